This design comes from an exercise in tuning for small area on the open sky130 flow, not from production work.
At most, simulation tests tie the RTL to the original design; equivalence was not proved.
The runs stand in the order in which they began. Some may have run side by side, so a run need not build on the results above it, and the first need not be the original design.
Some runs may be left out. An edit can pass the tests and still lose a function that they never use.
The RTL of runs 4 to 8, 10 to 15, 17, 18 and 21 was laid out without a check of its function.
No activity file was given, so power comes from the tool's default toggle rates. The clock port is modelled as an ideal driver; clocking choices that lean on that would not hold on a real chip.

$ cat design/flow/design.v
module meas_comp
#(
parameter C_IWIDTH = 20
)
(
input       [C_IWIDTH-1:0]  I_comp1,
input       [C_IWIDTH-1:0]  I_comp2,
output                      O_res
);
assign O_res = I_comp1 > I_comp2;
endmodule
module meas_mux
#(
parameter C_INUM = 48,
parameter C_IDWIDTH = 20,
parameter C_ISWIDTH = 6
)
(
input           [C_INUM*C_IDWIDTH-1:0]  I_data,
input           [C_ISWIDTH-1:0]         I_sel,
output          [C_IDWIDTH-1:0]         O_data
);
assign O_data = I_data[C_IDWIDTH * I_sel +: C_IDWIDTH];
endmodule
module meas_osc
#(
parameter C_DWIDTH = 20,
parameter C_LWIDTH = 6
)
(
input                     I_clk,
input                     I_osc,
input                     I_rst,     
input                     I_snap,    
input                     I_clr_hi,
output [C_DWIDTH-1:0]     O_data
);
reg S_gated_d;
reg [C_LWIDTH-1:0] S_live;
reg [C_LWIDTH-1:0] S_lo;
reg [C_DWIDTH-C_LWIDTH-1:0] S_hi;
wire gated_osc = I_rst & I_osc;
wire S_edge = gated_osc & ~S_gated_d;
wire [C_LWIDTH:0] S_live_n = S_live + S_edge;
always @(posedge I_clk) begin
    S_gated_d <= gated_osc;
    S_live <= I_rst ? S_live_n[C_LWIDTH-1:0] : {C_LWIDTH{1'b0}};
    if (I_snap)
        S_lo <= S_live;
    if (I_clr_hi)
        S_hi <= 0;
    else
        S_hi <= S_hi + S_live_n[C_LWIDTH];
end
assign O_data = {S_hi, S_lo};
endmodule
module meas
#(
parameter C_IOSCNUM = 48,
parameter C_IOSCDWIDTH = 20,
parameter C_OIDWIDTH = 24,
parameter C_MEMDATAWIDTH = 8,
parameter C_MEMADDRWIDTH = 10
)
(
input                               I_osc_rst,
input       [C_IOSCNUM-1:0]         I_osc,
input                               I_sclk,
input       [C_MEMDATAWIDTH-1:0]    I_mem_data,
output      [C_MEMADDRWIDTH-1:0]    O_mem_addr,
output reg  [C_OIDWIDTH-1:0]        O_prim_id,
output reg                          O_id_v
);
wire [C_IOSCNUM*C_IOSCDWIDTH-1:0] S_osc_data;
wire [C_IOSCDWIDTH-1:0] S_mux_data;
reg [5:0] S_addr;
reg [1:0] S_sub;
wire S_done = S_addr[5] & S_addr[4] & (S_sub == 2'd0);
always @(posedge I_sclk) begin
    if (!I_osc_rst) begin
        S_addr <= 0;
        S_sub <= 0;
        O_id_v <= 0;
    end else if (!S_done) begin
        if (S_addr[0] | (S_sub == 2'd1))
            S_addr <= S_addr + 1'b1;
        if (!S_addr[0])
            S_sub <= S_sub + 1'b1;
    end else begin
        O_id_v <= 1;
    end
end
assign O_mem_addr = {{(C_MEMADDRWIDTH-6){1'b0}}, S_addr};
reg S_osc_rst_d;
always @(posedge I_sclk) begin
    S_osc_rst_d <= I_osc_rst;
end
wire S_snap = S_osc_rst_d & ~I_osc_rst;
wire S_clr_hi = ~O_id_v & (S_snap | (I_osc_rst & S_done));
genvar i;
for (i = 0; i < C_IOSCNUM; i = i + 1) begin: gen_meas_osc
    meas_osc #(.C_DWIDTH(C_IOSCDWIDTH)) m(
        .I_clk(I_sclk),
        .I_osc(I_osc[i]),
        .I_rst(I_osc_rst),
        .I_snap(S_snap),
        .I_clr_hi(S_clr_hi),
        .O_data(S_osc_data[i*C_IOSCDWIDTH +: C_IOSCDWIDTH])
    );
end
meas_mux #(.C_INUM(C_IOSCNUM), .C_IDWIDTH(C_IOSCDWIDTH), .C_ISWIDTH(6)) mux(
    .I_data(S_osc_data),
    .I_sel(I_mem_data[5:0]),
    .O_data(S_mux_data)
);
reg [C_IOSCDWIDTH-1:0] S_first;
always @(posedge I_sclk) begin
    S_first <= S_mux_data;
end
wire S_comp;
meas_comp #(.C_IWIDTH(C_IOSCDWIDTH)) comp(
    .I_comp1(S_first),
    .I_comp2(S_mux_data),
    .O_res(S_comp)
);
always @(posedge I_sclk) begin
    if (S_addr[0])
        O_prim_id <= {O_prim_id[C_OIDWIDTH-2:0], S_comp};
end
endmodule
module control
#(
parameter MODE_BITS = 3,
parameter MEAS_COUNT = 20
)
(
input                               I_clk,
input [MODE_BITS-1:0]               I_mode,
input                               I_start,
input                               I_en,
input                               I_meas_v,
output reg                          O_meas_rst,
output reg                          O_enc_en,
output reg                          O_enc_start,
input                               I_enc_ready,
output reg                          O_dec_en,
output reg                          O_dec_start,
input                               I_dec_ready,
output reg                          O_ready
);
localparam ENCODE = 1;
localparam DECODE = 2;
reg S_start_d;
always @(posedge I_clk) begin
    if (!I_en) begin
        S_start_d <= 0;
    end else begin
        S_start_d <= I_start;
    end
end
reg S_start_up;
always @(posedge I_clk) begin
    if (!I_en) begin
        S_start_up <= 0;
    end else if (S_start_d == 0 && I_start == 1) begin
        S_start_up <= 1;
    end else begin
        S_start_up <= 0;
    end
end
reg [MEAS_COUNT-1:0] S_meas_rst_count;
always @(posedge I_clk) begin
    if (!I_en) begin
        S_meas_rst_count <= 0;
    end else if (S_start_up) begin
        S_meas_rst_count <= 0;
    end else begin
        S_meas_rst_count <= S_meas_rst_count + 1;
    end
end
always @(posedge I_clk) begin
    if (!I_en) begin
        O_meas_rst <= 1;
    end else if (S_start_up || (&S_meas_rst_count)) begin
        O_meas_rst <= 0;
    end else begin
        O_meas_rst <= 1;
    end
end
reg S_meas_fin;
always @(posedge I_clk) begin
    if (!I_en) begin
        S_meas_fin <= 0;
    end else if (!O_meas_rst) begin
        S_meas_fin <= 0;
    end else if (I_meas_v) begin
        S_meas_fin <= 1;
    end
end
reg start_mode_begin;
always @(posedge I_clk) begin
    if (!I_en) begin
        O_enc_en <= 0;
        O_dec_en <= 0;
        start_mode_begin <= 0;
    end else if (S_meas_fin) begin
        if (I_mode == ENCODE) begin
            O_enc_en <= 1;
        end else if (I_mode == DECODE) begin
            O_dec_en <= 1;
        end
        start_mode_begin <= 1;
    end else begin
        O_dec_en <= 0;
        O_enc_en <= 0;
        start_mode_begin <= 0;
    end
end
always @(posedge I_clk) begin
    if (!I_en) begin
        O_enc_start <= 0;
        O_dec_start <= 0;
    end else if (start_mode_begin) begin
        if (I_mode == ENCODE) begin
            O_enc_start <= 1;
        end else if (I_mode == DECODE) begin
            O_dec_start <= 1;
        end
    end else begin
        O_enc_start <= 0;
        O_dec_start <= 0;
    end
end
always @(posedge I_clk) begin
    if (!I_en) begin
        O_ready <= 0;
    end else if (!S_meas_fin) begin
        O_ready <= 0;
    end else if (I_enc_ready || I_dec_ready) begin
        O_ready <= 1;
    end
end
endmodule
module bpuf_core
(
input           clk,
input           en,
input           start,
input  [2:0]    mode,
input  [47:0]   osc,
input  [7:0]    mem_data,
input           enc_ready,
input           dec_ready,
output [9:0]    mem_addr,
output [23:0]   prim_id,
output          id_v,
output          enc_en,
output          enc_start,
output          dec_en,
output          dec_start,
output          ready
);
wire meas_rst;
control #(.MODE_BITS(3), .MEAS_COUNT(20)) u_con (
    .I_clk(clk),
    .I_mode(mode),
    .I_start(start),
    .I_en(en),
    .I_meas_v(id_v),
    .O_meas_rst(meas_rst),
    .O_enc_en(enc_en),
    .O_enc_start(enc_start),
    .I_enc_ready(enc_ready),
    .O_dec_en(dec_en),
    .O_dec_start(dec_start),
    .I_dec_ready(dec_ready),
    .O_ready(ready)
);
meas #(.C_IOSCNUM(48), .C_IOSCDWIDTH(20), .C_OIDWIDTH(24),
    .C_MEMDATAWIDTH(8), .C_MEMADDRWIDTH(10)) u_meas (
    .I_osc_rst(meas_rst),
    .I_osc(osc),
    .I_sclk(clk),
    .I_mem_data(mem_data),
    .O_mem_addr(mem_addr),
    .O_prim_id(prim_id),
    .O_id_v(id_v)
);
endmodule
$ cat design/flow/config.mk
export PLATFORM = sky130hd
export DESIGN_NAME = bpuf_core
export DESIGN_NICKNAME = bpuf_core
export VERILOG_FILES = /design/flow/design.v
export SDC_FILE = /design/flow/constraint.sdc
export NUM_CORES = 8
export LEC_CHECK = 0
export CAP_MARGIN = 40
export CORE_MARGIN = 2
export CORE_UTILIZATION = 40
export PLACE_DENSITY = 0.6
export SLEW_MARGIN = 20
$ cat design/flow/constraint.sdc
create_clock -name core_clock -period 10.0 [get_ports {clk}]
set_input_delay 2.0000 -clock core_clock [delete_from_list [all_inputs] [get_ports {clk}]]
set_output_delay 2.0000 -clock core_clock [all_outputs]
set_load 0.01 [all_outputs]
$ cat design/flow/run.sh
#!/bin/bash
# synth_recipe.tcl (not shown) runs the flow's synth.tcl, then flattens the netlist and writes it again
# the make line also repeats each setting of config.mk as NAME=value (left out here)
make -C /OpenROAD-flow-scripts/flow DESIGN_CONFIG=/design/flow/config.mk WORK_HOME=/design/flow/orfs CLKGATE_MAP_FILE= SYNTH_SCRIPT=/design/flow/synth_recipe.tcl finish
==> flow_metrics.env, run 1 <==
export IMPL_drc_errors=0
export IMPL_clkLatencyLatePin_ps=770
export IMPL_synth_async_reset_ratio_pct=0
export IMPL_synth_area_mux_share_pct=9.69
export IMPL_die_w_microns=390
export IMPL_antenna_found_initial=4
export IMPL_maxCapViolCount=0
export IMPL_first_pass_iters=5
export IMPL_yosysSeqAreaShare_pct=51.5
export IMPL_vias=38500
export IMPL_htree_levels=4
export IMPL_viasPerCell=5.16
export IMPL_power_total_w=0.0132
export IMPL_fmax_ghz=0.159
export IMPL_routedWlPerCell_microns=17.4
export IMPL_area_delta_synth_final_pct=13.2
export IMPL_initial_core_util_pct=40.4
export IMPL_r2r_setup_slack_ps=5990
export IMPL_first_global_vias=37800
export IMPL_power_density_nw_per_um2=195
export IMPL_die_h_microns=390
export IMPL_min_to="u_con.S_start_up"
export IMPL_numCtsBuffers=147
export IMPL_clk_path_buf_depth=3
export IMPL_dpl_hpwl_microns=90900
export IMPL_finClkSkew_ps=23.0
export IMPL_synth_cell_type_count=42
export IMPL_ios=104
export IMPL_hold_start="u_con.S_start_d"
export IMPL_drive_above_1_share_pct=10.2
export IMPL_endpoint_kind="flop"
export IMPL_synth_simple_area_share_pct=18.5
export IMPL_crit_path_max_fanout=25
export IMPL_grt_overflow=0
export IMPL_worstHoldPathType="flop to flop"
export IMPL_floorplan_rows=141
export IMPL_rsz0062_at_grt="no"
export IMPL_clk_pin_slew_ps=60
export IMPL_antenna_cells=0
export IMPL_clkSinkCount=1380
export IMPL_worst_pin_slew_ps=1120
export IMPL_ys_seq_elements=1380
export IMPL_syn_inst=5325
export IMPL_critPathKind="input port to flop"
export IMPL_io_buffers=97
export IMPL_synth_cell_area_sq_um=59700
export IMPL_ant_nets=0
export IMPL_fin_setup_tns_ps=0
export IMPL_status="complete, no violations"
export IMPL_peakVddDrop_mv=0.165
export IMPL_grt_usage_pct=17.1
export IMPL_synth_top_family_by_area="simple AND/OR/NAND/NOR gates"
export IMPL_postCtsHoldBufs=0
export IMPL_synthXorXnorAreaFrac_pct=9.94
export IMPL_yosysWarningCount=3
export IMPL_synthAdderAreaFrac_pct=4.52
export IMPL_route_final_wire_length_microns=130000
export IMPL_syn_area_per_cell_sq_um=11.2
export IMPL_synth_edf_count=312
export IMPL_leakage_nw=25.9
export IMPL_min_period_ps=6310
export IMPL_synth_ff_type="dfxtp_1"
export IMPL_hold_violations=0
export IMPL_dieArea_sq_um=152000
export IMPL_critical_path_required_ps=10450
export IMPL_grt_max_degree=218
export IMPL_coreArea_sq_um=148000
export IMPL_reg2reg_depth=13
export IMPL_cp_data_arrival_time_ps=6750
export IMPL_nNetsFinal=5692
export IMPL_holdPathStages=1
export IMPL_worst_setup_path_start_kind="input port"
export IMPL_synth_compound_area_share_pct=4.02
export IMPL_drtIter0Drc=2460
export IMPL_gp_congestion=0.822
export IMPL_cts_resized=0
export IMPL_clockRootBuffer="clkbuf_16"
export IMPL_r2r_start="u_con.O_meas_rst"
export IMPL_slew_viol_final=0
export IMPL_r2r_end="u_meas.gen_meas_osc[3].m.S_hi[13]"
export IMPL_cts_setup_buffers=0
export IMPL_setup_violations_final=0
export IMPL_cts_tree="built"
export IMPL_grt_pass1_wl_microns=208000
export IMPL_slew_headroom_pct=25.6
export IMPL_finalCritPeriodShare_pct=63.1
==> critical path, cell delays in order <==
cell,delay (ps)
buf_2,580
buf_4,470
and2_2,580
buf_4,440
a22oi_1,150
a21oi_1,420
nor3_1,120
ha_1,320
nand4_1,180
nor4_1,410
o21ai_0,190
o211ai_1,140
a2bb2oi_1,720
==> power by group <==
group	switching, W	internal, W	leakage [nW]
logic	0.000456	0.000552	11.9
clock network	0.00226	0.00329	2.45
registers	0.000364	0.00628	11.6
==> final cells by class <==
| cell class | instances | area, sq um |
|---|---|---|
| Clock inverter | 62 | 696 |
| Inverter | 36 | 135 |
| Multi-Input combinational cell | 3710 | 27900 |
| Sequential cell | 1380 | 30800 |
| Tap cell | 1930 | 2410 |
| Clock buffer | 208 | 4260 |
| Timing Repair Buffer | 137 | 1470 |
| Fill cell | 13500 | 80400 |
==> layer usage <==
layer | vias to the layer above | track usage, % | share of wire (%)
met3 | 158 | 2.69 | 4.2
met4 | 0 | 4.58 | 1.8
met2 | 623 | 28.4 | 48
met1 | 18700 | 23.2 | 46
li1 | 19000 | - | -
met5 | - | 0 | 0
==> logic make-up after synthesis <==
logic type,Yosys count
flops,1380
other cells,1
mux,261
compound gates,384
simple gates,2167
fa+ha+maj,216
buf+inv,238
xor+xnor,678
==> through the flow <==
step / hold WS (ps) / cells / area, sq um / utilization (%) / setup WS (ps)
4_1_cts: 389 / 7461 / 67600 / 45.7 / 3840
2_1_floorplan: 367 / 5328 / 59700 / - / 1050
5_1_grt: 393 / 7463 / 67600 / 45.7 / 3570
3_5_place_dp: 380 / 7191 / 62600 / 42.3 / 3040
3_3_place_gp: 372 / 7184 / 62500 / 42.2 / 3050
6_report: 385 / 7463 / 67600 / 45.7 / 3690
==> synth_stat cells, types with 2 or more instances <==
master / count / area (sq um)
a21oi_1: 114 / 571
edfxtp_1: 312 / 9370
ha_1: 216 / 2700
nand2b_1: 4 / 25.0
a211oi_1: 13 / 97.6
nor3_1: 30 / 150
buf_6: 9 / 101
xnor2_1: 315 / 2760
nor3b_1: 2 / 15.0
o21ai_0: 118 / 591
nor2b_1: 171 / 1070
and2_1: 296 / 1850
inv_2: 13 / 48.8
or3_1: 120 / 751
mux2i_1: 7 / 70.1
nor2_1: 633 / 2380
nand4_1: 112 / 701
inv_1: 23 / 86.3
buf_2: 89 / 445
nand3_1: 334 / 1670
mux4_2: 254 / 5720
nor4_1: 3 / 18.8
dfxtp_1: 1068 / 21400
clkbuf_1: 89 / 334
nand2_1: 244 / 916
and4_1: 50 / 438
buf_1: 4 / 15.0
a21boi_0: 34 / 255
and3_1: 167 / 1040
xor2_1: 363 / 3180
a221oi_2: 13 / 195
a22oi_1: 80 / 601
buf_4: 11 / 82.6
a21o_1: 6 / 45.0
==> state kept, by name, summed over array words and instances (netlist names) <==
name                             flops
u_con.O_dec_en                       1
u_con.O_dec_start                    1
u_con.O_enc_en                       1
u_con.O_enc_start                    1
u_con.O_meas_rst                     1
u_con.O_ready                        1
u_con.S_meas_fin                     1
u_con.S_meas_rst_count              20
u_con.S_start_d                      1
u_con.S_start_up                     1
u_con.start_mode_begin               1
u_meas.O_id_v                        1
u_meas.O_prim_id                    24
u_meas.S_addr                        6
u_meas.S_first                      20
u_meas.S_osc_rst_d                   1
u_meas.S_sub                         2
u_meas.gen_meas_osc.m.S_gated_d     48
u_meas.gen_meas_osc.m.S_hi         672
u_meas.gen_meas_osc.m.S_live       288
u_meas.gen_meas_osc.m.S_lo         288
==> cell usage in the layout (no fill, tap or decap), types with 118 or more instances in the layout <==
master	synthesis	final
xor2_1	363	363
nor2_1	633	631
xnor2_1	315	315
mux4_2	254	254
and2_1	296	295
edfxtp_1	312	312
ha_1	216	216
o21ai_0	118	118
clkbuf_16	0	154
nor2b_1	171	168
and3_1	167	167
nand3_1	334	334
or3_1	120	120
nand2_1	244	244
dfxtp_1	1068	1067
==> how the worst max path moves through the flow <==
stage | from | endpoint | cells after the start
after floorplan | u_con.O_meas_rst | u_meas.gen_meas_osc[10].m.S_hi[2] | 7
after global placement | mem_data[2] | u_meas.O_prim_id[0] | 13
after detailed placement | mem_data[2] | u_meas.O_prim_id[0] | 13
after CTS | mem_data[2] | u_meas.O_prim_id[0] | 13
after global routing | mem_data[2] | u_meas.O_prim_id[0] | 13
final | mem_data[2] | u_meas.O_prim_id[0] | 13
==> inputs of run 2 (changes only) <==
--- a/design/flow/config.mk
+++ b/design/flow/config.mk
@@ -8,5 +8,6 @@
 export CAP_MARGIN = 40
 export CORE_MARGIN = 2
 export CORE_UTILIZATION = 40
+export CTS_BUF_LIST = sky130_fd_sc_hd__clkbuf_4
 export PLACE_DENSITY = 0.6
 export SLEW_MARGIN = 20
==> flow_metrics.env, run 2 <==
export IMPL_ant_nets=0
export IMPL_hold_start="u_meas.gen_meas_osc[8].m.S_live[5]"
export IMPL_routedWlPerCell_microns=16.8
export IMPL_synth_area_mux_share_pct=9.69
export IMPL_io_buffers=97
export IMPL_grt_overflow=0
export IMPL_internal_power_w=0.00953
export IMPL_cp_num_cells=13
export IMPL_preCtsSetupSlack_ps=3040
export IMPL_ios=104
export IMPL_slowest_delay_ps=690
export IMPL_grt_usage_pct=17.4
export IMPL_dpl_hpwl_microns=90900
export IMPL_nNetsFinal=5919
export IMPL_p_seq_share_pct=52.5
export IMPL_synth_ff_type="dfxtp_1"
export IMPL_cts_resized=0
export IMPL_grt_pass1_wl_microns=212000
export IMPL_reg2reg_depth=13
export IMPL_floorplan_rows=141
export IMPL_drc_errors=0
export IMPL_leakage_nw=26.3
export IMPL_worst_setup_path_start_kind="input port"
export IMPL_crit_buf_inv=3
export IMPL_ys_seq_elements=1380
export IMPL_layout_common_cells="dfxtp_1, nor2_1, clkbuf_4"
export IMPL_synth_top_cells_by_count="dfxtp_1, nor2_1, xor2_1, nand3_1, xnor2_1"
export IMPL_htree_levels=5
export IMPL_cp_data_arrival_time_ps=6710
export IMPL_coreArea_sq_um=148000
export IMPL_clk_path_buf_depth=4
export IMPL_crit_chain="buf_2 -> buf_4 -> and2_2 -> buf_4 -> a22oi_1 -> a21oi_1 -> nor3_1 -> ha_1 -> nand4_1 -> nor4_1 -> o21ai_0 -> o211ai_1 -> a2bb2oi_1"
export IMPL_r2r_start="u_con.O_meas_rst"
export IMPL_power_density_nw_per_um2=187
export IMPL_reg_top3="u_meas.gen_meas_osc.m.S_hi: 672 flops, u_meas.gen_meas_osc.m.S_live: 288 flops, u_meas.gen_meas_osc.m.S_lo: 288 flops"
export IMPL_switching_share_pct=24.6
export IMPL_initial_core_util_pct=40.4
export IMPL_r2r_setup_slack_ps=6040
export IMPL_m1WireLength_microns=60100
export IMPL_die_w_microns=390
export IMPL_r2r_end="u_meas.gen_meas_osc[46].m.S_hi[12]"
export IMPL_synth_edf_count=312
export IMPL_grt_max_degree=218
export IMPL_synth_async_reset_ratio_pct=0
export IMPL_syn_area_per_cell_sq_um=11.2
export IMPL_synthAdderAreaFrac_pct=4.52
export IMPL_utilization_pct=45.6
export IMPL_setup_violations_final=0
export IMPL_peakVddDrop_mv=0.161
export IMPL_synth_top_area_cell="dfxtp_1"
export IMPL_crit_slowest_cell="a2bb2oi_1"
export IMPL_hold_violations=0
export IMPL_synth_compound_area_share_pct=4.02
export IMPL_worstHoldPathType="flop to flop"
export IMPL_synth_cell_type_count=42
export IMPL_vias=40000
export IMPL_min_to="u_meas.gen_meas_osc[8].m.S_lo[5]"
export IMPL_endpoint_kind="flop"
export IMPL_status="complete, no violations"
export IMPL_fin_setup_tns_ps=0
export IMPL_viasPerCell=5.10
export IMPL_finClkSkew_ps=129
export IMPL_cts_setup_buffers=0
export IMPL_drive_above_1_share_pct=15.7
export IMPL_synth_most_common_cell="dfxtp_1"
export IMPL_layout_setup_ws_ps=4230
export IMPL_synth_top_area_share_pct=35.8
export IMPL_top_register="u_meas.gen_meas_osc.m.S_hi"
export IMPL_largest_reg_flops=672
export IMPL_synthXorXnorAreaFrac_pct=9.94
export IMPL_p_clk_share_pct=39.5
export IMPL_cts_tree="built"
export IMPL_first_pass_iters=6
export IMPL_dieArea_sq_um=152000
export IMPL_clkSinkCount=1380
export IMPL_dpl_cell_count=7191
export IMPL_synth_cell_area_sq_um=59700
export IMPL_critical_path_required_ps=10940
export IMPL_first_global_vias=39900
export IMPL_maxCapViolCount=0
export IMPL_yosysWarningCount=3
export IMPL_combPwrFrac_pct=8.0
export IMPL_clkLatencyLatePin_ps=1290
export IMPL_finalCritPeriodShare_pct=57.7
export IMPL_syn_inst=5325
export IMPL_numCtsBuffers=374
export IMPL_crit_family="compound AO/OA/AOI/OAI gates"
export IMPL_path_common_cell="buf_4"
export IMPL_route_final_wire_length_microns=132000
export IMPL_gp_congestion=0.822
export IMPL_crit_path_max_fanout=25
export IMPL_route_met3_wl_microns=6920
export IMPL_yosys_top_cells_area="dfxtp_1, edfxtp_1, mux4_2"
export IMPL_holdPathStages=0
export IMPL_power_switching_w=0.00310
export IMPL_dr_wl_met2_microns=62500
export IMPL_die_h_microns=390
export IMPL_rsz0062_at_grt="no"
export IMPL_clk_pin_slew_ps=60
export IMPL_min_period_ps=5770
export IMPL_final_common_cell="dfxtp_1"
export IMPL_synth_top_family_by_area="simple AND/OR/NAND/NOR gates"
export IMPL_drtIter0Drc=2528
export IMPL_top_layer_used="met5"
export IMPL_fmax_ghz=0.173
export IMPL_clockRootBuffer="clkbuf_4"
export IMPL_yosysSeqAreaShare_pct=51.5
export IMPL_antenna_found_initial=5
export IMPL_synth_simple_area_share_pct=18.5
export IMPL_postCtsHoldBufs=0
export IMPL_slew_viol_final=0
export IMPL_critPathKind="input port to flop"
export IMPL_final_cells=7848
export IMPL_worst_pin_slew_ps=1090
export IMPL_slew_headroom_pct=27.2
export IMPL_area_delta_synth_final_pct=12.9
## run 2: worst register-to-register path: stages, from the launching register on
cell and delay, ps:
dfxtp_4 540, buf_12 390, and2_1 490, nor2b_1 130, ha_1 190, ha_1 210, nand3_1 80, nor2_1 350
ha_1 320, ha_1 210, and3_1 270, nand3_1 210, or3_1 390, a21oi_1 150
## run 2: logic make-up after synthesis
kind of cell / after synthesis
buf+inv: 238
mux: 261
fa+ha+maj: 216
xor+xnor: 678
flops: 1380
compound gates: 384
simple gates: 2167
other cells: 1
## run 2: worst max path at each step
stage	end	slack, ps	from
2_1_floorplan	u_meas.gen_meas_osc[10].m.S_hi[2]	1050	u_con.O_meas_rst
3_3_place_gp	u_meas.O_prim_id[0]	3050	mem_data[2]
3_5_place_dp	u_meas.O_prim_id[0]	3040	mem_data[2]
4_1_cts	u_meas.O_prim_id[0]	4440	mem_data[2]
5_1_grt	u_meas.O_prim_id[0]	4180	mem_data[2]
6_report	u_meas.O_prim_id[0]	4230	mem_data[2]
## run 2: power groups by stage
| stage | sequential, W | combinational, W | clock [W] |
|---|---|---|---|
| detailed placement | 0.00676 | 0.00102 | 0 |
| finish | 0.00664 | 0.00101 | 0.00498 |
| global route | 0.00670 | 0.00117 | 0.00548 |
| CTS | 0.00664 | 0.00103 | 0.00518 |
| global placement | 0.00674 | 0.000990 | 0 |
| floorplan | 0.00670 | 0.000731 | 0 |
## run 2: cell type report
type | instances | area, sq um
Fill cell | 13800 | 80600
Sequential cell | 1380 | 30800
Multi-Input combinational cell | 3710 | 27900
Clock buffer | 590 | 4430
Tap cell | 1930 | 2410
Timing Repair Buffer | 137 | 1470
Clock inverter | 60 | 287
Inverter | 36 | 135
Antenna cell | 5 | 12.5
## run 2: routing by layer
| layer | global-route usage, % | vias to the layer above |
|---|---|---|
| met5 | 0 | - |
| met1 | 22.7 | 19300 |
| met3 | 3.88 | 223 |
| li1 | - | 19700 |
| met4 | 5.74 | 2 |
| met2 | 28.5 | 853 |
## run 2: stage by stage
| stage | instance area (sq um) | hold slack, ps | power (W) |
|---|---|---|---|
| 6_report | 67400 | 377 | 0.0126 |
| 5_1_grt | 67400 | 394 | 0.0133 |
| 4_1_cts | 67400 | 367 | 0.0129 |
| 3_5_place_dp | 62600 | 380 | 0.00778 |
| 3_3_place_gp | 62500 | 372 | 0.00773 |
| 2_1_floorplan | 59700 | 367 | 0.00743 |
==> inputs of run 3 (changes only) <==
--- a/design/flow/config.mk
+++ b/design/flow/config.mk
@@ -7,7 +7,8 @@
 export LEC_CHECK = 0
 export CAP_MARGIN = 40
 export CORE_MARGIN = 2
-export CORE_UTILIZATION = 40
-export CTS_BUF_LIST = sky130_fd_sc_hd__clkbuf_4
-export PLACE_DENSITY = 0.6
+export CORE_UTILIZATION = 65
+export CTS_BUF_LIST = sky130_fd_sc_hd__clkbuf_8
+export CTS_CLUSTER_SIZE = 24
+export PLACE_DENSITY = 0.8
 export SLEW_MARGIN = 20
==> flow_metrics.env, run 3 <==
export IMPL_finClkSkew_ps=40.4
export IMPL_syn_inst=5325
export IMPL_gp_congestion=0.927
export IMPL_endpoint_kind="flop"
export IMPL_fin_setup_tns_ps=0
export IMPL_reg2reg_depth=13
export IMPL_synth_async_reset_ratio_pct=0
export IMPL_cts_setup_buffers=0
export IMPL_hold_violations=0
export IMPL_route_final_wire_length_microns=127000
export IMPL_synth_most_common_cell="dfxtp_1"
export IMPL_coreArea_sq_um=91400
export IMPL_slew_headroom_pct=37.8
export IMPL_power_density_nw_per_um2=188
export IMPL_ios=104
export IMPL_grt_pass1_wl_microns=205000
export IMPL_critical_path_required_ps=10590
export IMPL_dpl_cell_count=6437
export IMPL_ys_seq_elements=1380
export IMPL_cts_tree="built"
export IMPL_numCtsBuffers=212
export IMPL_min_to="u_con.S_start_up"
export IMPL_final_common_cell="dfxtp_1"
export IMPL_worstHoldPathType="flop to flop"
export IMPL_first_pass_iters=6
export IMPL_setup_violations_final=0
export IMPL_clkLatencyLatePin_ps=920
export IMPL_yosys_top_cells_area="dfxtp_1, edfxtp_1, mux4_2"
export IMPL_yosysSeqAreaShare_pct=51.5
export IMPL_clkSinkCount=1380
export IMPL_antenna_found_initial=3
export IMPL_viasPerCell=5.87
export IMPL_worst_pin_slew_ps=933
export IMPL_crit_family="buffers and inverters"
export IMPL_path_common_cell="mux4_2"
export IMPL_die_h_microns=307
export IMPL_min_period_ps=5990
export IMPL_crit_path_max_fanout=78
export IMPL_synth_top_area_share_pct=35.8
export IMPL_hold_start="u_con.S_start_d"
export IMPL_slew_viol_final=0
export IMPL_clockRootBuffer="clkbuf_8"
export IMPL_postCtsHoldBufs=0
export IMPL_power_total_w=0.0125
export IMPL_grt_overflow=0
export IMPL_drc_errors=0
export IMPL_reg_top3="u_meas.gen_meas_osc.m.S_hi: 672 flops, u_meas.gen_meas_osc.m.S_live: 288 flops, u_meas.gen_meas_osc.m.S_lo: 288 flops"
export IMPL_cts_resized=0
export IMPL_crit_buf_inv=2
export IMPL_io_buffers=97
export IMPL_synth_top_cells_by_count="dfxtp_1, nor2_1, xor2_1, nand3_1, xnor2_1"
export IMPL_top_register="u_meas.gen_meas_osc.m.S_hi"
export IMPL_worst_setup_path_start_kind="input port"
export IMPL_synth_cell_type_count=42
export IMPL_crit_chain="buf_8 -> buf_4 -> mux4_2 -> mux4_2 -> a221oi_2 -> ha_1 -> nand4_1 -> nor4_1 -> o21ai_0 -> o211ai_1 -> a2bb2oi_1"
export IMPL_status="complete, no violations"
export IMPL_synth_cell_area_sq_um=59700
export IMPL_place_area_sq_um=61600
export IMPL_dpl_hpwl_microns=86700
export IMPL_crit_slowest_cell="buf_8"
export IMPL_maxCapViolCount=0
export IMPL_yosysWarningCount=3
export IMPL_dieArea_sq_um=94300
export IMPL_syn_area_per_cell_sq_um=11.2
export IMPL_slowest_delay_ps=650
export IMPL_nNetsFinal=5747
export IMPL_cp_data_arrival_time_ps=6580
export IMPL_final_cells=6844
export IMPL_floorplan_rows=111
export IMPL_drive_above_1_share_pct=11.3
export IMPL_clk_path_buf_depth=3
export IMPL_synth_top_area_cell="dfxtp_1"
export IMPL_grt_max_degree=218
export IMPL_clk_pin_slew_ps=60
export IMPL_largest_reg_flops=672
export IMPL_die_w_microns=307
export IMPL_area_delta_synth_final_pct=10.8
export IMPL_r2r_start="u_con.O_meas_rst"
export IMPL_stdcell_area_sq_um=66200
export IMPL_routedWlPerCell_microns=18.5
export IMPL_vias=40200
export IMPL_initial_core_util_pct=65.4
export IMPL_first_global_vias=39300
export IMPL_r2r_end="u_meas.gen_meas_osc[23].m.S_hi[13]"
export IMPL_critPathKind="input port to flop"
export IMPL_layout_common_cells="dfxtp_1, nor2_1, xor2_1"
export IMPL_grt_usage_pct=27.0
export IMPL_holdPathStages=1
export IMPL_ant_nets=0
export IMPL_synth_ff_type="dfxtp_1"
export IMPL_rsz0062_at_grt="no"
export IMPL_finalCritPeriodShare_pct=59.9
export IMPL_r2r_setup_slack_ps=5610
export IMPL_fmax_ghz=0.167
export IMPL_htree_levels=4
export IMPL_fillers=6249
export IMPL_peakVddDrop_mv=0.200
export IMPL_worstSetupStartpoint="mem_data[0]"
export IMPL_synth_edf_count=312
export IMPL_drtIter0Drc=3494
export IMPL_leakage_nw=26.0
## run 3: cell counts after synthesis
Identical to the previous run, type by type.
## run 3: power by group
| group | switching [W] | internal [W] |
|---|---|---|
| clock network | 0.00223 | 0.00255 |
| logic | 0.000476 | 0.000556 |
| registers | 0.000369 | 0.00628 |
| total | 0.00308 | 0.00938 |
## run 3: area by class of cell
cell class	instances	area (sq um)	share of cell area [%]
Tap cell	1186	1480	2.24
Antenna cell	5	12.5	0.0189
Timing Repair Buffer	127	1390	2.10
Multi-Input combinational cell	3710	27900	42.2
Sequential cell	1380	30800	46.5
Inverter	36	135	0.204
Clock buffer	270	3720	5.62
Clock inverter	130	762	1.15
## run 3: layer usage
metal  vias up  track usage [%]  wire length (microns)
met1     19700             36.9                  55200
met2      1111             43.5                  60000
li1      19200                -                      -
met3       234             4.55                   7910
met5         -                0                     13
met4         2             9.85                   3680
## run 3: cell families after synthesis
| kind of cell | Yosys count | share of synthesized area, % |
|---|---|---|
| other | 1 | 0.00628 |
| adder cells (fa/ha/maj) | 216 | 4.52 |
| XOR/XNOR | 678 | 9.94 |
| AND/OR/NAND/NOR | 2167 | 18.5 |
| buffers and inverters | 238 | 1.86 |
| flip-flops | 1380 | 51.5 |
| multiplexers | 261 | 9.69 |
| AO/OA/AOI/OAI | 384 | 4.02 |
## run 3: worst max-delay path by stage
stage	end	slack [ps]	cells past startpoint
after floorplan	u_meas.gen_meas_osc[10].m.S_hi[2]	1050	7
final	u_meas.O_prim_id[0]	4010	11
after global placement	u_meas.O_prim_id[0]	3240	11
after detailed placement	u_meas.O_prim_id[0]	3180	11
after CTS	u_meas.O_prim_id[0]	4140	11
after global routing	u_meas.O_prim_id[0]	3810	11
## run 3: stage by stage
step                hold WS, ps  setup WS, ps  utilization (%)
floorplan                   367          1050                -
CTS                         380          4140             72.3
global route                408          3810             72.4
global placement            375          3240             67.3
finish                      381          4010             72.4
detailed placement          372          3180             67.4
==> inputs of run 4 (changes only) <==
--- a/design/flow/design.v
+++ b/design/flow/design.v
@@ -24,35 +24,52 @@
 endmodule
 module meas_osc
 #(
-parameter C_DWIDTH = 20,
-parameter C_LWIDTH = 6
+parameter C_L = 6,       
+parameter C_R = 2,       
+parameter C_P = 7        
 )
 (
 input                     I_clk,
 input                     I_osc,
 input                     I_rst,     
 input                     I_snap,    
-input                     I_clr_hi,
-output [C_DWIDTH-1:0]     O_data
+input                     I_take,    
+input                     I_last,    
+input                     I_keep,    
+output [C_R*C_P-1:0]      O_ring,    
+output                    O_c,
+output [C_L:0]            O_lo
 );
 reg S_gated_d;
-reg [C_LWIDTH-1:0] S_live;
-reg [C_LWIDTH-1:0] S_lo;
-reg [C_DWIDTH-C_LWIDTH-1:0] S_hi;
+reg [C_L:0] S_live;
+reg [C_L:0] S_lo;
+reg [C_R*C_P-1:0] S_ring;
+reg S_c;
 wire gated_osc = I_rst & I_osc;
-wire S_edge = gated_osc & ~S_gated_d;
-wire [C_LWIDTH:0] S_live_n = S_live + S_edge;
+wire [C_L:0] S_t;
+assign S_t[0] = gated_osc & ~S_gated_d;
+genvar j;
+for (j = 0; j < C_L; j = j + 1) begin: gen_live
+    assign S_t[j+1] = S_t[j] & S_live[j];
+end
+wire [C_R:0] S_tc;
+assign S_tc[0] = S_c;
+for (j = 0; j < C_R; j = j + 1) begin: gen_tap
+    assign S_tc[j+1] = S_tc[j] & S_ring[j];
+end
+wire [C_R-1:0] S_digit = {C_R{I_keep}} & (S_ring[C_R-1:0] ^ S_tc[C_R-1:0]);
 always @(posedge I_clk) begin
     S_gated_d <= gated_osc;
-    S_live <= I_rst ? S_live_n[C_LWIDTH-1:0] : {C_LWIDTH{1'b0}};
+    S_live[C_L-1:0] <= {C_L{I_rst}} & (S_live[C_L-1:0] ^ S_t[C_L-1:0]);
+    S_live[C_L] <= I_rst & (S_t[C_L] | (S_live[C_L] & ~I_take));
     if (I_snap)
         S_lo <= S_live;
-    if (I_clr_hi)
-        S_hi <= 0;
-    else
-        S_hi <= S_hi + S_live_n[C_LWIDTH];
+    S_ring <= {S_digit, S_ring[C_R*C_P-1:C_R]};
+    S_c <= I_last ? (S_live[C_L] & I_take) : (S_tc[C_R] & I_keep);
 end
-assign O_data = {S_hi, S_lo};
+assign O_ring = S_ring;
+assign O_c = S_c;
+assign O_lo = S_lo;
 endmodule
 module meas
 #(
@@ -71,8 +88,11 @@
 output reg  [C_OIDWIDTH-1:0]        O_prim_id,
 output reg                          O_id_v
 );
-wire [C_IOSCNUM*C_IOSCDWIDTH-1:0] S_osc_data;
-wire [C_IOSCDWIDTH-1:0] S_mux_data;
+localparam C_L = 6;
+localparam C_R = 2;
+localparam C_P = 7;
+localparam C_H = C_R * C_P;              
+localparam C_W = C_L + 1 + 1 + C_H;      
 reg [5:0] S_addr;
 reg [1:0] S_sub;
 wire S_done = S_addr[5] & S_addr[4] & (S_sub == 2'd0);
@@ -96,31 +116,64 @@
     S_osc_rst_d <= I_osc_rst;
 end
 wire S_snap = S_osc_rst_d & ~I_osc_rst;
-wire S_clr_hi = ~O_id_v & (S_snap | (I_osc_rst & S_done));
+reg [2:0] S_phase;
+always @(posedge I_sclk) begin
+    S_phase <= (S_phase == C_P - 1) ? 3'd0 : S_phase + 1'b1;
+end
+wire S_last = (S_phase == C_P - 1);
+reg [2:0] S_clr_cnt;
+wire S_clearing = (S_clr_cnt != 0);
+wire S_xfer = I_osc_rst & S_done & ~O_id_v;
+wire S_zero_snap = S_snap & ~(O_id_v & ~S_clearing);
+always @(posedge I_sclk) begin
+    if (S_xfer | S_zero_snap)
+        S_clr_cnt <= C_P;
+    else if (S_clearing)
+        S_clr_cnt <= S_clr_cnt - 1'b1;
+end
+reg S_zero;
+always @(posedge I_sclk) begin
+    if (S_snap)
+        S_zero <= S_zero_snap;
+end
+wire S_take = S_last & ~S_clearing & I_osc_rst;
+wire [C_IOSCNUM*C_W-1:0] S_osc_data;
 genvar i;
 for (i = 0; i < C_IOSCNUM; i = i + 1) begin: gen_meas_osc
-    meas_osc #(.C_DWIDTH(C_IOSCDWIDTH)) m(
+    meas_osc #(.C_L(C_L), .C_R(C_R), .C_P(C_P)) m(
         .I_clk(I_sclk),
         .I_osc(I_osc[i]),
         .I_rst(I_osc_rst),
         .I_snap(S_snap),
-        .I_clr_hi(S_clr_hi),
-        .O_data(S_osc_data[i*C_IOSCDWIDTH +: C_IOSCDWIDTH])
+        .I_take(S_take),
+        .I_last(S_last),
+        .I_keep(~S_clearing),
+        .O_ring(S_osc_data[i*C_W +: C_H]),
+        .O_c(S_osc_data[i*C_W + C_H]),
+        .O_lo(S_osc_data[i*C_W + C_H + 1 +: C_L + 1])
     );
 end
-meas_mux #(.C_INUM(C_IOSCNUM), .C_IDWIDTH(C_IOSCDWIDTH), .C_ISWIDTH(6)) mux(
+wire [C_W-1:0] S_mux_data;
+meas_mux #(.C_INUM(C_IOSCNUM), .C_IDWIDTH(C_W), .C_ISWIDTH(6)) mux(
     .I_data(S_osc_data),
     .I_sel(I_mem_data[5:0]),
     .O_data(S_mux_data)
 );
+wire [C_IOSCDWIDTH-1:0] S_value;
+meas_value #(.C_L(C_L), .C_R(C_R), .C_P(C_P), .C_DWIDTH(C_IOSCDWIDTH)) value(
+    .I_data(S_mux_data),
+    .I_phase(S_phase),
+    .I_zero(S_zero),
+    .O_value(S_value)
+);
 reg [C_IOSCDWIDTH-1:0] S_first;
 always @(posedge I_sclk) begin
-    S_first <= S_mux_data;
+    S_first <= S_value;
 end
 wire S_comp;
 meas_comp #(.C_IWIDTH(C_IOSCDWIDTH)) comp(
     .I_comp1(S_first),
-    .I_comp2(S_mux_data),
+    .I_comp2(S_value),
     .O_res(S_comp)
 );
 always @(posedge I_sclk) begin
@@ -128,6 +181,34 @@
         O_prim_id <= {O_prim_id[C_OIDWIDTH-2:0], S_comp};
 end
 endmodule
+module meas_value
+#(
+parameter C_L = 6,
+parameter C_R = 2,
+parameter C_P = 7,
+parameter C_DWIDTH = 20
+)
+(
+input       [C_L+1+C_R*C_P:0]   I_data,      
+input       [2:0]               I_phase,
+input                           I_zero,
+output      [C_DWIDTH-1:0]      O_value
+);
+localparam C_H = C_R * C_P;
+wire [C_H-1:0] S_ring = I_data[C_H-1:0];
+wire S_c = I_data[C_H];
+wire [C_L:0] S_lo = I_data[C_H+1 +: C_L + 1];
+wire [C_H-1:0] S_ring_c = S_ring + S_c;    
+reg [C_H-1:0] S_hi;
+integer d;
+always @(*) begin
+    S_hi = 0;
+    for (d = 0; d < C_P; d = d + 1)
+        S_hi[d*C_R +: C_R] = S_ring_c[((d + C_P - I_phase) % C_P)*C_R +: C_R];
+end
+assign O_value =
+    {{(C_DWIDTH-C_H-C_L){1'b0}}, (I_zero ? {C_H{1'b0}} : S_hi), {C_L{1'b0}}} + S_lo;
+endmodule
 module control
 #(
 parameter MODE_BITS = 3,
==> design/flow/flow/run.sh (new file) <==
#!/bin/bash
# Standard ORFS flow, with CTS that inserts no dummy loads and small port buffers.
set -e
export CTS_ARGS="-sink_clustering_enable -repair_clock_nets -dont_use_dummy_load"
export BUFFER_PORTS_ARGS="-buffer_cell sky130_fd_sc_hd__buf_1"
bash standard.sh > standard.log 2>&1
==> design/flow/standard.sh (new file) <==
#!/bin/bash
# synth_recipe.tcl (not shown) runs the flow's synth.tcl, then flattens the netlist and writes it again
# the make line also repeats each setting of config.mk as NAME=value (left out here)
make -C /OpenROAD-flow-scripts/flow DESIGN_CONFIG=/design/flow/config.mk WORK_HOME=/design/flow/orfs CLKGATE_MAP_FILE= SYNTH_SCRIPT=/design/flow/synth_recipe.tcl "${@:-finish}"
==> design/flow/config.mk (replaced) <==
export PLATFORM = sky130hd
export DESIGN_NAME = bpuf_core
export DESIGN_NICKNAME = bpuf_core
export VERILOG_FILES = /design/flow/design.v
export SDC_FILE = /design/flow/constraint.sdc
export NUM_CORES = 8
export LEC_CHECK = 0
export CAP_MARGIN = 40
export CORE_MARGIN = 2
export CORE_UTILIZATION = 40
export PLACE_DENSITY = 0.6
export SLEW_MARGIN = 20
removed: design/flow/run.sh
==> flow_metrics.env, run 4 <==
export IMPL_clockRootBuffer="clkbuf_16"
export IMPL_drive_above_1_share_pct=12.7
export IMPL_maxCapViolCount=0
export IMPL_p_clk_share_pct=37.5
export IMPL_whs_ps=327
export IMPL_synth_top_cells_by_count="dfxtp_1, and2_1, ha_1, edfxtp_1, mux4_2"
export IMPL_min_to="u_meas.gen_meas_osc[0].m.S_ring[8]"
export IMPL_viasPerCell=5.05
export IMPL_cts_tree="built"
export IMPL_postCtsHoldBufs=0
export IMPL_setup_violations_final=0
export IMPL_switching_share_pct=22.0
export IMPL_crit_path_max_fanout=25
export IMPL_gp_congestion=0.853
export IMPL_drc_errors=0
export IMPL_p_seq_share_pct=54.5
export IMPL_grt_pass1_wl_microns=182000
export IMPL_grt_usage_pct=16.2
export IMPL_critical_path_required_ps=10540
export IMPL_rsz0062_at_grt="no"
export IMPL_finClkSkew_ps=34.7
export IMPL_drtIter0Drc=2003
export IMPL_largest_reg_flops=672
export IMPL_reg_top3="u_meas.gen_meas_osc.m.S_ring: 672 flops, u_meas.gen_meas_osc.m.S_live: 336 flops, u_meas.gen_meas_osc.m.S_lo: 336 flops"
export IMPL_critPathKind="input port to flop"
export IMPL_dieArea_sq_um=147000
export IMPL_ios=104
export IMPL_antenna_found_initial=2
export IMPL_hold_violations=0
export IMPL_clk_pin_slew_ps=60
export IMPL_power_switching_w=0.00288
export IMPL_worst_pin_slew_ps=1050
export IMPL_internal_power_w=0.0102
export IMPL_fmax_ghz=0.119
export IMPL_die_w_microns=383
export IMPL_initial_core_util_pct=40.4
export IMPL_clk_path_buf_depth=3
export IMPL_layout_common_cells="dfxtp_1, and2_1, ha_1"
export IMPL_clkSinkCount=1531
export IMPL_final_common_cell="dfxtp_1"
export IMPL_combPwrFrac_pct=8.0
export IMPL_r2r_setup_slack_ps=2250
export IMPL_area_delta_synth_final_pct=11.1
export IMPL_leakage_nw=26.1
export IMPL_holdPathStages=0
export IMPL_synth_edf_count=361
export IMPL_yosys_top_cells_area="dfxtp_1, edfxtp_1, ha_1"
export IMPL_syn_inst=4056
export IMPL_grt_overflow=0
export IMPL_io_buffers=97
export IMPL_hold_start="u_meas.gen_meas_osc[0].m.S_ring[10]"
export IMPL_multi_input_area_sq_um=21900
export IMPL_cts_setup_buffers=0
export IMPL_peakVddDrop_mv=0.162
export IMPL_nNetsFinal=4696
export IMPL_floorplan_rows=138
export IMPL_synth_ff_type="dfxtp_1"
export IMPL_synth_most_common_cell="dfxtp_1"
export IMPL_status="complete, no violations"
export IMPL_cts_resized=0
export IMPL_yosysWarningCount=4
export IMPL_vias=30700
export IMPL_ant_nets=0
export IMPL_worstHoldPathType="flop to flop"
export IMPL_final_cells=6081
export IMPL_r2r_end="u_meas.O_prim_id[0]"
export IMPL_finalCritPeriodShare_pct=84.4
export IMPL_power_density_nw_per_um2=205
export IMPL_synth_async_reset_ratio_pct=0
export IMPL_regArea_sq_um=34300
export IMPL_r2r_start="u_meas.S_phase[1]"
export IMPL_clkLatencyLatePin_ps=760
export IMPL_dpl_hpwl_microns=81900
export IMPL_die_h_microns=383
export IMPL_grt_max_degree=170
export IMPL_endpoint_kind="flop"
export IMPL_ys_seq_elements=1531
export IMPL_stdcell_area_sq_um=63700
export IMPL_yosysSeqAreaShare_pct=59.7
export IMPL_power_total_w=0.0131
export IMPL_top_register="u_meas.gen_meas_osc.m.S_ring"
export IMPL_htree_levels=4
export IMPL_slew_viol_final=0
export IMPL_dpl_cell_count=5918
export IMPL_route_final_wire_length_microns=118000
export IMPL_fin_setup_tns_ps=0
export IMPL_fillers=12700
export IMPL_cp_data_arrival_time_ps=8980
export IMPL_routedWlPerCell_microns=19.4
export IMPL_first_global_vias=31000
export IMPL_slew_headroom_pct=29.9
export IMPL_coreArea_sq_um=142000
export IMPL_synth_cell_type_count=100
export IMPL_first_pass_iters=8
export IMPL_numCtsBuffers=159
export IMPL_reg2reg_depth=25
export IMPL_synth_top_area_cell="dfxtp_1"
export IMPL_syn_area_per_cell_sq_um=14.1
export IMPL_min_period_ps=8440
export IMPL_synth_top_area_share_pct=40.8
export IMPL_worst_setup_path_start_kind="input port"
export IMPL_place_area_sq_um=59700
export IMPL_synth_cell_area_sq_um=57400
[run 4: worst max-delay path by stage]
stage,startpoint,to,cells after the start
final,mem_data[0],u_meas.O_prim_id[0],26
after global routing,mem_data[0],u_meas.O_prim_id[0],23
after CTS,mem_data[0],u_meas.O_prim_id[0],26
after detailed placement,mem_data[0],u_meas.O_prim_id[0],26
after global placement,mem_data[0],u_meas.O_prim_id[0],26
after floorplan,u_con.O_meas_rst,u_meas.S_zero,1
[run 4: critical path: stages]
cell,delay (ps)
clkbuf_4,530
buf_4,370
mux4_2,520
mux4_2,540
mux2i_1,210
o22ai_1,150
ha_1,260
ha_1,250
o221a_2,190
a21o_1,210
and2_1,250
mux4_2,500
o211a_1,230
ha_1,210
ha_1,190
and2_1,150
nand4b_1,240
nor3_2,110
xnor2_1,140
ha_1,320
nand4_1,140
or2_2,330
nor3_1,290
a221oi_1,160
o221a_2,150
a21oi_1,260
[run 4: final cells by class]
type	count	share of cell area (%)
Sequential cell	1531	53.8
Multi-Input combinational cell	2285	34.3
Tap cell	1890	3.71
Timing Repair Buffer	167	1.70
Antenna cell	1	0.00393
Clock buffer	159	6.24
Inverter	48	0.283
[run 4: kinds of logic after synthesis]
logic type      Yosys count  share of synthesized area [%]
compound gates          405                           4.96
xor+xnor                 73                           1.14
fa+ha+maj               440                           9.61
buf+inv                 243                           2.25
flops                  1531                           59.7
mux                     410                           12.9
other cells               1                        0.00653
simple gates            953                           9.47
[run 4: metal layers]
layer / up-vias / part of all wire, % / GRT usage [%]
met1: 15000 / 47 / 22.6
li1: 14900 / - / -
met5: - / 0 / 0
met4: 0 / 2.6 / 5.26
met2: 617 / 45 / 25.2
met3: 193 / 4.5 / 3.15
[run 4: power by group through the flow]
stage | clock, W | sequential [W] | combinational, W
4_1_cts | 0.00506 | 0.00714 | 0.00107
5_1_grt | 0.00529 | 0.00719 | 0.00123
2_1_floorplan | 0 | 0.00725 | 0.000764
3_5_place_dp | 0 | 0.00727 | 0.00106
3_3_place_gp | 0 | 0.00724 | 0.00103
6_report | 0.00490 | 0.00713 | 0.00105
[run 4: metrics by stage]
step	setup WS [ps]	util (%)
5_1_grt	994	44.9
4_1_cts	1440	44.9
3_3_place_gp	772	42.0
6_report	1560	44.9
3_5_place_dp	639	42.1
2_1_floorplan	380	-
==> inputs of run 5 (changes only) <==
==> design/flow/run.sh (new file) <==
#!/bin/bash
# synth_recipe.tcl (not shown) runs the flow's synth.tcl, then flattens the netlist and writes it again
# the make line also repeats each setting of config.mk as NAME=value (left out here)
make -C /OpenROAD-flow-scripts/flow DESIGN_CONFIG=/design/flow/config.mk WORK_HOME=/design/flow/orfs CLKGATE_MAP_FILE= SYNTH_SCRIPT=/design/flow/synth_recipe.tcl finish
removed: design/flow/flow/run.sh
removed: design/flow/standard.sh
==> flow_metrics.env, run 5 <==
export IMPL_status="complete, no violations"
export IMPL_drc_errors=0
export IMPL_synth_top_area_cell="dfxtp_1"
export IMPL_critical_path_required_ps=10550
export IMPL_routedWlPerCell_microns=19.2
export IMPL_drtIter0Drc=1924
export IMPL_setup_violations_final=0
export IMPL_power_density_nw_per_um2=216
export IMPL_dpl_cell_count=5920
export IMPL_endpoint_kind="flop"
export IMPL_gp_congestion=0.888
export IMPL_cp_data_arrival_time_ps=8800
export IMPL_critPathKind="input port to flop"
export IMPL_maxCapViolCount=0
export IMPL_synth_top_area_share_pct=40.8
export IMPL_dpl_hpwl_microns=82000
export IMPL_min_period_ps=8250
export IMPL_final_common_cell="dfxtp_1"
export IMPL_top_register="u_meas.gen_meas_osc.m.S_ring"
export IMPL_synth_ff_type="dfxtp_1"
export IMPL_preCtsSetupSlack_ps=918
export IMPL_initial_core_util_pct=40.4
export IMPL_layout_common_cells="dfxtp_1, and2_1, ha_1"
export IMPL_worst_pin_slew_ps=785
export IMPL_crit_path_max_fanout=44
export IMPL_layout_setup_ws_ps=1750
export IMPL_cts_setup_buffers=0
export IMPL_slowest_delay_ps=610
export IMPL_route_final_wire_length_microns=119000
export IMPL_crit_slowest_cell="a211oi_1"
export IMPL_antenna_found_initial=2
export IMPL_first_pass_iters=6
export IMPL_fmax_ghz=0.121
export IMPL_final_cells=6209
export IMPL_yosysSeqAreaShare_pct=59.7
export IMPL_synth_async_reset_ratio_pct=0
export IMPL_clockRootBuffer="clkbuf_16"
export IMPL_slew_viol_final=0
export IMPL_die_h_microns=383
export IMPL_hold_violations=0
export IMPL_clk_pin_slew_ps=60
export IMPL_use_met2_pct=25.6
export IMPL_clkLatencyLatePin_ps=760
export IMPL_rsz0062_at_grt="no"
export IMPL_synth_cell_area_sq_um=57400
export IMPL_synth_edf_count=361
export IMPL_drive_above_1_share_pct=14.4
export IMPL_synth_most_common_cell="dfxtp_1"
export IMPL_worst_setup_path_start_kind="input port"
export IMPL_vias=30900
export IMPL_yosysWarningCount=4
export IMPL_floorplan_rows=138
export IMPL_yosys_top_cells_area="dfxtp_1, edfxtp_1, ha_1"
export IMPL_met1_usage_pct=22.8
export IMPL_nNetsFinal=4695
export IMPL_peakVddDrop_mv=0.174
export IMPL_path_common_cell="ha_1"
export IMPL_dieArea_sq_um=147000
export IMPL_cts_resized=0
export IMPL_grt_usage_pct=16.3
export IMPL_fin_setup_tns_ps=0
export IMPL_ys_seq_elements=1531
export IMPL_htree_levels=4
export IMPL_top_usage_layer="met2"
export IMPL_io_buffers=97
export IMPL_met3_usage_pct=2.99
export IMPL_antenna_cells=0
export IMPL_largest_reg_flops=672
export IMPL_grt_overflow=0
export IMPL_ios=104
export IMPL_slew_headroom_pct=47.3
export IMPL_die_w_microns=383
export IMPL_coreArea_sq_um=142000
export IMPL_postCtsHoldBufs=0
export IMPL_reg_top3="u_meas.gen_meas_osc.m.S_ring: 672 flops, u_meas.gen_meas_osc.m.S_live: 336 flops, u_meas.gen_meas_osc.m.S_lo: 336 flops"
export IMPL_finalCritPeriodShare_pct=82.5
export IMPL_area_delta_synth_final_pct=14.5
export IMPL_synth_cell_type_count=100
export IMPL_ant_nets=0
export IMPL_syn_area_per_cell_sq_um=14.1
export IMPL_numCtsBuffers=157
export IMPL_synth_top_cells_by_count="dfxtp_1, and2_1, ha_1, edfxtp_1, mux4_2"
export IMPL_leakage_nw=27.0
export IMPL_cts_tree="built"
export IMPL_finClkSkew_ps=20.3
export IMPL_worstHoldPathType="flop to flop"
export IMPL_place_area_sq_um=60300
export IMPL_stdcell_area_sq_um=65700
export IMPL_viasPerCell=4.98
export IMPL_syn_inst=4056
export IMPL_grt_max_degree=160
export IMPL_grt_pass1_wl_microns=184000
export IMPL_clkSinkCount=1531
export IMPL_clk_path_buf_depth=3
export IMPL_first_global_vias=31400
## run 5: final timing paths
kind	start	endpoint	slack (ps)	depth (start not counted)
setup / recovery	mem_data[0]	u_meas.O_prim_id[0]	1750	28
hold / removal	u_meas.gen_meas_osc[28].m.S_ring[11]	u_meas.gen_meas_osc[28].m.S_ring[9]	340	0
setup reg to reg	u_meas.S_phase[1]	u_meas.O_prim_id[0]	2330	25
hold reg to reg	u_meas.gen_meas_osc[28].m.S_ring[11]	u_meas.gen_meas_osc[28].m.S_ring[9]	340	0
## run 5: layout make-up
cell class | count | area, sq um
sequential | 1531 | 34300
tap | 1890 | 2360
fill | 12600 | 76200
multi-input combinational | 2285 | 21900
clock inverter | 52 | 633
inverter | 48 | 180
clock buffer | 235 | 4750
timing repair buffer | 168 | 1660
## run 5: cell families after synthesis
logic type,share of synthesized area (%)
mux,12.9
flops,59.7
other cells,0.00653
simple gates,9.47
xor+xnor,1.14
compound gates,4.96
fa+ha+maj,9.61
buf+inv,2.25
## run 5: layer usage
metal | vias up | wire length [microns]
met1 | 15000 | 56200
met3 | 186 | 5430
li1 | 15100 | -
met2 | 617 | 54400
met5 | - | 0
met4 | 0 | 3130
## run 5: through the flow
stage	util (%)	total power, W	hold slack (ps)
2_1_floorplan	-	0.00802	323
3_3_place_gp	42.4	0.00832	327
3_5_place_dp	42.5	0.00839	328
4_1_cts	46.3	0.0144	334
5_1_grt	46.3	0.0148	348
6_report	46.3	0.0142	337
## run 5: report_power, final
group / internal [W] / switching [W] / leakage [nW]
Combinational: 0.000554 / 0.000542 / 11.5
Clock: 0.00362 / 0.00235 / 2.63
Sequential: 0.00692 / 0.000215 / 12.9
## run 5: worst max-delay path: cells and delay by family
family / cells / cell delay (ps)
xor gates and xnor gates: 1 / 100
adders and majority gates: 3 / 670
muxes: 1 / 580
buffers and inverters: 5 / 1240
and+or+nand+nor: 10 / 2050
AOI/OAI and AO/OA: 8 / 2030
==> inputs of run 6 (changes only) <==
--- a/design/flow/design.v
+++ b/design/flow/design.v
@@ -20,7 +20,47 @@
 input           [C_ISWIDTH-1:0]         I_sel,
 output          [C_IDWIDTH-1:0]         O_data
 );
-assign O_data = I_data[C_IDWIDTH * I_sel +: C_IDWIDTH];
+wire [C_INUM-1:0] S_onehot;
+meas_dec #(.C_INUM(C_INUM), .C_ISWIDTH(C_ISWIDTH)) dec(
+    .I_sel(I_sel),
+    .O_onehot(S_onehot)
+);
+meas_andor #(.C_INUM(C_INUM), .C_IDWIDTH(C_IDWIDTH)) andor(
+    .I_data(I_data),
+    .I_onehot(S_onehot),
+    .O_data(O_data)
+);
+endmodule
+module meas_dec
+#(
+parameter C_INUM = 48,
+parameter C_ISWIDTH = 6
+)
+(
+input           [C_ISWIDTH-1:0]         I_sel,
+output          [C_INUM-1:0]            O_onehot
+);
+genvar i;
+for (i = 0; i < C_INUM; i = i + 1) begin: gen_dec
+    assign O_onehot[i] = (I_sel == i);
+end
+endmodule
+module meas_andor
+#(
+parameter C_INUM = 48,
+parameter C_IDWIDTH = 20
+)
+(
+input           [C_INUM*C_IDWIDTH-1:0]  I_data,
+input           [C_INUM-1:0]            I_onehot,
+output reg      [C_IDWIDTH-1:0]         O_data
+);
+integer i;
+always @(*) begin
+    O_data = {C_IDWIDTH{1'b0}};
+    for (i = 0; i < C_INUM; i = i + 1)
+        O_data = O_data | ({C_IDWIDTH{I_onehot[i]}} & I_data[i*C_IDWIDTH +: C_IDWIDTH]);
+end
 endmodule
 module meas_osc
 #(
@@ -198,16 +238,35 @@
 wire [C_H-1:0] S_ring = I_data[C_H-1:0];
 wire S_c = I_data[C_H];
 wire [C_L:0] S_lo = I_data[C_H+1 +: C_L + 1];
-wire [C_H-1:0] S_ring_c = S_ring + S_c;    
+wire [C_P-1:0] S_ph;
+genvar k;
+for (k = 0; k < C_P; k = k + 1) begin: gen_ph
+    assign S_ph[k] = (I_phase == k) & ~I_zero;
+end
 reg [C_H-1:0] S_hi;
-integer d;
+integer d, p;
 always @(*) begin
     S_hi = 0;
-    for (d = 0; d < C_P; d = d + 1)
-        S_hi[d*C_R +: C_R] = S_ring_c[((d + C_P - I_phase) % C_P)*C_R +: C_R];
+    for (p = 0; p < C_P; p = p + 1)
+        for (d = 0; d < C_P; d = d + 1)
+            S_hi[d*C_R +: C_R] = S_hi[d*C_R +: C_R] |
+                ({C_R{S_ph[p]}} & S_ring[((d + C_P - p) % C_P)*C_R +: C_R]);
+end
+wire [C_H:0] S_t;
+wire [C_H-1:0] S_sum;
+genvar j;
+for (j = 0; j < C_H; j = j + 1) begin: gen_inc
+    if (j % C_R == 0) begin: g_in
+        wire S_cin = (j == 0 ? S_lo[C_L] : S_t[j]) | (S_c & S_ph[j / C_R]);
+        assign S_sum[j] = S_hi[j] ^ S_cin;
+        assign S_t[j+1] = S_hi[j] & S_cin;
+    end else begin: g_mid
+        assign S_sum[j] = S_hi[j] ^ S_t[j];
+        assign S_t[j+1] = S_hi[j] & S_t[j];
+    end
 end
-assign O_value =
-    {{(C_DWIDTH-C_H-C_L){1'b0}}, (I_zero ? {C_H{1'b0}} : S_hi), {C_L{1'b0}}} + S_lo;
+assign S_t[0] = 1'b0;
+assign O_value = {{(C_DWIDTH-C_H-C_L){1'b0}}, S_sum, S_lo[C_L-1:0]};
 endmodule
 module control
 #(
==> design/flow/flow/run.sh (new file) <==
#!/bin/bash
# Standard ORFS flow, with CTS that inserts no dummy loads and small port buffers.
set -e
export CTS_ARGS="-sink_clustering_enable -repair_clock_nets -dont_use_dummy_load -sink_clustering_size 20 -sink_clustering_max_diameter 60 -buf_list sky130_fd_sc_hd__clkbuf_8"
export BUFFER_PORTS_ARGS="-buffer_cell sky130_fd_sc_hd__buf_1"
bash standard.sh > standard.log 2>&1
==> design/flow/standard.sh (new file) <==
#!/bin/bash
# synth_recipe.tcl (not shown) runs the flow's synth.tcl, then flattens the netlist and writes it again
# the make line also repeats each setting of config.mk as NAME=value (left out here)
make -C /OpenROAD-flow-scripts/flow DESIGN_CONFIG=/design/flow/config.mk WORK_HOME=/design/flow/orfs CLKGATE_MAP_FILE= SYNTH_SCRIPT=/design/flow/synth_recipe.tcl "${@:-finish}"
--- a/design/flow/config.mk
+++ b/design/flow/config.mk
@@ -10,3 +10,5 @@
 export CORE_UTILIZATION = 40
 export PLACE_DENSITY = 0.6
 export SLEW_MARGIN = 20
+export SYNTH_HIERARCHICAL = 1
+export SYNTH_MINIMUM_KEEP_SIZE = 0
removed: design/flow/run.sh
==> flow_metrics.env, run 6 <==
export IMPL_grt_usage_pct=23.9
export IMPL_synth_edf_count=361
export IMPL_cts_resized=0
export IMPL_first_pass_iters=7
export IMPL_syn_inst=3841
export IMPL_clkSinkCount=1531
export IMPL_largest_reg_flops=672
export IMPL_routedWlPerCell_microns=27.5
export IMPL_power_total_w=0.0109
export IMPL_coreArea_sq_um=132000
export IMPL_layout_common_cells="dfxtp_1, ha_1, edfxtp_1"
export IMPL_cts_setup_buffers=0
export IMPL_synth_top_cells_by_count="dfxtp_1, ha_1, edfxtp_1, and2_2, a22o_1"
export IMPL_top_register="u_meas.gen_meas_osc.m.S_ring"
export IMPL_slew_headroom_pct=25.9
export IMPL_synth_most_common_cell="dfxtp_1"
export IMPL_power_density_nw_per_um2=184
export IMPL_die_w_microns=369
export IMPL_fin_setup_tns_ps=0
export IMPL_min_period_ps=9510
export IMPL_peakVddDrop_mv=0.130
export IMPL_worstHoldPathType="flop to flop"
export IMPL_route_met3_wl_microns=12100
export IMPL_critPathKind="input port to flop"
export IMPL_endpoint_kind="flop"
export IMPL_viasPerCell=5.45
export IMPL_htree_levels=3
export IMPL_synth_cell_area_sq_um=53200
export IMPL_syn_area_per_cell_sq_um=13.8
export IMPL_worst_pin_slew_ps=1110
export IMPL_r2r_setup_slack_ps=2310
export IMPL_place_area_sq_um=57800
export IMPL_cp_data_arrival_time_ps=10060
export IMPL_slowest_delay_ps=520
export IMPL_first_global_vias=32200
export IMPL_r2r_end="u_meas.O_prim_id[0]"
export IMPL_yosysSeqAreaShare_pct=64.4
export IMPL_dpl_hpwl_microns=126000
export IMPL_p_seq_share_pct=65.3
export IMPL_postCtsHoldBufs=0
export IMPL_top_layer_used="met5"
export IMPL_crit_path_max_fanout=8
export IMPL_ios=104
export IMPL_route_final_wire_length_microns=165000
export IMPL_drc_errors=0
export IMPL_whs_ps=301
export IMPL_synth_async_reset_ratio_pct=0
export IMPL_synth_top_area_share_pct=44.0
export IMPL_ys_seq_elements=1531
export IMPL_crit_slowest_cell="or4_1"
export IMPL_status="complete, no violations"
export IMPL_final_common_cell="dfxtp_1"
export IMPL_reg2reg_depth=34
export IMPL_dr_wl_met2_microns=73800
export IMPL_antenna_found_initial=7
export IMPL_maxCapViolCount=0
export IMPL_grt_pass1_wl_microns=232000
export IMPL_yosys_top_cells_area="dfxtp_1, edfxtp_1, ha_1"
export IMPL_r2r_start="u_meas.gen_meas_osc[24].m.S_ring[12]"
export IMPL_critical_path_required_ps=10550
export IMPL_gp_congestion=0.991
export IMPL_vias=32700
export IMPL_p_clk_share_pct=26.5
export IMPL_setup_violations_final=0
export IMPL_finClkSkew_ps=100
export IMPL_worstSetupStartpoint="mem_data[1]"
export IMPL_rsz0062_at_grt="no"
export IMPL_drtIter0Drc=3286
export IMPL_stdcell_area_sq_um=59400
export IMPL_leakage_nw=24.7
export IMPL_synth_ff_type="dfxtp_1"
export IMPL_hold_violations=0
export IMPL_clk_path_buf_depth=3
export IMPL_synth_top_area_cell="dfxtp_1"
export IMPL_floorplan_rows=133
export IMPL_finalCritPeriodShare_pct=95.1
export IMPL_holdPathStages=0
export IMPL_dieArea_sq_um=136000
export IMPL_initial_core_util_pct=40.4
export IMPL_combPwrFrac_pct=8.1
export IMPL_path_common_cell="ha_1"
export IMPL_numCtsBuffers=115
export IMPL_grt_max_degree=174
export IMPL_slew_viol_final=0
export IMPL_yosysWarningCount=11
export IMPL_cts_tree="built"
export IMPL_hold_start="u_meas.gen_meas_osc[46].m.S_ring[4]"
export IMPL_switching_share_pct=23.1
export IMPL_area_delta_synth_final_pct=11.7
export IMPL_m1WireLength_microns=71700
export IMPL_nNetsFinal=4721
export IMPL_ant_nets=0
export IMPL_clk_pin_slew_ps=110
export IMPL_reg_top3="u_meas.gen_meas_osc.m.S_ring: 672 flops, u_meas.gen_meas_osc.m.S_live: 336 flops, u_meas.gen_meas_osc.m.S_lo: 336 flops"
export IMPL_internal_power_w=0.00842
export IMPL_io_buffers=97
export IMPL_die_h_microns=369
export IMPL_min_to="u_meas.gen_meas_osc[46].m.S_ring[2]"
export IMPL_worst_setup_path_start_kind="input port"
export IMPL_preCtsSetupSlack_ps=-275
export IMPL_synth_cell_type_count=79
export IMPL_layout_setup_ws_ps=488
export IMPL_clockRootBuffer="clkbuf_8"
export IMPL_clkLatencyLatePin_ps=870
export IMPL_fmax_ghz=0.105
export IMPL_drive_above_1_share_pct=21.4
export IMPL_grt_overflow=0
export IMPL_power_switching_w=0.00253
[run 6: cell count changes after synthesis, sizes merged, moves of 30 or more]
cell	change
mux4	-246
a221oi	+217
a22o	+169
mux2i	-102
clkbuf	-77
a21oi	-75
nand3	+66
a22oi	+58
o21a	+45
mux2	-39
nand2	-35
nand4	+33
xnor2	-30
[run 6: stage by stage]
step           utilization (%)  std cells
2_1_floorplan                -       3844
3_3_place_gp              43.7       5855
3_5_place_dp              43.9       5868
4_1_cts                   45.1       5983
5_1_grt                   45.1       5988
6_report                  45.1       5989
[run 6: per-layer routing]
layer,track usage [%],vias up
met5,0,-
met1,32.5,16200
met2,37.8,1281
met4,9.18,6
li1,-,14900
met3,4.43,274
[run 6: final cells by class]
class / instances / area, sq um
fill: 12100 / 72400
sequential: 1531 / 34300
multi-input combinational: 2147 / 18200
timing repair buffer: 402 / 3100
tap: 1755 / 2200
clock buffer: 115 / 1580
inverter: 35 / 136
antenna: 4 / 10.0
[run 6: worst max path at each step]
stage | endpoint | slack (ps) | cells after the start
finish | u_meas.O_prim_id[0] | 490 | 41
global route | u_meas.O_prim_id[0] | 140 | 40
CTS | u_meas.O_prim_id[0] | 610 | 40
detailed placement | u_meas.O_prim_id[0] | -270 | 40
global placement | u_meas.O_prim_id[0] | -210 | 39
floorplan | u_meas.O_prim_id[0] | 880 | 38
[run 6: power groups by stage]
stage                     clock (W)  sequential, W  combinational (W)
final                       0.00291        0.00715           0.000889
after floorplan                   0        0.00726           0.000634
after detailed placement          0        0.00730           0.000898
after global placement            0        0.00728           0.000861
after global routing        0.00320        0.00721            0.00105
after CTS                   0.00299        0.00716           0.000904
[run 6: cell families after synthesis]
group	count (synthesis)	share of synthesized area (%)
xor+xnor	15	0.247
compound gates	718	11.0
other cells	1	0.00705
fa+ha+maj	425	10.0
buf+inv	166	1.73
mux	23	0.494
flops	1531	64.4
simple gates	962	12.1
[run 6: worst max-delay path: cells and delay by family]
| kind | cells | cell delay, ps |
|---|---|---|
| compound gates | 12 | 2320 |
| buf+inv | 6 | 1170 |
| fa+ha+maj | 13 | 2650 |
| xor+xnor | 1 | 200 |
| simple gates | 9 | 1690 |
==> inputs of run 7 (changes only) <==
==> design/flow/flow/run.sh (replaced) <==
#!/bin/bash
# Standard ORFS flow, with CTS that inserts no dummy loads and small port buffers.
set -e
export CTS_ARGS="-sink_clustering_enable -repair_clock_nets -dont_use_dummy_load -sink_clustering_size 30 -sink_clustering_max_diameter 80 -buf_list sky130_fd_sc_hd__clkbuf_16"
export BUFFER_PORTS_ARGS="-buffer_cell sky130_fd_sc_hd__buf_1"
bash standard.sh > standard.log 2>&1
==> flow_metrics.env, run 7 <==
export IMPL_regArea_sq_um=34300
export IMPL_leakage_nw=24.7
export IMPL_min_period_ps=9560
export IMPL_grt_overflow=0
export IMPL_min_to="u_meas.gen_meas_osc[46].m.S_ring[2]"
export IMPL_synth_top_cells_by_count="dfxtp_1, ha_1, edfxtp_1, and2_2, a22o_1"
export IMPL_hold_violations=0
export IMPL_drtIter0Drc=3455
export IMPL_multi_input_area_sq_um=18200
export IMPL_synth_async_reset_ratio_pct=0
export IMPL_routedWlPerCell_microns=27.6
export IMPL_vias=32400
export IMPL_cts_setup_buffers=0
export IMPL_first_pass_iters=6
export IMPL_initial_core_util_pct=40.4
export IMPL_synth_top_area_share_pct=44.0
export IMPL_reg_top3="u_meas.gen_meas_osc.m.S_ring: 672 flops, u_meas.gen_meas_osc.m.S_live: 336 flops, u_meas.gen_meas_osc.m.S_lo: 336 flops"
export IMPL_area_delta_synth_final_pct=11.9
export IMPL_clockRootBuffer="clkbuf_16"
export IMPL_setup_violations_final=0
export IMPL_grt_max_degree=174
export IMPL_final_cells=5940
export IMPL_postCtsHoldBufs=0
export IMPL_slew_viol_final=0
export IMPL_synth_top_area_cell="dfxtp_1"
export IMPL_status="complete, no violations"
export IMPL_gp_congestion=0.991
export IMPL_nNetsFinal=4672
export IMPL_syn_inst=3841
export IMPL_clkLatencyLatePin_ps=680
export IMPL_ys_seq_elements=1531
export IMPL_htree_levels=3
export IMPL_drc_errors=0
export IMPL_critical_path_required_ps=10380
export IMPL_dieArea_sq_um=136000
export IMPL_endpoint_kind="flop"
export IMPL_synth_cell_type_count=79
export IMPL_viasPerCell=5.46
export IMPL_crit_path_max_fanout=10
export IMPL_fillers=12100
export IMPL_worstHoldPathType="flop to flop"
export IMPL_crit_slowest_cell="or4_1"
export IMPL_ant_nets=0
export IMPL_drive_above_1_share_pct=20.5
export IMPL_top_register="u_meas.gen_meas_osc.m.S_ring"
export IMPL_grt_pass1_wl_microns=230000
export IMPL_die_w_microns=369
export IMPL_cts_tree="built"
export IMPL_fmax_ghz=0.105
export IMPL_finClkSkew_ps=49.6
export IMPL_antenna_found_initial=7
export IMPL_clkSinkCount=1531
export IMPL_hold_start="u_meas.gen_meas_osc[46].m.S_ring[4]"
export IMPL_worst_setup_path_start_kind="input port"
export IMPL_numCtsBuffers=66
export IMPL_power_density_nw_per_um2=187
export IMPL_clk_pin_slew_ps=110
export IMPL_maxCapViolCount=0
export IMPL_power_total_w=0.0111
export IMPL_holdPathStages=0
export IMPL_critPathKind="input port to flop"
export IMPL_coreArea_sq_um=132000
export IMPL_io_buffers=97
export IMPL_synth_most_common_cell="dfxtp_1"
export IMPL_synth_edf_count=361
export IMPL_reg2reg_depth=34
export IMPL_largest_reg_flops=672
export IMPL_finalCritPeriodShare_pct=95.6
export IMPL_final_common_cell="dfxtp_1"
export IMPL_synth_cell_area_sq_um=53200
export IMPL_r2r_end="u_meas.O_prim_id[0]"
export IMPL_slowest_delay_ps=520
export IMPL_layout_common_cells="dfxtp_1, ha_1, edfxtp_1"
export IMPL_peakVddDrop_mv=0.127
export IMPL_cts_resized=0
export IMPL_clk_path_buf_depth=3
export IMPL_r2r_start="u_meas.gen_meas_osc[24].m.S_ring[12]"
export IMPL_r2r_setup_slack_ps=2260
export IMPL_first_global_vias=31900
export IMPL_route_final_wire_length_microns=164000
export IMPL_floorplan_rows=133
export IMPL_worst_pin_slew_ps=1110
export IMPL_crit_buf_inv=5
export IMPL_crit_family="adder cells"
export IMPL_synth_ff_type="dfxtp_1"
export IMPL_ios=104
export IMPL_whs_ps=322
export IMPL_yosysWarningCount=11
export IMPL_path_common_cell="ha_1"
export IMPL_rsz0062_at_grt="no"
export IMPL_dpl_hpwl_microns=126000
export IMPL_slew_headroom_pct=25.7
export IMPL_syn_area_per_cell_sq_um=13.8
export IMPL_grt_usage_pct=23.8
export IMPL_die_h_microns=369
export IMPL_yosys_top_cells_area="dfxtp_1, edfxtp_1, ha_1"
export IMPL_yosysSeqAreaShare_pct=64.4
export IMPL_cp_data_arrival_time_ps=9940
export IMPL_dpl_cell_count=5868
run 7: changes by cell type in the layout (fill, tap and decap cells not counted):
cell       delta
buf_1         -1
clkbuf_16    +66
clkbuf_8    -115
clkbuf_2      +1
run 7: kinds of logic (layout without fill, tap and decap cells):
| family | after synthesis | after routing | share of synthesized area, % |
|---|---|---|---|
| DFF | 1531 | 1531 | 64.4 |
| xor gates and xnor gates | 15 | 15 | 0.247 |
| AOI/OAI and AO/OA | 718 | 718 | 11.0 |
| and+or+nand+nor | 962 | 962 | 12.1 |
| muxes | 23 | 23 | 0.494 |
| other | 1 | 8 | 0.00705 |
| adders and majority gates | 425 | 425 | 10.0 |
| buffers and inverters | 166 | 503 | 1.73 |
run 7: worst reg2reg max path: cells and delay by family, from the launching register on:
kind / cells / cell delay, ps
DFF: 1 / 470
AOI/OAI and AO/OA: 11 / 2280
adders and majority gates: 14 / 2800
xor gates and xnor gates: 1 / 200
buffers and inverters: 1 / 70
and+or+nand+nor: 7 / 1620
run 7: worst max-delay path by stage:
stage	slack, ps	end	depth (start not counted)	start
CTS	410	u_meas.O_prim_id[0]	40	mem_data[1]
finish	440	u_meas.O_prim_id[0]	40	mem_data[2]
global route	40	u_meas.O_prim_id[0]	41	mem_data[1]
detailed placement	-270	u_meas.O_prim_id[0]	40	mem_data[1]
global placement	-210	u_meas.O_prim_id[0]	39	mem_data[1]
floorplan	880	u_meas.O_prim_id[0]	38	mem_data[2]
run 7: area by class of cell:
type                       instances  area share, %
tap                             1755           3.69
multi-input combinational       2147           30.5
inverter                          35          0.229
antenna                            4         0.0168
timing repair buffer             402           5.21
sequential                      1531           57.6
clock buffer                      66           2.78
run 7: metrics by stage:
step,area [sq um],utilization (%),TNS (ps),setup WS [ps]
6_report,59500,45.2,0,443
5_1_grt,59500,45.1,0,36.9
4_1_cts,59400,45.1,0,411
3_5_place_dp,57800,43.9,-275,-275
3_3_place_gp,57600,43.7,-213,-213
2_1_floorplan,53200,-,0,876
run 7: power by group:
| part | internal (W) | total (W) | switching (W) |
|---|---|---|---|
| Sequential | 0.00690 | 0.00715 | 0.000249 |
| Combinational | 0.000488 | 0.000889 | 0.000401 |
| Clock | 0.00120 | 0.00306 | 0.00187 |
| Total | 0.00859 | 0.0111 | 0.00252 |
run 7: metal layers:
| metal | track usage (%) | wire length (microns) | up-vias |
|---|---|---|---|
| met5 | 0 | 41 | - |
| met4 | 9.55 | 7730 | 6 |
| met3 | 4.06 | 11300 | 304 |
| met2 | 37.5 | 73300 | 1172 |
| met1 | 32.4 | 71700 | 16100 |
| li1 | - | - | 14800 |
==> inputs of run 8 (changes only) <==
--- a/design/flow/design.v
+++ b/design/flow/design.v
@@ -53,15 +53,35 @@
 (
 input           [C_INUM*C_IDWIDTH-1:0]  I_data,
 input           [C_INUM-1:0]            I_onehot,
-output reg      [C_IDWIDTH-1:0]         O_data
+output          [C_IDWIDTH-1:0]         O_data
 );
-integer i;
-always @(*) begin
-    O_data = {C_IDWIDTH{1'b0}};
-    for (i = 0; i < C_INUM; i = i + 1)
-        O_data = O_data | ({C_IDWIDTH{I_onehot[i]}} & I_data[i*C_IDWIDTH +: C_IDWIDTH]);
+localparam C_NG = (C_INUM + 2) / 3;
+wire [3*C_NG-1:0] S_sel = {{(3*C_NG-C_INUM){1'b0}}, I_onehot};
+genvar b, g;
+for (b = 0; b < C_IDWIDTH; b = b + 1) begin: gen_bit
+    wire [3*C_NG-1:0] S_bit;
+    for (g = 0; g < 3*C_NG; g = g + 1) begin: gen_in
+        assign S_bit[g] = (g < C_INUM) ? I_data[g*C_IDWIDTH + b] : 1'b0;
+    end
+    wire [C_NG-1:0] S_n;
+    for (g = 0; g < C_NG; g = g + 1) begin: gen_grp
+        meas_ao222n ao(
+            .I_a0(S_sel[3*g]),   .I_b0(S_bit[3*g]),
+            .I_a1(S_sel[3*g+1]), .I_b1(S_bit[3*g+1]),
+            .I_a2(S_sel[3*g+2]), .I_b2(S_bit[3*g+2]),
+            .O_y(S_n[g])
+        );
+    end
+    assign O_data[b] = ~(&S_n);
 end
 endmodule
+module meas_ao222n
+(
+input   I_a0, I_b0, I_a1, I_b1, I_a2, I_b2,
+output  O_y
+);
+assign O_y = ~((I_a0 & I_b0) | (I_a1 & I_b1) | (I_a2 & I_b2));
+endmodule
 module meas_osc
 #(
 parameter C_L = 6,       
@@ -309,19 +329,22 @@
     end
 end
 reg [MEAS_COUNT-1:0] S_meas_rst_count;
+wire S_count_low_zero = ~|S_meas_rst_count[MEAS_COUNT-2:0];
+wire S_count_fb = S_meas_rst_count[MEAS_COUNT-1] ^ S_meas_rst_count[2] ^ S_count_low_zero;
+wire S_count_last = S_meas_rst_count[MEAS_COUNT-1] & S_count_low_zero;
 always @(posedge I_clk) begin
     if (!I_en) begin
         S_meas_rst_count <= 0;
     end else if (S_start_up) begin
         S_meas_rst_count <= 0;
     end else begin
-        S_meas_rst_count <= S_meas_rst_count + 1;
+        S_meas_rst_count <= {S_meas_rst_count[MEAS_COUNT-2:0], S_count_fb};
     end
 end
 always @(posedge I_clk) begin
     if (!I_en) begin
         O_meas_rst <= 1;
-    end else if (S_start_up || (&S_meas_rst_count)) begin
+    end else if (S_start_up || S_count_last) begin
         O_meas_rst <= 0;
     end else begin
         O_meas_rst <= 1;
==> design/flow/flow/run.sh (replaced) <==
#!/bin/bash
# Standard ORFS flow with a leaner clock tree: CTS without dummy loads and with
# larger sink clusters, and the smallest buffer on the ports.
set -e
export CTS_ARGS="-sink_clustering_enable -repair_clock_nets -dont_use_dummy_load -sink_clustering_size 24 -sink_clustering_max_diameter 60 -buf_list sky130_fd_sc_hd__clkbuf_16"
export BUFFER_PORTS_ARGS="-buffer_cell sky130_fd_sc_hd__buf_1"
bash standard.sh > standard.log 2>&1
==> flow_metrics.env, run 8 <==
export IMPL_dieArea_sq_um=131000
export IMPL_htree_levels=3
export IMPL_critPathKind="input port to flop"
export IMPL_clkLatencyLatePin_ps=740
export IMPL_dpl_hpwl_microns=72600
export IMPL_grt_max_degree=162
export IMPL_ios=104
export IMPL_ys_seq_elements=1531
export IMPL_leakage_nw=24.0
export IMPL_endpoint_kind="flop"
export IMPL_cts_setup_buffers=0
export IMPL_antenna_found_initial=12
export IMPL_synth_cell_area_sq_um=51400
export IMPL_finClkSkew_ps=76.0
export IMPL_postCtsHoldBufs=0
export IMPL_worstHoldPathType="flop to flop"
export IMPL_synth_top_cells_by_count="dfxtp_1, ha_1, edfxtp_1, a222oi_1, and2_2"
export IMPL_peakVddDrop_mv=0.152
export IMPL_fin_setup_tns_ps=0
export IMPL_largest_reg_flops=672
export IMPL_floorplan_rows=131
export IMPL_clk_pin_slew_ps=80
export IMPL_worst_pin_slew_ps=1200
export IMPL_crit_family="adder cells"
export IMPL_power_switching_w=0.00252
export IMPL_synth_cell_type_count=77
export IMPL_min_period_ps=9390
export IMPL_fmax_ghz=0.106
export IMPL_io_buffers=97
export IMPL_clk_path_buf_depth=3
export IMPL_maxCapViolCount=0
export IMPL_synth_most_common_cell="dfxtp_1"
export IMPL_yosysWarningCount=10
export IMPL_numCtsBuffers=103
export IMPL_slew_viol_final=0
export IMPL_p_clk_share_pct=31.9
export IMPL_internal_power_w=0.00919
export IMPL_drc_errors=0
export IMPL_critical_path_required_ps=10500
export IMPL_setup_violations_final=0
export IMPL_place_area_sq_um=55600
export IMPL_grt_usage_pct=15.8
export IMPL_grt_pass1_wl_microns=164000
export IMPL_syn_area_per_cell_sq_um=14.6
export IMPL_top_register="u_meas.gen_meas_osc.m.S_ring"
export IMPL_synth_top_area_cell="dfxtp_1"
export IMPL_status="complete, no violations"
export IMPL_clkSinkCount=1531
export IMPL_nNetsFinal=4423
export IMPL_yosys_top_cells_area="dfxtp_1, edfxtp_1, ha_1"
export IMPL_grt_overflow=0
export IMPL_rsz0062_at_grt="no"
export IMPL_worst_setup_path_start_kind="input port"
export IMPL_area_delta_synth_final_pct=13.2
export IMPL_clockRootBuffer="clkbuf_16"
export IMPL_ant_nets=0
export IMPL_yosysSeqAreaShare_pct=66.7
export IMPL_drtIter0Drc=3142
export IMPL_final_common_cell="dfxtp_1"
export IMPL_cts_resized=0
export IMPL_synth_edf_count=361
export IMPL_path_common_cell="ha_1"
export IMPL_dpl_cell_count=5492
export IMPL_stdcell_area_sq_um=58200
export IMPL_cts_tree="built"
export IMPL_route_final_wire_length_microns=105000
export IMPL_synth_ff_type="dfxtp_1"
export IMPL_final_cells=5598
export IMPL_routedWlPerCell_microns=18.7
export IMPL_slowest_delay_ps=490
export IMPL_slew_headroom_pct=20.3
export IMPL_power_density_nw_per_um2=201
export IMPL_finalCritPeriodShare_pct=93.9
export IMPL_die_w_microns=362
export IMPL_initial_core_util_pct=40.3
export IMPL_viasPerCell=5.20
export IMPL_crit_slowest_cell="or4_1"
export IMPL_cp_data_arrival_time_ps=9900
export IMPL_reg_top3="u_meas.gen_meas_osc.m.S_ring: 672 flops, u_meas.gen_meas_osc.m.S_live: 336 flops, u_meas.gen_meas_osc.m.S_lo: 336 flops"
export IMPL_crit_path_max_fanout=12
export IMPL_power_total_w=0.0117
export IMPL_syn_inst=3524
export IMPL_layout_common_cells="dfxtp_1, ha_1, edfxtp_1"
export IMPL_first_pass_iters=8
export IMPL_switching_share_pct=21.5
export IMPL_fillers=11400
export IMPL_drive_above_1_share_pct=19.6
export IMPL_regArea_sq_um=34300
export IMPL_multi_input_area_sq_um=16800
export IMPL_crit_buf_inv=5
export IMPL_coreArea_sq_um=128000
export IMPL_utilization_pct=45.6
export IMPL_synth_async_reset_ratio_pct=0
export IMPL_vias=29100
export IMPL_gp_congestion=0.866
export IMPL_first_global_vias=29000
export IMPL_p_seq_share_pct=61.0
export IMPL_combPwrFrac_pct=7.2
export IMPL_die_h_microns=362
export IMPL_synth_top_area_share_pct=45.6
export IMPL_hold_violations=0
==> run 8: cell types whose count changed after synthesis, moves of 12 or more <==
cell / previous run / this run
a22oi_1: 93 / 5
buf_6: 21 / 1
a22o_1: 217 / 1
nand3_1: 106 / 58
nor2_1: 92 / 80
buf_2: 32 / 11
and2_1: 99 / 117
nand4_1: 52 / 92
a221oi_1: 211 / 2
a222oi_1: 0 / 352
clkbuf_1: 39 / 9
buf_1: 16 / 0
==> run 8: cell families after synthesis <==
kind of cell             Yosys count  share of synthesized area (%)
flip-flops                      1531                           66.7
AND/OR/NAND/NOR                  945                           12.6
AO/OA/AOI/OAI                    527                           9.13
adder cells (fa/ha/maj)          424                           10.3
buffers and inverters             67                          0.650
multiplexers                      24                          0.541
XOR/XNOR                           5                         0.0852
other                              1                        0.00730
==> run 8: final cells by class <==
class / instances / area share, %
flip-flops and latches: 1531 / 58.9
diodes: 3 / 0.0129
inverters: 33 / 0.222
multi-input cells: 1929 / 28.9
well taps: 1662 / 3.57
repair buffers: 337 / 3.96
clock buffers: 103 / 4.43
==> run 8: per-layer routing <==
metal | up-vias | global-route usage, % | share of wire (%)
li1 | 14300 | - | -
met1 | 14100 | 22.1 | 47
met5 | - | 0 | 0.023
met4 | 4 | 5.71 | 3.0
met2 | 608 | 24.6 | 44
met3 | 156 | 2.61 | 5.3
==> run 8: power by group through the flow <==
| stage | registers [W] | clock network, W | logic [W] |
|---|---|---|---|
| global placement | 0.00725 | 0 | 0.000816 |
| finish | 0.00714 | 0.00373 | 0.000839 |
| CTS | 0.00714 | 0.00387 | 0.000861 |
| floorplan | 0.00726 | 0 | 0.000630 |
| global route | 0.00719 | 0.00409 | 0.00100 |
| detailed placement | 0.00728 | 0 | 0.000855 |
==> run 8: worst paths after layout <==
check,start,to,slack [ps],cells past startpoint
hold reg to reg,u_meas.gen_meas_osc[34].m.S_ring[8],u_meas.gen_meas_osc[34].m.S_ring[6],310,0
setup / recovery,mem_data[3],u_meas.O_prim_id[0],610,39
setup reg to reg,u_meas.gen_meas_osc[0].m.S_ring[4],u_meas.O_prim_id[0],2530,34
hold / removal,u_meas.gen_meas_osc[34].m.S_ring[8],u_meas.gen_meas_osc[34].m.S_ring[6],310,0
==> run 8: through the flow <==
stage | worst slack, ps | hold slack, ps
5_1_grt | 121 | 304
4_1_cts | 631 | 296
2_1_floorplan | 901 | 330
3_5_place_dp | -64.6 | 335
3_3_place_gp | -51.7 | 333
6_report | 605 | 306
==> inputs of run 9 (changes only) <==
--- a/design/flow/design.v
+++ b/design/flow/design.v
@@ -219,10 +219,15 @@
     .I_sel(I_mem_data[5:0]),
     .O_data(S_mux_data)
 );
+reg [C_W-1:0] S_read;
+always @(posedge I_sclk) begin
+    S_read <= S_mux_data;
+end
+wire [2:0] S_phase_prev = (S_phase == 3'd0) ? C_P - 1 : S_phase - 1'b1;
 wire [C_IOSCDWIDTH-1:0] S_value;
 meas_value #(.C_L(C_L), .C_R(C_R), .C_P(C_P), .C_DWIDTH(C_IOSCDWIDTH)) value(
-    .I_data(S_mux_data),
-    .I_phase(S_phase),
+    .I_data(S_read),
+    .I_phase(S_phase_prev),
     .I_zero(S_zero),
     .O_value(S_value)
 );
@@ -237,7 +242,7 @@
     .O_res(S_comp)
 );
 always @(posedge I_sclk) begin
-    if (S_addr[0])
+    if (S_sub == 2'd2 && !S_addr[0])
         O_prim_id <= {O_prim_id[C_OIDWIDTH-2:0], S_comp};
 end
 endmodule
--- a/design/flow/config.mk
+++ b/design/flow/config.mk
@@ -8,6 +8,7 @@
 export CAP_MARGIN = 40
 export CORE_MARGIN = 2
 export CORE_UTILIZATION = 40
+export GPL_TIMING_DRIVEN = 0
 export PLACE_DENSITY = 0.6
 export SLEW_MARGIN = 20
 export SYNTH_HIERARCHICAL = 1
==> flow_metrics.env, run 9 <==
export IMPL_worstSetupStartpoint="u_meas.S_phase[0]"
export IMPL_critPathKind="flop to flop"
export IMPL_initial_core_util_pct=40.2
export IMPL_status="complete, no violations"
export IMPL_slew_headroom_pct=19.6
export IMPL_die_h_microns=364
export IMPL_grt_pass1_wl_microns=164000
export IMPL_worstHoldPathType="flop to flop"
export IMPL_routedWlPerCell_microns=18.9
export IMPL_fillers=11600
export IMPL_crit_slowest_cell="o21ai_0"
export IMPL_regArea_sq_um=34700
export IMPL_gp_congestion=0.916
export IMPL_numCtsBuffers=107
export IMPL_internal_power_w=0.00938
export IMPL_combPwrFrac_pct=7.2
export IMPL_synth_async_reset_ratio_pct=0
export IMPL_floorplan_rows=132
export IMPL_yosysWarningCount=10
export IMPL_yosys_top_cells_area="dfxtp_1, edfxtp_1, ha_1"
export IMPL_cts_setup_buffers=0
export IMPL_crit_buf_inv=5
export IMPL_fmax_ghz=0.137
export IMPL_cts_tree="built"
export IMPL_grt_usage_pct=15.8
export IMPL_ios=104
export IMPL_power_density_nw_per_um2=205
export IMPL_worst_setup_path_start_kind="flop"
export IMPL_drive_above_1_share_pct=17.7
export IMPL_layout_common_cells="dfxtp_1, ha_1, edfxtp_1"
export IMPL_cp_num_cells=35
export IMPL_largest_reg_flops=672
export IMPL_area_delta_synth_final_pct=12.4
export IMPL_critical_path_required_ps=10450
export IMPL_synth_top_cells_by_count="dfxtp_1, ha_1, edfxtp_1, a222oi_1, and2_2"
export IMPL_ys_seq_elements=1553
export IMPL_crit_path_end="u_meas.O_prim_id[0]"
export IMPL_worst_pin_slew_ps=1210
export IMPL_finClkSkew_ps=72.0
export IMPL_first_global_vias=28900
export IMPL_clk_pin_slew_ps=90
export IMPL_p_seq_share_pct=60.6
export IMPL_drc_errors=0
export IMPL_peakVddDrop_mv=0.131
export IMPL_viasPerCell=5.17
export IMPL_reg2reg_depth=35
export IMPL_yosysSeqAreaShare_pct=66.8
export IMPL_synth_edf_count=361
export IMPL_syn_inst=3559
export IMPL_synth_top_area_cell="dfxtp_1"
export IMPL_rsz0062_at_grt="no"
export IMPL_synth_top_area_share_pct=46.0
export IMPL_antenna_found_initial=9
export IMPL_endpoint_kind="flop"
export IMPL_synth_cell_area_sq_um=51900
export IMPL_die_w_microns=364
export IMPL_setup_violations_final=0
export IMPL_crit_family="adder cells"
export IMPL_dieArea_sq_um=133000
export IMPL_hold_violations=0
export IMPL_hold_start="u_meas.gen_meas_osc[31].m.S_ring[9]"
export IMPL_cp_data_arrival_time_ps=7770
export IMPL_synth_ff_type="dfxtp_1"
export IMPL_power_switching_w=0.00257
export IMPL_htree_levels=3
export IMPL_clkLatencyLatePin_ps=740
export IMPL_route_final_wire_length_microns=106000
export IMPL_finalCritPeriodShare_pct=73.2
export IMPL_final_common_cell="dfxtp_1"
export IMPL_r2r_setup_slack_ps=2680
export IMPL_nNetsFinal=4332
export IMPL_postCtsHoldBufs=0
export IMPL_dpl_hpwl_microns=74800
export IMPL_top_register="u_meas.gen_meas_osc.m.S_ring"
export IMPL_coreArea_sq_um=129000
export IMPL_switching_share_pct=21.5
export IMPL_syn_area_per_cell_sq_um=14.6
export IMPL_utilization_pct=45.2
export IMPL_slowest_delay_ps=390
export IMPL_clk_path_buf_depth=3
export IMPL_grt_overflow=0
export IMPL_stdcell_area_sq_um=58400
export IMPL_place_area_sq_um=55700
export IMPL_leakage_nw=23.7
export IMPL_synth_most_common_cell="dfxtp_1"
export IMPL_cts_resized=0
export IMPL_reg_top3="u_meas.gen_meas_osc.m.S_ring: 672 flops, u_meas.gen_meas_osc.m.S_live: 336 flops, u_meas.gen_meas_osc.m.S_lo: 336 flops"
export IMPL_path_common_cell="ha_1"
export IMPL_drtIter0Drc=3006
export IMPL_synth_cell_type_count=75
export IMPL_p_clk_share_pct=32.1
export IMPL_ant_nets=0
export IMPL_r2r_start="u_meas.S_phase[0]"
export IMPL_holdPathStages=0
export IMPL_maxCapViolCount=0
export IMPL_clkSinkCount=1553
export IMPL_grt_max_degree=87
export IMPL_min_period_ps=7320
export IMPL_crit_path_max_fanout=10
export IMPL_io_buffers=97
export IMPL_clockRootBuffer="clkbuf_16"
export IMPL_vias=28900
export IMPL_r2r_end="u_meas.O_prim_id[0]"
export IMPL_multi_input_area_sq_um=17000
export IMPL_slew_viol_final=0
export IMPL_first_pass_iters=6
run 9: metrics by stage:
stage / worst slack (ps) / hold slack, ps / std cells / power (W) / setup TNS (ps)
after detailed placement: 2670 / 336 / 5474 / 0.00828 / 0
after floorplan: 1450 / 330 / 3562 / 0.00800 / 0
after global routing: 2150 / 307 / 5581 / 0.0125 / 0
final: 2680 / 296 / 5583 / 0.0120 / 0
after CTS: 2620 / 297 / 5581 / 0.0121 / 0
after global placement: -4490 / 331 / 5401 / 0.00820 / -1484860
run 9: worst register-to-register path: cells and delay by family (launching register included):
family | cells | cell delay, ps
flops | 1 | 340
compound gates | 9 | 1880
fa+ha+maj | 15 | 3020
simple gates | 5 | 790
buf+inv | 5 | 780
xor+xnor | 1 | 200
run 9: logic make-up after synthesis:
kind of cell	synth area share (%)
fa+ha+maj	10.3
buf+inv	0.687
compound gates	9.09
other cells	0.00722
simple gates	12.5
flops	66.8
xor+xnor	0.0843
mux	0.513
run 9: power by group through the flow:
stage / Clock (W) / Sequential (W) / Combinational (W)
CTS: 0.00398 / 0.00725 / 0.000889
detailed placement: 0 / 0.00739 / 0.000886
floorplan: 0 / 0.00736 / 0.000641
global placement: 0 / 0.00739 / 0.000806
global route: 0.00420 / 0.00731 / 0.00103
finish: 0.00384 / 0.00724 / 0.000866
run 9: metal layers:
metal | vias up | wire, microns | GRT usage, %
met5 | - | 37 | 0
met4 | 6 | 4090 | 6.67
met3 | 175 | 6500 | 3.09
met2 | 671 | 45700 | 24.2
met1 | 13900 | 49300 | 21.8
li1 | 14100 | - | -
run 9: area by class of cell:
cell class,instances,area share [%]
Antenna cell,2,0.00857
Buffer,36,0.386
Clock buffer,107,4.59
Inverter,35,0.240
Multi-Input combinational cell,1938,29.1
Sequential cell,1553,59.5
Tap cell,1742,3.73
Timing Repair Buffer,170,2.45
run 9: how the worst min path moves through the flow:
stage                                                endpoint  slack [ps]
after floorplan            u_meas.gen_meas_osc[0].m.S_ring[0]         330
after global placement    u_meas.gen_meas_osc[26].m.S_ring[6]         330
after detailed placement  u_meas.gen_meas_osc[42].m.S_ring[4]         340
after CTS                 u_meas.gen_meas_osc[31].m.S_ring[7]         300
after global routing      u_meas.gen_meas_osc[38].m.S_ring[4]         310
final                     u_meas.gen_meas_osc[31].m.S_ring[7]         300
==> inputs of run 10 (changes only) <==
--- a/design/flow/design.v
+++ b/design/flow/design.v
@@ -82,54 +82,52 @@
 );
 assign O_y = ~((I_a0 & I_b0) | (I_a1 & I_b1) | (I_a2 & I_b2));
 endmodule
-module meas_osc
+module meas_value
 #(
-parameter C_L = 6,       
-parameter C_R = 2,       
-parameter C_P = 7        
+parameter C_L = 6,
+parameter C_R = 2,
+parameter C_P = 7,
+parameter C_DWIDTH = 20
 )
 (
-input                     I_clk,
-input                     I_osc,
-input                     I_rst,     
-input                     I_snap,    
-input                     I_take,    
-input                     I_last,    
-input                     I_keep,    
-output [C_R*C_P-1:0]      O_ring,    
-output                    O_c,
-output [C_L:0]            O_lo
-);
-reg S_gated_d;
-reg [C_L:0] S_live;
-reg [C_L:0] S_lo;
-reg [C_R*C_P-1:0] S_ring;
-reg S_c;
-wire gated_osc = I_rst & I_osc;
-wire [C_L:0] S_t;
-assign S_t[0] = gated_osc & ~S_gated_d;
+input       [C_L+1+C_R*C_P:0]   I_data,      
+input       [2:0]               I_phase,
+input                           I_zero,
+output      [C_DWIDTH-1:0]      O_value
+);
+localparam C_H = C_R * C_P;
+wire [C_H-1:0] S_ring = I_data[C_H-1:0];
+wire S_c = I_data[C_H];
+wire [C_L:0] S_lo = I_data[C_H+1 +: C_L + 1];
+wire [C_P-1:0] S_ph;
+genvar k;
+for (k = 0; k < C_P; k = k + 1) begin: gen_ph
+    assign S_ph[k] = (I_phase == k) & ~I_zero;
+end
+reg [C_H-1:0] S_hi;
+integer d, p;
+always @(*) begin
+    S_hi = 0;
+    for (p = 0; p < C_P; p = p + 1)
+        for (d = 0; d < C_P; d = d + 1)
+            S_hi[d*C_R +: C_R] = S_hi[d*C_R +: C_R] |
+                ({C_R{S_ph[p]}} & S_ring[((d + C_P - p) % C_P)*C_R +: C_R]);
+end
+wire [C_H:0] S_t;
+wire [C_H-1:0] S_sum;
 genvar j;
-for (j = 0; j < C_L; j = j + 1) begin: gen_live
-    assign S_t[j+1] = S_t[j] & S_live[j];
+for (j = 0; j < C_H; j = j + 1) begin: gen_inc
+    if (j % C_R == 0) begin: g_in
+        wire S_cin = (j == 0 ? S_lo[C_L] : S_t[j]) | (S_c & S_ph[j / C_R]);
+        assign S_sum[j] = S_hi[j] ^ S_cin;
+        assign S_t[j+1] = S_hi[j] & S_cin;
+    end else begin: g_mid
+        assign S_sum[j] = S_hi[j] ^ S_t[j];
+        assign S_t[j+1] = S_hi[j] & S_t[j];
+    end
 end
-wire [C_R:0] S_tc;
-assign S_tc[0] = S_c;
-for (j = 0; j < C_R; j = j + 1) begin: gen_tap
-    assign S_tc[j+1] = S_tc[j] & S_ring[j];
-end
-wire [C_R-1:0] S_digit = {C_R{I_keep}} & (S_ring[C_R-1:0] ^ S_tc[C_R-1:0]);
-always @(posedge I_clk) begin
-    S_gated_d <= gated_osc;
-    S_live[C_L-1:0] <= {C_L{I_rst}} & (S_live[C_L-1:0] ^ S_t[C_L-1:0]);
-    S_live[C_L] <= I_rst & (S_t[C_L] | (S_live[C_L] & ~I_take));
-    if (I_snap)
-        S_lo <= S_live;
-    S_ring <= {S_digit, S_ring[C_R*C_P-1:C_R]};
-    S_c <= I_last ? (S_live[C_L] & I_take) : (S_tc[C_R] & I_keep);
-end
-assign O_ring = S_ring;
-assign O_c = S_c;
-assign O_lo = S_lo;
+assign S_t[0] = 1'b0;
+assign O_value = {{(C_DWIDTH-C_H-C_L){1'b0}}, S_sum, S_lo[C_L-1:0]};
 endmodule
 module meas
 #(
@@ -197,21 +195,37 @@
         S_zero <= S_zero_snap;
 end
 wire S_take = S_last & ~S_clearing & I_osc_rst;
+wire S_keep = ~S_clearing;
 wire [C_IOSCNUM*C_W-1:0] S_osc_data;
-genvar i;
+genvar i, j;
 for (i = 0; i < C_IOSCNUM; i = i + 1) begin: gen_meas_osc
-    meas_osc #(.C_L(C_L), .C_R(C_R), .C_P(C_P)) m(
-        .I_clk(I_sclk),
-        .I_osc(I_osc[i]),
-        .I_rst(I_osc_rst),
-        .I_snap(S_snap),
-        .I_take(S_take),
-        .I_last(S_last),
-        .I_keep(~S_clearing),
-        .O_ring(S_osc_data[i*C_W +: C_H]),
-        .O_c(S_osc_data[i*C_W + C_H]),
-        .O_lo(S_osc_data[i*C_W + C_H + 1 +: C_L + 1])
-    );
+    reg S_gated_d;
+    reg [C_L:0] S_live;
+    reg [C_L:0] S_lo;
+    reg [C_H-1:0] S_ring;
+    reg S_c;
+    wire gated_osc = I_osc_rst & I_osc[i];
+    wire [C_L:0] S_t;
+    assign S_t[0] = gated_osc & ~S_gated_d;
+    for (j = 0; j < C_L; j = j + 1) begin: gen_live
+        assign S_t[j+1] = S_t[j] & S_live[j];
+    end
+    wire [C_R:0] S_tc;
+    assign S_tc[0] = S_c;
+    for (j = 0; j < C_R; j = j + 1) begin: gen_tap
+        assign S_tc[j+1] = S_tc[j] & S_ring[j];
+    end
+    wire [C_R-1:0] S_digit = {C_R{S_keep}} & (S_ring[C_R-1:0] ^ S_tc[C_R-1:0]);
+    always @(posedge I_sclk) begin
+        S_gated_d <= gated_osc;
+        S_live[C_L-1:0] <= {C_L{I_osc_rst}} & (S_live[C_L-1:0] ^ S_t[C_L-1:0]);
+        S_live[C_L] <= I_osc_rst & (S_t[C_L] | (S_live[C_L] & ~S_take));
+        if (S_snap)
+            S_lo <= S_live;
+        S_ring <= {S_digit, S_ring[C_H-1:C_R]};
+        S_c <= S_last ? (S_live[C_L] & S_take) : (S_tc[C_R] & S_keep);
+    end
+    assign S_osc_data[i*C_W +: C_W] = {S_lo, S_c, S_ring};
 end
 wire [C_W-1:0] S_mux_data;
 meas_mux #(.C_INUM(C_IOSCNUM), .C_IDWIDTH(C_W), .C_ISWIDTH(6)) mux(
@@ -246,53 +260,6 @@
         O_prim_id <= {O_prim_id[C_OIDWIDTH-2:0], S_comp};
 end
 endmodule
-module meas_value
-#(
-parameter C_L = 6,
-parameter C_R = 2,
-parameter C_P = 7,
-parameter C_DWIDTH = 20
-)
-(
-input       [C_L+1+C_R*C_P:0]   I_data,      
-input       [2:0]               I_phase,
-input                           I_zero,
-output      [C_DWIDTH-1:0]      O_value
-);
-localparam C_H = C_R * C_P;
-wire [C_H-1:0] S_ring = I_data[C_H-1:0];
-wire S_c = I_data[C_H];
-wire [C_L:0] S_lo = I_data[C_H+1 +: C_L + 1];
-wire [C_P-1:0] S_ph;
-genvar k;
-for (k = 0; k < C_P; k = k + 1) begin: gen_ph
-    assign S_ph[k] = (I_phase == k) & ~I_zero;
-end
-reg [C_H-1:0] S_hi;
-integer d, p;
-always @(*) begin
-    S_hi = 0;
-    for (p = 0; p < C_P; p = p + 1)
-        for (d = 0; d < C_P; d = d + 1)
-            S_hi[d*C_R +: C_R] = S_hi[d*C_R +: C_R] |
-                ({C_R{S_ph[p]}} & S_ring[((d + C_P - p) % C_P)*C_R +: C_R]);
-end
-wire [C_H:0] S_t;
-wire [C_H-1:0] S_sum;
-genvar j;
-for (j = 0; j < C_H; j = j + 1) begin: gen_inc
-    if (j % C_R == 0) begin: g_in
-        wire S_cin = (j == 0 ? S_lo[C_L] : S_t[j]) | (S_c & S_ph[j / C_R]);
-        assign S_sum[j] = S_hi[j] ^ S_cin;
-        assign S_t[j+1] = S_hi[j] & S_cin;
-    end else begin: g_mid
-        assign S_sum[j] = S_hi[j] ^ S_t[j];
-        assign S_t[j+1] = S_hi[j] & S_t[j];
-    end
-end
-assign S_t[0] = 1'b0;
-assign O_value = {{(C_DWIDTH-C_H-C_L){1'b0}}, S_sum, S_lo[C_L-1:0]};
-endmodule
 module control
 #(
 parameter MODE_BITS = 3,
==> design/flow/flow/run.sh (replaced) <==
#!/bin/bash
# Standard ORFS flow with a leaner clock tree: CTS without dummy loads and with
# larger sink clusters, and the smallest buffer on the ports.
set -e
export CTS_ARGS="-sink_clustering_enable -repair_clock_nets -dont_use_dummy_load -sink_clustering_size 28 -sink_clustering_max_diameter 60 -buf_list sky130_fd_sc_hd__clkbuf_16"
export BUFFER_PORTS_ARGS="-buffer_cell sky130_fd_sc_hd__buf_1"
bash standard.sh > standard.log 2>&1
==> flow_metrics.env, run 10 <==
export IMPL_status="complete, no violations"
export IMPL_reg_top3="u_meas.gen_meas_osc.S_ring: 672 flops, u_meas.gen_meas_osc.S_live: 336 flops, u_meas.gen_meas_osc.S_lo: 336 flops"
export IMPL_die_h_microns=361
export IMPL_path_common_cell="ha_1"
export IMPL_drive_above_1_share_pct=7.79
export IMPL_crit_slowest_cell="clkbuf_1"
export IMPL_grt_overflow=0
export IMPL_postCtsHoldBufs=0
export IMPL_critPathKind="flop to flop"
export IMPL_hold_start="u_meas.gen_meas_osc[35].S_ring[12]"
export IMPL_dpl_cell_count=5346
export IMPL_io_buffers=97
export IMPL_slowest_delay_ps=410
export IMPL_r2r_setup_slack_ps=2200
export IMPL_worst_pin_slew_ps=900
export IMPL_crit_buf_inv=5
export IMPL_rsz0062_at_grt="no"
export IMPL_final_common_cell="dfxtp_1"
export IMPL_synth_top_area_share_pct=46.8
export IMPL_endpoint_kind="flop"
export IMPL_clk_path_buf_depth=3
export IMPL_route_final_wire_length_microns=108000
export IMPL_min_to="u_meas.gen_meas_osc[35].S_ring[10]"
export IMPL_floorplan_rows=131
export IMPL_stdcell_area_sq_um=56900
export IMPL_syn_area_per_cell_sq_um=14.5
export IMPL_coreArea_sq_um=127000
export IMPL_ant_nets=0
export IMPL_htree_levels=3
export IMPL_finalCritPeriodShare_pct=78.0
export IMPL_min_period_ps=7800
export IMPL_nNetsFinal=4282
export IMPL_first_pass_iters=6
export IMPL_largest_reg_flops=672
export IMPL_area_delta_synth_final_pct=11.5
export IMPL_initial_core_util_pct=40.2
export IMPL_drc_errors=0
export IMPL_peakVddDrop_mv=0.132
export IMPL_yosys_top_cells_area="dfxtp_1, edfxtp_1, ha_1"
export IMPL_synth_edf_count=361
export IMPL_cts_setup_buffers=0
export IMPL_worstHoldPathType="flop to flop"
export IMPL_maxCapViolCount=0
export IMPL_utilization_pct=44.8
export IMPL_top_register="u_meas.gen_meas_osc.S_ring"
export IMPL_numCtsBuffers=105
export IMPL_hold_violations=0
export IMPL_die_w_microns=361
export IMPL_finClkSkew_ps=65.0
export IMPL_vias=28400
export IMPL_synth_top_area_cell="dfxtp_1"
export IMPL_ys_seq_elements=1553
export IMPL_clk_pin_slew_ps=100
export IMPL_critical_path_required_ps=10450
export IMPL_reg2reg_depth=35
export IMPL_leakage_nw=22.9
export IMPL_gp_congestion=0.825
export IMPL_synth_cell_type_count=72
export IMPL_layout_common_cells="dfxtp_1, and2_1, ha_1"
export IMPL_slew_viol_final=0
export IMPL_grt_pass1_wl_microns=164000
export IMPL_yosysWarningCount=9
export IMPL_clkSinkCount=1553
export IMPL_synth_async_reset_ratio_pct=0
export IMPL_cp_data_arrival_time_ps=8250
export IMPL_crit_family="adder cells"
export IMPL_synth_top_cells_by_count="dfxtp_1, and2_1, ha_1, edfxtp_1, a222oi_1"
export IMPL_slew_headroom_pct=40.0
export IMPL_dpl_hpwl_microns=80000
export IMPL_viasPerCell=5.21
export IMPL_holdPathStages=0
export IMPL_synth_ff_type="dfxtp_1"
export IMPL_routedWlPerCell_microns=19.8
export IMPL_dieArea_sq_um=130000
export IMPL_power_density_nw_per_um2=207
export IMPL_cts_resized=0
export IMPL_ios=104
export IMPL_first_global_vias=27600
export IMPL_grt_usage_pct=16.4
export IMPL_drtIter0Drc=3276
export IMPL_syn_inst=3529
export IMPL_place_area_sq_um=54300
export IMPL_r2r_end="u_meas.O_prim_id[0]"
export IMPL_r2r_start="u_meas.S_phase[2]"
export IMPL_cts_tree="built"
export IMPL_power_total_w=0.0118
export IMPL_grt_max_degree=106
export IMPL_synth_cell_area_sq_um=51000
export IMPL_clkLatencyLatePin_ps=720
export IMPL_worst_setup_path_start_kind="flop"
export IMPL_antenna_found_initial=3
export IMPL_final_cells=5453
export IMPL_fmax_ghz=0.128
export IMPL_yosysSeqAreaShare_pct=68.0
export IMPL_clockRootBuffer="clkbuf_16"
export IMPL_synth_most_common_cell="dfxtp_1"
export IMPL_crit_path_max_fanout=10
export IMPL_setup_violations_final=0
run 10: worst max-delay path by stage:
stage,from,endpoint,slack (ps),depth (start not counted)
finish,u_meas.S_phase[2],u_meas.O_prim_id[0],2200,35
global route,u_meas.S_phase[2],u_meas.O_prim_id[0],1590,35
CTS,u_meas.S_phase[2],u_meas.O_prim_id[0],2010,35
detailed placement,u_meas.S_phase[2],u_meas.O_prim_id[0],2100,35
global placement,u_con.O_meas_rst,u_meas.gen_meas_osc[22].S_lo[1],-1490,3
floorplan,u_con.O_meas_rst,u_meas.S_zero,2150,3
run 10: through the flow:
stage | setup slack (ps) | hold WS (ps) | TNS [ps]
floorplan | 2150 | 330 | 0
global placement | -1490 | 331 | -488470
detailed placement | 2100 | 335 | 0
CTS | 2010 | 310 | 0
global route | 1590 | 310 | 0
finish | 2200 | 309 | 0
run 10: per-layer routing:
layer / vias up / track usage (%) / wire length, microns
li1: 13900 / - / -
met4: 4 / 5.25 / 2640
met2: 702 / 26.0 / 49100
met1: 13600 / 23.2 / 51000
met3: 138 / 2.20 / 5260
met5: - / 0 / 21
run 10: where the power goes:
part,total [W],switching [W],internal [W]
registers,0.00724,0.000232,0.00700
logic,0.000789,0.000394,0.000395
clock network,0.00378,0.00194,0.00184
run 10: cell families after synthesis:
family / synth area share, %
xor+xnor: 0.0858
other cells: 0.00735
flops: 68.0
mux: 0.537
fa+ha+maj: 10.5
compound gates: 9.44
buf+inv: 1.31
simple gates: 10.2
run 10: final cells by class:
cell class / instances / area (sq um)
multi-input combinational: 1839 / 15800
tap: 1662 / 2080
inverter: 33 / 131
buffer: 107 / 546
fill: 11300 / 70100
clock buffer: 105 / 2630
sequential: 1553 / 34700
antenna: 2 / 5.00
timing repair buffer: 152 / 1030
==> inputs of run 11 (changes only) <==
==> design/flow/flow/run.sh (replaced) <==
#!/bin/bash
# Standard ORFS flow with a leaner clock tree: CTS without dummy loads and with
# larger sink clusters, and the smallest buffer on the ports.
set -e
export CTS_ARGS="-sink_clustering_enable -repair_clock_nets -dont_use_dummy_load -sink_clustering_size 32 -sink_clustering_max_diameter 50 -buf_list sky130_fd_sc_hd__clkbuf_16"
export BUFFER_PORTS_ARGS="-buffer_cell sky130_fd_sc_hd__buf_1"
bash standard.sh > standard.log 2>&1
==> flow_metrics.env, run 11 <==
export IMPL_synth_top_area_share_pct=46.8
export IMPL_path_common_cell="ha_1"
export IMPL_worstSetupStartpoint="u_meas.S_phase[2]"
export IMPL_yosys_top_cells_area="dfxtp_1, edfxtp_1, ha_1"
export IMPL_regArea_sq_um=34700
export IMPL_r2r_setup_slack_ps=2200
export IMPL_postCtsHoldBufs=0
export IMPL_holdPathStages=0
export IMPL_clk_path_buf_depth=3
export IMPL_crit_buf_inv=5
export IMPL_place_area_sq_um=54300
export IMPL_numCtsBuffers=119
export IMPL_power_density_nw_per_um2=211
export IMPL_slew_viol_final=0
export IMPL_synth_ff_type="dfxtp_1"
export IMPL_worst_pin_slew_ps=915
export IMPL_grt_overflow=0
export IMPL_maxCapViolCount=0
export IMPL_min_to="u_meas.gen_meas_osc[46].S_ring[10]"
export IMPL_cts_setup_buffers=0
export IMPL_finClkSkew_ps=89.3
export IMPL_drive_above_1_share_pct=8.13
export IMPL_crit_slowest_cell="clkbuf_1"
export IMPL_ys_seq_elements=1553
export IMPL_fillers=11300
export IMPL_initial_core_util_pct=40.2
export IMPL_largest_reg_flops=672
export IMPL_synth_cell_type_count=72
export IMPL_drc_errors=0
export IMPL_dpl_hpwl_microns=80000
export IMPL_drtIter0Drc=3339
export IMPL_r2r_start="u_meas.S_phase[2]"
export IMPL_first_global_vias=27800
export IMPL_ios=104
export IMPL_synth_top_area_cell="dfxtp_1"
export IMPL_layout_common_cells="dfxtp_1, and2_1, ha_1"
export IMPL_cts_resized=0
export IMPL_hold_violations=0
export IMPL_clockRootBuffer="clkbuf_16"
export IMPL_antenna_found_initial=3
export IMPL_whs_ps=279
export IMPL_multi_input_area_sq_um=15800
export IMPL_crit_path_max_fanout=10
export IMPL_worst_setup_path_start_kind="flop"
export IMPL_final_common_cell="dfxtp_1"
export IMPL_cp_data_arrival_time_ps=8260
export IMPL_min_period_ps=7800
export IMPL_floorplan_rows=131
export IMPL_utilization_pct=45.1
export IMPL_routedWlPerCell_microns=19.8
export IMPL_slew_headroom_pct=39.0
export IMPL_area_delta_synth_final_pct=12.2
export IMPL_r2r_end="u_meas.O_prim_id[0]"
export IMPL_critical_path_required_ps=10460
export IMPL_route_final_wire_length_microns=108000
export IMPL_first_pass_iters=9
export IMPL_grt_max_degree=106
export IMPL_clk_pin_slew_ps=100
export IMPL_setup_violations_final=0
export IMPL_status="complete, no violations"
export IMPL_nNetsFinal=4296
export IMPL_clkSinkCount=1553
export IMPL_critPathKind="flop to flop"
export IMPL_peakVddDrop_mv=0.131
export IMPL_synth_most_common_cell="dfxtp_1"
export IMPL_gp_congestion=0.825
export IMPL_synth_edf_count=361
export IMPL_hold_start="u_meas.gen_meas_osc[46].S_ring[12]"
export IMPL_finalCritPeriodShare_pct=78.0
export IMPL_stdcell_area_sq_um=57300
export IMPL_syn_inst=3529
export IMPL_reg2reg_depth=35
export IMPL_dieArea_sq_um=130000
export IMPL_synth_top_cells_by_count="dfxtp_1, and2_1, ha_1, edfxtp_1, a222oi_1"
export IMPL_yosysSeqAreaShare_pct=68.0
export IMPL_grt_pass1_wl_microns=164000
export IMPL_fmax_ghz=0.128
export IMPL_cts_tree="built"
export IMPL_coreArea_sq_um=127000
export IMPL_io_buffers=97
export IMPL_synth_async_reset_ratio_pct=0
export IMPL_leakage_nw=23.1
export IMPL_slowest_delay_ps=400
export IMPL_viasPerCell=5.20
export IMPL_vias=28400
export IMPL_die_w_microns=361
export IMPL_yosysWarningCount=9
export IMPL_synth_cell_area_sq_um=51000
export IMPL_reg_top3="u_meas.gen_meas_osc.S_ring: 672 flops, u_meas.gen_meas_osc.S_live: 336 flops, u_meas.gen_meas_osc.S_lo: 336 flops"
export IMPL_htree_levels=3
export IMPL_ant_nets=0
export IMPL_endpoint_kind="flop"
export IMPL_die_h_microns=361
export IMPL_worstHoldPathType="flop to flop"
export IMPL_grt_usage_pct=16.4
export IMPL_top_register="u_meas.gen_meas_osc.S_ring"
export IMPL_syn_area_per_cell_sq_um=14.5
export IMPL_clkLatencyLatePin_ps=740
export IMPL_crit_family="adder cells"
export IMPL_rsz0062_at_grt="no"
run 11: cell counts after synthesis:
Identical to the previous run, type by type.
run 11: cell type report:
class	count	share of cell area [%]
Antenna cell	4	0.0175
Buffer	107	0.952
Clock buffer	119	5.20
Inverter	33	0.229
Multi-Input combinational cell	1839	27.6
Sequential cell	1553	60.6
Tap cell	1662	3.63
Timing Repair Buffer	152	1.80
run 11: logic make-up after synthesis:
family,Yosys count,share of synthesized area (%)
flops,1553,68.0
simple gates,844,10.2
compound gates,538,9.44
fa+ha+maj,427,10.5
buf+inv,140,1.31
mux,21,0.537
xor+xnor,5,0.0858
other cells,1,0.00735
run 11: how the worst max path moves through the flow:
stage,to,slack [ps],cells past startpoint
final,u_meas.O_prim_id[0],2200,35
after global routing,u_meas.O_prim_id[0],1590,35
after CTS,u_meas.O_prim_id[0],2000,35
after detailed placement,u_meas.O_prim_id[0],2100,35
after global placement,u_meas.gen_meas_osc[22].S_lo[1],-1490,3
after floorplan,u_meas.S_zero,2150,3
run 11: metal layers:
layer / share of wire, % / GRT usage (%) / up-vias / wire [microns]
li1: - / - / 14000 / -
met1: 47 / 23.1 / 13600 / 50900
met2: 45 / 25.9 / 704 / 48900
met3: 5.1 / 2.31 / 161 / 5580
met4: 2.8 / 5.69 / 4 / 3030
met5: 0.019 / 0 / - / 21
run 11: metrics by stage:
stage                     worst slack [ps]  std cells  power, W  setup TNS, ps
after global routing                  1590       5465    0.0127              0
after detailed placement              2100       5346   0.00819              0
final                                 2200       5469    0.0121              0
after CTS                             2000       5465    0.0122              0
after floorplan                       2150       3532   0.00791              0
after global placement               -1490       5291   0.00814        -488470
run 11: where the power goes:
part / switching, W / leakage, nW / internal [W]
logic: 0.000395 / 8.61 / 0.000396
clock network: 0.00198 / 1.47 / 0.00208
registers: 0.000232 / 13.0 / 0.00701
total: 0.00261 / 23.1 / 0.00948
==> inputs of run 12 (changes only) <==
==> design/flow/flow/run.sh (replaced) <==
#!/bin/bash
# Standard ORFS flow with a leaner clock tree: CTS without dummy loads and with
# larger sink clusters, and the smallest buffer on the ports.
set -e
export CTS_ARGS="-sink_clustering_enable -repair_clock_nets -dont_use_dummy_load -sink_clustering_size 40 -sink_clustering_max_diameter 65 -buf_list sky130_fd_sc_hd__clkbuf_16"
export REMOVE_ABC_BUFFERS=1
export BUFFER_PORTS_ARGS="-buffer_cell sky130_fd_sc_hd__buf_1"
bash standard.sh > standard.log 2>&1
==> flow_metrics.env, run 12 <==
export IMPL_power_density_nw_per_um2=206
export IMPL_die_w_microns=361
export IMPL_syn_inst=3529
export IMPL_synth_ff_type="dfxtp_1"
export IMPL_cts_tree="built"
export IMPL_yosysWarningCount=9
export IMPL_first_global_vias=28000
export IMPL_synth_top_family_by_area="adder cells"
export IMPL_postCtsHoldBufs=0
export IMPL_vias=28200
export IMPL_synth_edf_count=361
export IMPL_reg_top3="u_meas.gen_meas_osc.S_ring: 672 flops, u_meas.gen_meas_osc.S_live: 336 flops, u_meas.gen_meas_osc.S_lo: 336 flops"
export IMPL_worst_setup_path_start_kind="flop"
export IMPL_endpoint_kind="flop"
export IMPL_synthAdderAreaFrac_pct=10.5
export IMPL_synth_top_cells_by_count="dfxtp_1, and2_1, ha_1, edfxtp_1, a222oi_1"
export IMPL_final_cells=5358
export IMPL_ant_nets=0
export IMPL_clkSinkCount=1553
export IMPL_dpl_cell_count=5255
export IMPL_power_switching_w=0.00252
export IMPL_cp_data_arrival_time_ps=8320
export IMPL_path_common_cell="ha_1"
export IMPL_maxCapViolCount=0
export IMPL_route_final_wire_length_microns=104000
export IMPL_area_delta_synth_final_pct=11.1
export IMPL_critPathKind="flop to flop"
export IMPL_stdcell_area_sq_um=56700
export IMPL_reg2reg_depth=36
export IMPL_slew_headroom_pct=27.8
export IMPL_nNetsFinal=4185
export IMPL_die_h_microns=361
export IMPL_routedWlPerCell_microns=19.5
export IMPL_worst_pin_slew_ps=1080
export IMPL_slew_viol_final=0
export IMPL_clockRootBuffer="clkbuf_16"
export IMPL_synth_async_reset_ratio_pct=0
export IMPL_clk_pin_slew_ps=70
export IMPL_synth_cell_area_sq_um=51000
export IMPL_io_buffers=97
export IMPL_finalCritPeriodShare_pct=79.0
export IMPL_cts_resized=0
export IMPL_ys_seq_elements=1553
export IMPL_final_common_cell="dfxtp_1"
export IMPL_clk_path_buf_depth=3
export IMPL_place_area_sq_um=54200
export IMPL_leakage_nw=22.8
export IMPL_initial_core_util_pct=40.2
export IMPL_status="complete, no violations"
export IMPL_rsz0062_at_grt="no"
export IMPL_drc_errors=0
export IMPL_grt_pass1_wl_microns=162000
export IMPL_p_clk_share_pct=31.4
export IMPL_htree_levels=3
export IMPL_synth_cell_type_count=72
export IMPL_cts_setup_buffers=0
export IMPL_synth_simple_area_share_pct=10.2
export IMPL_holdPathStages=0
export IMPL_antenna_found_initial=10
export IMPL_yosysSeqAreaShare_pct=68.0
export IMPL_combPwrFrac_pct=6.6
export IMPL_switching_share_pct=21.6
export IMPL_floorplan_rows=131
export IMPL_critical_path_required_ps=10420
export IMPL_yosys_top_cells_area="dfxtp_1, edfxtp_1, ha_1"
export IMPL_internal_power_w=0.00915
export IMPL_dpl_hpwl_microns=73300
export IMPL_numCtsBuffers=99
export IMPL_synthXorXnorAreaFrac_pct=0.0858
export IMPL_p_seq_share_pct=62.0
export IMPL_ios=104
export IMPL_largest_reg_flops=672
export IMPL_slowest_delay_ps=420
export IMPL_synth_top_area_cell="dfxtp_1"
export IMPL_crit_path_max_fanout=35
export IMPL_synth_compound_area_share_pct=9.44
export IMPL_grt_overflow=0
export IMPL_synth_area_mux_share_pct=0.537
export IMPL_layout_common_cells="dfxtp_1, and2_1, ha_1"
export IMPL_drtIter0Drc=3051
export IMPL_fmax_ghz=0.127
export IMPL_utilization_pct=44.6
export IMPL_grt_max_degree=106
export IMPL_drive_above_1_share_pct=7.12
export IMPL_clkLatencyLatePin_ps=730
export IMPL_syn_area_per_cell_sq_um=14.5
export IMPL_viasPerCell=5.27
export IMPL_hold_violations=0
export IMPL_finClkSkew_ps=76.8
export IMPL_min_period_ps=7900
export IMPL_synth_top_area_share_pct=46.8
export IMPL_gp_congestion=0.834
export IMPL_coreArea_sq_um=127000
export IMPL_first_pass_iters=6
export IMPL_grt_usage_pct=15.7
export IMPL_setup_violations_final=0
export IMPL_synth_most_common_cell="dfxtp_1"
export IMPL_top_register="u_meas.gen_meas_osc.S_ring"
export IMPL_whs_ps=317
export IMPL_worstHoldPathType="flop to flop"
export IMPL_crit_slowest_cell="and3_1"
export IMPL_dieArea_sq_um=130000
export IMPL_peakVddDrop_mv=0.154
-- run 12: cell counts after synthesis --
No cell type changed its count.
-- run 12: logic make-up after synthesis --
logic type,after synthesis
DFF,1553
and+or+nand+nor,844
AOI/OAI and AO/OA,538
adders and majority gates,427
buffers and inverters,140
muxes,21
xor gates and xnor gates,5
other,1
-- run 12: metrics by stage --
stage                     power, W  setup WS, ps  setup TNS [ps]
after detailed placement   0.00818          2130               0
after floorplan            0.00789          -303         -102060
after global placement     0.00810         -8250        -3469630
after global routing        0.0122          1620               0
final                       0.0117          2100               0
after CTS                   0.0118          2110               0
-- run 12: final timing paths --
path | from | endpoint | slack, ps
worst min register to register | u_meas.gen_meas_osc[0].S_ring[8] | u_meas.gen_meas_osc[0].S_ring[6] | 320
worst min-delay path | u_meas.gen_meas_osc[0].S_ring[8] | u_meas.gen_meas_osc[0].S_ring[6] | 320
worst max register to register | u_meas.S_phase[0] | u_meas.O_prim_id[0] | 2100
worst max-delay path | u_meas.S_phase[0] | u_meas.O_prim_id[0] | 2100
-- run 12: layout make-up --
type                       instances  area, sq um
tap                             1662         2080
sequential                      1553        34700
antenna                            4         10.0
multi-input combinational       1839        15800
fill                           11300        70300
timing repair buffer             168         1460
clock buffer                      99         2480
inverter                          33          131
-- run 12: power by group through the flow --
stage | combinational (W) | clock (W) | sequential (W)
after floorplan | 0.000543 | 0 | 0.00735
after global placement | 0.000710 | 0 | 0.00739
after detailed placement | 0.000791 | 0 | 0.00738
after CTS | 0.000794 | 0.00380 | 0.00724
after global routing | 0.000934 | 0.00402 | 0.00729
final | 0.000774 | 0.00366 | 0.00723
-- run 12: per-layer routing --
| layer | vias up | share of wire, % | track usage, % |
|---|---|---|---|
| li1 | 13700 | - | - |
| met1 | 13700 | 47 | 21.6 |
| met2 | 651 | 45 | 25.4 |
| met3 | 139 | 5.1 | 2.47 |
| met4 | 4 | 2.5 | 5.12 |
| met5 | - | 0.021 | 0 |
-- run 12: critical path, delay by kind of cell, from the launching register on --
kind | cells | cell delay (ps)
buffers and inverters | 3 | 430
adders and majority gates | 15 | 3130
AOI/OAI and AO/OA | 10 | 2130
DFF | 1 | 360
xor gates and xnor gates | 1 | 180
and+or+nand+nor | 7 | 1410
==> inputs of run 13 (changes only) <==
==> design/flow/flow/run.sh (replaced) <==
#!/bin/bash
# Standard ORFS flow with a leaner clock tree: CTS without dummy loads and with
# larger sink clusters, and the smallest buffer on the ports.
set -e
export CTS_ARGS="-sink_clustering_enable -repair_clock_nets -dont_use_dummy_load -sink_clustering_size 30 -sink_clustering_max_diameter 100 -buf_list sky130_fd_sc_hd__clkbuf_16"
export REMOVE_ABC_BUFFERS=1
export BUFFER_PORTS_ARGS="-buffer_cell sky130_fd_sc_hd__buf_1"
bash standard.sh > standard.log 2>&1
==> flow_metrics.env, run 13 <==
export IMPL_status="complete, no violations"
export IMPL_antenna_found_initial=12
export IMPL_nNetsFinal=4146
export IMPL_htree_levels=2
export IMPL_peakVddDrop_mv=0.150
export IMPL_synth_cell_area_sq_um=51000
export IMPL_endpoint_kind="flop"
export IMPL_yosys_top_cells_area="dfxtp_1, edfxtp_1, ha_1"
export IMPL_ys_seq_elements=1553
export IMPL_fin_setup_tns_ps=0
export IMPL_gp_congestion=0.834
export IMPL_multi_input_area_sq_um=15800
export IMPL_worstHoldPathType="flop to flop"
export IMPL_yosysSeqAreaShare_pct=68.0
export IMPL_first_pass_iters=8
export IMPL_syn_area_per_cell_sq_um=14.5
export IMPL_syn_inst=3529
export IMPL_drtIter0Drc=3174
export IMPL_grt_usage_pct=15.4
export IMPL_fmax_ghz=0.127
export IMPL_grt_overflow=0
export IMPL_crit_buf_inv=3
export IMPL_grt_pass1_wl_microns=159000
export IMPL_crit_family="adder cells"
export IMPL_routedWlPerCell_microns=19.3
export IMPL_layout_common_cells="dfxtp_1, and2_1, ha_1"
export IMPL_dpl_hpwl_microns=73300
export IMPL_finalCritPeriodShare_pct=79.0
export IMPL_vias=27900
export IMPL_final_common_cell="dfxtp_1"
export IMPL_area_delta_synth_final_pct=9.21
export IMPL_initial_core_util_pct=40.2
export IMPL_slew_viol_final=0
export IMPL_setup_violations_final=0
export IMPL_top_register="u_meas.gen_meas_osc.S_ring"
export IMPL_drive_above_1_share_pct=6.13
export IMPL_clkSinkCount=1553
export IMPL_path_common_cell="ha_1"
export IMPL_synth_cell_type_count=72
export IMPL_slew_headroom_pct=27.1
export IMPL_route_final_wire_length_microns=103000
export IMPL_whs_ps=291
export IMPL_synth_edf_count=361
export IMPL_maxCapViolCount=0
export IMPL_ant_nets=0
export IMPL_drc_errors=0
export IMPL_rsz0062_at_grt="no"
export IMPL_synth_ff_type="dfxtp_1"
export IMPL_dieArea_sq_um=130000
export IMPL_cts_setup_buffers=0
export IMPL_crit_path_max_fanout=35
export IMPL_io_buffers=97
export IMPL_postCtsHoldBufs=0
export IMPL_worst_pin_slew_ps=1090
export IMPL_critical_path_required_ps=10470
export IMPL_ios=104
export IMPL_worst_setup_path_start_kind="flop"
export IMPL_fillers=11400
export IMPL_clk_path_buf_depth=3
export IMPL_synth_most_common_cell="dfxtp_1"
export IMPL_synth_async_reset_ratio_pct=0
export IMPL_die_h_microns=361
export IMPL_synth_top_area_share_pct=46.8
export IMPL_synth_top_cells_by_count="dfxtp_1, and2_1, ha_1, edfxtp_1, a222oi_1"
export IMPL_critPathKind="flop to flop"
export IMPL_hold_violations=0
export IMPL_grt_max_degree=106
export IMPL_largest_reg_flops=672
export IMPL_crit_slowest_cell="and3_1"
export IMPL_floorplan_rows=131
export IMPL_cp_data_arrival_time_ps=8370
export IMPL_die_w_microns=361
export IMPL_regArea_sq_um=34700
export IMPL_cts_tree="built"
export IMPL_coreArea_sq_um=127000
export IMPL_clkLatencyLatePin_ps=700
export IMPL_reg_top3="u_meas.gen_meas_osc.S_ring: 672 flops, u_meas.gen_meas_osc.S_live: 336 flops, u_meas.gen_meas_osc.S_lo: 336 flops"
export IMPL_synth_top_area_cell="dfxtp_1"
export IMPL_power_density_nw_per_um2=195
export IMPL_yosysWarningCount=9
export IMPL_clk_pin_slew_ps=110
export IMPL_first_global_vias=27600
export IMPL_min_period_ps=7900
export IMPL_leakage_nw=22.3
export IMPL_r2r_setup_slack_ps=2100
export IMPL_viasPerCell=5.24
export IMPL_finClkSkew_ps=84.5
export IMPL_slowest_delay_ps=420
export IMPL_numCtsBuffers=60
export IMPL_cts_resized=0
export IMPL_clockRootBuffer="clkbuf_16"
[run 13: cell counts after synthesis]
Identical to the previous run, type by type.
[run 13: cell type report]
cell class,instances,area share (%)
multi-input cells,1839,28.4
well taps,1662,3.73
clock buffers,60,2.69
diodes,5,0.0224
flip-flops and latches,1553,62.3
repair buffers,168,2.63
inverters,33,0.236
[run 13: through the flow]
stage               std cells  instance area [sq um]  total power [W]  setup slack [ps]  util (%)
CTS                      5315                  55700           0.0110              2070      43.9
detailed placement       5255                  54200          0.00818              2130      42.7
global route             5316                  55700           0.0114              1580      43.9
global placement         5184                  53000          0.00810             -8250      41.7
finish                   5320                  55700           0.0109              2100      43.9
floorplan                3425                  50500          0.00789              -303         -
[run 13: worst paths after layout]
kind | from | to | depth (start not counted)
hold reg to reg | u_meas.gen_meas_osc[30].S_ring[7] | u_meas.gen_meas_osc[30].S_ring[5] | 0
hold / removal | u_meas.gen_meas_osc[30].S_ring[7] | u_meas.gen_meas_osc[30].S_ring[5] | 0
setup reg to reg | u_meas.S_phase[0] | u_meas.O_prim_id[0] | 35
setup / recovery | u_meas.S_phase[0] | u_meas.O_prim_id[0] | 35
[run 13: cells by family after synthesis]
logic type               share of synthesized area (%)
AO/OA/AOI/OAI                                     9.44
XOR/XNOR                                        0.0858
adder cells (fa/ha/maj)                           10.5
buffers and inverters                             1.31
flip-flops                                        68.0
multiplexers                                     0.537
other                                          0.00735
AND/OR/NAND/NOR                                   10.2
[run 13: layer usage]
layer / global-route usage, % / part of all wire, %
met4: 4.17 / 2.4
met3: 2.03 / 4.9
met5: 0 / 0
met1: 21.6 / 47
met2: 25.2 / 45
[run 13: where the power goes]
part | internal [W] | switching, W | total, W | leakage (nW)
Clock | 0.00108 | 0.00178 | 0.00285 | 0.739
Sequential | 0.00700 | 0.000230 | 0.00723 | 13.0
Combinational | 0.000398 | 0.000374 | 0.000772 | 8.50
==> inputs of run 14 (changes only) <==
--- a/design/flow/design.v
+++ b/design/flow/design.v
@@ -87,11 +87,12 @@
 parameter C_L = 6,
 parameter C_R = 2,
 parameter C_P = 7,
+parameter C_PB = 3,
 parameter C_DWIDTH = 20
 )
 (
 input       [C_L+1+C_R*C_P:0]   I_data,      
-input       [2:0]               I_phase,
+input       [C_PB-1:0]          I_phase,
 input                           I_zero,
 output      [C_DWIDTH-1:0]      O_value
 );
@@ -227,21 +228,20 @@
     end
     assign S_osc_data[i*C_W +: C_W] = {S_lo, S_c, S_ring};
 end
+reg [5:0] S_sel;
+always @(posedge I_sclk) begin
+    S_sel <= I_mem_data[5:0];
+end
 wire [C_W-1:0] S_mux_data;
 meas_mux #(.C_INUM(C_IOSCNUM), .C_IDWIDTH(C_W), .C_ISWIDTH(6)) mux(
     .I_data(S_osc_data),
-    .I_sel(I_mem_data[5:0]),
+    .I_sel(S_sel),
     .O_data(S_mux_data)
 );
-reg [C_W-1:0] S_read;
-always @(posedge I_sclk) begin
-    S_read <= S_mux_data;
-end
-wire [2:0] S_phase_prev = (S_phase == 3'd0) ? C_P - 1 : S_phase - 1'b1;
 wire [C_IOSCDWIDTH-1:0] S_value;
 meas_value #(.C_L(C_L), .C_R(C_R), .C_P(C_P), .C_DWIDTH(C_IOSCDWIDTH)) value(
-    .I_data(S_read),
-    .I_phase(S_phase_prev),
+    .I_data(S_mux_data),
+    .I_phase(S_phase),
     .I_zero(S_zero),
     .O_value(S_value)
 );
--- a/design/flow/config.mk
+++ b/design/flow/config.mk
@@ -7,9 +7,9 @@
 export LEC_CHECK = 0
 export CAP_MARGIN = 40
 export CORE_MARGIN = 2
-export CORE_UTILIZATION = 40
+export CORE_UTILIZATION = 60
 export GPL_TIMING_DRIVEN = 0
-export PLACE_DENSITY = 0.6
+export PLACE_DENSITY = 0.75
 export SLEW_MARGIN = 20
 export SYNTH_HIERARCHICAL = 1
 export SYNTH_MINIMUM_KEEP_SIZE = 0
==> flow_metrics.env, run 14 <==
export IMPL_status="complete, no violations"
export IMPL_postCtsHoldBufs=0
export IMPL_area_delta_synth_final_pct=7.65
export IMPL_leakage_nw=22.1
export IMPL_reg_top3="u_meas.gen_meas_osc.S_ring: 672 flops, u_meas.gen_meas_osc.S_live: 336 flops, u_meas.gen_meas_osc.S_lo: 336 flops"
export IMPL_place_area_sq_um=53000
export IMPL_cp_data_arrival_time_ps=9710
export IMPL_maxCapViolCount=0
export IMPL_ys_seq_elements=1537
export IMPL_critPathKind="flop to flop"
export IMPL_die_w_microns=295
export IMPL_fmax_ghz=0.107
export IMPL_clockRootBuffer="clkbuf_16"
export IMPL_final_common_cell="dfxtp_1"
export IMPL_crit_path_max_fanout=17
export IMPL_crit_buf_inv=2
export IMPL_synth_cell_type_count=70
export IMPL_synth_top_area_share_pct=46.5
export IMPL_critical_path_required_ps=10370
export IMPL_grt_pass1_wl_microns=155000
export IMPL_vias=28400
export IMPL_preCtsSetupSlack_ps=762
export IMPL_antenna_found_initial=3
export IMPL_coreArea_sq_um=83600
export IMPL_top_usage_layer="met2"
export IMPL_cts_resized=0
export IMPL_synth_cell_area_sq_um=50600
export IMPL_synth_ff_type="dfxtp_1"
export IMPL_reg2reg_depth=37
export IMPL_dieArea_sq_um=86700
export IMPL_slew_headroom_pct=40.0
export IMPL_yosysWarningCount=9
export IMPL_route_final_wire_length_microns=98800
export IMPL_min_period_ps=9340
export IMPL_drtIter0Drc=3554
export IMPL_crit_family="adder cells"
export IMPL_worst_setup_path_start_kind="flop"
export IMPL_synth_area_mux_share_pct=0.563
export IMPL_crit_path_end="u_meas.O_prim_id[0]"
export IMPL_whs_ps=340
export IMPL_nNetsFinal=4116
export IMPL_antenna_cells=0
export IMPL_layout_setup_ws_ps=663
export IMPL_grt_max_degree=103
export IMPL_grt_overflow=0
export IMPL_r2r_setup_slack_ps=660
export IMPL_routedWlPerCell_microns=21.0
export IMPL_met1_usage_pct=32.7
export IMPL_crit_slowest_cell="a222oi_1"
export IMPL_dpl_hpwl_microns=70700
export IMPL_hold_violations=0
export IMPL_syn_inst=3503
export IMPL_path_common_cell="ha_1"
export IMPL_drc_errors=0
export IMPL_ios=104
export IMPL_synth_simple_area_share_pct=10.2
export IMPL_largest_reg_flops=672
export IMPL_utilization_pct=65.2
export IMPL_cts_tree="built"
export IMPL_clk_path_buf_depth=3
export IMPL_met3_usage_pct=2.95
export IMPL_synth_top_area_cell="dfxtp_1"
export IMPL_synth_edf_count=361
export IMPL_endpoint_kind="flop"
export IMPL_synthAdderAreaFrac_pct=10.5
export IMPL_layout_common_cells="dfxtp_1, and2_1, ha_1"
export IMPL_synth_compound_area_share_pct=9.46
export IMPL_first_pass_iters=8
export IMPL_initial_core_util_pct=60.6
export IMPL_io_buffers=97
export IMPL_htree_levels=2
export IMPL_synth_most_common_cell="dfxtp_1"
export IMPL_slowest_delay_ps=800
export IMPL_yosysSeqAreaShare_pct=67.9
export IMPL_rsz0062_at_grt="no"
export IMPL_worstHoldPathType="flop to flop"
export IMPL_finClkSkew_ps=51.1
export IMPL_stdcell_area_sq_um=54500
export IMPL_syn_area_per_cell_sq_um=14.5
export IMPL_power_density_nw_per_um2=196
export IMPL_worstSetupStartpoint="u_meas.S_sel[5]"
export IMPL_slew_viol_final=0
export IMPL_setup_violations_final=0
export IMPL_die_h_microns=295
export IMPL_synth_async_reset_ratio_pct=0
export IMPL_synthXorXnorAreaFrac_pct=0.0865
export IMPL_cts_setup_buffers=0
export IMPL_worst_pin_slew_ps=901
export IMPL_peakVddDrop_mv=0.180
export IMPL_numCtsBuffers=57
export IMPL_clkLatencyLatePin_ps=670
export IMPL_cp_num_cells=37
export IMPL_top_register="u_meas.gen_meas_osc.S_ring"
export IMPL_use_met2_pct=36.8
export IMPL_viasPerCell=6.04
export IMPL_floorplan_rows=106
export IMPL_first_global_vias=27600
export IMPL_synth_top_cells_by_count="dfxtp_1, and2_1, ha_1, edfxtp_1, a222oi_1"
export IMPL_ant_nets=0
export IMPL_finalCritPeriodShare_pct=93.4
export IMPL_clk_pin_slew_ps=110
export IMPL_r2r_end="u_meas.O_prim_id[0]"
export IMPL_drive_above_1_share_pct=6.07
export IMPL_yosys_top_cells_area="dfxtp_1, edfxtp_1, ha_1"
export IMPL_clkSinkCount=1537
export IMPL_gp_congestion=0.872
export IMPL_grt_usage_pct=22.8
export IMPL_r2r_start="u_meas.S_sel[5]"
export IMPL_synth_top_family_by_area="adder cells"
[run 14: cell count changes in the layout (fill, tap and decap cells not counted), moves of 2 or more]
cell and delta:
diode_2 -5, buf_6 -6, ha_1 -2, inv_1 -3
buf_16 -3, a21oi_4 -2, buf_8 +8, nor3_1 -2
clkbuf_16 -3, dfxtp_1 -17
[run 14: worst min-delay path by stage]
stage,startpoint,to,cells past startpoint
after global routing,u_meas.gen_meas_osc[40].S_ring[2],u_meas.gen_meas_osc[40].S_ring[0],0
after CTS,u_meas.gen_meas_osc[4].S_ring[8],u_meas.gen_meas_osc[4].S_ring[6],0
after global placement,u_meas.gen_meas_osc[27].S_ring[8],u_meas.gen_meas_osc[27].S_ring[6],0
final,u_meas.gen_meas_osc[4].S_ring[8],u_meas.gen_meas_osc[4].S_ring[6],0
after detailed placement,u_meas.gen_meas_osc[37].S_ring[3],u_meas.gen_meas_osc[37].S_ring[1],0
after floorplan,u_meas.gen_meas_osc[0].S_ring[2],u_meas.gen_meas_osc[0].S_ring[0],0
[run 14: per-layer routing]
layer | routed length, microns | vias to the layer above
li1 | - | 13500
met1 | 44900 | 14000
met2 | 45200 | 787
met3 | 6110 | 137
met4 | 2530 | 2
met5 | 10 | -
[run 14: logic make-up after synthesis]
family / count (synthesis)
xor gates and xnor gates: 5
AOI/OAI and AO/OA: 534
adders and majority gates: 425
DFF: 1537
muxes: 22
other: 1
buffers and inverters: 136
and+or+nand+nor: 843
[run 14: area by class of cell]
class | instances | area (sq um)
Sequential cell | 1537 | 34400
Fill cell | 6046 | 29000
Multi-Input combinational cell | 1833 | 15800
Timing Repair Buffer | 168 | 1450
Clock buffer | 57 | 1430
Tap cell | 1080 | 1350
Inverter | 30 | 120
[run 14: report_power, final]
part / switching [W] / leakage [nW] / internal (W)
Clock: 0.00171 / 0.702 / 0.00103
Sequential: 0.000233 / 12.9 / 0.00693
Combinational: 0.000380 / 8.46 / 0.000402
Total: 0.00232 / 22.1 / 0.00836
[run 14: stage by stage]
stage	setup TNS, ps	power (W)	cells
after detailed placement	0	0.00811	4645
after CTS	0	0.0108	4702
final	0	0.0107	4705
after global placement	-2831510	0.00802	4577
after global routing	0	0.0112	4705
after floorplan	-102060	0.00782	3400
==> inputs of run 15 (changes only) <==
--- a/design/flow/config.mk
+++ b/design/flow/config.mk
@@ -5,11 +5,11 @@
 export SDC_FILE = /design/flow/constraint.sdc
 export NUM_CORES = 8
 export LEC_CHECK = 0
-export CAP_MARGIN = 40
+export CAP_MARGIN = 10
 export CORE_MARGIN = 2
 export CORE_UTILIZATION = 60
 export GPL_TIMING_DRIVEN = 0
 export PLACE_DENSITY = 0.75
-export SLEW_MARGIN = 20
+export SLEW_MARGIN = 10
 export SYNTH_HIERARCHICAL = 1
 export SYNTH_MINIMUM_KEEP_SIZE = 0
==> flow_metrics.env, run 15 <==
export IMPL_htree_levels=2
export IMPL_fmax_ghz=0.105
export IMPL_yosysSeqAreaShare_pct=67.9
export IMPL_layout_setup_ws_ps=479
export IMPL_synth_cell_area_sq_um=50600
export IMPL_rsz0062_at_grt="no"
export IMPL_synth_async_reset_ratio_pct=0
export IMPL_routedWlPerCell_microns=21.1
export IMPL_peakVddDrop_mv=0.183
export IMPL_crit_buf_inv=1
export IMPL_route_final_wire_length_microns=98700
export IMPL_synth_top_area_share_pct=46.5
export IMPL_synth_edf_count=361
export IMPL_crit_path_max_fanout=22
export IMPL_grt_max_degree=121
export IMPL_grt_overflow=0
export IMPL_floorplan_rows=106
export IMPL_viasPerCell=6.07
export IMPL_initial_core_util_pct=60.6
export IMPL_synth_top_area_cell="dfxtp_1"
export IMPL_clkSinkCount=1537
export IMPL_layout_common_cells="dfxtp_1, and2_1, ha_1"
export IMPL_drive_above_1_share_pct=5.63
export IMPL_drtIter0Drc=3681
export IMPL_die_h_microns=295
export IMPL_endpoint_kind="flop"
export IMPL_power_switching_w=0.00233
export IMPL_drc_errors=0
export IMPL_reg_top3="u_meas.gen_meas_osc.S_ring: 672 flops, u_meas.gen_meas_osc.S_live: 336 flops, u_meas.gen_meas_osc.S_lo: 336 flops"
export IMPL_synth_cell_type_count=70
export IMPL_cp_data_arrival_time_ps=9890
export IMPL_first_global_vias=27400
export IMPL_path_common_cell="ha_1"
export IMPL_hold_violations=0
export IMPL_preCtsSetupSlack_ps=447
export IMPL_worst_setup_path_start_kind="flop"
export IMPL_cts_tree="built"
export IMPL_whs_ps=337
export IMPL_nNetsFinal=4098
export IMPL_p_seq_share_pct=67.1
export IMPL_dieArea_sq_um=86700
export IMPL_finalCritPeriodShare_pct=95.2
export IMPL_ios=104
export IMPL_dpl_hpwl_microns=70100
export IMPL_clockRootBuffer="clkbuf_16"
export IMPL_yosysWarningCount=9
export IMPL_ant_nets=0
export IMPL_top_register="u_meas.gen_meas_osc.S_ring"
export IMPL_leakage_nw=21.9
export IMPL_combPwrFrac_pct=7.2
export IMPL_worst_pin_slew_ps=1220
export IMPL_first_pass_iters=9
export IMPL_synth_top_cells_by_count="dfxtp_1, and2_1, ha_1, edfxtp_1, a222oi_1"
export IMPL_slew_headroom_pct=18.2
export IMPL_synth_ff_type="dfxtp_1"
export IMPL_ys_seq_elements=1537
export IMPL_area_delta_synth_final_pct=7.25
export IMPL_antenna_found_initial=4
export IMPL_fillers=6088
export IMPL_p_clk_share_pct=25.7
export IMPL_slew_viol_final=0
export IMPL_io_buffers=97
export IMPL_syn_area_per_cell_sq_um=14.5
export IMPL_stdcell_area_sq_um=54300
export IMPL_clk_path_buf_depth=3
export IMPL_place_area_sq_um=52900
export IMPL_maxCapViolCount=0
export IMPL_internal_power_w=0.00835
export IMPL_grt_pass1_wl_microns=154000
export IMPL_clk_pin_slew_ps=110
export IMPL_finClkSkew_ps=51.6
export IMPL_die_w_microns=295
export IMPL_crit_slowest_cell="a222oi_1"
export IMPL_numCtsBuffers=57
export IMPL_slowest_delay_ps=870
export IMPL_min_period_ps=9520
export IMPL_gp_congestion=0.872
export IMPL_critical_path_required_ps=10370
export IMPL_coreArea_sq_um=83600
export IMPL_final_common_cell="dfxtp_1"
export IMPL_clkLatencyLatePin_ps=670
export IMPL_largest_reg_flops=672
export IMPL_status="complete, no violations"
export IMPL_power_total_w=0.0107
export IMPL_power_density_nw_per_um2=197
export IMPL_setup_violations_final=0
export IMPL_utilization_pct=65.0
export IMPL_critPathKind="flop to flop"
export IMPL_grt_usage_pct=22.6
export IMPL_crit_family="simple AND/OR/NAND/NOR gates"
export IMPL_worstHoldPathType="flop to flop"
export IMPL_synth_most_common_cell="dfxtp_1"
export IMPL_yosys_top_cells_area="dfxtp_1, edfxtp_1, ha_1"
export IMPL_syn_inst=3503
export IMPL_vias=28500
export IMPL_switching_share_pct=21.8
-- run 15: worst paths after layout --
path | startpoint | to | slack (ps) | cells after the start
worst max-delay path | u_meas.S_sel[1] | u_meas.O_prim_id[0] | 480 | 36
worst min-delay path | u_meas.gen_meas_osc[40].S_ring[2] | u_meas.gen_meas_osc[40].S_ring[0] | 340 | 0
worst max register to register | u_meas.S_sel[1] | u_meas.O_prim_id[0] | 480 | 36
worst min register to register | u_meas.gen_meas_osc[40].S_ring[2] | u_meas.gen_meas_osc[40].S_ring[0] | 340 | 0
-- run 15: routing by layer --
| layer | up-vias | track usage, % | routed length, microns |
|---|---|---|---|
| li1 | 13500 | - | - |
| met1 | 14000 | 32.5 | 45200 |
| met2 | 801 | 36.5 | 45200 |
| met4 | 0 | 5.56 | 2310 |
| met5 | - | 0 | 0 |
| met3 | 123 | 2.92 | 6070 |
-- run 15: cell type report --
| class | instances | area (sq um) | area share, % |
|---|---|---|---|
| clock buffers | 57 | 1430 | 2.63 |
| repair buffers | 150 | 1240 | 2.29 |
| multi-input cells | 1833 | 15800 | 29.0 |
| well taps | 1080 | 1350 | 2.49 |
| diodes | 1 | 2.50 | 0.00461 |
| inverters | 30 | 120 | 0.221 |
| flip-flops and latches | 1537 | 34400 | 63.3 |
-- run 15: metrics by stage --
stage                      TNS, ps  instances
after floorplan            -102060       3400
after global placement    -2831510       4577
after detailed placement         0       4630
after CTS                        0       4687
after global routing             0       4687
final                            0       4688
-- run 15: worst register-to-register path: cells and delay by family (launching register included) --
| family | cells | cell delay [ps] |
|---|---|---|
| simple gates | 9 | 3170 |
| fa+ha+maj | 14 | 2850 |
| compound gates | 11 | 2500 |
| flops | 1 | 450 |
| xor+xnor | 1 | 200 |
| buf+inv | 1 | 60 |
-- run 15: repair_timing --
| item | CTS | global route |
|---|---|---|
| setup endpoints to repair | 0 | 1 |
| resized for setup | 0 | 1 |
| hold buffers | 0 | 0 |
| setup buffers | 0 | 0 |
-- run 15: logic make-up after synthesis --
group           synth area share [%]
fa+ha+maj                       10.5
compound gates                  9.46
other cells                  0.00741
simple gates                    10.2
mux                            0.563
buf+inv                         1.25
xor+xnor                      0.0865
flops                           67.9
-- run 15: power by group through the flow --
| stage | clock (W) | sequential [W] | combinational, W |
|---|---|---|---|
| floorplan | 0 | 0.00728 | 0.000543 |
| global placement | 0 | 0.00732 | 0.000701 |
| detailed placement | 0 | 0.00732 | 0.000787 |
| CTS | 0.00281 | 0.00717 | 0.000791 |
| global route | 0.00301 | 0.00723 | 0.000931 |
| finish | 0.00274 | 0.00717 | 0.000774 |
==> inputs of run 16 (changes only) <==
--- a/design/flow/design.v
+++ b/design/flow/design.v
@@ -114,20 +114,26 @@
             S_hi[d*C_R +: C_R] = S_hi[d*C_R +: C_R] |
                 ({C_R{S_ph[p]}} & S_ring[((d + C_P - p) % C_P)*C_R +: C_R]);
 end
-wire [C_H:0] S_t;
-wire [C_H-1:0] S_sum;
-genvar j;
-for (j = 0; j < C_H; j = j + 1) begin: gen_inc
-    if (j % C_R == 0) begin: g_in
-        wire S_cin = (j == 0 ? S_lo[C_L] : S_t[j]) | (S_c & S_ph[j / C_R]);
-        assign S_sum[j] = S_hi[j] ^ S_cin;
-        assign S_t[j+1] = S_hi[j] & S_cin;
-    end else begin: g_mid
-        assign S_sum[j] = S_hi[j] ^ S_t[j];
-        assign S_t[j+1] = S_hi[j] & S_t[j];
+wire [C_P-1:0] S_inj;
+for (k = 0; k < C_P; k = k + 1) begin: gen_inj
+    assign S_inj[k] = (S_c & S_ph[k]) | ((k == 0) ? S_lo[C_L] : 1'b0);
+end
+reg [C_H-1:0] S_cy;
+reg S_run;
+integer q, b;
+always @(*) begin
+    for (q = 0; q < C_H; q = q + 1) begin
+        S_cy[q] = 1'b0;
+        for (p = 0; p < C_P; p = p + 1)
+            if (p * C_R <= q) begin
+                S_run = S_inj[p];
+                for (b = p * C_R; b < q; b = b + 1)
+                    S_run = S_run & S_hi[b];
+                S_cy[q] = S_cy[q] | S_run;
+            end
     end
 end
-assign S_t[0] = 1'b0;
+wire [C_H-1:0] S_sum = S_hi ^ S_cy;
 assign O_value = {{(C_DWIDTH-C_H-C_L){1'b0}}, S_sum, S_lo[C_L-1:0]};
 endmodule
 module meas
==> flow_metrics.env, run 16 <==
export IMPL_antenna_cells=0
export IMPL_antenna_found_initial=6
export IMPL_finalCritPeriodShare_pct=75.2
export IMPL_largest_reg_flops=672
export IMPL_drive_above_1_share_pct=5.72
export IMPL_initial_core_util_pct=60.8
export IMPL_utilization_pct=65.1
export IMPL_slew_viol_final=0
export IMPL_syn_area_per_cell_sq_um=14.2
export IMPL_worst_pin_slew_ps=1090
export IMPL_power_total_w=0.0107
export IMPL_worst_setup_path_start_kind="flop"
export IMPL_synth_async_reset_ratio_pct=0
export IMPL_viasPerCell=5.98
export IMPL_synth_cell_type_count=83
export IMPL_dieArea_sq_um=87200
export IMPL_synth_most_common_cell="dfxtp_1"
export IMPL_synth_ff_type="dfxtp_1"
export IMPL_slew_headroom_pct=27.2
export IMPL_synth_cell_area_sq_um=50900
export IMPL_syn_inst=3590
export IMPL_vias=28800
export IMPL_min_period_ps=7520
export IMPL_power_density_nw_per_um2=197
export IMPL_synth_top_cells_by_count="dfxtp_1, and2_1, ha_1, edfxtp_1, a222oi_1"
export IMPL_clockRootBuffer="clkbuf_16"
export IMPL_yosysSeqAreaShare_pct=67.5
export IMPL_first_pass_iters=9
export IMPL_nNetsFinal=4166
export IMPL_stdcell_area_sq_um=54600
export IMPL_reg_top3="u_meas.gen_meas_osc.S_ring: 672 flops, u_meas.gen_meas_osc.S_live: 336 flops, u_meas.gen_meas_osc.S_lo: 336 flops"
export IMPL_drc_errors=0
export IMPL_grt_pass1_wl_microns=154000
export IMPL_endpoint_kind="flop"
export IMPL_grt_overflow=0
export IMPL_critical_path_required_ps=10380
export IMPL_ios=104
export IMPL_route_final_wire_length_microns=99000
export IMPL_r2r_setup_slack_ps=2480
export IMPL_coreArea_sq_um=83800
export IMPL_status="complete, no violations"
export IMPL_first_global_vias=27900
export IMPL_hold_violations=0
export IMPL_clk_pin_slew_ps=110
export IMPL_clkSinkCount=1537
export IMPL_gp_congestion=0.912
export IMPL_io_buffers=97
export IMPL_leakage_nw=21.9
export IMPL_synth_edf_count=361
export IMPL_preCtsSetupSlack_ps=2720
export IMPL_cp_data_arrival_time_ps=7900
export IMPL_cts_resized=0
export IMPL_place_area_sq_um=53100
export IMPL_setup_violations_final=0
export IMPL_fmax_ghz=0.133
export IMPL_rsz0062_at_grt="no"
export IMPL_routedWlPerCell_microns=20.5
export IMPL_grt_max_degree=117
export IMPL_clk_path_buf_depth=3
export IMPL_yosys_top_cells_area="dfxtp_1, edfxtp_1, ha_1"
export IMPL_die_w_microns=295
export IMPL_yosysWarningCount=9
export IMPL_die_h_microns=295
export IMPL_htree_levels=2
export IMPL_numCtsBuffers=57
export IMPL_synth_top_area_cell="dfxtp_1"
export IMPL_layout_setup_ws_ps=2480
export IMPL_cts_setup_buffers=0
export IMPL_layout_common_cells="dfxtp_1, and2_1, ha_1"
export IMPL_floorplan_rows=106
export IMPL_area_delta_synth_final_pct=7.17
export IMPL_postCtsHoldBufs=0
export IMPL_drtIter0Drc=3382
export IMPL_clkLatencyLatePin_ps=670
export IMPL_ant_nets=0
export IMPL_critPathKind="flop to flop"
export IMPL_cts_tree="built"
export IMPL_final_common_cell="dfxtp_1"
export IMPL_ys_seq_elements=1537
export IMPL_finClkSkew_ps=46.1
export IMPL_synth_top_area_share_pct=46.2
export IMPL_crit_path_max_fanout=22
export IMPL_grt_usage_pct=22.5
export IMPL_maxCapViolCount=0
export IMPL_worstHoldPathType="flop to flop"
export IMPL_dpl_hpwl_microns=69500
export IMPL_top_register="u_meas.gen_meas_osc.S_ring"
export IMPL_peakVddDrop_mv=0.197
## run 16: worst max-delay path, stage by stage, from the launching register on
cell and delay, ps:
dfxtp_1 450, nand2b_1 870, nor2_2 420, a222oi_1 960
nand4_1 160, or4_1 750, mux2i_1 220, o2bb2ai_1 90
a222oi_1 210, o21ai_0 170, ha_1 250, ha_1 180
a31oi_1 230, a31oi_1 120, a32oi_2 300, o22ai_2 160
nand3_2 120, and2_1 140, xnor2_1 140, inv_1 70
ha_1 320, nand4_1 190, nor3_4 310, nand2_1 80
nor2_1 230, a21oi_1 100
## run 16: final cells by class
type | instances | area (sq um)
Timing Repair Buffer | 148 | 1230
Fill cell | 6148 | 29200
Inverter | 31 | 124
Multi-Input combinational cell | 1913 | 16000
Sequential cell | 1537 | 34400
Tap cell | 1134 | 1420
Clock buffer | 57 | 1430
## run 16: cells by family (layout without fill, tap and decap cells)
kind of cell / after synthesis / count (layout) / share of synthesized area (%)
simple gates: 916 / 916 / 10.7
compound gates: 551 / 551 / 9.71
buf+inv: 143 / 236 / 1.39
fa+ha+maj: 414 / 414 / 10.2
flops: 1537 / 1537 / 67.5
mux: 17 / 17 / 0.359
other cells: 1 / 4 / 0.00736
xor+xnor: 11 / 11 / 0.189
## run 16: metal layers
metal  track usage [%]  vias up  share of wire [%]
met5                 0        -                  0
met4              6.93        0                3.1
met3              3.73      131                6.4
met2              35.9      786                 45
met1              31.6    14100                 45
li1                  -    13800                  -
## run 16: final timing paths
path / start / end / cells after the start
worst min-delay path: u_meas.gen_meas_osc[10].S_ring[6] / u_meas.gen_meas_osc[10].S_ring[4] / 0
worst min register to register: u_meas.gen_meas_osc[10].S_ring[6] / u_meas.gen_meas_osc[10].S_ring[4] / 0
worst max-delay path: u_meas.S_sel[1] / u_meas.O_prim_id[0] / 25
worst max register to register: u_meas.S_sel[1] / u_meas.O_prim_id[0] / 25
## run 16: power breakdown
part / internal, W / switching (W)
Sequential: 0.00695 / 0.000241
Combinational: 0.000403 / 0.000403
Clock: 0.00103 / 0.00171
Total: 0.00838 / 0.00236
## run 16: per-stage QoR
stage,cells,hold slack [ps],TNS (ps)
finish,4820,328,0
detailed placement,4762,335,0
global route,4820,329,0
floorplan,3481,330,-374800
CTS,4819,326,0
global placement,4712,331,-3602680
==> inputs of run 17 (changes only) <==
--- a/design/flow/design.v
+++ b/design/flow/design.v
@@ -1,13 +1,19 @@
 module meas_comp
 #(
-parameter C_IWIDTH = 20
+parameter C_IWIDTH = 24
 )
 (
 input       [C_IWIDTH-1:0]  I_comp1,
 input       [C_IWIDTH-1:0]  I_comp2,
 output                      O_res
 );
-assign O_res = I_comp1 > I_comp2;
+wire [C_IWIDTH:0] S_c;
+assign S_c[0] = 1'b1;
+genvar i;
+for (i = 0; i < C_IWIDTH; i = i + 1) begin: gen_c
+    assign S_c[i+1] = (I_comp2[i] & ~I_comp1[i]) | ((I_comp2[i] | ~I_comp1[i]) & S_c[i]);
+end
+assign O_res = ~S_c[C_IWIDTH];
 endmodule
 module meas_mux
 #(
@@ -188,27 +194,34 @@
 wire S_last = (S_phase == C_P - 1);
 reg [2:0] S_clr_cnt;
 wire S_clearing = (S_clr_cnt != 0);
-wire S_xfer = I_osc_rst & S_done & ~O_id_v;
-wire S_zero_snap = S_snap & ~(O_id_v & ~S_clearing);
+reg S_valid;     
+wire S_zero_snap = S_snap & ~S_valid;
+wire S_reads_done = I_osc_rst & S_addr[5] & S_addr[4] & (S_sub == 2'd2);
 always @(posedge I_sclk) begin
-    if (S_xfer | S_zero_snap)
+    if (S_reads_done | S_zero_snap)
         S_clr_cnt <= C_P;
     else if (S_clearing)
         S_clr_cnt <= S_clr_cnt - 1'b1;
 end
+always @(posedge I_sclk) begin
+    if (S_snap)
+        S_valid <= 1'b0;
+    else if (S_clr_cnt == 3'd1)
+        S_valid <= 1'b1;
+end
 reg S_zero;
 always @(posedge I_sclk) begin
     if (S_snap)
         S_zero <= S_zero_snap;
 end
-wire S_take = S_last & ~S_clearing & I_osc_rst;
+wire S_take = S_last & ~S_clearing;
 wire S_keep = ~S_clearing;
 wire [C_IOSCNUM*C_W-1:0] S_osc_data;
 genvar i, j;
 for (i = 0; i < C_IOSCNUM; i = i + 1) begin: gen_meas_osc
     reg S_gated_d;
     reg [C_L:0] S_live;
-    reg [C_L:0] S_lo;
+    reg [C_L-1:0] S_lo;
     reg [C_H-1:0] S_ring;
     reg S_c;
     wire gated_osc = I_osc_rst & I_osc[i];
@@ -226,13 +239,13 @@
     always @(posedge I_sclk) begin
         S_gated_d <= gated_osc;
         S_live[C_L-1:0] <= {C_L{I_osc_rst}} & (S_live[C_L-1:0] ^ S_t[C_L-1:0]);
-        S_live[C_L] <= I_osc_rst & (S_t[C_L] | (S_live[C_L] & ~S_take));
+        S_live[C_L] <= ~S_zero_snap & (S_t[C_L] | (S_live[C_L] & ~S_take));
         if (S_snap)
-            S_lo <= S_live;
+            S_lo <= S_live[C_L-1:0];
         S_ring <= {S_digit, S_ring[C_H-1:C_R]};
         S_c <= S_last ? (S_live[C_L] & S_take) : (S_tc[C_R] & S_keep);
     end
-    assign S_osc_data[i*C_W +: C_W] = {S_lo, S_c, S_ring};
+    assign S_osc_data[i*C_W +: C_W] = {S_live[C_L], S_lo, S_c, S_ring};
 end
 reg [5:0] S_sel;
 always @(posedge I_sclk) begin
==> design/flow/config.mk (replaced) <==
export PLATFORM = sky130hd
export DESIGN_NAME = bpuf_core
export DESIGN_NICKNAME = bpuf_core
export VERILOG_FILES = /design/flow/design.v
export SDC_FILE = /design/flow/constraint.sdc
export NUM_CORES = 8
export LEC_CHECK = 0
export CAP_MARGIN = 0
export CORE_MARGIN = 2
export CORE_UTILIZATION = 65
export GPL_TIMING_DRIVEN = 0
export PLACE_DENSITY = 0.85
export SLEW_MARGIN = 0
export SYNTH_HIERARCHICAL = 1
export SYNTH_MINIMUM_KEEP_SIZE = 0
==> flow_metrics.env, run 17 <==
export IMPL_status="complete, no violations"
export IMPL_crit_path_max_fanout=22
export IMPL_synth_top_cells_by_count="dfxtp_1, and2_1, ha_1, a222oi_1, edfxtp_1"
export IMPL_fmax_ghz=0.132
export IMPL_synth_most_common_cell="dfxtp_1"
export IMPL_yosysWarningCount=9
export IMPL_postCtsHoldBufs=0
export IMPL_min_period_ps=7560
export IMPL_r2r_start="u_meas.S_sel[0]"
export IMPL_crit_chain="nand2b_1 -> nor2_2 -> a222oi_1 -> nand4_1 -> or4_1 -> mux2i_1 -> o2bb2ai_1 -> a222oi_1 -> o21ai_0 -> ha_1 -> ha_1 -> a31oi_1 -> a31oi_1 -> a32oi_2 -> o22ai_2 -> a21oi_1 -> xnor2_1 -> nor2b_1 -> a211oi_1 -> a211o_1 -> a311oi_1 -> a21o_1 -> o221ai_1 -> and2_1"
export IMPL_crit_path_end="u_meas.O_prim_id[0]"
export IMPL_synth_edf_count=313
export IMPL_antenna_cells=0
export IMPL_internal_power_w=0.00811
export IMPL_crit_slowest_cell="nand2b_1"
export IMPL_grt_pass1_wl_microns=153000
export IMPL_r2r_setup_slack_ps=2440
export IMPL_gp_congestion=0.936
export IMPL_layout_setup_ws_ps=2440
export IMPL_synth_top_area_share_pct=48.0
export IMPL_vias=28500
export IMPL_worstHoldPathType="flop to flop"
export IMPL_cp_num_cells=24
export IMPL_yosysSeqAreaShare_pct=67.1
export IMPL_setup_violations_final=0
export IMPL_fillers=4847
export IMPL_p_seq_share_pct=66.8
export IMPL_area_delta_synth_final_pct=6.59
export IMPL_route_met3_wl_microns=7940
export IMPL_layout_common_cells="dfxtp_1, and2_1, ha_1"
export IMPL_place_area_sq_um=50900
export IMPL_power_density_nw_per_um2=199
export IMPL_endpoint_kind="flop"
export IMPL_die_w_microns=279
export IMPL_cp_data_arrival_time_ps=7970
export IMPL_reg_top3="u_meas.gen_meas_osc.S_ring: 672 flops, u_meas.gen_meas_osc.S_live: 336 flops, u_meas.gen_meas_osc.S_lo: 288 flops"
export IMPL_fin_setup_tns_ps=0
export IMPL_slew_viol_final=0
export IMPL_rsz0062_at_grt="no"
export IMPL_critical_path_required_ps=10420
export IMPL_numCtsBuffers=55
export IMPL_syn_area_per_cell_sq_um=14.1
export IMPL_dieArea_sq_um=77700
export IMPL_leakage_nw=21.3
export IMPL_grt_usage_pct=25.0
export IMPL_slowest_delay_ps=810
export IMPL_reg2reg_depth=24
export IMPL_nNetsFinal=4023
export IMPL_routedWlPerCell_microns=21.7
export IMPL_drive_above_1_share_pct=5.05
export IMPL_top_register="u_meas.gen_meas_osc.S_ring"
export IMPL_synth_async_reset_ratio_pct=0
export IMPL_die_h_microns=279
export IMPL_initial_core_util_pct=65.8
export IMPL_viasPerCell=6.29
export IMPL_largest_reg_flops=672
export IMPL_hold_violations=0
export IMPL_regArea_sq_um=33000
export IMPL_clockRootBuffer="clkbuf_16"
export IMPL_clk_path_buf_depth=3
export IMPL_synth_cell_area_sq_um=49100
export IMPL_finalCritPeriodShare_pct=75.6
export IMPL_syn_inst=3477
export IMPL_worst_setup_path_start_kind="flop"
export IMPL_dpl_hpwl_microns=69600
export IMPL_cts_setup_buffers=0
export IMPL_worstSetupStartpoint="u_meas.S_sel[0]"
export IMPL_htree_levels=2
export IMPL_route_final_wire_length_microns=98400
export IMPL_top_layer_used="met5"
export IMPL_multi_input_area_sq_um=15600
export IMPL_floorplan_rows=100
export IMPL_power_switching_w=0.00232
export IMPL_ys_seq_elements=1490
export IMPL_p_clk_share_pct=25.3
export IMPL_stdcell_area_sq_um=52300
export IMPL_m1WireLength_microns=41400
export IMPL_grt_overflow=0
export IMPL_yosys_top_cells_area="dfxtp_1, edfxtp_1, ha_1"
export IMPL_r2r_end="u_meas.O_prim_id[0]"
export IMPL_critPathKind="flop to flop"
export IMPL_combPwrFrac_pct=7.9
export IMPL_drtIter0Drc=3576
export IMPL_ant_nets=0
export IMPL_crit_buf_inv=0
export IMPL_cts_resized=0
export IMPL_ios=104
export IMPL_crit_family="compound AO/OA/AOI/OAI gates"
export IMPL_coreArea_sq_um=74600
export IMPL_synth_top_area_cell="dfxtp_1"
export IMPL_drc_errors=0
export IMPL_final_common_cell="dfxtp_1"
export IMPL_grt_max_degree=112
export IMPL_finClkSkew_ps=23.0
export IMPL_clkSinkCount=1490
export IMPL_slew_headroom_pct=5.08
export IMPL_maxCapViolCount=0
export IMPL_synth_cell_type_count=85
export IMPL_peakVddDrop_mv=0.223
export IMPL_antenna_found_initial=10
export IMPL_preCtsSetupSlack_ps=2580
export IMPL_first_global_vias=28000
export IMPL_switching_share_pct=22.2
export IMPL_io_buffers=97
export IMPL_clkLatencyLatePin_ps=660
export IMPL_cts_tree="built"
export IMPL_power_total_w=0.0104
export IMPL_dr_wl_met2_microns=45200
export IMPL_first_pass_iters=8
export IMPL_clk_pin_slew_ps=110
export IMPL_worst_pin_slew_ps=1420
export IMPL_synth_ff_type="dfxtp_1"
## run 17: cell types whose count changed after synthesis, sizes merged, moves of 5 or more
cell	previous run	this run
buf	49	44
edfxtp	361	313
o21ai	66	20
nand2	128	24
a21oi	17	64
ha	414	395
maj3	0	5
nor2	71	123
## run 17: metrics by stage
step / utilization (%) / std cells / hold WS (ps)
2_1_floorplan: - / 3374 / 330
3_3_place_gp: 67.3 / 4440 / 331
3_5_place_dp: 68.3 / 4476 / 335
4_1_cts: 70.1 / 4531 / 336
5_1_grt: 70.2 / 4531 / 347
6_report: 70.2 / 4531 / 347
## run 17: final cells by class
cell class	count	area share [%]
sequential	1490	63.0
multi-input combinational	1856	29.9
clock buffer	55	2.63
tap	969	2.32
timing repair buffer	133	1.95
inverter	28	0.201
## run 17: metal layers
metal,global-route usage (%),up-vias
met4,9.69,10
li1,-,13400
met1,33.5,13800
met5,0,-
met2,40.5,1088
met3,4.65,216
## run 17: cells by family (layout without fill, tap and decap cells)
logic type,Yosys count,in the layout,synth area share (%)
AO/OA/AOI/OAI,561,561,10.2
XOR/XNOR,12,12,0.214
adder cells (fa/ha/maj),400,400,10.2
buffers and inverters,134,216,1.30
flip-flops,1490,1490,67.1
multiplexers,14,14,0.311
other,1,4,0.00764
AND/OR/NAND/NOR,865,865,10.6
## run 17: power groups by stage
stage	sequential [W]	clock, W	combinational [W]
floorplan	0.00707	0	0.000546
global placement	0.00711	0	0.000707
detailed placement	0.00710	0	0.000835
CTS	0.00697	0.00268	0.000845
global route	0.00702	0.00287	0.000968
finish	0.00696	0.00264	0.000829
## run 17: worst min-delay path by stage
| stage | slack, ps | start | cells past startpoint | to |
|---|---|---|---|---|
| 3_5_place_dp | 340 | u_meas.gen_meas_osc[27].S_ring[12] | 0 | u_meas.gen_meas_osc[27].S_ring[10] |
| 5_1_grt | 350 | u_meas.gen_meas_osc[42].S_ring[8] | 0 | u_meas.gen_meas_osc[42].S_ring[6] |
| 4_1_cts | 340 | u_meas.gen_meas_osc[0].S_ring[6] | 0 | u_meas.gen_meas_osc[0].S_ring[4] |
| 2_1_floorplan | 330 | u_meas.gen_meas_osc[0].S_ring[2] | 0 | u_meas.gen_meas_osc[0].S_ring[0] |
| 3_3_place_gp | 330 | u_meas.gen_meas_osc[5].S_ring[7] | 0 | u_meas.gen_meas_osc[5].S_ring[5] |
| 6_report | 350 | u_meas.gen_meas_osc[31].S_ring[2] | 0 | u_meas.gen_meas_osc[31].S_ring[0] |
==> inputs of run 18 (changes only) <==
==> design/flow/flow/run.sh (replaced) <==
#!/bin/bash
# Standard ORFS flow with a leaner clock tree: CTS without dummy loads and with
# larger sink clusters, and the smallest buffer on the ports.
set -e
export CTS_ARGS="-sink_clustering_enable -repair_clock_nets -dont_use_dummy_load -sink_clustering_size 33 -sink_clustering_max_diameter 100 -buf_list sky130_fd_sc_hd__clkbuf_16"
export REMOVE_ABC_BUFFERS=1
export BUFFER_PORTS_ARGS="-buffer_cell sky130_fd_sc_hd__buf_1"
bash standard.sh > standard.log 2>&1
--- a/design/flow/config.mk
+++ b/design/flow/config.mk
@@ -7,9 +7,9 @@
 export LEC_CHECK = 0
 export CAP_MARGIN = 0
 export CORE_MARGIN = 2
-export CORE_UTILIZATION = 65
+export CORE_UTILIZATION = 70
 export GPL_TIMING_DRIVEN = 0
-export PLACE_DENSITY = 0.85
+export PLACE_DENSITY = 0.9
 export SLEW_MARGIN = 0
 export SYNTH_HIERARCHICAL = 1
 export SYNTH_MINIMUM_KEEP_SIZE = 0
==> flow_metrics.env, run 18 <==
export IMPL_route_final_wire_length_microns=103000
export IMPL_synth_async_reset_ratio_pct=0
export IMPL_clk_path_buf_depth=3
export IMPL_synth_edf_count=313
export IMPL_syn_area_per_cell_sq_um=14.1
export IMPL_numCtsBuffers=51
export IMPL_die_w_microns=269
export IMPL_syn_inst=3477
export IMPL_ant_nets=0
export IMPL_status="complete, no violations"
export IMPL_synth_cell_area_sq_um=49100
export IMPL_slew_viol_final=0
export IMPL_grt_max_degree=107
export IMPL_worstHoldPathType="flop to flop"
export IMPL_cts_resized=0
export IMPL_rsz0062_at_grt="no"
export IMPL_finClkSkew_ps=49.0
export IMPL_clkSinkCount=1490
export IMPL_p_clk_share_pct=24.7
export IMPL_synth_top_cells_by_count="dfxtp_1, and2_1, ha_1, a222oi_1, edfxtp_1"
export IMPL_grt_usage_pct=28.2
export IMPL_floorplan_rows=97
export IMPL_cts_tree="built"
export IMPL_io_buffers=97
export IMPL_first_pass_iters=13
export IMPL_utilization_pct=74.7
export IMPL_internal_power_w=0.00806
export IMPL_critPathKind="flop to flop"
export IMPL_synth_most_common_cell="dfxtp_1"
export IMPL_leakage_nw=21.2
export IMPL_yosysWarningCount=9
export IMPL_ys_seq_elements=1490
export IMPL_layout_common_cells="dfxtp_1, and2_1, ha_1"
export IMPL_nNetsFinal=4019
export IMPL_p_seq_share_pct=67.1
export IMPL_drive_above_1_share_pct=4.95
export IMPL_endpoint_kind="flop"
export IMPL_clk_pin_slew_ps=120
export IMPL_top_register="u_meas.gen_meas_osc.S_ring"
export IMPL_min_period_ps=8030
export IMPL_antenna_found_initial=8
export IMPL_power_density_nw_per_um2=199
export IMPL_yosys_top_cells_area="dfxtp_1, edfxtp_1, ha_1"
export IMPL_dpl_hpwl_microns=71400
export IMPL_htree_levels=2
export IMPL_switching_share_pct=22.5
export IMPL_reg_top3="u_meas.gen_meas_osc.S_ring: 672 flops, u_meas.gen_meas_osc.S_live: 336 flops, u_meas.gen_meas_osc.S_lo: 288 flops"
export IMPL_stdcell_area_sq_um=52200
export IMPL_preCtsSetupSlack_ps=2660
export IMPL_clockRootBuffer="clkbuf_16"
export IMPL_worst_setup_path_start_kind="flop"
export IMPL_vias=29300
export IMPL_postCtsHoldBufs=0
export IMPL_largest_reg_flops=672
export IMPL_crit_slowest_cell="a222oi_1"
export IMPL_crit_buf_inv=0
export IMPL_initial_core_util_pct=70.4
export IMPL_routedWlPerCell_microns=23.0
export IMPL_r2r_setup_slack_ps=1970
export IMPL_fmax_ghz=0.125
export IMPL_die_h_microns=269
export IMPL_combPwrFrac_pct=8.2
export IMPL_peakVddDrop_mv=0.201
export IMPL_drtIter0Drc=4540
export IMPL_ios=104
export IMPL_grt_overflow=0
export IMPL_final_common_cell="dfxtp_1"
export IMPL_yosysSeqAreaShare_pct=67.1
export IMPL_critical_path_required_ps=10400
export IMPL_viasPerCell=6.51
export IMPL_fin_setup_tns_ps=0
export IMPL_path_common_cell="a31oi_1"
export IMPL_drc_errors=0
export IMPL_first_global_vias=28800
export IMPL_crit_chain="nand2b_1 -> nor2_2 -> a222oi_1 -> nand4_1 -> or4_1 -> mux2i_1 -> o2bb2ai_1 -> a222oi_1 -> o21ai_0 -> ha_1 -> ha_1 -> a31oi_1 -> a31oi_1 -> a32oi_2 -> o22ai_2 -> a21o_1 -> a31oi_1 -> nor2b_1 -> a211oi_1 -> a211o_1 -> a311oi_1 -> a21o_1 -> o221ai_1 -> and2_1"
export IMPL_slowest_delay_ps=1090
export IMPL_slew_headroom_pct=7.31
export IMPL_dieArea_sq_um=72300
export IMPL_crit_family="compound AO/OA/AOI/OAI gates"
export IMPL_coreArea_sq_um=69800
export IMPL_maxCapViolCount=0
export IMPL_layout_setup_ws_ps=1970
export IMPL_cts_setup_buffers=0
export IMPL_finalCritPeriodShare_pct=80.3
export IMPL_synth_ff_type="dfxtp_1"
export IMPL_synth_top_area_cell="dfxtp_1"
export IMPL_worst_pin_slew_ps=1390
export IMPL_area_delta_synth_final_pct=6.24
export IMPL_cp_data_arrival_time_ps=8430
export IMPL_clkLatencyLatePin_ps=660
export IMPL_grt_pass1_wl_microns=158000
export IMPL_power_switching_w=0.00233
export IMPL_setup_violations_final=0
export IMPL_hold_violations=0
export IMPL_place_area_sq_um=50800
export IMPL_gp_congestion=0.950
export IMPL_crit_path_max_fanout=22
export IMPL_power_total_w=0.0104
export IMPL_synth_cell_type_count=85
export IMPL_synth_top_area_share_pct=48.0
[run 18: cell counts after synthesis]
No cell type changed its count.
[run 18: cell families after synthesis]
group / after synthesis / synth area share, %
AO/OA/AOI/OAI: 561 / 10.2
XOR/XNOR: 12 / 0.214
adder cells (fa/ha/maj): 400 / 10.2
buffers and inverters: 134 / 1.30
flip-flops: 1490 / 67.1
multiplexers: 14 / 0.311
other: 1 / 0.00764
AND/OR/NAND/NOR: 865 / 10.6
[run 18: layout make-up]
| class | instances | area [sq um] |
|---|---|---|
| Antenna cell | 3 | 7.51 |
| Clock buffer | 51 | 1280 |
| Fill cell | 4077 | 17600 |
| Inverter | 28 | 105 |
| Multi-Input combinational cell | 1856 | 15600 |
| Sequential cell | 1490 | 33000 |
| Tap cell | 940 | 1180 |
| Timing Repair Buffer | 133 | 982 |
[run 18: stage by stage]
step           instances  hold WS, ps
2_1_floorplan       3374          330
3_3_place_gp        4411          331
3_5_place_dp        4444          335
4_1_cts             4495          326
5_1_grt             4499          340
6_report            4501          330
[run 18: metal layers]
layer | track usage, % | up-vias | part of all wire [%]
li1 | - | 13400 | -
met3 | 5.04 | 273 | 8.7
met4 | 10.7 | 10 | 4.3
met1 | 36.9 | 14300 | 39
met5 | 0 | - | 0.067
met2 | 47.0 | 1359 | 47
[run 18: power by group through the flow]
stage          Combinational, W  Sequential, W  Clock [W]
3_3_place_gp           0.000704        0.00712          0
6_report               0.000854        0.00697    0.00257
2_1_floorplan          0.000546        0.00707          0
3_5_place_dp           0.000853        0.00711          0
5_1_grt                 0.00100        0.00702    0.00279
4_1_cts                0.000871        0.00697    0.00259
[run 18: worst paths after layout]
path	start	endpoint	depth (start not counted)
hold reg to reg	u_meas.gen_meas_osc[22].S_ring[10]	u_meas.gen_meas_osc[22].S_ring[8]	0
setup reg to reg	u_meas.S_sel[0]	u_meas.O_prim_id[0]	24
setup / recovery	u_meas.S_sel[0]	u_meas.O_prim_id[0]	24
hold / removal	u_meas.gen_meas_osc[22].S_ring[10]	u_meas.gen_meas_osc[22].S_ring[8]	0
[run 18: worst register-to-register path: stages, from the launching register on]
cell and delay (ps):
dfxtp_1 440, nand2b_1 820, nor2_2 460, a222oi_1 1090
nand4_1 420, or4_1 850, mux2i_1 220, o2bb2ai_1 100
a222oi_1 240, o21ai_0 190, ha_1 260, ha_1 170
a31oi_1 230, a31oi_1 110, a32oi_2 300, o22ai_2 170
a21o_1 230, a31oi_1 210, nor2b_1 270, a211oi_1 80
a211o_1 310, a311oi_1 270, a21o_1 120, o221ai_1 90
and2_1 150
==> inputs of run 19 (changes only) <==
--- a/design/flow/design.v
+++ b/design/flow/design.v
@@ -200,6 +200,8 @@
 always @(posedge I_sclk) begin
     if (S_reads_done | S_zero_snap)
         S_clr_cnt <= C_P;
+    else if (S_snap)
+        S_clr_cnt <= 3'd0;
     else if (S_clearing)
         S_clr_cnt <= S_clr_cnt - 1'b1;
 end
==> design/flow/flow/run.sh (replaced) <==
#!/bin/bash
# Standard ORFS flow with a leaner clock tree: CTS without dummy loads and with
# larger sink clusters, and the smallest buffer on the ports.
set -e
export CTS_ARGS="-sink_clustering_enable -repair_clock_nets -dont_use_dummy_load -sink_clustering_size 30 -sink_clustering_max_diameter 100 -buf_list sky130_fd_sc_hd__clkbuf_16"
export REMOVE_ABC_BUFFERS=1
export BUFFER_PORTS_ARGS="-buffer_cell sky130_fd_sc_hd__buf_1"
bash standard.sh > standard.log 2>&1
--- a/design/flow/config.mk
+++ b/design/flow/config.mk
@@ -7,9 +7,9 @@
 export LEC_CHECK = 0
 export CAP_MARGIN = 0
 export CORE_MARGIN = 2
-export CORE_UTILIZATION = 70
+export CORE_UTILIZATION = 65
 export GPL_TIMING_DRIVEN = 0
-export PLACE_DENSITY = 0.9
+export PLACE_DENSITY = 0.85
 export SLEW_MARGIN = 0
 export SYNTH_HIERARCHICAL = 1
 export SYNTH_MINIMUM_KEEP_SIZE = 0
==> flow_metrics.env, run 19 <==
export IMPL_status="complete, no violations"
export IMPL_largest_reg_flops=672
export IMPL_grt_overflow=0
export IMPL_fmax_ghz=0.134
export IMPL_floorplan_rows=100
export IMPL_utilization_pct=70.1
export IMPL_dieArea_sq_um=77800
export IMPL_synth_top_area_cell="dfxtp_1"
export IMPL_synth_top_cells_by_count="dfxtp_1, and2_1, ha_1, a222oi_1, edfxtp_1"
export IMPL_synth_edf_count=313
export IMPL_reg_top3="u_meas.gen_meas_osc.S_ring: 672 flops, u_meas.gen_meas_osc.S_live: 336 flops, u_meas.gen_meas_osc.S_lo: 288 flops"
export IMPL_hold_violations=0
export IMPL_top_register="u_meas.gen_meas_osc.S_ring"
export IMPL_leakage_nw=21.3
export IMPL_first_global_vias=27900
export IMPL_slew_headroom_pct=9.58
export IMPL_power_total_w=0.0104
export IMPL_critical_path_required_ps=10420
export IMPL_final_common_cell="dfxtp_1"
export IMPL_multi_input_area_sq_um=15600
export IMPL_drive_above_1_share_pct=5.02
export IMPL_clkSinkCount=1490
export IMPL_cp_data_arrival_time_ps=7870
export IMPL_r2r_setup_slack_ps=2550
export IMPL_synth_ff_type="dfxtp_1"
export IMPL_rsz0062_at_grt="no"
export IMPL_numCtsBuffers=55
export IMPL_syn_area_per_cell_sq_um=14.1
export IMPL_viasPerCell=6.33
export IMPL_area_delta_synth_final_pct=6.48
export IMPL_antenna_found_initial=5
export IMPL_first_pass_iters=10
export IMPL_worst_setup_path_start_kind="flop"
export IMPL_critPathKind="flop to flop"
export IMPL_fin_setup_tns_ps=0
export IMPL_io_buffers=97
export IMPL_setup_violations_final=0
export IMPL_cts_resized=0
export IMPL_clockRootBuffer="clkbuf_16"
export IMPL_die_w_microns=279
export IMPL_maxCapViolCount=0
export IMPL_synth_async_reset_ratio_pct=0
export IMPL_cts_tree="built"
export IMPL_drc_errors=0
export IMPL_vias=28700
export IMPL_drtIter0Drc=4216
export IMPL_slew_viol_final=0
export IMPL_nNetsFinal=4024
export IMPL_power_density_nw_per_um2=200
export IMPL_worst_pin_slew_ps=1350
export IMPL_synth_cell_type_count=85
export IMPL_coreArea_sq_um=74600
export IMPL_ant_nets=0
export IMPL_grt_usage_pct=24.9
export IMPL_grt_pass1_wl_microns=153000
export IMPL_finalCritPeriodShare_pct=74.5
export IMPL_route_final_wire_length_microns=98500
export IMPL_cts_setup_buffers=0
export IMPL_clkLatencyLatePin_ps=670
export IMPL_ios=104
export IMPL_synth_most_common_cell="dfxtp_1"
export IMPL_worstHoldPathType="flop to flop"
export IMPL_stdcell_area_sq_um=52300
export IMPL_gp_congestion=0.933
export IMPL_yosysSeqAreaShare_pct=67.1
export IMPL_layout_common_cells="dfxtp_1, and2_1, ha_1"
export IMPL_crit_path_max_fanout=12
export IMPL_min_period_ps=7450
export IMPL_die_h_microns=279
export IMPL_synth_top_area_share_pct=48.0
export IMPL_peakVddDrop_mv=0.169
export IMPL_ys_seq_elements=1490
export IMPL_htree_levels=2
export IMPL_yosysWarningCount=9
export IMPL_routedWlPerCell_microns=21.7
export IMPL_yosys_top_cells_area="dfxtp_1, edfxtp_1, ha_1"
export IMPL_endpoint_kind="flop"
export IMPL_place_area_sq_um=50800
export IMPL_fillers=4821
export IMPL_clk_path_buf_depth=3
export IMPL_syn_inst=3476
export IMPL_regArea_sq_um=33000
export IMPL_finClkSkew_ps=40.5
export IMPL_grt_max_degree=113
export IMPL_initial_core_util_pct=65.8
export IMPL_synth_cell_area_sq_um=49100
export IMPL_postCtsHoldBufs=0
export IMPL_dpl_hpwl_microns=68900
export IMPL_clk_pin_slew_ps=110
run 19: stage by stage:
stage	hold slack (ps)	setup WS (ps)	cells
3_3_place_gp	332	-41090	4439
4_1_cts	313	2780	4531
6_report	329	2550	4534
3_5_place_dp	336	2850	4476
5_1_grt	338	2260	4532
2_1_floorplan	330	-10130	3373
run 19: metal layers:
layer	vias to the layer above	track usage (%)	wire [microns]	part of all wire [%]
met3	198	4.03	7590	7.7
met5	-	0	0	0
met2	1086	40.1	45100	46
met1	14000	34.2	41900	43
li1	13400	-	-	-
met4	0	9.46	3950	4.0
run 19: logic make-up (layout without fill, tap and decap cells):
| logic type | count (synthesis) | after routing | synth area share, % |
|---|---|---|---|
| other | 1 | 6 | 0.00764 |
| XOR/XNOR | 12 | 12 | 0.214 |
| AO/OA/AOI/OAI | 562 | 562 | 10.2 |
| buffers and inverters | 134 | 218 | 1.29 |
| AND/OR/NAND/NOR | 861 | 861 | 10.6 |
| multiplexers | 16 | 16 | 0.354 |
| flip-flops | 1490 | 1490 | 67.1 |
| adder cells (fa/ha/maj) | 400 | 400 | 10.2 |
run 19: final timing paths:
check,startpoint,end,cells after the start
worst max-delay path,u_meas.S_sel[0],u_meas.O_prim_id[0],24
worst min-delay path,u_meas.gen_meas_osc[35].S_ring[12],u_meas.gen_meas_osc[35].S_ring[10],0
worst max register to register,u_meas.S_sel[0],u_meas.O_prim_id[0],24
worst min register to register,u_meas.gen_meas_osc[35].S_ring[12],u_meas.gen_meas_osc[35].S_ring[10],0
run 19: power breakdown:
part	total [W]	internal, W	switching (W)
registers	0.00696	0.00671	0.000246
logic	0.000841	0.000409	0.000432
clock network	0.00264	0.000991	0.00165
total	0.0104	0.00811	0.00233
run 19: worst max-delay path: stages (launching register included):
cell and delay [ps]:
dfxtp_1 410, nand2b_1 760, nor2_1 440, a222oi_1 790
nand4_1 240, or4_1 790, mux2i_1 200, o2bb2ai_1 100
a222oi_1 270, o21ai_0 200, ha_1 260, ha_1 170
a31oi_1 230, a31oi_1 120, a32oi_2 330, o22ai_2 180
a21oi_1 250, xnor2_1 190, nor2b_1 240, a211oi_1 100
a211o_1 310, a311oi_1 290, a21o_1 110, o221ai_1 90
and2_1 140
run 19: area by class of cell:
cell class                 instances  area share [%]
timing repair buffer             135            1.86
multi-input combinational       1855            29.9
tap                              969            2.32
antenna                            2         0.00957
inverter                          28           0.201
clock buffer                      55            2.63
sequential                      1490            63.1
==> inputs of run 20 (changes only) <==
==> design/flow/flow/run.sh (replaced) <==
#!/bin/bash
# Standard ORFS flow with a leaner clock tree: CTS without dummy loads and with
# larger sink clusters, and the smallest buffer on the ports.
set -e
export CTS_ARGS="-sink_clustering_enable -repair_clock_nets -dont_use_dummy_load -sink_clustering_size 30 -sink_clustering_max_diameter 140 -buf_list sky130_fd_sc_hd__clkbuf_16"
export REMOVE_ABC_BUFFERS=1
export BUFFER_PORTS_ARGS="-buffer_cell sky130_fd_sc_hd__buf_1"
bash standard.sh > standard.log 2>&1
==> flow_metrics.env, run 20 <==
export IMPL_fmax_ghz=0.136
export IMPL_synth_edf_count=313
export IMPL_grt_max_degree=113
export IMPL_worst_pin_slew_ps=1330
export IMPL_drc_errors=0
export IMPL_hold_violations=0
export IMPL_first_global_vias=27700
export IMPL_io_buffers=97
export IMPL_preCtsSetupSlack_ps=2850
export IMPL_ios=104
export IMPL_ant_nets=0
export IMPL_yosysSeqAreaShare_pct=67.1
export IMPL_clkLatencyLatePin_ps=670
export IMPL_worstHoldPathType="flop to flop"
export IMPL_status="complete, no violations"
export IMPL_layout_common_cells="dfxtp_1, and2_1, ha_1"
export IMPL_leakage_nw=21.3
export IMPL_finClkSkew_ps=34.7
export IMPL_syn_area_per_cell_sq_um=14.1
export IMPL_drive_above_1_share_pct=5.02
export IMPL_clockRootBuffer="clkbuf_16"
export IMPL_peakVddDrop_mv=0.211
export IMPL_crit_chain="nand2b_1 -> nor2_1 -> a222oi_1 -> nand4_1 -> or4_1 -> mux2i_1 -> o2bb2ai_1 -> a222oi_1 -> o21ai_0 -> ha_1 -> ha_1 -> a31oi_1 -> a31oi_1 -> a32oi_2 -> o22ai_2 -> a21oi_1 -> xnor2_1 -> nor2b_1 -> a211oi_1 -> a211o_1 -> a311oi_1 -> a21o_1 -> o221ai_1 -> and2_1"
export IMPL_synth_async_reset_ratio_pct=0
export IMPL_synth_ff_type="dfxtp_1"
export IMPL_postCtsHoldBufs=0
export IMPL_htree_levels=2
export IMPL_grt_usage_pct=24.8
export IMPL_stdcell_area_sq_um=52300
export IMPL_synth_top_cells_by_count="dfxtp_1, and2_1, ha_1, a222oi_1, edfxtp_1"
export IMPL_grt_pass1_wl_microns=152000
export IMPL_largest_reg_flops=672
export IMPL_die_w_microns=279
export IMPL_clkSinkCount=1490
export IMPL_grt_overflow=0
export IMPL_utilization_pct=70.1
export IMPL_synth_most_common_cell="dfxtp_1"
export IMPL_yosys_top_cells_area="dfxtp_1, edfxtp_1, ha_1"
export IMPL_drtIter0Drc=4115
export IMPL_cp_data_arrival_time_ps=7790
export IMPL_numCtsBuffers=55
export IMPL_clk_pin_slew_ps=110
export IMPL_final_common_cell="dfxtp_1"
export IMPL_gp_congestion=0.933
export IMPL_route_final_wire_length_microns=98100
export IMPL_slowest_delay_ps=790
export IMPL_maxCapViolCount=0
export IMPL_synth_top_area_cell="dfxtp_1"
export IMPL_endpoint_kind="flop"
export IMPL_rsz0062_at_grt="no"
export IMPL_antenna_cells=0
export IMPL_top_register="u_meas.gen_meas_osc.S_ring"
export IMPL_place_area_sq_um=50800
export IMPL_synth_cell_area_sq_um=49100
export IMPL_antenna_found_initial=4
export IMPL_dpl_hpwl_microns=68900
export IMPL_worst_setup_path_start_kind="flop"
export IMPL_cts_resized=0
export IMPL_crit_slowest_cell="nand2b_1"
export IMPL_crit_path_max_fanout=12
export IMPL_die_h_microns=279
export IMPL_viasPerCell=6.33
export IMPL_cts_tree="built"
export IMPL_nNetsFinal=4024
export IMPL_coreArea_sq_um=74600
export IMPL_slew_viol_final=0
export IMPL_setup_violations_final=0
export IMPL_ys_seq_elements=1490
export IMPL_critical_path_required_ps=10440
export IMPL_first_pass_iters=9
export IMPL_power_total_w=0.0104
export IMPL_synth_top_area_share_pct=48.0
export IMPL_floorplan_rows=100
export IMPL_vias=28700
export IMPL_fin_setup_tns_ps=0
export IMPL_power_density_nw_per_um2=200
export IMPL_area_delta_synth_final_pct=6.47
export IMPL_min_period_ps=7350
export IMPL_layout_setup_ws_ps=2650
export IMPL_synth_cell_type_count=85
export IMPL_dieArea_sq_um=77800
export IMPL_syn_inst=3476
export IMPL_yosysWarningCount=9
export IMPL_critPathKind="flop to flop"
export IMPL_initial_core_util_pct=65.8
export IMPL_finalCritPeriodShare_pct=73.5
export IMPL_clk_path_buf_depth=3
export IMPL_fillers=4829
export IMPL_slew_headroom_pct=11.1
export IMPL_reg_top3="u_meas.gen_meas_osc.S_ring: 672 flops, u_meas.gen_meas_osc.S_live: 336 flops, u_meas.gen_meas_osc.S_lo: 288 flops"
export IMPL_cts_setup_buffers=0
export IMPL_routedWlPerCell_microns=21.6
-- run 20: metrics by stage --
stage	hold WS (ps)	instances
2_1_floorplan	330	3373
3_3_place_gp	332	4439
3_5_place_dp	336	4476
4_1_cts	349	4531
5_1_grt	350	4532
6_report	344	4532
-- run 20: logic make-up (layout without fill, tap and decap cells) --
logic type / count (synthesis) / after routing / share of synthesized area [%]
other: 1 / 4 / 0.00764
and+or+nand+nor: 861 / 861 / 10.6
buffers and inverters: 134 / 218 / 1.29
xor gates and xnor gates: 12 / 12 / 0.214
DFF: 1490 / 1490 / 67.1
AOI/OAI and AO/OA: 562 / 562 / 10.2
adders and majority gates: 400 / 400 / 10.2
muxes: 16 / 16 / 0.354
-- run 20: path summary, 6_finish.rpt --
path	startpoint	to	slack (ps)	cells after the start
setup / recovery	u_meas.S_sel[0]	u_meas.O_prim_id[0]	2650	24
hold / removal	u_meas.gen_meas_osc[25].S_ring[11]	u_meas.gen_meas_osc[25].S_ring[9]	340	0
setup reg to reg	u_meas.S_sel[0]	u_meas.O_prim_id[0]	2650	24
hold reg to reg	u_meas.gen_meas_osc[25].S_ring[11]	u_meas.gen_meas_osc[25].S_ring[9]	340	0
-- run 20: cell type report --
| class | instances | area, sq um | area share, % |
|---|---|---|---|
| repair buffers | 135 | 973 | 1.86 |
| multi-input cells | 1855 | 15600 | 29.9 |
| inverters | 28 | 105 | 0.201 |
| well taps | 969 | 1210 | 2.32 |
| flip-flops and latches | 1490 | 33000 | 63.1 |
| clock buffers | 55 | 1380 | 2.63 |
-- run 20: layer usage --
layer | vias up | routed length [microns] | global-route usage, %
met4 | 2 | 3510 | 9.13
met2 | 1123 | 45200 | 40.1
met3 | 205 | 7840 | 4.00
met5 | - | 11 | 0
li1 | 13400 | - | -
met1 | 13900 | 41500 | 34.1
-- run 20: report_power, final --
group          leakage (nW)  internal (W)  switching [W]
logic                  8.11      0.000410       0.000434
registers              12.5       0.00671       0.000245
clock network         0.678      0.000991        0.00165
total                  21.3       0.00812        0.00233
-- run 20: critical path, delay by kind of cell (launching register included) --
family                   cells  cell delay, ps
multiplexers                 1             200
AND/OR/NAND/NOR              6            2620
XOR/XNOR                     1             180
flip-flops                   1             410
adder cells (fa/ha/maj)      2             420
AO/OA/AOI/OAI               14            3250
==> inputs of run 21 (changes only) <==
--- a/design/flow/design.v
+++ b/design/flow/design.v
@@ -211,11 +211,6 @@
     else if (S_clr_cnt == 3'd1)
         S_valid <= 1'b1;
 end
-reg S_zero;
-always @(posedge I_sclk) begin
-    if (S_snap)
-        S_zero <= S_zero_snap;
-end
 wire S_take = S_last & ~S_clearing;
 wire S_keep = ~S_clearing;
 wire [C_IOSCNUM*C_W-1:0] S_osc_data;
@@ -263,7 +258,7 @@
 meas_value #(.C_L(C_L), .C_R(C_R), .C_P(C_P), .C_DWIDTH(C_IOSCDWIDTH)) value(
     .I_data(S_mux_data),
     .I_phase(S_phase),
-    .I_zero(S_zero),
+    .I_zero(S_clearing),
     .O_value(S_value)
 );
 reg [C_IOSCDWIDTH-1:0] S_first;
==> design/flow/flow/run.sh (replaced) <==
#!/bin/bash
# Standard ORFS flow with a leaner clock tree: CTS without dummy loads and with
# larger sink clusters, and the smallest buffer on the ports.
set -e
export CTS_ARGS="-sink_clustering_enable -repair_clock_nets -dont_use_dummy_load -sink_clustering_size 30 -sink_clustering_max_diameter 100 -buf_list sky130_fd_sc_hd__clkbuf_16"
export REMOVE_ABC_BUFFERS=1
export BUFFER_PORTS_ARGS="-buffer_cell sky130_fd_sc_hd__buf_1"
bash standard.sh > standard.log 2>&1
==> flow_metrics.env, run 21 <==
export IMPL_dieArea_sq_um=77700
export IMPL_area_delta_synth_final_pct=6.41
export IMPL_die_h_microns=279
export IMPL_slew_headroom_pct=8.08
export IMPL_route_met3_wl_microns=7280
export IMPL_crit_buf_inv=0
export IMPL_cts_resized=0
export IMPL_peakVddDrop_mv=0.203
export IMPL_top_register="u_meas.gen_meas_osc.S_ring"
export IMPL_syn_inst=3475
export IMPL_htree_levels=2
export IMPL_synth_ff_type="dfxtp_1"
export IMPL_clkLatencyLatePin_ps=660
export IMPL_synth_async_reset_ratio_pct=0
export IMPL_worst_pin_slew_ps=1380
export IMPL_min_period_ps=7430
export IMPL_power_density_nw_per_um2=201
export IMPL_slew_viol_final=0
export IMPL_maxCapViolCount=0
export IMPL_synth_cell_area_sq_um=49100
export IMPL_antenna_found_initial=9
export IMPL_r2r_setup_slack_ps=2570
export IMPL_viasPerCell=6.31
export IMPL_synth_cell_type_count=86
export IMPL_min_to="u_meas.gen_meas_osc[0].S_ring[0]"
export IMPL_yosysWarningCount=9
export IMPL_critical_path_required_ps=10420
export IMPL_drive_above_1_share_pct=5.09
export IMPL_ant_nets=0
export IMPL_first_global_vias=28200
export IMPL_first_pass_iters=12
export IMPL_largest_reg_flops=672
export IMPL_hold_violations=0
export IMPL_floorplan_rows=100
export IMPL_crit_family="compound AO/OA/AOI/OAI gates"
export IMPL_critPathKind="flop to flop"
export IMPL_clockRootBuffer="clkbuf_16"
export IMPL_postCtsHoldBufs=0
export IMPL_slowest_delay_ps=850
export IMPL_leakage_nw=21.2
export IMPL_worstHoldPathType="flop to flop"
export IMPL_clk_pin_slew_ps=110
export IMPL_reg_top3="u_meas.gen_meas_osc.S_ring: 672 flops, u_meas.gen_meas_osc.S_live: 336 flops, u_meas.gen_meas_osc.S_lo: 288 flops"
export IMPL_m1WireLength_microns=41800
export IMPL_grt_pass1_wl_microns=154000
export IMPL_clkSinkCount=1489
export IMPL_numCtsBuffers=55
export IMPL_synth_top_area_share_pct=48.0
export IMPL_synth_top_cells_by_count="dfxtp_1, and2_1, ha_1, a222oi_1, edfxtp_1"
export IMPL_worst_setup_path_start_kind="flop"
export IMPL_r2r_end="u_meas.O_prim_id[0]"
export IMPL_dr_wl_met2_microns=45800
export IMPL_synth_edf_count=312
export IMPL_place_area_sq_um=50800
export IMPL_ys_seq_elements=1489
export IMPL_grt_overflow=0
export IMPL_cts_setup_buffers=0
export IMPL_top_layer_used="met5"
export IMPL_holdPathStages=0
export IMPL_layout_common_cells="dfxtp_1, and2_1, ha_1"
export IMPL_crit_chain="nand2b_1 -> nor2_2 -> a222oi_1 -> nand4_1 -> or4_1 -> mux2i_1 -> o2bb2ai_1 -> a222oi_1 -> o21ai_0 -> ha_1 -> ha_1 -> a31oi_1 -> a31oi_1 -> a32oi_2 -> o22ai_2 -> a21oi_1 -> xnor2_1 -> nor2b_1 -> a211oi_1 -> a211o_1 -> a311oi_1 -> a21o_1 -> o221ai_1 -> and2_1"
export IMPL_vias=28600
export IMPL_syn_area_per_cell_sq_um=14.1
export IMPL_endpoint_kind="flop"
export IMPL_io_buffers=97
export IMPL_finalCritPeriodShare_pct=74.3
export IMPL_synth_most_common_cell="dfxtp_1"
export IMPL_die_w_microns=279
export IMPL_whs_ps=346
export IMPL_gp_congestion=0.914
export IMPL_dpl_hpwl_microns=69300
export IMPL_yosys_top_cells_area="dfxtp_1, edfxtp_1, ha_1"
export IMPL_dpl_cell_count=4473
export IMPL_initial_core_util_pct=65.8
export IMPL_routedWlPerCell_microns=21.8
export IMPL_status="complete, no violations"
export IMPL_drc_errors=0
export IMPL_cp_data_arrival_time_ps=7860
export IMPL_fmax_ghz=0.135
export IMPL_final_common_cell="dfxtp_1"
export IMPL_synth_top_area_cell="dfxtp_1"
export IMPL_yosysSeqAreaShare_pct=67.1
export IMPL_r2r_start="u_meas.S_sel[1]"
export IMPL_crit_slowest_cell="nand2b_1"
export IMPL_crit_path_max_fanout=22
export IMPL_stdcell_area_sq_um=52200
export IMPL_utilization_pct=70.1
export IMPL_ios=104
export IMPL_cts_tree="built"
export IMPL_reg2reg_depth=24
export IMPL_cp_num_cells=24
export IMPL_grt_usage_pct=25.1
export IMPL_final_cells=4529
export IMPL_grt_max_degree=111
export IMPL_nNetsFinal=4020
export IMPL_rsz0062_at_grt="no"
export IMPL_clk_path_buf_depth=3
export IMPL_drtIter0Drc=3630
export IMPL_route_final_wire_length_microns=98700
export IMPL_finClkSkew_ps=18.7
export IMPL_coreArea_sq_um=74600
export IMPL_setup_violations_final=0
export IMPL_hold_start="u_meas.gen_meas_osc[0].S_ring[2]"
export IMPL_fillers=4828
-- run 21: cell count changes after synthesis, moves of 2 or more --
cell	change
buf_2	-2
buf_6	+3
buf_4	+2
clkbuf_1	-3
-- run 21: worst max-delay path by stage --
stage               slack [ps]              from                         endpoint
finish                    2570   u_meas.S_sel[1]              u_meas.O_prim_id[0]
detailed placement        2640   u_meas.S_sel[0]              u_meas.O_prim_id[0]
global route              2270   u_meas.S_sel[1]              u_meas.O_prim_id[0]
global placement        -41160  u_con.O_meas_rst  u_meas.gen_meas_osc[34].S_lo[0]
floorplan               -10080  u_con.O_meas_rst   u_meas.gen_meas_osc[0].S_lo[0]
CTS                       2580   u_meas.S_sel[0]              u_meas.O_prim_id[0]
-- run 21: report_power, final --
part           total, W  leakage [nW]  switching [W]  internal [W]
logic          0.000887          8.10       0.000466      0.000421
clock network   0.00264         0.678        0.00165      0.000992
registers       0.00696          12.5       0.000245       0.00671
total            0.0105          21.2        0.00236       0.00812
-- run 21: metal layers --
| layer | track usage, % | vias up |
|---|---|---|
| met1 | 34.1 | 13900 |
| met2 | 40.9 | 1072 |
| met4 | 9.36 | 6 |
| met3 | 4.14 | 190 |
| li1 | - | 13400 |
| met5 | 0 | - |
-- run 21: stage by stage --
| step | setup WS [ps] | total power [W] | setup TNS (ps) |
|---|---|---|---|
| after floorplan | -10080 | 0.00764 | -2940560 |
| after global placement | -41160 | 0.00786 | - |
| after detailed placement | 2640 | 0.00799 | 0 |
| after CTS | 2580 | 0.0105 | 0 |
| after global routing | 2270 | 0.0109 | 0 |
| final | 2570 | 0.0105 | 0 |
-- run 21: cells by family after synthesis --
| kind of cell | synth area share (%) |
|---|---|
| multiplexers | 0.354 |
| AO/OA/AOI/OAI | 10.2 |
| adder cells (fa/ha/maj) | 10.2 |
| buffers and inverters | 1.36 |
| XOR/XNOR | 0.214 |
| AND/OR/NAND/NOR | 10.6 |
| other | 0.00764 |
| flip-flops | 67.1 |
-- run 21: layout make-up --
type | instances | area (sq um) | share of cell area (%)
well taps | 969 | 1210 | 2.32
flip-flops and latches | 1489 | 32900 | 63.0
inverters | 29 | 109 | 0.208
clock buffers | 55 | 1380 | 2.63
multi-input cells | 1854 | 15600 | 29.9
repair buffers | 132 | 962 | 1.84
diodes | 1 | 2.50 | 0.00479
==> inputs of run 22 (changes only) <==
--- a/design/flow/design.v
+++ b/design/flow/design.v
@@ -120,26 +120,20 @@
             S_hi[d*C_R +: C_R] = S_hi[d*C_R +: C_R] |
                 ({C_R{S_ph[p]}} & S_ring[((d + C_P - p) % C_P)*C_R +: C_R]);
 end
-wire [C_P-1:0] S_inj;
-for (k = 0; k < C_P; k = k + 1) begin: gen_inj
-    assign S_inj[k] = (S_c & S_ph[k]) | ((k == 0) ? S_lo[C_L] : 1'b0);
-end
-reg [C_H-1:0] S_cy;
-reg S_run;
-integer q, b;
-always @(*) begin
-    for (q = 0; q < C_H; q = q + 1) begin
-        S_cy[q] = 1'b0;
-        for (p = 0; p < C_P; p = p + 1)
-            if (p * C_R <= q) begin
-                S_run = S_inj[p];
-                for (b = p * C_R; b < q; b = b + 1)
-                    S_run = S_run & S_hi[b];
-                S_cy[q] = S_cy[q] | S_run;
-            end
+wire [C_H:0] S_t;
+wire [C_H-1:0] S_sum;
+genvar j;
+for (j = 0; j < C_H; j = j + 1) begin: gen_inc
+    if (j % C_R == 0) begin: g_in
+        wire S_cin = (j == 0 ? S_lo[C_L] : S_t[j]) | (S_c & S_ph[j / C_R]);
+        assign S_sum[j] = S_hi[j] ^ S_cin;
+        assign S_t[j+1] = S_hi[j] & S_cin;
+    end else begin: g_mid
+        assign S_sum[j] = S_hi[j] ^ S_t[j];
+        assign S_t[j+1] = S_hi[j] & S_t[j];
     end
 end
-wire [C_H-1:0] S_sum = S_hi ^ S_cy;
+assign S_t[0] = 1'b0;
 assign O_value = {{(C_DWIDTH-C_H-C_L){1'b0}}, S_sum, S_lo[C_L-1:0]};
 endmodule
 module meas
==> flow_metrics.env, run 22 <==
export IMPL_synth_top_area_share_pct=48.1
export IMPL_cts_setup_buffers=0
export IMPL_finalCritPeriodShare_pct=89.8
export IMPL_path_common_cell="ha_1"
export IMPL_crit_path_end="u_meas.O_prim_id[0]"
export IMPL_grt_pass1_wl_microns=154000
export IMPL_fillers=4753
export IMPL_crit_path_max_fanout=22
export IMPL_leakage_nw=21.3
export IMPL_numCtsBuffers=56
export IMPL_finClkSkew_ps=40.1
export IMPL_antenna_found_initial=4
export IMPL_syn_inst=3442
export IMPL_viasPerCell=6.36
export IMPL_clockRootBuffer="clkbuf_16"
export IMPL_r2r_setup_slack_ps=1020
export IMPL_stdcell_area_sq_um=52200
export IMPL_coreArea_sq_um=74400
export IMPL_critical_path_required_ps=10420
export IMPL_cts_tree="built"
export IMPL_reg2reg_depth=32
export IMPL_initial_core_util_pct=65.7
export IMPL_clkLatencyLatePin_ps=660
export IMPL_yosysWarningCount=9
export IMPL_gp_congestion=0.942
export IMPL_worstSetupStartpoint="u_meas.S_sel[1]"
export IMPL_regArea_sq_um=32900
export IMPL_min_period_ps=8980
export IMPL_yosysSeqAreaShare_pct=67.3
export IMPL_r2r_end="u_meas.O_prim_id[0]"
export IMPL_utilization_pct=70.1
export IMPL_critPathKind="flop to flop"
export IMPL_cts_resized=0
export IMPL_route_final_wire_length_microns=98200
export IMPL_postCtsHoldBufs=0
export IMPL_worstHoldPathType="flop to flop"
export IMPL_nNetsFinal=4002
export IMPL_crit_slowest_cell="a222oi_1"
export IMPL_status="complete, no violations"
export IMPL_power_density_nw_per_um2=201
export IMPL_area_delta_synth_final_pct=6.57
export IMPL_worst_setup_path_start_kind="flop"
export IMPL_layout_common_cells="dfxtp_1, and2_1, ha_1"
export IMPL_slew_viol_final=0
export IMPL_drive_above_1_share_pct=4.99
export IMPL_multi_input_area_sq_um=15500
export IMPL_yosys_top_cells_area="dfxtp_1, edfxtp_1, ha_1"
export IMPL_clkSinkCount=1489
export IMPL_grt_overflow=0
export IMPL_holdPathStages=0
export IMPL_synth_ff_type="dfxtp_1"
export IMPL_clk_path_buf_depth=3
export IMPL_clk_pin_slew_ps=110
export IMPL_grt_max_degree=111
export IMPL_ant_nets=0
export IMPL_r2r_start="u_meas.S_sel[1]"
export IMPL_ys_seq_elements=1489
export IMPL_maxCapViolCount=0
export IMPL_final_common_cell="dfxtp_1"
export IMPL_first_pass_iters=8
export IMPL_htree_levels=2
export IMPL_worst_pin_slew_ps=1200
export IMPL_peakVddDrop_mv=0.194
export IMPL_slew_headroom_pct=19.9
export IMPL_slowest_delay_ps=940
export IMPL_endpoint_kind="flop"
export IMPL_fmax_ghz=0.111
export IMPL_place_area_sq_um=50700
export IMPL_vias=28600
export IMPL_syn_area_per_cell_sq_um=14.2
export IMPL_floorplan_rows=100
export IMPL_synth_top_area_cell="dfxtp_1"
export IMPL_rsz0062_at_grt="no"
export IMPL_io_buffers=97
export IMPL_die_h_microns=278
export IMPL_synth_most_common_cell="dfxtp_1"
export IMPL_dieArea_sq_um=77500
export IMPL_power_total_w=0.0105
export IMPL_largest_reg_flops=672
export IMPL_first_global_vias=28200
export IMPL_synth_edf_count=312
export IMPL_drc_errors=0
export IMPL_synth_cell_type_count=73
export IMPL_top_register="u_meas.gen_meas_osc.S_ring"
export IMPL_hold_violations=0
export IMPL_die_w_microns=278
export IMPL_grt_usage_pct=25.0
export IMPL_cp_data_arrival_time_ps=9400
export IMPL_setup_violations_final=0
export IMPL_synth_async_reset_ratio_pct=0
export IMPL_synth_top_cells_by_count="dfxtp_1, and2_1, ha_1, a222oi_1, edfxtp_1"
export IMPL_dpl_hpwl_microns=68500
export IMPL_reg_top3="u_meas.gen_meas_osc.S_ring: 672 flops, u_meas.gen_meas_osc.S_live: 336 flops, u_meas.gen_meas_osc.S_lo: 288 flops"
export IMPL_hold_start="u_meas.gen_meas_osc[25].S_ring[3]"
export IMPL_synth_cell_area_sq_um=48900
export IMPL_ios=104
export IMPL_routedWlPerCell_microns=21.8
export IMPL_drtIter0Drc=3799
run 22: changes by cell type in the layout (fill, tap and decap cells not counted), sizes merged, moves of 4 or more:
cell    previous run  this run
a22oi             11         0
ha               395       406
o211ai             8         0
nand3b            10         4
a21oi             64        69
nand2             22        17
nand3             12         7
xnor2              8         3
a31oi              8         4
mux4               0         4
xor2               4         0
run 22: cells by family after synthesis:
kind of cell / synth area share [%]
flops: 67.3
simple gates: 10.2
compound gates: 10.0
fa+ha+maj: 10.5
buf+inv: 1.32
mux: 0.606
xor+xnor: 0.0537
other cells: 0.00766
run 22: area by class of cell:
type / count / area share (%)
Tap cell: 969 / 2.32
Clock buffer: 56 / 2.69
Sequential cell: 1489 / 63.1
Timing Repair Buffer: 134 / 1.89
Inverter: 28 / 0.202
Multi-Input combinational cell: 1823 / 29.7
Antenna cell: 3 / 0.0144
run 22: through the flow:
| step | std cells | hold WS, ps | TNS, ps | setup slack, ps |
|---|---|---|---|---|
| 3_5_place_dp | 4441 | 335 | 0 | 1160 |
| 4_1_cts | 4497 | 323 | 0 | 1070 |
| 2_1_floorplan | 3340 | 330 | -2940560 | -10080 |
| 5_1_grt | 4499 | 322 | 0 | 796 |
| 6_report | 4502 | 319 | 0 | 1020 |
| 3_3_place_gp | 4406 | 331 | - | -41980 |
run 22: critical path: cells and delay by family (launching register included):
kind | cells | cell delay, ps
DFF | 1 | 430
adders and majority gates | 12 | 2570
and+or+nand+nor | 6 | 2540
AOI/OAI and AO/OA | 14 | 3180
run 22: worst min path at each step:
| stage | slack, ps | to |
|---|---|---|
| 4_1_cts | 320 | u_meas.gen_meas_osc[25].S_ring[1] |
| 6_report | 320 | u_meas.gen_meas_osc[25].S_ring[1] |
| 2_1_floorplan | 330 | u_meas.gen_meas_osc[0].S_ring[0] |
| 3_3_place_gp | 330 | u_meas.gen_meas_osc[42].S_ring[8] |
| 5_1_grt | 320 | u_meas.gen_meas_osc[25].S_ring[1] |
| 3_5_place_dp | 330 | u_meas.gen_meas_osc[6].S_ring[11] |
run 22: routing by layer:
| metal | GRT usage (%) | share of wire, % | vias to the layer above |
|---|---|---|---|
| met5 | 0 | 0.054 | - |
| met4 | 9.74 | 4.0 | 8 |
| met3 | 4.16 | 7.8 | 231 |
| met2 | 40.9 | 46 | 1121 |
| met1 | 33.4 | 42 | 14000 |
| li1 | - | - | 13300 |
run 22: power by group:
| part | internal [W] | total (W) | switching (W) |
|---|---|---|---|
| Sequential | 0.00671 | 0.00695 | 0.000243 |
| Clock | 0.00101 | 0.00266 | 0.00165 |
| Combinational | 0.000418 | 0.000883 | 0.000465 |
| Total | 0.00814 | 0.0105 | 0.00236 |

## afterwards: timing with drivers on the ports
No port has a modelled driver above. Below, the same layouts with a new extraction and two added sets of constraints.
Step 1: set_driving_cell puts a clkbuf_16 on clk and a buf_2 on each other input, an assumption about the parent block.
Step 2 times the ports against the registers' clock, not the clock port: input delays grow and output delays shrink by t, the midpoint of the rising clock arrivals with the driver on.
Slacks: no drivers / after step 1 / after step 2; pairs: no drivers / after step 1.
| run | shift t [ns] | slack for setup (ns) | worst hold slack (ns) | worst setup path after step 2 | worst register clock-pin slew, ns |
|---|---|---|---|---|---|
| run 1 | 0.839 | 3.695 / 3.713 / 2.873 | 0.385 / 0.385 / 0.385 | input to register | 0.06 / 0.06 |
| run 2 | 1.304 | 4.230 / 4.241 / 2.938 | 0.377 / 0.377 / 0.377 | input to register | 0.07 / 0.07 |
| run 3 | 0.959 | 4.014 / 4.019 / 3.060 | 0.381 / 0.381 / 0.381 | input to register | 0.07 / 0.07 |
| run 4 | 0.812 | 1.562 / 1.608 / 0.796 | 0.327 / 0.327 / 0.327 | input to register | 0.06 / 0.06 |
| run 5 | 0.822 | 1.754 / 1.764 / 0.943 | 0.337 / 0.337 / 0.337 | input to register | 0.06 / 0.06 |
| run 6 | 0.897 | 0.488 / 0.530 / -0.367 | 0.301 / 0.301 / 0.301 | input to register | 0.12 / 0.12 |
| run 7 | 0.728 | 0.443 / 0.489 / -0.239 | 0.322 / 0.322 / 0.322 | input to register | 0.12 / 0.12 |
| run 8 | 0.769 | 0.605 / 0.502 / -0.267 | 0.306 / 0.306 / 0.306 | input to register | 0.09 / 0.09 |
| run 9 | 0.778 | 2.683 / 2.683 / 2.683 | 0.296 / 0.296 / 0.296 | register to register | 0.09 / 0.09 |
| run 10 | 0.750 | 2.201 / 2.201 / 2.201 | 0.309 / 0.309 / 0.309 | register to register | 0.10 / 0.10 |
| run 11 | 0.770 | 2.202 / 2.202 / 2.202 | 0.279 / 0.279 / 0.279 | register to register | 0.10 / 0.10 |
| run 12 | 0.763 | 2.095 / 2.095 / 2.095 | 0.317 / 0.317 / 0.317 | register to register | 0.10 / 0.10 |
| run 13 | 0.734 | 2.099 / 2.099 / 2.099 | 0.291 / 0.291 / 0.291 | register to register | 0.11 / 0.11 |
| run 14 | 0.714 | 0.663 / 0.663 / 0.663 | 0.340 / 0.340 / 0.340 | register to register | 0.11 / 0.11 |
| run 15 | 0.714 | 0.479 / 0.479 / 0.479 | 0.337 / 0.337 / 0.337 | register to register | 0.12 / 0.12 |
| run 16 | 0.711 | 2.477 / 2.477 / 2.477 | 0.328 / 0.328 / 0.328 | register to register | 0.11 / 0.11 |
| run 17 | 0.717 | 2.443 / 2.443 / 2.443 | 0.347 / 0.347 / 0.347 | register to register | 0.11 / 0.11 |
| run 18 | 0.705 | 1.969 / 1.969 / 1.969 | 0.330 / 0.330 / 0.330 | register to register | 0.12 / 0.12 |
| run 19 | 0.714 | 2.553 / 2.553 / 2.553 | 0.329 / 0.329 / 0.329 | register to register | 0.11 / 0.11 |
| run 20 | 0.716 | 2.650 / 2.650 / 2.650 | 0.344 / 0.344 / 0.344 | register to register | 0.11 / 0.11 |
| run 21 | 0.709 | 2.567 / 2.567 / 2.567 | 0.346 / 0.346 / 0.346 | register to register | 0.11 / 0.11 |
| run 22 | 0.709 | 1.022 / 1.022 / 1.022 | 0.319 / 0.319 / 0.319 | register to register | 0.11 / 0.11 |
Met with ideal ports but missed after step 2: setup timing in run 6, run 7 and run 8. The setup slack of run 2, which loses most, moves by +0.011 ns with the drivers and by -1.292 ns with both steps.
